What follows belongs to an exercise in optimizing a design on an open flow for small area and a short achievable clock period; a production flow would make more cautious choices.
At most, simulation tests tie the RTL to the original design; equivalence was not proved.
Order is by start time. A run may have started before the one above it ended, and the first run may already hold edits.
The series may have gaps, and a smaller design here may also do less where the tests do not look.
Only the layout flow was run in runs 3 to 7, 11, 20 and 22; the RTL was not checked for function there.
Power is estimated from default activity; no workload was simulated.

$ cat config.mk
export PLATFORM = sky130hd
export DESIGN_NAME = lru
export DESIGN_NICKNAME = lru
export VERILOG_FILES = /design/flow/design.v
export SDC_FILE = /design/flow/constraint.sdc
export NUM_CORES = 4
export LEC_CHECK = 0
export CAP_MARGIN = 20
export CORE_MARGIN = 2
export CORE_UTILIZATION = 30
export SETUP_SLACK_MARGIN = 0.5
export SLEW_MARGIN = 20
$ cat constraint.sdc
create_clock -name core_clock -period 7.5 [get_ports {clk}]
set_input_delay 1.5000 -clock core_clock [delete_from_list [all_inputs] [get_ports {clk}]]
set_output_delay 1.5000 -clock core_clock [all_outputs]
set_load 0.01 [all_outputs]
$ cat design.v
module lru #(
  parameter NUM_WAYS = 32
)(
  input   logic                         clk,
  input   logic                         reset,
  input   logic                         ls_valid_i,
  input   logic [1:0]                   ls_op_i,
  input   logic [$clog2(NUM_WAYS)-1:0]  ls_way_i,
  output  logic                         lru_valid_o,
  output  logic [NUM_WAYS-1:0]          lru_way_o
);
  localparam WAYS_LOG2 = $clog2(NUM_WAYS);
  typedef enum logic [1:0] {
    LOAD       = 2'b01,
    STORE      = 2'b10,
    INVALIDATE = 2'b11
  } op_t;
  logic                ld_valid;
  logic [NUM_WAYS-1:0] ld_way;
  logic                st_valid;
  logic                inv_valid;
  logic [NUM_WAYS-1:0] inv_way;
  assign ld_valid = ls_valid_i & (ls_op_i == LOAD);
  for (genvar i = 0; i < NUM_WAYS; i++) begin : ld_one_hot_signal
    assign ld_way[i] = ld_valid & (ls_way_i == i[WAYS_LOG2-1:0]);
  end
  assign st_valid = ls_valid_i & (ls_op_i == STORE);
  assign inv_valid = ls_valid_i & (ls_op_i == INVALIDATE);
  for (genvar i = 0; i < NUM_WAYS; i++) begin : inv_one_hot_signal
    assign inv_way[i] = inv_valid & (ls_way_i == i[WAYS_LOG2-1:0]);
  end
  logic [NUM_WAYS-1:0] available_ways_q;
  logic [NUM_WAYS-1:0] nxt_available_ways;
  logic [NUM_WAYS-1:0] valid_ways;
  logic [NUM_WAYS-1:0] selected_way;
  logic [NUM_WAYS-1:0] [NUM_WAYS-1:0] lru_matrix;
  logic [NUM_WAYS-1:0] active_ways;
  logic [NUM_WAYS-1:0] oldest_way;
  always_ff @(posedge clk or posedge reset) begin
    if (reset)
      available_ways_q <= {NUM_WAYS{1'b1}};
    else
      available_ways_q <= nxt_available_ways;
  end
  assign nxt_available_ways = inv_way | (available_ways_q & ~selected_way);
  assign valid_ways = ~available_ways_q;
  assign oldest_way[0] = ~|(lru_matrix[0] & valid_ways);
  assign selected_way[0] = st_valid & (available_ways_q[0] | (~|available_ways_q & oldest_way[0]));
  for (genvar i = 1; i < NUM_WAYS; i++) begin
    assign oldest_way[i] = ~|(lru_matrix[i] & valid_ways);
    assign selected_way[i] = st_valid & ~|selected_way[i-1:0] & (available_ways_q[i] | (~|available_ways_q & oldest_way[i]));
  end
  assign active_ways = selected_way | ld_way;
  for (genvar i = 0; i < NUM_WAYS; i++) begin
    for (genvar j = 0; j < NUM_WAYS; j++) begin
      if (i == j) begin
        assign lru_matrix[i][j] = 1'b0;
      end else if (i < j) begin
        assign lru_matrix[i][j] = ~lru_matrix[j][i];
      end else begin
        logic value_q;
        logic nxt_value;
        assign nxt_value = (active_ways[i] | lru_matrix[i][j]) & ~active_ways[j];
        always_ff @(posedge clk)
          if (|active_ways)
            value_q <= nxt_value;
        assign lru_matrix[i][j] = value_q;
      end
    end
  end
  assign lru_valid_o = st_valid;
  assign lru_way_o = selected_way;
endmodule
$ cat run.sh
#!/bin/bash
# synth_recipe.tcl (not shown) runs the flow's synth.tcl, then flattens the netlist and writes it again
# the make line also repeats each setting of config.mk as NAME=value (left out here)
make -C /OpenROAD-flow-scripts/flow DESIGN_CONFIG=/design/flow/config.mk WORK_HOME=/design/flow/orfs CLKGATE_MAP_FILE= SYNTH_SCRIPT=/design/flow/synth_recipe.tcl finish
==> metrics list, run 1 <==
- Status: finished clean
* Worst clock skew on the final layout: roughly 27 ps
- The share of the Yosys chip area taken by registers is 0.566.
- Slew at the pin closest to its max-slew limit: around 1300 ps
- Clock net sink count: 528
- Entering global routing, the biggest net connects between 100 and 150 pins.
* Buffers inserted by post-CTS timing repair: 0
- P&R area growth vs syn: 16.1%
* Initial DRC Count: around 5300
* Initial core utilization: 0.303
* Distinct cell type count of the synthesized netlist: 73
- CTS Buf Count: 60
* Wire length after detailed routing: between 150000 and 200000 um
* Filler cell count: between 9000 and 10000
- In the final layout, the share of cells above drive strength 1 is 0.113.
- IR analysis of the VDD net gives a maximum drop of 0.198 mV.
* Avg Synthesized Cell Area: between 10 and 15 sq um
* Synthesized net count: ~2700
* Number of enable flip-flop cells after synthesis: roughly 500
- Clock network latency to the later pin of the worst-skew pair: between 600 and 700 ps
* Number of instances in the synthesized netlist: 2727
- Setup violations remaining at the end of the flow were counted as 0.
- The worst register-to-register path begins at available_ways_q[20].
- The initialized floorplan defines approximately 110 standard-cell rows.
* Beginning of the worst hold path: genblk4[27].genblk1[17].genblk1.genblk1.value_q
* Boundary Pins: between 40 and 50
- Logic depth of the worst register-to-register path: 15
- Number of storage elements in the synthesis netlist: 528
- For this run, the leading register cell type out of synthesis is edfxtp_1.
- Across all hold checks on the routed design, the worst slack comes to approximately 580 ps.
- The via count of the first global-routing pass came to between 20000 and 25000.
- Period minus WS final: 7030 ps
- In this run the worst path has a maximum fanout of 20.
- Hold violation total from the final report: 0
- Cell area after synthesis: about 28000 sq um
- For this run, the number of Yosys warnings is 1.
* Total Die Area: 95100 sq um
- In this run the deepest clock path goes through 3 buffers.
- Detailed placement finished with a half-perimeter wire length of between 100000 and 150000 um.
- H-tree depth reported by CTS: 2
- Drt pass-1 iters: 9
- In this run the vertical extent of the chip is a little over 300 um.
- Worst slew margin relative to its limit: 0.149
- Count of nets left with antenna violations after detail routing: 0
- The detailed router placed between 20000 and 30000 vias in this run.
- Final Wtd Congestion: 1.09
- DRC: 0
- Leakage power figure: between 10 and 15 nW
- The tool flagged a number of max-cap violations equal to 0.
* Post-CTS clock slew at the launch and capture registers of the worst setup and hold paths: approximately 60 ps
- Across every metal layer, demand over resource in global routing totals 0.338.
* Number of antenna violations at the first check in global routing: 14
- Data required time at the worst endpoint: 6000 ps
- Setup repair after global routing left no endpoint under its margin.
* Number of input and output port buffers inserted: 42
- Wire length of the first global-routing pass: 218000 um
* X dimension of the die: around 310 um
- Number of cells on the worst hold path: 2
* Endpoint arrival time on the critical path: between 5000 and 6000 ps
- The final count of pins violating max slew is 0.
- CP Class: reg -> out
* CP Launch Type: flip-flop
* Overall power after layout: 11.8 mW
* CTS tree: yes
- Hold-critical path endpoint: genblk4[27].genblk1[17].genblk1.genblk1.value_q
- Crit end category: output pin
- In the layout the commonest cells are 751 x nor2_1, 496 x edfxtp_1, 191 x o22ai_1, 145 x nor2b_1, 140 x o21a_1.
- The library cell used most frequently in the layout, excluding fill and tap cells, is nor2_1.
- Based on the critical path, the design can be clocked at up to around 140 MHz.
* Worst reg2reg path endpoint: genblk4[23].genblk1[5].genblk1.genblk1.value_q
- The tightest min-delay check is of the reg -> reg type.
- In this run the standard cell core region covers just over 90000 sq um.
* Cell chosen for the clock root: clkbuf_16
* Proportion of register bits with asynchronous set or reset after synthesis: 0.0606
* Average routed wire per standard cell: 41.3 um
- For this run the aggregate overflow at the end of global routing stands at 0.
- In the routed layout, each cell is associated on average with a via count of between 6 and 7.
- Dividing total power by cell area gives a power density of between 300 and 400 nW/um^2.
- Share of the clock period used by the worst path after layout: 0.937
* Number of nets in the layout: between 2000 and 3000
* Register-to-register path setup slack: 1060 ps
area by class of cell:
class | count | area (sq um) | share of cell area
Antenna cell | 6 | 15.0 | 0.000465
Clock buffer | 70 | 1560 | 0.0484
Clock inverter | 41 | 438 | 0.0136
Inverter | 97 | 365 | 0.0113
Multi-Input combinational cell | 1895 | 11300 | 0.350
Sequential cell | 528 | 15700 | 0.488
Tap cell | 1186 | 1480 | 0.0460
Timing Repair Buffer | 159 | 1360 | 0.0422
through the flow:
step / setup TNS, ps / worst slack, ps / instance area, sq um / utilization / std cells
final: 0 / 474 / 32300 / 0.352 / 3982
after global routing: 0 / 502 / 32300 / 0.352 / 3976
after CTS: 0 / 524 / 32200 / 0.351 / 3976
after detailed placement: 0 / 329 / 30200 / 0.330 / 3865
after global placement: 0 / 443 / 30200 / 0.330 / 3865
after floorplan: -609640 / -1230 / 27900 / - / 2727
where the power goes:
part | total (mW) | internal, mW | switching [mW]
Clock | 3.09 | 1.76 | 1.33
Combinational | 3.03 | 0.973 | 2.05
Sequential | 5.64 | 4.46 | 1.17
Total | 11.8 | 7.20 | 4.55
worst max-delay path by stage:
stage,start,end,cells after the start,slack (ps)
5_1_grt,available_ways_q[29],lru_way_o[31],10,500
4_1_cts,ls_op_i[1],lru_way_o[27],10,520
2_1_floorplan,available_ways_q[9],genblk4[10].genblk1[0].genblk1.genblk1.value_q,14,-1230
3_3_place_gp,ls_op_i[1],lru_way_o[24],11,440
6_report,available_ways_q[29],lru_way_o[31],10,470
3_5_place_dp,ls_op_i[1],lru_way_o[24],11,330
repair_timing:
action,in CTS,in global routing
endpoints found under the setup margin,1,10
gates resized for setup,1,6
pin swaps,0,1
hold buffers,0,0
sequential cells by signal (all words and copies together), names as in the netlist:
register / count
available_ways_q: 32
genblk4.genblk1.genblk1.genblk1.value_q: 496
critical path, cell delays in order, from the launching register on:
cell and delay (ps):
dfstp_2 930, nor3_1 230, nand4_1 210, nor4_2 60
buf_4 250, a31oi_1 770, nand3_1 520, or4_1 790
nor4bb_1 340, and2_1 200, clkdlybuf4s50_1 560
routing by layer:
layer | routed length (um) | track usage | vias to the layer above
li1 | - | - | 10193
met1 | 60700 | 0.437 | 13214
met2 | 65100 | 0.469 | 2614
met3 | 23600 | 0.118 | 692
met4 | 14900 | 0.238 | 12
met5 | 231 | 0.00724 | -
Yosys cell counts, drive strengths merged (10+ instances only):
cell type | instances | area [sq um]
a221o | 13 | 130
edfxtp | 496 | 14900
a22o | 29 | 254
buf | 44 | 218
o21a | 140 | 1050
nor4 | 56 | 363
o2bb2ai | 30 | 263
dfstp | 32 | 841
a22oi | 16 | 120
nand2 | 46 | 173
clkbuf | 163 | 612
inv | 94 | 353
a21boi | 20 | 150
o31a | 10 | 87.6
a2111o | 38 | 428
or4 | 10 | 78.8
a21oi | 59 | 295
o22ai | 196 | 1230
o21ai | 23 | 115
nand3 | 21 | 105
a2111oi | 45 | 394
a221oi | 18 | 158
and2 | 14 | 87.6
or2 | 10 | 62.6
nor2b | 145 | 907
nand2b | 10 | 62.6
a211oi | 21 | 158
nor2 | 753 | 2830
nor3 | 28 | 140
o221ai | 10 | 87.6
nand4 | 22 | 138
cell families after synthesis:
kind of cell | Yosys count | synth area share
and+or+nand+nor | 1158 | 0.191
buffers and inverters | 304 | 0.0430
DFF | 528 | 0.566
xor gates and xnor gates | 1 | 0.000315
AOI/OAI and AO/OA | 736 | 0.199
==> inputs of run 2 (changes only) <==
==> design.v (replaced) <==
module lru #(
  parameter NUM_WAYS = 32
)(
  input   logic                         clk,
  input   logic                         reset,
  input   logic                         ls_valid_i,
  input   logic [1:0]                   ls_op_i,
  input   logic [$clog2(NUM_WAYS)-1:0]  ls_way_i,
  output  logic                         lru_valid_o,
  output  logic [NUM_WAYS-1:0]          lru_way_o
);
  localparam W = $clog2(NUM_WAYS);
  logic ld, st, inv;
  assign ld  = ls_valid_i & (ls_op_i == 2'b01);
  assign st  = ls_valid_i & (ls_op_i == 2'b10);
  assign inv = ls_valid_i & (ls_op_i == 2'b11);
  logic [NUM_WAYS-1:0] valid_q;    
  logic [W-1:0]        slot_q [NUM_WAYS];
  logic                full;
  logic [NUM_WAYS-1:0] first_free;
  logic [NUM_WAYS-1:0] oldest;
  logic [NUM_WAYS-1:0] choice;
  logic [W-1:0]        ff_idx;
  assign full = &valid_q;
  for (genvar i = 0; i < NUM_WAYS; i++) begin : g_sel
    if (i == 0) begin : g0
      assign first_free[i] = ~valid_q[i];
    end else begin : gn
      assign first_free[i] = ~valid_q[i] & (&valid_q[i-1:0]);
    end
    assign oldest[i] = (slot_q[NUM_WAYS-1] == i);
  end
  always_comb begin
    ff_idx = '0;
    for (int i = 0; i < NUM_WAYS; i++)
      ff_idx = ff_idx | (i[W-1:0] & {W{first_free[i]}});
  end
  assign choice = full ? oldest : first_free;
  assign lru_valid_o = st;
  assign lru_way_o   = st ? choice : '0;
  logic [W-1:0] use_idx;
  assign use_idx = ld ? ls_way_i : (full ? slot_q[NUM_WAYS-1] : ff_idx);
  logic act;
  assign act = ld | st;
  logic [NUM_WAYS-1:0] hit;
  logic [NUM_WAYS-1:0] move;    
  for (genvar k = 0; k < NUM_WAYS; k++) begin : g_hit
    assign hit[k] = (slot_q[k] == use_idx);
    if (k == 0) begin : g0
      assign move[k] = act;
    end else begin : gn
      assign move[k] = act & ~(|hit[k-1:0]);
    end
  end
  for (genvar k = 0; k < NUM_WAYS; k++) begin : g_slot
    always_ff @(posedge clk)
      if (move[k])
        slot_q[k] <= (k == 0) ? use_idx : slot_q[(k == 0) ? 0 : k-1];
  end
  always_ff @(posedge clk or posedge reset) begin
    if (reset)
      valid_q <= '0;
    else
      for (int i = 0; i < NUM_WAYS; i++)
        valid_q[i] <= (inv & (ls_way_i == i)) ? 1'b0 : (valid_q[i] | (st & choice[i]));
  end
endmodule
==> run 2 against run 1 <==
Compared with the run above: global-route usage decreased by 19 points; first-iteration DRC count down 87%; still clean; critical path depth rose by 1; critical endpoint is now slot_q[30][0]; largest power group unchanged; wire length down 84%; fmax grew 12%; synthesized cell count decreased by 68%; clock skew fell by 12 ps.
==> metrics list, run 2 <==
- Setup violations remaining at the end of the flow were counted as 0.
* Via count of the first global-routing pass: between 6000 and 7000
* Worst slew margin relative to its limit: 0.308
- Of all cell types, the one taking the most synthesized area is edfxtp_1.
- Cell family with most CP delay: simple AND/OR/NAND/NOR gates
* Post-layout utilization of the core: 0.345
- CP Class: in -> reg
- The worst setup path is captured at a flip-flop.
* Share of final-layout standard cells stronger than drive strength 1: 0.0886
* Wire length after detailed routing: roughly 26000 um
* H-tree depth reported by CTS: 4
* DRC: 0
* Slew at the pin closest to its max-slew limit: between 1000 and 1500 ps
- The first detailed-routing pass took 5 iterations.
- Ys Warns: 2
- Area post-placement: approximately 11000 sq um
- Unrepaired setup endpoints after global routing: no
- After filler insertion, the fill cell instance count of the layout stands at around 3300.
- The worst-case IR drop observed on VDD is approximately 0.16 mV.
* Hold Crit Class: reg -> reg
- After synthesis, the share of flip-flops with an asynchronous set or reset is 0.167.
* Max clock buf depth: 2
* Max_cap viols: 0
- Timing analysis after detailed placement gives a worst setup slack of 783 ps.
* Commonest cells after routing, fill and taps aside: 160 x edfxtp_1, 99 x nor2_1, 92 x xnor2_1, 57 x a21oi_1, 49 x nand2_1
- Clock network latency to the later pin of the worst-skew pair: ~450 ps
- Cell with the most instances after synthesis: edfxtp_1
* Proportion of netlist area held by the largest area contributor: 0.477
- Number of cells on the worst hold path: 0
* Prevailing post-synth register cell: edfxtp_1
- Across all setup checks in the final design, the least slack found is ~1200 ps.
- Number of enable flip-flop cells after synthesis: 160
- For this run the aggregate overflow at the end of global routing stands at 0.
- The first global-routing pass estimated 40200 um of wire.
* Initial DRC Count: 710
- Critical path's slowest cell: nor4_1
* Number of instances in the synthesized netlist: ~880
- Leakage power figure: about 3.7 nW
* Standard cell core area: between 30000 and 40000 sq um
- Ranked by instance count, the synthesized netlist is headed by 160 x edfxtp_1, 99 x nor2_1, 92 x xnor2_1, 57 x a21oi_1, 49 x nand2_1.
* Data required time at the worst endpoint: between 7000 and 8000 ps
* Initial core utilization: 0.302
- The largest registers in the layout are slot_q (160), valid_q (32).
- For this run, the register share of the synthesized area comes to 0.557.
* X dimension of the die: about 190 um
- Along the worst path, the maximum fanout reaches 19.
- Entering global routing, the biggest net connects 33 pins.
* Peak per-stage delay on the critical path: slightly below 900 ps
* Overall die height: around 190 um
* Most common cell after layout, fill and taps aside: edfxtp_1
- Post-CTS clock slew at the launch and capture registers of the worst setup and hold paths: ~90 ps
* Distinct cell type count of the synthesized netlist: 80
- Hold violation total from the final report: 0
* Largest cells by area after synthesis: edfxtp_1 48%, xnor2_1 8.0%, dfrtp_1 8.0%
- The worst register-to-register path begins at valid_q[0].
- Number of nets in the layout: 923
- Status: finished clean
* Detailed-route vias per instance: around 5.2
- Once the clock tree was built, the resizer swapped 0 gates to a different size.
- For this design the top-level I/O count stands at 43.
- Once detail routing completed, the nets flagged for antenna violations numbered 0.
* Top register by number of flip-flops: slot_q
* Endpoint arrival time on the critical path: between 6000 and 7000 ps
- In this run the power density over the cells is 339 nW/um^2.
- The number of buffers and inverters on the critical path is 2.
* Clock net sink count: between 150 and 200
- The routed design could run at a clock period as short as around 6300 ps.
* Register-to-register path setup slack: 1480 ps
* Final TNS setup: 0 ps
- Across the routed clock network, the largest skew measured is around 15 ps.
- P&R area growth vs syn: 14.2%
* Cell Rows: 67
- Average routed wire per standard cell: around 19 um
- Cts-stage hold buffer count: 0
- Final instance area: between 10000 and 15000 sq um
- Number of pins exceeding their max-slew limit in the final report: 0
* Synthesized net count: between 800 and 900
- Buffers inserted by post-CTS timing repair: 0
- Of the available clock period, the critical path in the final layout requires 0.835.
- Walking the worst path, the cells encountered are clkdlybuf4s50_1, and3b_1, nor3_1, or2_1, inv_6, xnor2_1, a41oi_2, nand4_4, nor3_4, nand3_2, nor4_1.
- Counting cells, the worst reg-to-reg path comes to 13.
* Vias after detailed routing: approximately 7100
* Final Wtd Congestion: around 0.87
- Number of flip-flops under the largest register name: 160
* Worst reg2reg path endpoint: slot_q[30][0]
- The count of buffers added on input and output ports is 42.
- In this run the cell area of the synthesized design comes to between 10000 and 15000 sq um.
- CTS Buf Count: 17
- The number of antenna violations at the first check in global routing was 0.
* Number of storage elements in the synthesis netlist: approximately 190
- Avg Synthesized Cell Area: around 11 sq um
- 0 antenna diodes ended up in the layout.
- Cell chosen for the clock root: clkbuf_16
- CTS tree: yes
- Beginning of the worst hold path: slot_q[25][2]
- Overall power after layout: between 3 and 4 mW
- Global-route usage over all layers: 0.148
- CP Launch Type: input pin
- Timing would allow up to between 150 and 200 MHz.
* DPL Wire Length: approximately 18000 um
- The die covers roughly 35000 sq um.
- Hold-critical path endpoint: slot_q[26][2]
run 2: logic make-up (layout without fill, tap and decap cells):
family                 Yosys count  count (layout)  synth area share
multiplexers                     4               4           0.00423
XOR/XNOR                       124             124             0.108
flip-flops                     192             192             0.557
AND/OR/NAND/NOR                326             326             0.183
AO/OA/AOI/OAI                  165             165             0.109
buffers and inverters           70             115            0.0389
run 2: per-layer routing:
metal  vias to the layer above  global-route usage  wire, um
met4                         0              0.0424       408
met3                        28              0.0345      1770
met5                         -                   0         0
met1                      3536               0.203     11900
li1                       3325                   -         -
met2                       257               0.233     11700
run 2: layout make-up:
class / count / area, sq um / share of cell area
Sequential cell: 192 / 5610 / 0.488
Multi-Input combinational cell: 619 / 4070 / 0.354
Tap cell: 448 / 561 / 0.0488
Timing Repair Buffer: 53 / 503 / 0.0438
Clock buffer: 17 / 425 / 0.0370
Clock inverter: 15 / 206 / 0.0180
Inverter: 30 / 124 / 0.0108
run 2: worst reg2reg max path, stage by stage (launching register included):
cell     delay [ps]
dfrtp_1         480
nand4_1         560
nor4_4          380
buf_4           260
nand3_1         130
mux2i_1         340
or2_1           690
inv_6           250
xnor2_1         210
a41oi_2         440
nand4_4         240
nor3_4          510
nand3_2         290
nor4_1          880
run 2: per-stage QoR:
step	hold WS, ps	std cells
6_report	469	1374
5_1_grt	477	1374
4_1_cts	471	1374
3_5_place_dp	455	1342
3_3_place_gp	445	1342
2_1_floorplan	436	881
run 2: worst max-delay path by stage:
stage               startpoint            end  slack (ps)  depth (start not counted)
finish              ls_op_i[1]  slot_q[30][0]        1230                         11
global route        ls_op_i[1]  slot_q[30][0]         750                         11
CTS                 ls_op_i[1]  slot_q[30][2]        1240                         11
detailed placement  ls_op_i[1]  slot_q[30][1]         780                         11
global placement    ls_op_i[1]  slot_q[29][3]        1070                         11
floorplan           ls_op_i[1]  slot_q[31][0]        2550                         12
run 2: where the power goes:
group | leakage, nW | switching (mW) | internal (mW) | total, mW
Clock | 0.307 | 0.502 | 0.470 | 0.972
Combinational | 1.54 | 0.742 | 0.453 | 1.19
Sequential | 1.89 | 0.211 | 1.51 | 1.72
==> inputs of run 3 (changes only) <==
==> design.v (replaced) <==
module lru #(
  parameter NUM_WAYS = 32
)(
  input   logic                         clk,
  input   logic                         reset,
  input   logic                         ls_valid_i,
  input   logic [1:0]                   ls_op_i,
  input   logic [$clog2(NUM_WAYS)-1:0]  ls_way_i,
  output  logic                         lru_valid_o,
  output  logic [NUM_WAYS-1:0]          lru_way_o
);
  localparam W = $clog2(NUM_WAYS);
  logic ld, st, inv, act;
  assign ld  = ls_valid_i & ~ls_op_i[1] &  ls_op_i[0];
  assign st  = ls_valid_i &  ls_op_i[1] & ~ls_op_i[0];
  assign inv = ls_valid_i &  ls_op_i[1] &  ls_op_i[0];
  assign act = ls_valid_i & (ls_op_i[1] ^ ls_op_i[0]);
  logic [NUM_WAYS-1:0] valid_q;    
  logic [W-1:0]        slot_q [NUM_WAYS];
  logic [NUM_WAYS:0]   all_below;
  logic [NUM_WAYS-1:0] first_free;
  logic                full;
  logic [W-1:0]        ff_idx;
  logic [W-1:0]        lru_idx;
  logic [NUM_WAYS-1:0] choice;
  always_comb begin
    for (int i = 0; i <= NUM_WAYS; i++) begin
      all_below[i] = 1'b1;
      for (int j = 0; j < i; j++)
        all_below[i] = all_below[i] & valid_q[j];
    end
  end
  assign full    = all_below[NUM_WAYS];
  assign lru_idx = slot_q[NUM_WAYS-1];
  for (genvar i = 0; i < NUM_WAYS; i++) begin : g_sel
    assign first_free[i] = ~valid_q[i] & all_below[i];
    assign choice[i]     = first_free[i] | (full & (lru_idx == i));
  end
  always_comb begin
    ff_idx = '0;
    for (int i = 0; i < NUM_WAYS; i++)
      ff_idx = ff_idx | (i[W-1:0] & {W{first_free[i]}});
  end
  assign lru_valid_o = st;
  assign lru_way_o   = choice & {NUM_WAYS{st}};
  logic [W-1:0] use_idx;
  assign use_idx = ls_op_i[0] ? ls_way_i : (full ? lru_idx : ff_idx);
  logic [NUM_WAYS-1:0] hit;
  logic [NUM_WAYS:0]   nohit_below;    
  for (genvar k = 0; k < NUM_WAYS; k++) begin : g_hit
    assign hit[k] = (slot_q[k] == use_idx);
  end
  always_comb begin
    for (int k = 0; k <= NUM_WAYS; k++) begin
      nohit_below[k] = 1'b1;
      for (int j = 0; j < k; j++)
        nohit_below[k] = nohit_below[k] & ~hit[j];
    end
  end
  always_ff @(posedge clk) begin
    if (act)
      slot_q[0] <= use_idx;
    for (int k = 1; k < NUM_WAYS; k++)
      if (act & nohit_below[k])
        slot_q[k] <= slot_q[k-1];
  end
  always_ff @(posedge clk or posedge reset) begin
    if (reset)
      valid_q <= '0;
    else
      for (int i = 0; i < NUM_WAYS; i++)
        valid_q[i] <= (inv & (ls_way_i == i)) ? 1'b0 : (valid_q[i] | (st & first_free[i]));
  end
endmodule
--- a/config.mk
+++ b/config.mk
@@ -8,5 +8,5 @@
 export CAP_MARGIN = 20
 export CORE_MARGIN = 2
 export CORE_UTILIZATION = 30
-export SETUP_SLACK_MARGIN = 0.5
+export SETUP_SLACK_MARGIN = 4.0
 export SLEW_MARGIN = 20
==> run 3 against run 2 <==
Compared with the run above: still clean on timing, DRC and antenna; final cell count rose by 18%; first-iteration DRC count rose by 61%; worst hold slack improved by 3.1 ps; synthesized cell count rose by 5.8%; wire length rose by 39%; non-clock buffer count rose by 189; power rose by 11%; clock-buffer cell count rose by 2; clock skew rose by 0.86 ps; global-route usage rose by 3.9 points; highest routed layer unchanged.
==> metrics list, run 3 <==
* Max clock buf depth: 2
- The largest registers in the layout are slot_q (160), valid_q (32).
* Number of flip-flops under the largest register name: 160
* Net switching share of the total power: 0.380
* Standard cell core area: 34500 sq um
* Share of the clock period used by the worst path after layout: 0.604
* Number of instances in the synthesized netlist: 932
- Boundary Pins: 43
- Number of antenna violations at the first check in global routing: 2
* Hold violation total from the final report: 0
* Final Wtd Congestion: roughly 0.9
- slot_q holds more flip-flops than any other register.
- Clock net sink count: approximately 190
- The top cell types in the final layout, fill and taps aside, are 160 x edfxtp_1, 146 x buf_4, 83 x xnor2_1, 57 x a21oi_1, 47 x nand2_1.
- The count of buffers added on input and output ports is 42.
* Post-synthesis cell type with the largest combined area: edfxtp_1
- Counting every net in the synthesized netlist gives 942.
- Hold Crit Class: reg -> reg
- The detailed router finished its first iteration with about 1100 violations.
- Compared with the post-synthesis result, the final layout area differs by 43.6%.
- At the worst endpoint, the required time is approximately 6000 ps.
- Final TNS setup: 0 ps
- In the synthesized netlist the dominant register cell turns out to be edfxtp_1.
- Number of pins exceeding their max-slew limit in the final report: 0
- For this run, design rule violations remaining after detail routing come to 0.
- Entering global routing, the biggest net connects 33 pins.
- Via count of the first global-routing pass: approximately 8500
* H-tree depth reported by CTS: 4
- X dimension of the die: ~190 um
- Global-route usage over all layers: 0.187
- Number of storage elements in the synthesis netlist: 192
- Cts-stage hold buffer count: 0
- Vias after detailed routing: approximately 9000
- Period minus WS final: between 4000 and 5000 ps
- After filler insertion, the fill cell instance count of the layout stands at about 3100.
* Flop pwr share: 0.390
- CTS placed an instance of clkbuf_16 at the clock tree root.
- Along the worst path, the maximum fanout reaches 4.
- The later pin in the worst-skew pair is clocked with a latency of between 400 and 500 ps.
* Proportion of register bits with asynchronous set or reset after synthesis: 0.167
- Total Die Area: between 30000 and 40000 sq um
- Cell area after synthesis: ~10000 sq um
- Count of endpoints failing setup in the final report: 0
- Of the post-synthesis cell area, the dominant cell type holds 0.459.
- Yosys attributes the largest share of cell area to edfxtp_1 46%, dfrtp_1 7.6%, xnor2_1 7.4%.
- Antenna Diode Count: 0
* Ys Warns: 2
- Unrepaired setup endpoints after global routing: yes
* Logic depth of the worst register-to-register path: 14
- Avg Synthesized Cell Area: around 11 sq um
- Derived from the worst setup path, the maximum achievable clock frequency is 221 MHz.
* Worst slew margin relative to its limit: 0.298
- Most common cell after layout, fill and taps aside: edfxtp_1
- Post-CTS clock slew at the launch and capture registers of the worst setup and hold paths: roughly 70 ps
- Wire length after detailed routing: between 30000 and 40000 um
* Overflow left after global routing: 0
- STA classifies the critical path endpoint as an output pin.
- CP Launch Type: input pin
* Critical path's slowest cell: o32ai_2
- Number of cells on the worst hold path: 0
- Post-layout utilization of the core: 0.436
- Synth top cells by count: 160 x edfxtp_1, 89 x xnor2_1, 66 x nand2_1, 65 x nor2_1, 58 x a21oi_1
- Peak per-stage delay on the critical path: 280 ps
- Counting the buffers created by CTS gives 17.
- Of the total power, combinational logic draws 0.397.
* Cell with the most instances after synthesis: edfxtp_1
- The count of nets left with antenna violations once routing finished came out at 0.
- Max_cap viols: 0
- Proportion of synthesized chip area in sequential cells: 0.535
* Worst voltage drop across the vdd grid: 0.175 mV
- After detailed routing, the average wire length per cell comes to roughly 22 um.
- Summed over all cells, the static leakage comes to ~5.3 nW.
- Synthesis instantiated 85 different standard cells from the library.
* Power per unit of standard cell area: about 290 nW/um^2
- The net count of the finished layout is around 1200.
* Critical Path, Cell by Cell: buf_8, buf_12, inv_16, nand3_4, buf_6, nor3_4, nand2_4, nor2_4, nand2_4, o32ai_2, buf_2
- For this configuration, the core starts out at a cell density of 0.304.
- Net Switching: roughly 1.6 mW
- CTS tree: yes
- Detailed placement finished with a half-perimeter wire length of around 22000 um.
- Final hold analysis gives a worst-case slack of about 470 ps.
* CP Class: in -> out
- Overall die height: 191 um
- The pre-antenna-repair detailed-routing pass consisted of 6 iterations.
- Detailed-route vias per instance: about 5.6
- The internal power of the cells totals 2.67 mW.
* Relative contribution of the clock network to total power: 0.213
- Share of final-layout standard cells stronger than drive strength 1: 0.414
- The synthesized design contains 160 enable-type register cells.
* Slew at the pin closest to its max-slew limit: 1050 ps
- Most used cell, CP: nand2_4
- Across the routed clock network, the largest skew measured is ~16 ps.
- The initialized floorplan defines 68 standard-cell rows.
* Endpoint arrival time on the critical path: just over 3000 ps
- Status: finished clean
- The first global-routing pass estimated roughly 52000 um of wire.
-- run 3: cell types whose count changed after synthesis, moves of 6 or more --
cell / change
nand3_1: +6
nor2_1: -34
nor4_1: +6
mux2i_1: +8
o21ai_0: +16
o22ai_1: +22
xor2_1: +7
nand2_1: +17
-- run 3: worst paths after layout --
| check | startpoint | slack, ps | to |
|---|---|---|---|
| hold / removal | slot_q[29][0] | 470 | slot_q[30][0] |
| hold reg to reg | slot_q[29][0] | 470 | slot_q[30][0] |
| setup / recovery | ls_op_i[0] | 2970 | lru_way_o[20] |
| min in group asynchronous | reset | 1470 | valid_q[27] |
| setup reg to reg | valid_q[17] | 3070 | slot_q[31][0] |
| max in group asynchronous | reset | 5680 | valid_q[16] |
-- run 3: critical path, delay by kind of cell --
family,cells,cell delay (ps)
buf+inv,5,620
simple gates,5,620
compound gates,1,280
-- run 3: kinds of logic (layout without fill, tap and decap cells) --
| group | after synthesis | count (layout) | synth area share |
|---|---|---|---|
| and+or+nand+nor | 318 | 320 | 0.177 |
| AOI/OAI and AO/OA | 215 | 216 | 0.137 |
| muxes | 11 | 11 | 0.0106 |
| xor gates and xnor gates | 128 | 128 | 0.107 |
| DFF | 192 | 192 | 0.535 |
| buffers and inverters | 68 | 300 | 0.0326 |
-- run 3: layout make-up --
class                           instances  area [sq um]  area share
Multi-Input combinational cell        675          5930       0.394
Tap cell                              455           569      0.0379
Timing Repair Buffer                  242          2190       0.146
Inverter                               25           140     0.00932
Clock inverter                         13           146     0.00973
Timing Repair inverter                  1          8.76    0.000582
Sequential cell                       192          5620       0.374
Clock buffer                           19           433      0.0288
-- run 3: per-layer routing --
layer	global-route usage	wire length (um)
met1	0.250	14700
met2	0.296	16500
met3	0.0403	3140
met4	0.0710	1340
met5	0	0
-- run 3: per-stage QoR --
step                      setup slack, ps  std cells  cell area (sq um)  total power [mW]
final                                2970       1622              15000              4.31
after global placement               1540       1396              12000              2.87
after CTS                            2920       1544              14000              4.08
after detailed placement             1500       1396              12000              2.88
after global routing                 2900       1622              15000              4.48
after floorplan                      3070        932              11200              2.57
-- run 3: power groups by stage --
| stage | Combinational [mW] | Clock [mW] | Sequential (mW) |
|---|---|---|---|
| 4_1_cts | 1.48 | 0.930 | 1.67 |
| 6_report | 1.71 | 0.918 | 1.68 |
| 3_3_place_gp | 1.19 | 0 | 1.68 |
| 2_1_floorplan | 0.982 | 0 | 1.58 |
| 3_5_place_dp | 1.20 | 0 | 1.68 |
| 5_1_grt | 1.81 | 0.972 | 1.70 |
-- run 3: timing repair --
item,CTS,global route
gates cloned,5,1
endpoints found under the setup margin,190,188
buffers inserted,111,77
pin swaps,44,43
resized for setup,274,97
endpoints found under the hold margin,0,0
==> inputs of run 4 (changes only) <==
--- a/config.mk
+++ b/config.mk
@@ -8,5 +8,5 @@
 export CAP_MARGIN = 20
 export CORE_MARGIN = 2
 export CORE_UTILIZATION = 30
-export SETUP_SLACK_MARGIN = 4.0
+export SETUP_SLACK_MARGIN = 0.5
 export SLEW_MARGIN = 20
==> run 4 against run 3 <==
Compared with the run above: die area is the same; first-iteration DRC count shrank 16%; cell area shrank 20%; critical path depth is the same; clock-buffer cell count shrank 2; synthesized cell count is the same; worst hold slack gained 3.8 ps.
==> metrics list, run 4 <==
- The run finished with no timing, DRC or antenna violations.
- Drt pass-1 iters: 8
- The share of the Yosys chip area taken by registers is 0.535.
* Max Fclk: roughly 150 MHz
* Max clock buf depth: 2
* Count of nets left with antenna violations after detail routing: 0
- The worst hold path belongs to the class reg -> reg.
* Largest cells by area after synthesis: edfxtp_1 46%, dfrtp_1 7.6%, xnor2_1 7.4%
* P&R area growth vs syn: 14.6%
* Crit end category: output pin
- After detailed routing, the total wire length is 30300 um.
- DRC: 0
- Endpoint arrival time on the critical path: ~5200 ps
- Leaving out fill and tap cells, the most frequent cell in the layout is edfxtp_1.
- Standard cell core area: around 34000 sq um
- Ranked by instance count, the synthesized netlist is headed by 160 x edfxtp_1, 89 x xnor2_1, 66 x nand2_1, 65 x nor2_1, 58 x a21oi_1.
* Pin count of the biggest net entering global routing: 34
- TritonCTS created 17 clock buffers.
- Share of the clock period used by the worst path after layout: 0.898
- Prevailing post-synth register cell: edfxtp_1
- After clock tree synthesis, the repair step resized 0 gates.
- Maximum fanout count along the critical path: 12
- Leaving out fill and tap cells, the most frequent cells in the layout are 160 x edfxtp_1, 89 x xnor2_1, 66 x nand2_1, 65 x nor2_1, 58 x a21oi_1.
* Avg Synthesized Cell Area: between 10 and 15 sq um
- Period minus WS final: 6740 ps
- Post-synthesis cell type with the largest combined area: edfxtp_1
- Post-synthesis share of cell area spent on and, or, nand and nor gates: 0.177
- Top register by number of flip-flops: slot_q
* Synthesized net count: roughly 940
* Cell area after synthesis: about 10000 sq um
- The netlist uses 85 different library cells.
- Vias after detailed routing: 7912
* Max_cap viols: 0
- For this block, the initial DRC count from the detailed router was about 950.
- Worst slew margin relative to its limit: 0.284
- CP Class: in -> out
- The share of synthesized area in the top cell type comes to 0.459.
* Main combinational cell family by area after synthesis: simple AND/OR/NAND/NOR gates
- Number of storage elements in the synthesis netlist: between 150 and 200
- After detailed routing, the number of vias per cell comes to 5.53.
- Unrepaired setup endpoints after global routing: no
- At the end of routability-driven placement, the weighted congestion stood at 0.929.
- The floorplan step defined a die boundary enclosing roughly 36000 sq um.
- Of all flip-flops after synthesis, the portion carrying an async set or reset was 0.167.
- The root buffer cell chosen for the clock tree is clkbuf_16.
* Initial core utilization: 0.304
* Power per unit of standard cell area: between 300 and 400 nW/um^2
* Largest regs: slot_q (160), valid_q (32)
- Number of enable flip-flop cells after synthesis: 160
* Adder-cell share of the synthesized area: 0
- The floorplan step set the die height to 191 um.
- The final count of pins violating max slew was 0.
* Overflow left after global routing: 0
- Yosys instantiated no cell more often than edfxtp_1.
- Boundary Pins: 43
- The tree built by TritonCTS fans out to 192 sinks.
* Number of antenna violations at the first check in global routing: 0
- H-tree depth reported by CTS: 4
- Via count of the first global-routing pass: ~7700
- Clock-pin slew was measured on the worst setup and hold paths at 80 ps.
* Filler cell count: around 3400
* Number of instances in the synthesized netlist: approximately 930
* CP Launch Type: input pin
- Clock network latency to the later pin of the worst-skew pair: 450 ps
* Data required time at the worst endpoint: 6000 ps
- Number of nets in the layout: between 900 and 1000
* Post-layout utilization of the core: 0.348
- Dividing the detail-routed wire length by the instance count gives around 21 um.
* Hold violation total from the final report: 0
* Leakage power figure: between 3 and 4 nW
- Across the routed clock network, the largest skew measured is about 16 ps.
- TritonCTS built the clock tree.
- The floorplan has slightly below 70 rows.
- The die is ~190 um wide.
* Xor and xnor area share after synthesis: 0.107
* Final TNS setup: 0 ps
- Slew at the pin closest to its max-slew limit: 1070 ps
* Worst voltage drop across the vdd grid: ~0.14 mV
- Number of flip-flops under the largest register name: 160
- Ys Warns: 2
- Number of input and output port buffers inserted: 42
- The post-synthesis compound-gate area fraction is 0.137.
- The repair_antennas step left the layout with diodes totalling 0.
* Overall power after layout: roughly 3.8 mW
- Cts-stage hold buffer count: 0
- Wire length of the first global-routing pass: approximately 47000 um
* Global-route usage over all layers: 0.169
- Buffers inserted by post-CTS timing repair: 0
- After synthesis, the share of cell area in mux cells is 0.0106.
- The HPWL after detailed placement is 21600 um.
- Share of final-layout standard cells stronger than drive strength 1: 0.0890
- Count of endpoints failing setup in the final report: 0
-- run 4: power breakdown --
part | leakage, nW | internal [mW] | switching (mW)
registers | 1.87 | 1.45 | 0.202
logic | 1.68 | 0.403 | 0.705
clock network | 0.312 | 0.499 | 0.501
total | 3.86 | 2.35 | 1.41
-- run 4: cell type report --
cell class | instances | area [sq um] | share of cell area
multi-input cells | 672 | 4540 | 0.378
flip-flops and latches | 192 | 5610 | 0.467
repair buffers | 56 | 546 | 0.0455
clock inverters | 15 | 215 | 0.0179
well taps | 455 | 569 | 0.0474
inverters | 25 | 100 | 0.00834
clock buffers | 17 | 425 | 0.0354
-- run 4: logic make-up after synthesis --
logic type,Yosys count
DFF,192
and+or+nand+nor,318
muxes,11
xor gates and xnor gates,128
buffers and inverters,68
AOI/OAI and AO/OA,215
-- run 4: through the flow --
step / std cells / instance area [sq um] / hold WS (ps) / worst slack (ps)
2_1_floorplan: 932 / 10500 / 445 / 2640
3_3_place_gp: 1399 / 11300 / 451 / 939
3_5_place_dp: 1400 / 11400 / 455 / 774
4_1_cts: 1432 / 12000 / 473 / 739
5_1_grt: 1432 / 12000 / 481 / 511
6_report: 1432 / 12000 / 476 / 763
-- run 4: worst paths after layout --
| check | startpoint | end | slack [ps] | depth (start not counted) |
|---|---|---|---|---|
| worst max-delay path | ls_op_i[0] | lru_way_o[22] | 760 | 11 |
| worst min-delay path | slot_q[27][1] | slot_q[28][1] | 480 | 0 |
| worst max register to register | valid_q[10] | slot_q[31][3] | 1830 | 11 |
| worst min register to register | slot_q[27][1] | slot_q[28][1] | 480 | 0 |
| max in group asynchronous | reset | valid_q[13] | 5740 | 3 |
| min in group asynchronous | reset | valid_q[28] | 1450 | 3 |
-- run 4: per-layer routing --
layer	global-route usage	up-vias	share of wire
li1	-	3600	-
met1	0.236	3908	0.45
met2	0.269	364	0.46
met3	0.0294	40	0.074
met4	0.0468	0	0.015
met5	0	-	0
-- run 4: worst max-delay path, cell delays in order --
cell and delay [ps]:
clkdlybuf4s50_1 700, clkinvlp_4 390, nand3_1 360, clkinv_1 320, nand2_1 150, nor3_1 470
nand2_1 190, nor3_1 340, nand2_1 110, o22ai_1 140, clkdlybuf4s50_1 560
==> inputs of run 5 (changes only) <==
==> design.v (replaced) <==
module lru_choice #(
  parameter N = 32,
  parameter W = 5
)(
  input  logic [N-1:0] valid,
  input  logic [W-1:0] lru_idx,
  output logic [N-1:0] choice,
  output logic         full,
  output logic [W-1:0] st_idx
);
  logic [N:0]   all_below;    
  logic [N-1:0] first_free;
  logic [W-1:0] ff_idx;
  always_comb begin
    for (int i = 0; i <= N; i++) begin
      all_below[i] = 1'b1;
      for (int j = 0; j < i; j++)
        all_below[i] = all_below[i] & valid[j];
    end
  end
  assign full = all_below[N];
  for (genvar i = 0; i < N; i++) begin : g_sel
    assign first_free[i] = ~valid[i] & all_below[i];
    assign choice[i]     = first_free[i] | (full & (lru_idx == i));
  end
  always_comb begin
    ff_idx = '0;
    for (int i = 0; i < N; i++)
      ff_idx = ff_idx | (i[W-1:0] & {W{first_free[i]}});
  end
  assign st_idx = full ? lru_idx : ff_idx;
endmodule
module lru_move #(
  parameter N = 32,
  parameter W = 5
)(
  input  logic [N*W-1:0] slots,
  input  logic [W-1:0]   use_idx,
  input  logic           act,
  output logic [N-1:0]   move
);
  logic [N-1:0] hit;
  for (genvar k = 0; k < N; k++) begin : g_hit
    assign hit[k] = (slots[k*W +: W] == use_idx);
  end
  always_comb begin
    for (int k = 0; k < N; k++) begin
      move[k] = act;
      for (int j = 0; j < k; j++)
        move[k] = move[k] & ~hit[j];
    end
  end
endmodule
module lru_out #(
  parameter N = 32
)(
  input  logic         ls_valid_i,
  input  logic [1:0]   ls_op_i,
  input  logic [N-1:0] choice,
  output logic         lru_valid_o,
  output logic [N-1:0] lru_way_o
);
  logic st;
  assign st = ls_valid_i & ls_op_i[1] & ~ls_op_i[0];
  assign lru_valid_o = st;
  assign lru_way_o   = choice & {N{st}};
endmodule
module lru #(
  parameter NUM_WAYS = 32
)(
  input   logic                         clk,
  input   logic                         reset,
  input   logic                         ls_valid_i,
  input   logic [1:0]                   ls_op_i,
  input   logic [$clog2(NUM_WAYS)-1:0]  ls_way_i,
  output  logic                         lru_valid_o,
  output  logic [NUM_WAYS-1:0]          lru_way_o
);
  localparam W = $clog2(NUM_WAYS);
  logic st, inv, act;
  assign st  = ls_valid_i &  ls_op_i[1] & ~ls_op_i[0];
  assign inv = ls_valid_i &  ls_op_i[1] &  ls_op_i[0];
  assign act = ls_valid_i & (ls_op_i[1] ^ ls_op_i[0]);
  logic [NUM_WAYS-1:0]   valid_q;    
  logic [NUM_WAYS*W-1:0] slot_q;     
  logic [NUM_WAYS-1:0] choice;
  logic                full;
  logic [W-1:0]        st_idx;
  lru_choice #(.N(NUM_WAYS), .W(W)) u_choice (
    .valid(valid_q), .lru_idx(slot_q[(NUM_WAYS-1)*W +: W]),
    .choice(choice), .full(full), .st_idx(st_idx)
  );
  lru_out #(.N(NUM_WAYS)) u_out (
    .ls_valid_i(ls_valid_i), .ls_op_i(ls_op_i), .choice(choice),
    .lru_valid_o(lru_valid_o), .lru_way_o(lru_way_o)
  );
  logic [W-1:0]        use_idx;
  logic [NUM_WAYS-1:0] move;
  assign use_idx = ls_op_i[0] ? ls_way_i : st_idx;
  lru_move #(.N(NUM_WAYS), .W(W)) u_move (
    .slots(slot_q), .use_idx(use_idx), .act(act), .move(move)
  );
  always_ff @(posedge clk) begin
    if (move[0])
      slot_q[0 +: W] <= use_idx;
    for (int k = 1; k < NUM_WAYS; k++)
      if (move[k])
        slot_q[k*W +: W] <= slot_q[(k-1)*W +: W];
  end
  always_ff @(posedge clk or posedge reset) begin
    if (reset)
      valid_q <= '0;
    else
      for (int i = 0; i < NUM_WAYS; i++)
        valid_q[i] <= (inv & (ls_way_i == i)) ? 1'b0 : (valid_q[i] | (st & choice[i]));
  end
endmodule
--- a/config.mk
+++ b/config.mk
@@ -8,5 +8,7 @@
 export CAP_MARGIN = 20
 export CORE_MARGIN = 2
 export CORE_UTILIZATION = 30
-export SETUP_SLACK_MARGIN = 0.5
+export SETUP_SLACK_MARGIN = 3.9
 export SLEW_MARGIN = 20
+export SYNTH_HIERARCHICAL = 1
+export SYNTH_MINIMUM_KEEP_SIZE = 0
==> run 5 against run 4 <==
Compared with the run above: still clean; sequential power about the same; first-iteration DRC count decreased by 4.2%; combinational power increased by 23%; worst hold slack got worse by 8.6 ps; via count decreased by 2.0%; worst setup slack improved by 2100 ps; fmax increased by 47%; utilization increased by 7.0 points.
==> metrics list, run 5 <==
* Status: finished clean
- At the pin with the least slew margin, the transition time is between 1000 and 1500 ps.
- Number of pins exceeding their max-slew limit in the final report: 0
* Share of synthesized area spent on multiplexers: 0.00551
- Average routed wire per standard cell: about 21 um
- Data required time at the worst endpoint: about 6000 ps
- Max clock buf depth: 2
* Hold violation total from the final report: 0
- During synthesis, Yosys emitted a total of 9 warnings.
- Number of input and output port buffers inserted: 42
- For this block, the initial DRC count from the detailed router was 913.
- Number of cells on the worst hold path: 0
* Top register by number of flip-flops: slot_q
- Max Fclk: 218 MHz
- For this design the ratio of total power to cell area is 281 nW/um^2.
- After synthesis the netlist holds a flip-flop and latch count of 192.
- The register with the most flip-flops in the layout has 160 of them.
- The final route contains roughly 7800 vias.
- The post-synthesis compound-gate area fraction came to 0.0815.
- Number of nets in the layout: a little under 1000
- Largest regs: slot_q (160), valid_q (32)
- Cell area after synthesis: between 10000 and 15000 sq um
* Met3 Usage GRT: 0.0227
- For this run, the leading register cell type out of synthesis is edfxtp_1.
* Unrepaired setup endpoints after global routing: yes
- 43 I/O pins were placed.
- Number of enable flip-flop cells after synthesis: 160
* Beginning of the worst hold path: slot_q[79]
- Most common cell after layout, fill and taps aside: edfxtp_1
- Cell Rows: 67
- Counting the buffers created by CTS gives 17.
- The worst setup path is captured at an output pin.
- Walking the worst path, the cells encountered are nand3_2, or4_4, or4_4, buf_6, buf_4, o32ai_4, and4b_1, clkdlybuf4s15_2.
* Avg Synthesized Cell Area: 13.0 sq um
- For this run, asynchronously set or reset flops after synthesis account for 0.167.
- DPL Wire Length: between 15000 and 20000 um
- Post-synthesis share of cell area spent on and, or, nand and nor gates: 0.185
- Worst slew margin relative to its limit: 0.298
- Among all cell types in the netlist, the one instantiated most often is edfxtp_1.
- Clock network latency to the later pin of the worst-skew pair: between 400 and 500 ps
- Endpoint arrival time on the critical path: between 3000 and 4000 ps
- Count of endpoints failing setup in the final report: 0
* Drt pass-1 iters: 5
- Overflow left after global routing: 0
* Max_cap viols: 0
- Once detail routing completed, the nets flagged for antenna violations numbered 0.
- At the end of routability-driven placement, the weighted congestion stood at approximately 0.94.
- CP Class: reg -> out
- Proportion of netlist area held by the largest area contributor: 0.470
* H-tree depth reported by CTS: 4
- For met2 alone, demand over resource in global routing was 0.248.
- Number of antenna violations at the first check in global routing: 0
* Initial core utilization: 0.305
* Distinct cell type count of the synthesized netlist: between 60 and 70
* Commonest cells after routing, fill and taps aside: 160 x edfxtp_1, 128 x buf_4, 81 x xnor2_1, 74 x xor2_1, 61 x and4b_1
- Clock-pin slew was measured on the worst setup and hold paths at approximately 80 ps.
- Peak per-stage delay on the critical path: approximately 550 ps
- Along the worst path, the maximum fanout reaches 7.
- Adder-cell share of the synthesized area: 0
- The worst-case IR drop observed on VDD is 0.191 mV.
* Final cell count without fillers: 1427
* Number of instances in the synthesized netlist: slightly below 800
* Antenna Diode Count: 0
- For met1 alone, demand over resource in global routing was 0.218.
* Largest cells by area after synthesis: edfxtp_1 47%, dfrtp_1 7.8%, xnor2_1 6.9%
- Wire length of the first global-routing pass: around 44000 um
- Xor and xnor area share after synthesis: 0.134
- CP Launch Type: flip-flop
* CTS tree: yes
* Global-route usage over all layers: 0.157
* Critical path's slowest cell: or4_4
* Worst reg2reg path endpoint: slot_q[146]
- Dividing the final minimum period by the clock period gives 0.613.
- Wires add up to a little under 30000 um.
- The cell sitting at the root of the clock tree is a clkbuf_16.
- Worst reg2reg startpoint: valid_q[5]
- Hold Crit Class: reg -> reg
- Via count of the first global-routing pass: around 7300
- The die is 189 um tall.
- Standard cell core area: approximately 34000 sq um
- Most used cell, CP: or4_4
* Synth top cells by count: 160 x edfxtp_1, 81 x xnor2_1, 75 x xor2_1, 61 x and4b_1, 36 x nand3_1
- Total Die Area: around 36000 sq um
- Hold-critical path endpoint: slot_q[84]
- Summed over all cells, the static leakage comes to roughly 5.3 nW.
* Clock net sink count: 192
- Final TNS setup: 0 ps
* Register-to-register path setup slack: about 3000 ps
* P&R area growth vs syn: 37.4%
* Logic depth of the worst register-to-register path: 17
* Filler cell count: about 3000
- Period minus WS final: 4590 ps
- Entering global routing, the biggest net connects 38 pins.
- Detailed-route vias per instance: between 5 and 6
* Proportion of synthesized chip area in sequential cells: 0.548
* DRC: 0
- Post-synthesis cell type with the largest combined area: edfxtp_1
* Main combinational cell family by area after synthesis: simple AND/OR/NAND/NOR gates
- When the netlist entered floorplanning its net count stood at 794.
- X dimension of the die: 189 um
* Most crowded layer after global routing: met2
- Between clock sinks in the finished design, the worst skew comes to 22.2 ps.
- Placed Cells incl. Taps: 1228
- Share of final-layout standard cells stronger than drive strength 1: 0.416
[run 5: changes by cell type in the layout (fill, tap and decap cells not counted), moves of 37 or more]
cell,delta
o21ai_0,-37
buf_4,+115
and4b_1,+61
nand2_1,-49
a21oi_1,-51
nor2_1,-55
clkdlybuf4s50_1,-39
[run 5: worst max path at each step]
stage | startpoint | slack [ps] | endpoint
3_5_place_dp | valid_q[1] | 1620 | slot_q[146]
5_1_grt | valid_q[19] | 2860 | slot_q[158]
3_3_place_gp | valid_q[0] | 1590 | slot_q[155]
2_1_floorplan | valid_q[10] | 3100 | slot_q[125]
4_1_cts | valid_q[11] | 2880 | lru_way_o[1]
6_report | valid_q[5] | 2910 | lru_way_o[16]
[run 5: metal layers]
metal  up-vias  part of all wire
li1       3394                 -
met1      3848              0.43
met2       423              0.47
met3        88             0.064
met4         0             0.034
met5         -                 0
[run 5: cells by family after synthesis]
| family | Yosys count |
|---|---|
| simple gates | 263 |
| flops | 192 |
| xor+xnor | 156 |
| compound gates | 102 |
| buf+inv | 66 |
| mux | 5 |
[run 5: per-stage QoR]
| step | hold slack (ps) | power [mW] | setup slack (ps) | cell area, sq um | util |
|---|---|---|---|---|---|
| final | 468 | 3.94 | 2910 | 14000 | 0.419 |
| after global routing | 480 | 4.12 | 2860 | 14000 | 0.419 |
| after CTS | 475 | 3.83 | 2880 | 13300 | 0.396 |
| after detailed placement | 456 | 2.61 | 1620 | 11100 | 0.332 |
| after global placement | 451 | 2.61 | 1590 | 11100 | 0.332 |
| after floorplan | 447 | 2.46 | 3100 | 10600 | - |
[run 5: repair_timing]
item / CTS / global route
setup endpoints to repair: 188 / 189
gates cloned: 11 / 1
hold buffers: 0 / 0
endpoints found under the hold margin: 0 / 0
buffers inserted: 93 / 62
resized for setup: 250 / 65
pin swaps: 47 / 49
[run 5: layout make-up]
cell class              instances  area [sq um]  share of cell area
multi-input cells             531          5190               0.370
repair buffers                211          1960               0.140
inverters                      13          58.8             0.00419
clock buffers                  17           425              0.0303
clock inverters                15           210              0.0150
flip-flops and latches        192          5630               0.401
well taps                     448           561              0.0399
[run 5: report_power, final]
part	switching, mW	internal [mW]
Clock	0.467	0.486
Combinational	0.739	0.628
Sequential	0.177	1.45
Total	1.38	2.56
[run 5: worst max-delay path: cells and delay by family (launching register included)]
kind | cells | cell delay [ps]
flip-flops | 1 | 470
buffers and inverters | 3 | 530
AO/OA/AOI/OAI | 1 | 250
AND/OR/NAND/NOR | 4 | 1400
==> inputs of run 6 (changes only) <==
--- a/config.mk
+++ b/config.mk
@@ -8,7 +8,7 @@
 export CAP_MARGIN = 20
 export CORE_MARGIN = 2
 export CORE_UTILIZATION = 30
-export SETUP_SLACK_MARGIN = 3.9
+export SETUP_SLACK_MARGIN = 0.5
 export SLEW_MARGIN = 20
 export SYNTH_HIERARCHICAL = 1
 export SYNTH_MINIMUM_KEEP_SIZE = 0
==> run 6 against run 5 <==
Compared with the run above: worst hold slack better by 2.2 ps; still clean on timing, DRC and antenna; global-route usage decreased by 2.1 points; utilization is 7.6 points lower; worst setup slack got worse by 1600 ps; via count shrank 15%; area after synthesis unchanged; synthesized cell count unchanged; sequential power barely moved; highest routed layer unchanged.
==> metrics list, run 6 <==
* Status: finished clean
- Dividing the detail-routed wire length by the instance count gives 18.8 um.
* Worst reg2reg startpoint: valid_q[10]
- The tool flagged a number of max-cap violations equal to 0.
* Number of pins exceeding their max-slew limit in the final report: 0
* Detailed-route vias per instance: roughly 5.2
- Worst slew margin relative to its limit: 0.384
- The sequential cells in the finished layout cover a total of between 5000 and 6000 sq um.
- Avg Synthesized Cell Area: 13.0 sq um
- Boundary Pins: 43
- Worst voltage drop across the vdd grid: between 0.15 and 0.2 mV
- Most used cell, CP: or4_1
- The worst setup path is captured at a flip-flop.
- Once the clock tree was built, the setup fixing pass inserted 0 buffers.
- Adding up every negative setup slack in the final design gives 0 ps.
- The Yosys step of the flow raised 9 warnings.
- Standard cell core area: approximately 34000 sq um
* Relative contribution of the clock network to total power: 0.275
* H-tree depth reported by CTS: 4
- Of the synthesized area, sequential elements account for 0.548.
- By area the synthesized netlist is led by edfxtp_1 47%, dfrtp_1 7.8%, xnor2_1 6.9%.
- In the final layout, the share of cells above drive strength 1 is 0.124.
* Number of flip-flops under the largest register name: 160
- Drt pass-1 iters: 5
- Leakage power figure: between 3 and 4 nW
- The area growth from synthesis to layout is 12.3%.
- Of the total synthesized cell area, the portion taken by AND, OR, NAND and NOR gates is 0.185.
* CP Launch Type: flip-flop
* Combinational group share of total power: 0.262
- The floorplan step defined a die boundary enclosing between 30000 and 40000 sq um.
- The commonest cells after synthesis are 160 x edfxtp_1, 81 x xnor2_1, 75 x xor2_1, 61 x and4b_1, 36 x nand3_1.
- During placement, the flow inserted port buffers numbering 42.
* CP Class: reg -> reg
- Synthesis inferred 192 register bits.
- X dimension of the die: between 150 and 200 um
* Post-CTS clock slew at the launch and capture registers of the worst setup and hold paths: ~80 ps
* Prevailing post-synth register cell: edfxtp_1
- Critical Path, Cell by Cell: nand4_2, or4_4, or4_1, nor2_1, a21oi_1, mux2_2, buf_4, xnor2_1, nand3_1, nor3_1, or4_1, a31oi_1, nand4bb_1, nor4_1
* Vias after detailed routing: 6569
* Wire length of the first global-routing pass: between 30000 and 40000 um
- Setup repair after global routing left no endpoint under its margin.
* Post-route setup slack: 1340 ps
- Maximum fanout count along the critical path: 22
* Wire length after detailed routing: about 24000 um
- The initial utilization of the core area, before any placement, comes to 0.305.
- Power per unit of standard cell area: 301 nW/um^2
- The path class of the tightest hold or removal check is reg -> reg.
- Commonest cells after routing, fill and taps aside: 160 x edfxtp_1, 81 x xnor2_1, 75 x xor2_1, 61 x and4b_1, 39 x clkdlybuf4s50_1
* Proportion of register bits with asynchronous set or reset after synthesis: 0.167
- CTS Buf Count: 17
- In this run the deepest clock path goes through 2 buffers.
* Final Wtd Congestion: between 0.9 and 1
* Count of nets left with antenna violations after detail routing: 0
* Overall die height: 189 um
- The final hold violation count was 0.
- Top register by number of flip-flops: slot_q
* Post-synthesis cell type with the largest combined area: edfxtp_1
* Main combinational cell family by area after synthesis: simple AND/OR/NAND/NOR gates
- Number of gates given a new drive strength after cts: 0
- Data required time at the worst endpoint: 7570 ps
* Register-to-register path setup slack: between 1000 and 1500 ps
- In the global route stage, overall resource usage came out at 0.137.
- Cell area after synthesis: about 10000 sq um
- Share of the clock period used by the worst path after layout: 0.822
- Xor and xnor area share after synthesis: 0.134
* Internal Pwr Total: roughly 2.3 mW
* Net switching share of the total power: 0.331
- Via count of the first global-routing pass: about 6600
- The slowest stage of the critical path belongs to the cell nor4_1.
- Count of endpoints failing setup in the final report: 0
- Initial DRC Count: 690
- Distinct cell type count of the synthesized netlist: 69
- Cell Rows: 67
* Adder-cell share of the synthesized area: 0
* Peak per-stage delay on the critical path: roughly 920 ps
- The repair_antennas step left the layout with diodes totalling 0.
* Pre-CTS setup slack: ~1400 ps
- Number of enable flip-flop cells after synthesis: 160
- Max Fclk: 162 MHz
- The critical path ends at slot_q[149].
- The analysis attributes to net switching a power of between 1 and 1.5 mW.
- CTS tree: yes
- Area of the multi-input gates: 4150 sq um
* Period minus WS final: around 6000 ps
* Logic depth of the worst register-to-register path: 14
- Overflow left after global routing: 0
- Number of instances in the synthesized netlist: between 700 and 800
- At the end of the flow, the number of nets in the layout was a little over 800.
* Pin count of the biggest net entering global routing: 75
* Most common cell after layout, fill and taps aside: edfxtp_1
- Of the total power, registers draw 0.463.
- Yosys instantiated no cell more often than edfxtp_1.
- Proportion of netlist area held by the largest area contributor: 0.470
- The post-synthesis compound-gate area fraction was 0.0815.
* Share of synthesized area spent on multiplexers: 0.00551
- Once detailed placement completed, the half-perimeter wirelength came to about 16000 um.
- Number of antenna violations at the first check in global routing: 0
* Cell chosen for the clock root: clkbuf_16
- Clock net sink count: between 150 and 200
- The most critical setup path has its startpoint at valid_q[10].
- Filler cell count: about 3300
- At the pin with the least slew margin, the transition time is a little over 900 ps.
- STA puts the critical path data arrival time at ~6200 ps.
* Synthesized net count: around 790
* Cts-stage hold buffer count: 0
- For this run, design rule violations remaining after detail routing come to 0.
* Clock network latency to the later pin of the worst-skew pair: ~440 ps
* Worst reg2reg path endpoint: slot_q[149]
- Worst clock skew on the final layout: ~14 ps
* Largest regs: slot_q (160), valid_q (32)
-- run 6: how the worst min path moves through the flow --
stage,slack (ps),start,cells past startpoint,to
floorplan,450,slot_q[97],0,slot_q[102]
global placement,450,slot_q[52],0,slot_q[57]
detailed placement,460,slot_q[150],0,slot_q[155]
CTS,470,slot_q[96],0,slot_q[101]
global route,480,slot_q[153],0,slot_q[158]
finish,470,slot_q[96],0,slot_q[101]
-- run 6: area by class of cell --
| type | count | area share |
|---|---|---|
| clock inverter | 15 | 0.0170 |
| multi-input combinational | 526 | 0.362 |
| clock buffer | 17 | 0.0371 |
| inverter | 13 | 0.00425 |
| tap | 448 | 0.0489 |
| timing repair buffer | 53 | 0.0425 |
| sequential | 192 | 0.489 |
-- run 6: through the flow --
stage                     total power [mW]  hold WS, ps  instance area (sq um)   util  std cells
after floorplan                       2.33          447                  10200      -        784
after global placement                2.51          450                  10800  0.323       1232
after detailed placement              2.52          456                  10800  0.323       1232
after CTS                             3.48          469                  11500  0.342       1264
after global routing                  3.63          479                  11500  0.342       1264
final                                 3.46          470                  11500  0.342       1264
-- run 6: routing by layer --
metal  vias to the layer above  part of all wire  global-route usage
met5                         -                 0                   0
met4                         0             0.021              0.0469
met3                        30             0.050              0.0304
met2                       178              0.45               0.208
met1                      3314              0.47               0.192
li1                       3047                 -                   -
-- run 6: power by group through the flow --
| stage | Sequential, mW | Clock, mW | Combinational, mW |
|---|---|---|---|
| after floorplan | 1.56 | 0 | 0.776 |
| after global placement | 1.61 | 0 | 0.897 |
| final | 1.60 | 0.951 | 0.906 |
| after detailed placement | 1.62 | 0 | 0.907 |
| after global routing | 1.62 | 1.01 | 0.998 |
| after CTS | 1.60 | 0.971 | 0.911 |
-- run 6: critical path, delay by kind of cell, from the launching register on --
family	cells	cell delay [ps]
buf+inv	1	320
xor+xnor	1	140
simple gates	9	3890
mux	1	550
compound gates	2	390
flops	1	470
-- run 6: cells by family (layout without fill, tap and decap cells) --
| logic type | Yosys count | after routing |
|---|---|---|
| buffers and inverters | 66 | 98 |
| AOI/OAI and AO/OA | 102 | 102 |
| muxes | 5 | 5 |
| and+or+nand+nor | 263 | 263 |
| DFF | 192 | 192 |
| xor gates and xnor gates | 156 | 156 |
==> inputs of run 7 (changes only) <==
--- a/config.mk
+++ b/config.mk
@@ -7,8 +7,8 @@
 export LEC_CHECK = 0
 export CAP_MARGIN = 20
 export CORE_MARGIN = 2
-export CORE_UTILIZATION = 30
-export SETUP_SLACK_MARGIN = 0.5
+export CORE_UTILIZATION = 55
+export SETUP_SLACK_MARGIN = 3.9
 export SLEW_MARGIN = 20
 export SYNTH_HIERARCHICAL = 1
 export SYNTH_MINIMUM_KEEP_SIZE = 0
==> run 7 against run 6 <==
Compared with the run above: die area is 45% lower; clock-buffer cell count stayed put; synthesized cell count stayed put; highest routed layer unchanged.
==> metrics list, run 7 <==
- OpenSTA, run right after detailed placement, puts the worst setup slack at around 1600 ps.
- Max Fclk: ~220 MHz
- Total Die Area: 19700 sq um
* Number of input and output port buffers inserted: 42
- Leakage power figure: between 5 and 6 nW
- Overflow left after global routing: 0
- Cts-stage hold buffer count: 0
- For this configuration, the core starts out at a cell density of 0.565.
- Initial DRC Count: just over 700
* Overall die height: between 100 and 150 um
- Number of storage elements in the synthesis netlist: about 190
* Worst reg2reg path endpoint: slot_q[125]
- Met2 wire len: 13800 um
- Post-CTS clock slew at the launch and capture registers of the worst setup and hold paths: about 80 ps
* Average routed wire per standard cell: 24.3 um
- In the final layout, the registers with the most flip-flops are slot_q (160), valid_q (32).
- Top register by number of flip-flops: slot_q
- Among all flip-flop cells after synthesis, the most frequent one is edfxtp_1.
- Across every metal layer, demand over resource in global routing totals 0.280.
* Share of synthesized area spent on multiplexers: 0.00551
* Worst slew margin relative to its limit: 0.282
* Standard cell core area: between 15000 and 20000 sq um
- Cell with the most instances after synthesis: edfxtp_1
- In this run the count of I/O pins placed on the die edge is between 40 and 50.
- The worst setup path is captured at a flip-flop.
* Cell family with most CP delay: simple AND/OR/NAND/NOR gates
- Main combinational cell family by area after synthesis: simple AND/OR/NAND/NOR gates
- Endpoint arrival time on the critical path: approximately 4700 ps
- Critical Path, Cell by Cell: buf_4, buf_4, nand3_1, or3_1, a311oi_1, a211oi_1, a31oi_1, mux2_4, buf_12, xor2_1, nor3_2, or4_4, nor4_4, buf_6, nand2_8, buf_12, nor3b_4
* Number of instances in the synthesized netlist: 784
* Detailed-route vias per instance: roughly 6.5
* Number of nets in the layout: 945
* Routed metal-1 wire length: approximately 12000 um
- CTS Buf Count: 17
- The most critical setup path has its startpoint at valid_q[11].
- Ys Warns: 9
- Logic depth of the worst register-to-register path: 17
- STA classifies the critical path startpoint as a flip-flop.
- The first global-routing pass estimated 42300 um of wire.
- The tightest min-delay check is of the reg -> reg type.
- Most common cell after layout, fill and taps aside: edfxtp_1
- X dimension of the die: approximately 140 um
- The tree is rooted in a clkbuf_16.
- Commonest cells after routing, fill and taps aside: 160 x edfxtp_1, 88 x buf_4, 78 x xnor2_1, 68 x xor2_1, 61 x and4b_1
- Post-synthesis share of cell area spent on and, or, nand and nor gates: 0.185
* Wire length after detailed routing: between 20000 and 30000 um
- Of the total synthesized cell area, the portion taken by XOR and XNOR cells is 0.134.
- Measured on the finished design, the core utilization comes to 0.754.
- In this run the remaining antenna-violating nets after routing total 0.
- The number of antenna violations at the first check in global routing came to 0.
- Post-synthesis cell type with the largest combined area: edfxtp_1
- Compared with the post-synthesis result, the final layout area differs by 33.3%.
* Clock network latency to the later pin of the worst-skew pair: 430 ps
* Synth top cells by count: 160 x edfxtp_1, 81 x xnor2_1, 75 x xor2_1, 61 x and4b_1, 36 x nand3_1
- The highest metal layer carrying signal wires in the routed design is met4.
- Maximum fanout count along the critical path: 15
- The register with the most flip-flops in the layout has 160 of them.
* Period minus WS final: 4610 ps
- Proportion of netlist area held by the largest area contributor: 0.470
- The synthesized design contains 160 enable-type register cells.
- Count of endpoints failing setup in the final report: 0
- DPL Wire Length: roughly 16000 um
- Distinct cell type count of the synthesized netlist: just under 70
* Worst clock skew on the final layout: 14.3 ps
* Adder-cell share of the synthesized area: 0
- Largest cells by area after synthesis: edfxtp_1 47%, dfrtp_1 7.8%, xnor2_1 6.9%
* Via count of the first global-routing pass: about 7400
* Max_cap viols: 0
- Status: finished clean
* Share of the clock period used by the worst path after layout: 0.615
* Crit path capture: slot_q[125]
* Filler cell count: 1096
- Worst voltage drop across the vdd grid: between 0.2 and 0.25 mV
- The worst register-to-register path has a setup slack of 2890 ps.
* Number of pins exceeding their max-slew limit in the final report: 0
* CP Class: reg -> reg
- Data required time at the worst endpoint: around 7600 ps
- Final TNS setup: 0 ps
- H-tree depth reported by CTS: 4
- Critical path's slowest cell: or4_4
- The clock drives roughly 190 sinks.
- 0 antenna diodes ended up in the layout.
- Cell Rows: 49
- The critical path crosses 17 cells after its start point.
- Synthesized net count: around 790
- For this run, the slowest stage of the critical path takes 560 ps.
* Proportion of synthesized chip area in sequential cells: 0.548
- Slew at the pin closest to its max-slew limit: about 1100 ps
- Metal3 WL: a little under 2000 um
- Count of buffer and inverter cells on the critical path: 5
- For this design the ratio of total power to cell area is slightly below 300 nW/um^2.
- TritonCTS built the clock tree.
* Hold violation total from the final report: 0
* Vias after detailed routing: roughly 7600
- Once routing completed, OpenROAD measured the worst setup slack at a little under 3000 ps.
- Setup repair after global routing could not meet its margin everywhere.
- Worst reg2reg startpoint: valid_q[11]
- Cell area after synthesis: a little over 10000 sq um
- Of the cells placed in the final design, the portion with a size suffix greater than 1 is 0.402.
* Proportion of register bits with asynchronous set or reset after synthesis: 0.167
- Avg Synthesized Cell Area: 13.0 sq um
* Drt pass-1 iters: 6
- For this run, design rule violations remaining after detail routing come to 0.
* Max clock buf depth: 2
- The congestion estimate from routability-driven global placement came to between 0.9 and 1.
- Pin count of the biggest net entering global routing: 75
- Compound-gate portion of the synthesized area: 0.0815
==> run 7: cell counts after synthesis <==
Identical to the previous run, type by type.
==> run 7: power breakdown <==
| part | internal (mW) | switching (mW) | total, mW |
|---|---|---|---|
| Clock | 0.469 | 0.428 | 0.897 |
| Combinational | 0.688 | 0.791 | 1.48 |
| Sequential | 1.45 | 0.183 | 1.63 |
==> run 7: cell type report <==
cell class	instances	area, sq um	area share
Inverter	13	70.1	0.00514
Tap cell	229	287	0.0210
Clock buffer	17	425	0.0312
Clock inverter	13	153	0.0112
Timing Repair Buffer	180	1770	0.130
Sequential cell	192	5630	0.413
Multi-Input combinational cell	531	5300	0.389
==> run 7: metal layers <==
| layer | global-route usage | vias up |
|---|---|---|
| met3 | 0.0499 | 78 |
| met5 | 0 | - |
| met4 | 0.0840 | 0 |
| li1 | - | 3311 |
| met1 | 0.395 | 3816 |
| met2 | 0.448 | 413 |
==> run 7: cells by family after synthesis <==
| group | Yosys count |
|---|---|
| buf+inv | 66 |
| xor+xnor | 156 |
| simple gates | 263 |
| mux | 5 |
| compound gates | 102 |
| flops | 192 |
==> run 7: through the flow <==
| stage | hold WS (ps) | area (sq um) | std cells | power (mW) |
|---|---|---|---|---|
| 3_3_place_gp | 450 | 10900 | 1008 | 2.60 |
| 6_report | 472 | 13600 | 1175 | 4.00 |
| 5_1_grt | 478 | 13600 | 1175 | 4.16 |
| 4_1_cts | 473 | 12800 | 1121 | 3.79 |
| 2_1_floorplan | 447 | 10600 | 784 | 2.46 |
| 3_5_place_dp | 456 | 10900 | 1008 | 2.63 |
==> run 7: worst min path at each step <==
stage | from | to | slack (ps) | depth (start not counted)
finish | slot_q[134] | slot_q[139] | 470 | 0
global placement | slot_q[84] | slot_q[89] | 450 | 0
global route | slot_q[134] | slot_q[139] | 480 | 0
detailed placement | slot_q[97] | slot_q[102] | 460 | 0
CTS | slot_q[134] | slot_q[139] | 470 | 0
floorplan | slot_q[97] | slot_q[102] | 450 | 0
==> run 7: what timing repair did <==
item                       CTS  global route
cloned                       7             1
gates resized for setup    258            78
pin swaps                   47            47
buffers inserted            76            53
setup endpoints to repair  188           188
==> inputs of run 8 (changes only) <==
==> design.v (replaced) <==
module lru_out #(
  parameter N = 32,
  parameter W = 5
)(
  input  logic         ls_valid_i,
  input  logic [1:0]   ls_op_i,
  input  logic [W-1:0] sel_idx,
  output logic         lru_valid_o,
  output logic [N-1:0] lru_way_o
);
  logic st;
  assign st = ls_valid_i & ls_op_i[1] & ~ls_op_i[0];
  assign lru_valid_o = st;
  for (genvar i = 0; i < N; i++) begin : g_out
    assign lru_way_o[i] = st & (sel_idx == i);
  end
endmodule
module lru_free #(
  parameter N = 32,
  parameter W = 5
)(
  input  logic [N-1:0] valid,
  output logic         full,
  output logic [W-1:0] ff_idx
);
  logic [N:0]   all_below;    
  logic [N-1:0] first_free;
  always_comb begin
    for (int i = 0; i <= N; i++) begin
      all_below[i] = 1'b1;
      for (int j = 0; j < i; j++)
        all_below[i] = all_below[i] & valid[j];
    end
  end
  assign full = all_below[N];
  for (genvar i = 0; i < N; i++) begin : g_ff
    assign first_free[i] = ~valid[i] & all_below[i];
  end
  always_comb begin
    ff_idx = '0;
    for (int i = 0; i < N; i++)
      ff_idx = ff_idx | (i[W-1:0] & {W{first_free[i]}});
  end
endmodule
module lru_move #(
  parameter N = 32,
  parameter W = 5
)(
  input  logic [N*W-1:0] slots,
  input  logic [W-1:0]   use_idx,
  input  logic           act,
  output logic [N-1:0]   move
);
  logic [N-1:0] hit;
  for (genvar k = 0; k < N; k++) begin : g_hit
    assign hit[k] = (slots[k*W +: W] == use_idx);
  end
  always_comb begin
    for (int k = 0; k < N; k++) begin
      move[k] = act;
      for (int j = 0; j < k; j++)
        move[k] = move[k] & ~hit[j];
    end
  end
endmodule
module lru #(
  parameter NUM_WAYS = 32
)(
  input   logic                         clk,
  input   logic                         reset,
  input   logic                         ls_valid_i,
  input   logic [1:0]                   ls_op_i,
  input   logic [$clog2(NUM_WAYS)-1:0]  ls_way_i,
  output  logic                         lru_valid_o,
  output  logic [NUM_WAYS-1:0]          lru_way_o
);
  localparam W = $clog2(NUM_WAYS);
  logic st, inv, act;
  assign st  = ls_valid_i &  ls_op_i[1] & ~ls_op_i[0];
  assign inv = ls_valid_i &  ls_op_i[1] &  ls_op_i[0];
  assign act = ls_valid_i & (ls_op_i[1] ^ ls_op_i[0]);
  logic [NUM_WAYS-1:0]   valid_q;    
  logic [NUM_WAYS*W-1:0] slot_q;     
  logic [W-1:0]          ff_q;
  logic                  full_q;
  logic [W-1:0] sel_idx;
  assign sel_idx = full_q ? slot_q[(NUM_WAYS-1)*W +: W] : ff_q;
  lru_out #(.N(NUM_WAYS), .W(W)) u_out (
    .ls_valid_i(ls_valid_i), .ls_op_i(ls_op_i), .sel_idx(sel_idx),
    .lru_valid_o(lru_valid_o), .lru_way_o(lru_way_o)
  );
  logic [W-1:0]        use_idx;
  logic [NUM_WAYS-1:0] move;
  assign use_idx = ls_op_i[0] ? ls_way_i : sel_idx;
  lru_move #(.N(NUM_WAYS), .W(W)) u_move (
    .slots(slot_q), .use_idx(use_idx), .act(act), .move(move)
  );
  always_ff @(posedge clk) begin
    if (move[0])
      slot_q[0 +: W] <= use_idx;
    for (int k = 1; k < NUM_WAYS; k++)
      if (move[k])
        slot_q[k*W +: W] <= slot_q[(k-1)*W +: W];
  end
  logic [NUM_WAYS-1:0] valid_d;
  logic                full_d;
  logic [W-1:0]        ff_d;
  for (genvar i = 0; i < NUM_WAYS; i++) begin : g_valid
    assign valid_d[i] = (inv & (ls_way_i == i)) ? 1'b0 : (valid_q[i] | lru_way_o[i]);
  end
  lru_free #(.N(NUM_WAYS), .W(W)) u_free (
    .valid(valid_d), .full(full_d), .ff_idx(ff_d)
  );
  always_ff @(posedge clk or posedge reset) begin
    if (reset) begin
      valid_q <= '0;
      ff_q    <= '0;
      full_q  <= 1'b0;
    end else begin
      valid_q <= valid_d;
      ff_q    <= ff_d;
      full_q  <= full_d;
    end
  end
endmodule
==> flow/run.sh (new file) <==
#!/bin/bash
# Standard layout (standard.sh), with slow many-input cells (or4, nor4, or3,
# nor3, a2111, ...) kept out of synthesis and repair in addition to the
# platform's own don't-use list. dont_use.txt holds the platform's list
# followed by the added cells. standard.sh's make output goes to standard.log.
set -euo pipefail
here=$(cd "$(dirname "$0")" && pwd)
cells=$(tr '\n' ' ' < "$here/dont_use.txt")
bash standard.sh "DONT_USE_CELLS=$cells" finish > standard.log 2>&1
==> flow/dont_use.txt (new file) <==
sky130_fd_sc_hd__probe_p_8
sky130_fd_sc_hd__probec_p_8
sky130_fd_sc_hd__lpflow_bleeder_1
sky130_fd_sc_hd__lpflow_clkbufkapwr_1
sky130_fd_sc_hd__lpflow_clkbufkapwr_16
sky130_fd_sc_hd__lpflow_clkbufkapwr_2
sky130_fd_sc_hd__lpflow_clkbufkapwr_4
sky130_fd_sc_hd__lpflow_clkbufkapwr_8
sky130_fd_sc_hd__lpflow_clkinvkapwr_1
sky130_fd_sc_hd__lpflow_clkinvkapwr_16
sky130_fd_sc_hd__lpflow_clkinvkapwr_2
sky130_fd_sc_hd__lpflow_clkinvkapwr_4
sky130_fd_sc_hd__lpflow_clkinvkapwr_8
sky130_fd_sc_hd__lpflow_decapkapwr_12
sky130_fd_sc_hd__lpflow_decapkapwr_3
sky130_fd_sc_hd__lpflow_decapkapwr_4
sky130_fd_sc_hd__lpflow_decapkapwr_6
sky130_fd_sc_hd__lpflow_decapkapwr_8
sky130_fd_sc_hd__lpflow_inputiso0n_1
sky130_fd_sc_hd__lpflow_inputiso0p_1
sky130_fd_sc_hd__lpflow_inputiso1n_1
sky130_fd_sc_hd__lpflow_inputiso1p_1
sky130_fd_sc_hd__lpflow_inputisolatch_1
sky130_fd_sc_hd__lpflow_isobufsrc_1
sky130_fd_sc_hd__lpflow_isobufsrc_16
sky130_fd_sc_hd__lpflow_isobufsrc_2
sky130_fd_sc_hd__lpflow_isobufsrc_4
sky130_fd_sc_hd__lpflow_isobufsrc_8
sky130_fd_sc_hd__lpflow_isobufsrckapwr_16
sky130_fd_sc_hd__lpflow_lsbuf_lh_hl_isowell_tap_1
sky130_fd_sc_hd__lpflow_lsbuf_lh_hl_isowell_tap_2
sky130_fd_sc_hd__lpflow_lsbuf_lh_hl_isowell_tap_4
sky130_fd_sc_hd__lpflow_lsbuf_lh_isowell_4
sky130_fd_sc_hd__lpflow_lsbuf_lh_isowell_tap_1
sky130_fd_sc_hd__lpflow_lsbuf_lh_isowell_tap_2
sky130_fd_sc_hd__lpflow_lsbuf_lh_isowell_tap_4
sky130_fd_sc_hd__a2111o_1
sky130_fd_sc_hd__a2111o_2
sky130_fd_sc_hd__a2111o_4
sky130_fd_sc_hd__a2111oi_0
sky130_fd_sc_hd__a2111oi_1
sky130_fd_sc_hd__a2111oi_2
sky130_fd_sc_hd__a2111oi_4
sky130_fd_sc_hd__nor4_1
sky130_fd_sc_hd__nor4_2
sky130_fd_sc_hd__nor4_4
sky130_fd_sc_hd__nor4b_1
sky130_fd_sc_hd__nor4b_2
sky130_fd_sc_hd__nor4b_4
sky130_fd_sc_hd__nor4bb_1
sky130_fd_sc_hd__nor4bb_2
sky130_fd_sc_hd__nor4bb_4
sky130_fd_sc_hd__o2111a_1
sky130_fd_sc_hd__o2111a_2
sky130_fd_sc_hd__o2111a_4
sky130_fd_sc_hd__o2111ai_1
sky130_fd_sc_hd__o2111ai_2
sky130_fd_sc_hd__o2111ai_4
sky130_fd_sc_hd__or4_1
sky130_fd_sc_hd__or4_2
sky130_fd_sc_hd__or4_4
sky130_fd_sc_hd__or4b_1
sky130_fd_sc_hd__or4b_2
sky130_fd_sc_hd__or4b_4
sky130_fd_sc_hd__or4bb_1
sky130_fd_sc_hd__or4bb_2
sky130_fd_sc_hd__or4bb_4
sky130_fd_sc_hd__a311o_1
sky130_fd_sc_hd__a311o_2
sky130_fd_sc_hd__a311o_4
sky130_fd_sc_hd__a311oi_1
sky130_fd_sc_hd__a311oi_2
sky130_fd_sc_hd__a311oi_4
sky130_fd_sc_hd__a32o_1
sky130_fd_sc_hd__a32o_2
sky130_fd_sc_hd__a32o_4
sky130_fd_sc_hd__a32oi_1
sky130_fd_sc_hd__a32oi_2
sky130_fd_sc_hd__a32oi_4
sky130_fd_sc_hd__a41o_1
sky130_fd_sc_hd__a41o_2
sky130_fd_sc_hd__a41o_4
sky130_fd_sc_hd__a41oi_1
sky130_fd_sc_hd__a41oi_2
sky130_fd_sc_hd__a41oi_4
sky130_fd_sc_hd__nor3_1
sky130_fd_sc_hd__nor3_2
sky130_fd_sc_hd__nor3_4
sky130_fd_sc_hd__nor3b_1
sky130_fd_sc_hd__nor3b_2
sky130_fd_sc_hd__nor3b_4
sky130_fd_sc_hd__o311a_1
sky130_fd_sc_hd__o311a_2
sky130_fd_sc_hd__o311a_4
sky130_fd_sc_hd__o311ai_0
sky130_fd_sc_hd__o311ai_1
sky130_fd_sc_hd__o311ai_2
sky130_fd_sc_hd__o311ai_4
sky130_fd_sc_hd__o32a_1
sky130_fd_sc_hd__o32a_2
sky130_fd_sc_hd__o32a_4
sky130_fd_sc_hd__o32ai_1
sky130_fd_sc_hd__o32ai_2
sky130_fd_sc_hd__o32ai_4
sky130_fd_sc_hd__o41a_1
sky130_fd_sc_hd__o41a_2
sky130_fd_sc_hd__o41a_4
sky130_fd_sc_hd__o41ai_1
sky130_fd_sc_hd__o41ai_2
sky130_fd_sc_hd__o41ai_4
sky130_fd_sc_hd__or3_1
sky130_fd_sc_hd__or3_2
sky130_fd_sc_hd__or3_4
sky130_fd_sc_hd__or3b_1
sky130_fd_sc_hd__or3b_2
sky130_fd_sc_hd__or3b_4
==> standard.sh (new file) <==
#!/bin/bash
# synth_recipe.tcl (not shown) runs the flow's synth.tcl, then flattens the netlist and writes it again
# the make line also repeats each setting of config.mk as NAME=value (left out here)
make -C /OpenROAD-flow-scripts/flow DESIGN_CONFIG=/design/flow/config.mk WORK_HOME=/design/flow/orfs CLKGATE_MAP_FILE= SYNTH_SCRIPT=/design/flow/synth_recipe.tcl "${@:-finish}"
--- a/config.mk
+++ b/config.mk
@@ -7,7 +7,7 @@
 export LEC_CHECK = 0
 export CAP_MARGIN = 20
 export CORE_MARGIN = 2
-export CORE_UTILIZATION = 55
+export CORE_UTILIZATION = 30
 export SETUP_SLACK_MARGIN = 3.9
 export SLEW_MARGIN = 20
 export SYNTH_HIERARCHICAL = 1
removed: run.sh
==> run 8 against run 7 <==
Compared with the run above: still clean on timing, DRC and antenna; first-iteration DRC count fell by 28%; worst hold slack got worse by 2.5 ps; non-clock buffer count fell by 51; area after synthesis fell by 8.1%; synthesized cell count fell by 12%; utilization fell by 35 points; largest cell class unchanged.
==> metrics list, run 8 <==
- Crit end category: output pin
- Cts-stage hold buffer count: 0
- Final TNS setup: 0 ps
* Hold Crit Class: reg -> reg
* Worst slew margin relative to its limit: 0.487
* Status: finished clean
- Post-synthesis share of cell area spent on and, or, nand and nor gates: 0.131
* Final Wtd Congestion: between 0.8 and 0.9
- STA classifies the critical path startpoint as an input pin.
- Net switching share of the total power: 0.311
* Worst clock skew on the final layout: between 10 and 15 ps
* Wire length after detailed routing: about 24000 um
* Xor and xnor area share after synthesis: 0.145
* CP Class: in -> out
- Cell area after synthesis: around 9400 sq um
- Global routing finished with a remaining overflow of 0.
* Proportion of register bits with asynchronous set or reset after synthesis: 0.192
- By count the netlist is led by 160 x edfxtp_1, 109 x xnor2_1, 65 x nor2_1, 47 x xor2_1, 38 x dfrtp_1.
- Boundary Pins: 43
- The share of total power dissipated in sequential elements is 0.437.
* Area post-placement: between 10000 and 15000 sq um
* Relative contribution of the clock network to total power: 0.278
* Clock net sink count: roughly 200
- The via count of the first global-routing pass is ~6300.
- Combinational group share of total power: 0.286
- Max Fclk: between 200 and 300 MHz
* Share of synthesized area spent on multiplexers: 0.0108
- Initial DRC Count: ~520
- In this run the remaining antenna-violating nets after routing total 0.
* Power per unit of standard cell area: about 280 nW/um^2
* Distinct cell type count of the synthesized netlist: 57
- The region available for standard cell placement spans roughly 30000 sq um.
* Clock network latency to the later pin of the worst-skew pair: about 440 ps
- Summed over all cells, the static leakage comes to between 4 and 5 nW.
- For this run, the leading register cell type out of synthesis is edfxtp_1.
* Ys Warns: 9
- Slew at the pin closest to its max-slew limit: ~770 ps
* Proportion of synthesized chip area in sequential cells: 0.613
- Of all cell types, the one taking the most synthesized area is edfxtp_1.
* Main combinational cell family by area after synthesis: XOR/XNOR gates
* CTS Buf Count: 17
- The clock passes through at most 2 buffers.
* P&R area growth vs syn: 31.1%
- Number of enable flip-flop cells after synthesis: 160
- STA puts the critical path data required time at roughly 6000 ps.
* Cell chosen for the clock root: clkbuf_16
- The first global-routing pass estimated approximately 36000 um of wire.
- Internal power comes to 2.40 mW.
- DRC: 0
* Cell with the most instances after synthesis: edfxtp_1
- Largest regs: slot_q (160), valid_q (32), ff_q (5)
- Post-CTS clock slew at the launch and capture registers of the worst setup and hold paths: ~70 ps
* Detailed-route vias per instance: between 5 and 6
- Final worst hold slack: about 470 ps
- The final hold violation count was 0.
- Number of cells on the worst hold path: 0
- Compound-gate portion of the synthesized area: 0.0641
- For this design the total switching power over the nets is around 1.1 mW.
* Number of input and output port buffers inserted: 42
* Count of endpoints failing setup in the final report: 0
- Worst voltage drop across the vdd grid: about 0.15 mV
* Final instance area: roughly 12000 sq um
- The first detailed-routing pass ran for 6 iterations.
* Number of storage elements in the synthesis netlist: just under 200
* Average routed wire per standard cell: just under 20 um
* Vias after detailed routing: 6174
- Share of the clock period used by the worst path after layout: 0.501
* Overall die height: 181 um
- CTS tree: yes
- Share of final-layout standard cells stronger than drive strength 1: 0.335
* Largest cells by area after synthesis: edfxtp_1 51%, xnor2_1 10%, dfrtp_1 10%
- Total Die Area: between 30000 and 40000 sq um
* Proportion of netlist area held by the largest area contributor: 0.511
- Cell Rows: 64
- The number of antenna violations at the first check in global routing came to 0.
- For this configuration, the core starts out at a cell density of 0.306.
* Max_cap viols: 0
- Adder-cell share of the synthesized area: 0
- Most common cell after layout, fill and taps aside: edfxtp_1
- Maximum fanout count along the critical path: 4
- The library cells used most frequently in the layout, excluding fill and tap cells, are 160 x edfxtp_1, 106 x xnor2_1, 59 x buf_4, 45 x xor2_1, 45 x buf_6.
* Number of flip-flops under the largest register name: 160
- The die is roughly 180 um wide.
* Endpoint arrival time on the critical path: approximately 2300 ps
- Unrepaired setup endpoints after global routing: yes
* H-tree depth reported by CTS: 4
* DPL Wire Length: 13700 um
- Fill cells in the final layout number ~2900.
- Period minus WS final: ~3800 ps
- Synthesis produced between 600 and 700 cells.
- Top register by number of flip-flops: slot_q
* Pin count of the biggest net entering global routing: 39
- The final count of pins violating max slew was 0.
* Post-layout utilization of the core: 0.400
- Avg Synthesized Cell Area: 13.6 sq um
* Antenna Diode Count: 0
* Synthesized net count: between 700 and 800
- Number of nets in the layout: 827
* Global-route usage over all layers: 0.145
- For the worst flop-to-flop path, the logic depth is 9.
## run 8: routing by layer
| layer | track usage | vias to the layer above | wire, um |
|---|---|---|---|
| li1 | - | 2802 | - |
| met1 | 0.192 | 3097 | 10500 |
| met2 | 0.236 | 225 | 11500 |
| met3 | 0.0292 | 50 | 1490 |
| met4 | 0.0520 | 0 | 552 |
| met5 | 0 | - | 0 |
## run 8: power by group through the flow
stage                     Clock (mW)  Sequential, mW  Combinational [mW]
final                          0.968            1.52               0.995
after global routing            1.02            1.54                1.07
after CTS                      0.981            1.52               0.886
after detailed placement           0            1.54               0.709
after global placement             0            1.54               0.702
after floorplan                    0            1.50               0.610
## run 8: cell families after synthesis
family          after synthesis
buf+inv                      43
mux                           9
flops                       198
compound gates               75
simple gates                211
xor+xnor                    156
## run 8: through the flow
step | total power, mW | setup slack (ps) | std cells
detailed placement | 2.25 | 1970 | 1104
CTS | 3.39 | 3740 | 1201
global route | 3.63 | 3710 | 1226
global placement | 2.24 | 2060 | 1104
floorplan | 2.11 | 3670 | 692
finish | 3.48 | 3740 | 1226
## run 8: final cells by class
class,count,area (sq um),area share
multi-input cells,458,4000,0.325
clock inverters,15,194,0.0158
flip-flops and latches,198,5760,0.467
clock buffers,17,425,0.0345
well taps,396,495,0.0402
inverters,13,75.1,0.00610
repair buffers,129,1370,0.111
## run 8: path summary, 6_finish.rpt
path / to / slack [ps] / startpoint
min reg2reg: slot_q[108] / 470 / slot_q[103]
max reg2reg: slot_q[157] / 4140 / full_q
max: lru_way_o[28] / 3740 / ls_op_i[1]
min in group asynchronous: valid_q[3] / 1490 / reset
min: slot_q[108] / 470 / slot_q[103]
max in group asynchronous: ff_q[3] / 5650 / reset
## run 8: repair_timing
item,CTS,global route
resized for setup,328,24
pin swaps,31,20
setup endpoints to repair,194,117
gates cloned,10,2
setup buffers,55,23
endpoints found under the hold margin,0,0
## run 8: critical path, cell delays in order
cell and delay (ps):
buf_12 90, buf_12 100, and4_4 240, and3_4 220, buf_6 110
==> inputs of run 9 (changes only) <==
==> flow/run.sh (replaced) <==
#!/bin/bash
# Standard layout (standard.sh), with slow many-input cells (or4, nor4, or3,
# nor3, a2111, ...) kept out of synthesis and repair in addition to the
# platform's own don't-use list. dont_use.txt holds the platform's list
# followed by the added cells; extra_vars.txt holds further ORFS make
# variables. standard.sh's make output goes to standard.log.
set -euo pipefail
here=$(cd "$(dirname "$0")" && pwd)
cells=$(tr '\n' ' ' < "$here/dont_use.txt")
read -r -a extra < "$here/extra_vars.txt" || true
bash standard.sh "DONT_USE_CELLS=$cells" "${extra[@]}" finish > standard.log 2>&1
==> flow/extra_vars.txt (new file) <==

--- a/config.mk
+++ b/config.mk
@@ -7,7 +7,8 @@
 export LEC_CHECK = 0
 export CAP_MARGIN = 20
 export CORE_MARGIN = 2
-export CORE_UTILIZATION = 30
+export CORE_UTILIZATION = 50
+export PLACE_DENSITY = 0.75
 export SETUP_SLACK_MARGIN = 3.9
 export SLEW_MARGIN = 20
 export SYNTH_HIERARCHICAL = 1
==> run 9 against run 8 <==
Compared with the run above: fmax down 4.5%; sequential share of layout area down 1.1 points; largest power group unchanged; largest cell class unchanged; flip-flop and latch count unchanged; clock-buffer cell count up 2; clock power down 9.2%; first-iteration DRC count up 62%.
==> metrics list, run 9 <==
- Pre-CTS setup slack: ~1700 ps
* Cell Rows: 50
- The number of antenna diodes in the final layout is 0.
- Drt pass-1 iters: 6
* Status: finished clean
- Overall power consumption after layout is estimated at 3.54 mW.
- Data required time at the worst endpoint: roughly 6000 ps
- Entering global routing, the biggest net connects 39 pins.
- CP Launch Type: input pin
- Clock tree synthesis inserted a total of 17 buffers.
* Count of nets left with antenna violations after detail routing: 0
* Cts-stage hold buffer count: 0
- Hold Crit Class: reg -> reg
- By instance count, the leading cell after synthesis is edfxtp_1.
- Across the VDD grid, the largest voltage drop is approximately 0.22 mV.
- Max-cap violations in this run came to 0.
- Setup violations remaining at the end of the flow were counted as 0.
- For hold timing, the worst endpoint is slot_q[25].
- After detailed routing, the average wire length per cell comes to 25.4 um.
* Synth top cells by count: 160 x edfxtp_1, 109 x xnor2_1, 65 x nor2_1, 47 x xor2_1, 38 x dfrtp_1
* Register-to-register path setup slack: between 4000 and 5000 ps
- Yosys attributes the largest share of cell area to edfxtp_1 51%, xnor2_1 10%, dfrtp_1 10%.
- The finished cells cover 12600 sq um.
- The finished layout holds 1121 standard cells, fillers aside.
- The clock net in this run drives a total of around 200 sinks.
- The detailed router finished its first iteration with about 850 violations.
- Maximum fanout count along the critical path: 6
- Via count of the first global-routing pass: between 6000 and 7000
* Area post-placement: 9950 sq um
* Beginning of the worst hold path: slot_q[20]
- For this run, the register share of the synthesized area comes to 0.613.
* Distinct cell type count of the synthesized netlist: 57
* Vias after detailed routing: approximately 7000
* Proportion of register bits with asynchronous set or reset after synthesis: 0.192
* Unrepaired setup endpoints after global routing: yes
- Max clock buf depth: 2
- After routing, the total negative slack on setup checks comes to 0 ps.
- At the later pin of the worst-skew pair, clock insertion delay measures around 460 ps.
* Boundary Pins: 43
* Number of nets in the layout: a little under 900
- Worst reg2reg path endpoint: slot_q[156]
- In the global route stage, overall resource usage came out at 0.264.
- Post-CTS clock slew at the launch and capture registers of the worst setup and hold paths: around 70 ps
* Worst reg2reg startpoint: full_q
- Crit end category: output pin
- After floorplanning, the core was sized to cover roughly 19000 sq um.
* Wire length after detailed routing: 28500 um
- Placed Cells incl. Taps: 940
- Number of pins exceeding their max-slew limit in the final report: 0
- Number of enable flip-flop cells after synthesis: between 150 and 200
* H-tree depth reported by CTS: 4
- Of the cells placed in the final design, the portion with a size suffix greater than 1 is 0.383.
* DRC: 0
* Overall die height: between 100 and 150 um
* Post-synthesis cell type with the largest combined area: edfxtp_1
- Cell area after synthesis: 9390 sq um
* Number of cells on the worst hold path: 0
- Across all hold checks on the routed design, the worst slack comes to 470 ps.
* Cell chosen for the clock root: clkbuf_16
- The register with the most flip-flops in the layout has between 150 and 200 of them.
- The largest registers in the layout are slot_q (160), valid_q (32), ff_q (5).
- The critical path is of the in -> out type.
* Number of storage elements in the synthesis netlist: between 150 and 200
- In this run the tool buffered the top-level ports with 42 buffer cells.
- The smallest clock period supported by the final layout is computed as 3940 ps.
* Detailed-route vias per instance: ~6.3
- Leakage power figure: between 4 and 5 nW
- Based on the critical path, the design can be clocked at up to roughly 250 MHz.
* Prevailing post-synth register cell: edfxtp_1
- Number of instances in the synthesized netlist: 692
* DPL Wire Length: ~13000 um
- Endpoint arrival time on the critical path: ~2400 ps
- The first global-routing pass estimated ~40000 um of wire.
* Ys Warns: 9
- Final Wtd Congestion: a little over 0.9
- For this configuration, the core starts out at a cell density of 0.506.
- In this run the mean area of a mapped cell was about 14 sq um.
* Post-layout utilization of the core: 0.679
* Logic depth of the worst register-to-register path: 10
- X dimension of the die: 141 um
- Post-route setup slack: ~3600 ps
* Most common cell after layout, fill and taps aside: edfxtp_1
- In this run the power density over the cells is between 200 and 300 nW/um^2.
- The final hold violation count was 0.
- Worst slew margin relative to its limit: 0.391
- slot_q holds more flip-flops than any other register.
- TritonCTS built the clock tree.
* Worst clock skew on the final layout: between 15 and 20 ps
- Proportion of netlist area held by the largest area contributor: 0.511
- Filler cell count: between 1000 and 1500
* Overflow left after global routing: 0
* P&R area growth vs syn: 34.3%
- Share of the clock period used by the worst path after layout: 0.525
- For the pin with the worst max-slew slack, the measured transition is approximately 900 ps.
- Synthesized net count: about 700
- Total Die Area: between 15000 and 20000 sq um
- The number of antenna violations at the first check in global routing came to 0.
- Commonest cells after routing, fill and taps aside: 160 x edfxtp_1, 107 x xnor2_1, 95 x buf_4, 61 x buf_6, 45 x xor2_1
## run 9: cell count changes in the layout (fill, tap and decap cells not counted), moves of 4 or more
cell,change
buf_12,+7
buf_2,-6
buf_4,+36
buf_6,+16
clkdlybuf4s15_2,+4
clkinv_4,-5
inv_1,-4
nor2_1,-4
## run 9: worst max path at each step
stage	cells past startpoint	slack, ps	end	startpoint
after floorplan	11	3670	slot_q[155]	ls_op_i[0]
after global placement	10	1920	slot_q[100]	ls_op_i[0]
after detailed placement	10	1740	slot_q[100]	ls_op_i[0]
after CTS	6	3650	lru_way_o[31]	ls_op_i[0]
after global routing	12	3570	slot_q[156]	ls_op_i[0]
final	5	3560	lru_way_o[19]	ls_op_i[0]
## run 9: cell type report
class	instances	area, sq um	area share
Clock inverter	13	105	0.00833
Clock buffer	19	433	0.0343
Multi-Input combinational cell	458	4070	0.323
Inverter	13	63.8	0.00506
Tap cell	234	293	0.0232
Timing Repair Buffer	186	1890	0.150
Sequential cell	198	5760	0.456
## run 9: what timing repair did
action,4_1_cts,5_1_grt
resized for setup,292,72
pin swaps,31,33
buffers inserted,82,58
cloned,9,0
setup endpoints to repair,194,166
## run 9: critical path: stages
cell and delay (ps):
buf_16 120, nand4b_1 220, buf_4 210, nor2_2 200
buf_2 190
## run 9: logic make-up after synthesis
logic type / Yosys count / share of synthesized area
compound gates: 75 / 0.0641
xor+xnor: 156 / 0.145
flops: 198 / 0.613
simple gates: 211 / 0.131
buf+inv: 43 / 0.0357
mux: 9 / 0.0108
## run 9: routing by layer
| metal | vias to the layer above | wire length (um) | GRT usage |
|---|---|---|---|
| met5 | - | 0 | 0 |
| met3 | 143 | 2420 | 0.0601 |
| met4 | 0 | 1300 | 0.124 |
| met2 | 479 | 13800 | 0.423 |
| met1 | 3489 | 11000 | 0.343 |
| li1 | 2907 | - | - |
## run 9: power by group
part           internal (mW)  total [mW]  switching, mW
clock network          0.455       0.879          0.424
registers               1.42        1.53          0.109
logic                  0.507        1.13          0.624
==> inputs of run 10 (changes only) <==
--- a/config.mk
+++ b/config.mk
@@ -8,7 +8,6 @@
 export CAP_MARGIN = 20
 export CORE_MARGIN = 2
 export CORE_UTILIZATION = 50
-export PLACE_DENSITY = 0.75
 export SETUP_SLACK_MARGIN = 3.9
 export SLEW_MARGIN = 20
 export SYNTH_HIERARCHICAL = 1
==> run 10 against run 9 <==
Compared with the run above: still clean on timing, DRC and antenna; via count fell by 7.6%; area after synthesis did not move; flip-flop and latch count did not move; first-iteration DRC count fell by 43%; clock power rose by 4.4%; clock skew barely moved; critical path type unchanged; largest power group unchanged.
==> metrics list, run 10 <==
* Endpoint arrival time on the critical path: 2290 ps
- Final TNS setup: 0 ps
- Largest regs: slot_q (160), valid_q (32), ff_q (5)
- The detailed router finished its first iteration with 485 violations.
- Crit path capture: lru_way_o[8]
* Clock network latency to the later pin of the worst-skew pair: about 440 ps
* Wire length of the first global-routing pass: ~37000 um
- Share of the clock period used by the worst path after layout: 0.505
- For this run, asynchronously set or reset flops after synthesis account for 0.192.
- After layout, the minimum clock period comes to about 3800 ps.
- H-tree depth reported by CTS: 4
- Yosys mapped a number of flops with a built-in enable equal to 160.
- Number of input and output port buffers inserted: 42
* Overall die height: ~140 um
- The number of nets in the synthesized netlist is approximately 700.
- The final layout contains routed wiring with a total length of 24900 um.
- CTS tree: yes
* Hold violation total from the final report: 0
- Across the run, the number of max-cap violations was 0.
* Post-synthesis cell type with the largest combined area: edfxtp_1
* Slew at the pin closest to its max-slew limit: slightly below 700 ps
* X dimension of the die: roughly 140 um
- Drt pass-1 iters: 5
- Crit end category: output pin
- Dividing total power by cell area gives a power density of 277 nW/um^2.
- The share of synthesized area in the top cell type comes to 0.511.
- Cell area after synthesis: between 9000 and 10000 sq um
- Detailed-route vias per instance: around 5.9
* Synth top cells by count: 160 x edfxtp_1, 109 x xnor2_1, 65 x nor2_1, 47 x xor2_1, 38 x dfrtp_1
- Initial core utilization: 0.506
- Derived from the worst setup path, the maximum achievable clock frequency is roughly 260 MHz.
- Worst voltage drop across the vdd grid: around 0.22 mV
- The run finished with no timing, DRC or antenna violations.
- Average routed wire per standard cell: 22.5 um
* Final Wtd Congestion: between 0.8 and 0.9
* Antenna Diode Count: 0
- Count of endpoints failing setup in the final report: 0
- In this run the standard cell core region covers between 15000 and 20000 sq um.
- The floorplan has 50 rows.
- Clock tree synthesis selected as its root buffer the cell clkbuf_16.
- Of all nets on the critical path, the largest fanout is 5.
- CP Launch Type: input pin
- The count of nets left with antenna violations once routing finished came out at 0.
* Clock net sink count: between 150 and 200
- For this design the top-level I/O count stands at 43.
- slot_q holds more flip-flops than any other register.
* Post-CTS clock slew at the launch and capture registers of the worst setup and hold paths: 70 ps
* CP Class: in -> out
- CTS Buf Count: 17
- Data on the critical path is required at its endpoint by around 6000 ps.
- Global routing finished with a remaining overflow of 0.
- Distinct cell type count of the synthesized netlist: 57
- The final count of pins violating max slew was 0.
- The via count of the first global-routing pass is 6500.
- Prevailing post-synth register cell: edfxtp_1
* Vias after detailed routing: around 6500
- After detailed routing, the number of remaining DRC violations is 0.
- DPL Wire Length: 13800 um
* P&R area growth vs syn: 33.1%
- In the final design database the tool counted around 870 nets.
* Number of storage elements in the synthesis netlist: around 200
* Ys Warns: 9
* Pin count of the biggest net entering global routing: 39
* Unrepaired setup endpoints after global routing: yes
* Number of flip-flops under the largest register name: 160
* Logic depth of the worst register-to-register path: 13
- Yosys attributes the largest share of cell area to edfxtp_1 51%, xnor2_1 10%, dfrtp_1 10%.
- Setup slack on the worst reg-to-reg path comes out at between 4000 and 5000 ps.
- Worst reg2reg path endpoint: ff_q[0]
* Overall power after layout: 3.46 mW
- Worst slew margin relative to its limit: 0.539
- Avg Synthesized Cell Area: between 10 and 15 sq um
* Number of instances in the synthesized netlist: just under 700
- The filler cells instantiated in the layout total 1266.
- Hold Crit Class: reg -> reg
* Proportion of synthesized chip area in sequential cells: 0.613
- For this design, the CTS-stage hold fixing added 0 buffers.
* Global-route usage over all layers: 0.247
* Number of antenna violations at the first check in global routing: 0
- Commonest cells after routing, fill and taps aside: 160 x edfxtp_1, 104 x xnor2_1, 89 x buf_4, 59 x buf_6, 46 x xor2_1
- The critical path starts at ls_op_i[1].
- Leakage power figure: ~4.6 nW
- The most common cell in the synthesized netlist is edfxtp_1.
* Total Die Area: about 20000 sq um
* Share of final-layout standard cells stronger than drive strength 1: 0.377
- Max clock buf depth: 2
* Most common cell after layout, fill and taps aside: edfxtp_1
- The worst hold path passes through 0 cells.
- Worst clock skew on the final layout: approximately 16 ps
- The startpoint identified for the worst register-to-register timing path is full_q.
run 10: changes by cell type in the layout (fill, tap and decap cells not counted), sizes merged:
cell           previous run  this run
buf                     177       164
inv                      14        20
clkbuf                   23        18
clkinv                    6         2
clkdlybuf4s15             4         1
mux2                     15        18
bufbuf                    0         2
clkinvlp                  5         4
nor2                     68        69
o21ba                     2         1
run 10: final cells by class:
class | count | area (sq um) | share of cell area
repair buffers | 168 | 1690 | 0.135
flip-flops and latches | 198 | 5760 | 0.460
clock buffers | 18 | 429 | 0.0343
inverters | 13 | 72.6 | 0.00580
well taps | 234 | 293 | 0.0234
clock inverters | 14 | 158 | 0.0126
multi-input cells | 461 | 4100 | 0.328
run 10: timing repair:
action / in CTS / in global routing
setup buffers: 81 / 37
gates cloned: 12 / 2
gates resized for setup: 321 / 52
endpoints found under the hold margin: 0 / 0
pin swaps: 44 / 40
setup endpoints to repair: 194 / 129
run 10: worst min-delay path by stage:
stage	from	endpoint	slack (ps)
2_1_floorplan	slot_q[95]	slot_q[100]	450
3_3_place_gp	slot_q[57]	slot_q[62]	450
3_5_place_dp	slot_q[82]	slot_q[87]	450
4_1_cts	slot_q[82]	slot_q[87]	460
5_1_grt	slot_q[82]	slot_q[87]	470
6_report	slot_q[82]	slot_q[87]	460
run 10: power breakdown:
group	total (mW)	switching, mW	leakage [nW]	internal (mW)
Sequential	1.52	0.105	1.99	1.42
Combinational	1.02	0.561	2.36	0.459
Clock	0.918	0.442	0.284	0.476
Total	3.46	1.11	4.63	2.35
run 10: through the flow:
step	cells	utilization	setup WS [ps]	hold slack [ps]	instance area, sq um
floorplan	692	-	3670	447	9550
global placement	942	0.536	1970	450	9970
detailed placement	942	0.536	1830	454	9970
CTS	1067	0.643	3740	464	12000
global route	1106	0.673	3680	472	12500
finish	1106	0.673	3710	464	12500
run 10: logic make-up after synthesis:
| kind of cell | Yosys count | synth area share |
|---|---|---|
| compound gates | 75 | 0.0641 |
| xor+xnor | 156 | 0.145 |
| buf+inv | 43 | 0.0357 |
| flops | 198 | 0.613 |
| mux | 9 | 0.0108 |
| simple gates | 211 | 0.131 |
run 10: worst max-delay path: stages:
cell and delay [ps]:
buf_12 90, and4b_1 260, buf_6 130, and3_4 200, buf_6 100
run 10: metal layers:
metal | up-vias | track usage | wire, um
met5 | - | 0 | 0
met4 | 0 | 0.0942 | 607
met3 | 54 | 0.0510 | 1470
met2 | 259 | 0.391 | 11900
met1 | 3285 | 0.338 | 10900
li1 | 2890 | - | -
==> inputs of run 11 (changes only) <==
--- a/design.v
+++ b/design.v
@@ -1,19 +1,43 @@
-module lru_out #(
-  parameter N = 32,
+module lru_predec #(
   parameter W = 5
 )(
-  input  logic         ls_valid_i,
-  input  logic [1:0]   ls_op_i,
   input  logic [W-1:0] sel_idx,
-  output logic         lru_valid_o,
+  output logic [3:0]   lo,       
+  output logic [7:0]   hi        
+);
+  for (genvar i = 0; i < 4; i++) begin : g_lo
+    assign lo[i] = (sel_idx[1:0] == i);
+  end
+  for (genvar i = 0; i < 8; i++) begin : g_hi
+    assign hi[i] = (sel_idx[4:2] == i);
+  end
+endmodule
+module lru_selgate #(
+  parameter N = 32
+)(
+  input  logic [3:0]   lo,
+  input  logic [7:0]   hi,
+  output logic [N-1:0] sel_n
+);
+  for (genvar i = 0; i < N; i++) begin : g_sel
+    assign sel_n[i] = ~(lo[i%4] & hi[i/4]);
+  end
+endmodule
+module lru_stn (
+  input  logic       ls_valid_i,
+  input  logic [1:0] ls_op_i,
+  output logic       st_n
+);
+  assign st_n = ~(ls_valid_i & ls_op_i[1] & ~ls_op_i[0]);
+endmodule
+module lru_outgate #(
+  parameter N = 32
+)(
+  input  logic         st_n,
+  input  logic [N-1:0] sel_n,
   output logic [N-1:0] lru_way_o
 );
-  logic st;
-  assign st = ls_valid_i & ls_op_i[1] & ~ls_op_i[0];
-  assign lru_valid_o = st;
-  for (genvar i = 0; i < N; i++) begin : g_out
-    assign lru_way_o[i] = st & (sel_idx == i);
-  end
+  assign lru_way_o = ~(sel_n | {N{st_n}});
 endmodule
 module lru_free #(
   parameter N = 32,
@@ -85,10 +109,15 @@
   logic                  full_q;
   logic [W-1:0] sel_idx;
   assign sel_idx = full_q ? slot_q[(NUM_WAYS-1)*W +: W] : ff_q;
-  lru_out #(.N(NUM_WAYS), .W(W)) u_out (
-    .ls_valid_i(ls_valid_i), .ls_op_i(ls_op_i), .sel_idx(sel_idx),
-    .lru_valid_o(lru_valid_o), .lru_way_o(lru_way_o)
-  );
+  logic [3:0]          sel_lo;
+  logic [7:0]          sel_hi;
+  logic [NUM_WAYS-1:0] sel_n;
+  logic                st_n;
+  lru_predec #(.W(W)) u_predec (.sel_idx(sel_idx), .lo(sel_lo), .hi(sel_hi));
+  lru_selgate #(.N(NUM_WAYS)) u_selgate (.lo(sel_lo), .hi(sel_hi), .sel_n(sel_n));
+  lru_stn u_stn (.ls_valid_i(ls_valid_i), .ls_op_i(ls_op_i), .st_n(st_n));
+  lru_outgate #(.N(NUM_WAYS)) u_outgate (.st_n(st_n), .sel_n(sel_n), .lru_way_o(lru_way_o));
+  assign lru_valid_o = st;
   logic [W-1:0]        use_idx;
   logic [NUM_WAYS-1:0] move;
   assign use_idx = ls_op_i[0] ? ls_way_i : sel_idx;
--- a/config.mk
+++ b/config.mk
@@ -7,7 +7,7 @@
 export LEC_CHECK = 0
 export CAP_MARGIN = 20
 export CORE_MARGIN = 2
-export CORE_UTILIZATION = 50
+export CORE_UTILIZATION = 30
 export SETUP_SLACK_MARGIN = 3.9
 export SLEW_MARGIN = 20
 export SYNTH_HIERARCHICAL = 1
==> run 11 against run 10 <==
Compared with the run above: clock-buffer cell count decreased by 1; sequential share of layout area up 0.39 points; non-clock buffer count is 29 lower; cell area fell by 0.81%; critical path depth up 2; first-iteration DRC count up 0.62%; global-route usage fell by 10 points; flip-flop and latch count unchanged; critical path type unchanged.
==> metrics list, run 11 <==
- Status: finished clean
* Max Fclk: roughly 250 MHz
- Clock net sink count: 198
- CP Class: in -> out
- Worst reg2reg startpoint: full_q
- The via count of the first global-routing pass was around 6500.
* Proportion of synthesized chip area in sequential cells: 0.607
* Sequential standard cell area: 5760 sq um
* Unrepaired setup endpoints after global routing: yes
- The critical path contains buffers and inverters numbering 5 combined.
* Number of cells on the worst hold path: 0
* Number of instances in the synthesized netlist: 760
- The HPWL after detailed placement is approximately 13000 um.
- Worst voltage drop across the vdd grid: around 0.14 mV
- Number of enable flip-flop cells after synthesis: between 150 and 200
- Share of the clock period used by the worst path after layout: 0.527
* Boundary Pins: 43
* CTS tree: yes
* Post-synthesis share of cell area spent on and, or, nand and nor gates: 0.140
- In this run the number of H-tree levels came out at 4.
- Dividing the synthesized area by the synthesized cell count gives 12.5 sq um.
* Cell with the most instances after synthesis: edfxtp_1
- In the routed design, unresolved DRC markers number 0.
* Worst slew margin relative to its limit: 0.664
- After synthesis, the share of cell area in mux cells is 0.0107.
- The floorplan step defined a die boundary enclosing between 30000 and 40000 sq um.
- Number of antenna violations at the first check in global routing: 0
- Main combinational cell family by area after synthesis: XOR/XNOR gates
- For this configuration, the core starts out at a cell density of 0.303.
* Most used cell, CP: buf_6
* Number of input and output port buffers inserted: 42
* Worst reg2reg path endpoint: ff_q[1]
* Count of nets left with antenna violations after detail routing: 0
- Slew at the pin closest to its max-slew limit: 501 ps
* Post-layout utilization of the core: 0.396
- The worst setup path is launched from an input pin.
- For the worst setup path, the data required time is about 6000 ps.
* Relative contribution of the clock network to total power: 0.279
- Vias after detailed routing: 6319
* Share of final-layout standard cells stronger than drive strength 1: 0.323
- In this run, synthesis produced a sequential element count of 198.
- The post-synthesis compound-gate area fraction came to 0.0569.
* Maximum fanout count along the critical path: 5
* Internal Pwr Total: about 2.4 mW
* Clock network latency to the later pin of the worst-skew pair: ~440 ps
* Net switching share of the total power: 0.314
- Beginning of the worst hold path: slot_q[66]
* Most common cell after layout, fill and taps aside: edfxtp_1
- Critical Path, Cell by Cell: buf_12, nand3b_1, buf_6, buf_6, buf_16, nor2_4, buf_6
- Hold violation total from the final report: 0
- Antenna Diode Count: 0
- The tree is rooted in a clkbuf_16.
* Critical path's slowest cell: buf_6
* Post-route setup slack: 3550 ps
- Post-synthesis cell type with the largest combined area: edfxtp_1
- The detailed router finished its first iteration with between 400 and 500 violations.
- The register with the most flip-flops in the layout has 160 of them.
- Top register by number of flip-flops: slot_q
* Hold-critical path endpoint: slot_q[71]
- Setup violations remaining at the end of the flow were counted as 0.
- Global-route usage over all layers: 0.142
* Distinct cell type count of the synthesized netlist: 59
* Synth top cells by count: 160 x edfxtp_1, 116 x nor2_1, 109 x xnor2_1, 57 x nand2_1, 47 x xor2_1
* Filler cell count: about 2800
- Dividing total power by cell area gives a power density of between 200 and 300 nW/um^2.
- The area growth from synthesis to layout is 30.9%.
- After global routing the overflow that remains totals 0.
- Standard cell core area: ~31000 sq um
* Pin count of the biggest net entering global routing: 39
- Wire length after detailed routing: 23200 um
* Logic depth of the worst register-to-register path: 12
- Endpoint arrival time on the critical path: 2450 ps
- Across all register-to-register paths, the minimum setup slack is roughly 4300 ps.
- Number of pins exceeding their max-slew limit in the final report: 0
- When the netlist entered floorplanning its net count stood at 770.
- Max-cap violations in this run came to 0.
* Area of the multi-input gates: between 4000 and 5000 sq um
* Proportion of netlist area held by the largest area contributor: 0.507
* Max clock buf depth: 2
- Final Wtd Congestion: between 0.8 and 0.9
- On the worst path, the slowest cell contributes a delay of approximately 180 ps.
- Final cell count without fillers: ~1300
- The tightest min-delay check is of the reg -> reg type.
- For this run, the leading register cell type out of synthesis is edfxtp_1.
* Flop pwr share: 0.430
* Proportion of register bits with asynchronous set or reset after synthesis: 0.192
* Average routed wire per standard cell: 17.8 um
- Largest cells by area after synthesis: edfxtp_1 51%, xnor2_1 10%, dfrtp_1 10%
- Number of nets in the layout: just under 900
- Overall die height: between 150 and 200 um
- Of the total synthesized cell area, the portion taken by full adders, half adders and majority gates is 0.
* Net Switching: between 1 and 1.5 mW
- CTS Buf Count: 17
* Combinational group share of total power: 0.290
* Wire length of the first global-routing pass: around 36000 um
* Overall power after layout: approximately 3.5 mW
- After routing, the total negative slack on setup checks comes to 0 ps.
- Final worst hold slack: approximately 470 ps
* Drt pass-1 iters: 6
* Crit end category: output pin
* Xor and xnor area share after synthesis: 0.144
- Counting tap cells, the placed design contains a total of 1172 instances.
- Cts-stage hold buffer count: 0
* Leakage power figure: roughly 4.4 nW
- Cell family with most CP delay: buffers and inverters
- Once placement finished, the instance area stood at between 10000 and 15000 sq um.
- During synthesis, Yosys emitted a total of 9 warnings.
- Commonest cells after routing, fill and taps aside: 160 x edfxtp_1, 107 x xnor2_1, 71 x buf_4, 66 x nor2_1, 55 x nand2_1
- After synthesis the cells add up to ~9500 sq um.
* Period minus WS final: approximately 4000 ps
* Detailed-route vias per instance: approximately 4.9
- Row generation in the floorplan step produced 65 rows.
* Largest regs: slot_q (160), valid_q (32), ff_q (5)
* X dimension of the die: about 180 um
- After clock tree synthesis, the clock-pin slew on the worst setup and hold paths is about 70 ps.
- Prior to clock tree synthesis, the placed netlist has a worst setup slack of approximately 1700 ps.
* Final instance area: roughly 12000 sq um
- Worst clock skew on the final layout: around 13 ps
## run 11: how the worst max path moves through the flow
stage	startpoint	slack, ps	to	cells past startpoint
after global placement	ls_op_i[0]	1740	lru_way_o[0]	5
after detailed placement	ls_op_i[0]	1720	lru_way_o[0]	5
after floorplan	ls_op_i[0]	3600	slot_q[155]	13
after CTS	ls_op_i[0]	3580	lru_way_o[26]	7
after global routing	ls_op_i[0]	3520	lru_way_o[28]	7
final	ls_op_i[0]	3550	lru_way_o[28]	7
## run 11: Yosys stat by module (local to each module, per instance), excerpt
module	times used	area [sq um]	cells
lru	1	6390	303
lru_stn	1	7.51	1
## run 11: cell families after synthesis
| kind of cell | count (synthesis) |
|---|---|
| buffers and inverters | 52 |
| AND/OR/NAND/NOR | 270 |
| AO/OA/AOI/OAI | 76 |
| flip-flops | 198 |
| XOR/XNOR | 156 |
| multiplexers | 8 |
## run 11: routing by layer
| layer | up-vias | routed length, um | track usage |
|---|---|---|---|
| met1 | 3188 | 10600 | 0.192 |
| met2 | 177 | 11100 | 0.227 |
| met5 | - | 0 | 0 |
| met3 | 21 | 1110 | 0.0289 |
| met4 | 0 | 320 | 0.0517 |
| li1 | 2933 | - | - |
## run 11: worst register-to-register path, delay by kind of cell (launching register included)
family,cells,cell delay [ps]
mux,1,430
compound gates,5,1110
simple gates,5,980
buf+inv,1,120
flops,1,450
## run 11: final cells by class
class / instances / share of cell area
Tap cell: 402 / 0.0406
Inverter: 14 / 0.00636
Clock inverter: 15 / 0.0163
Multi-Input combinational cell: 514 / 0.323
Timing Repair Buffer: 139 / 0.115
Clock buffer: 17 / 0.0343
Sequential cell: 198 / 0.464
## run 11: timing repair
item / in CTS / in global routing
gates resized for setup: 257 / 70
endpoints found under the setup margin: 216 / 153
cloned: 8 / 0
pin swaps: 40 / 26
setup buffers: 57 / 30
## run 11: power groups by stage
stage          combinational, mW  sequential (mW)  clock, mW
6_report                    1.02             1.51      0.981
2_1_floorplan              0.629             1.50          0
3_5_place_dp               0.739             1.53          0
3_3_place_gp               0.729             1.53          0
5_1_grt                     1.10             1.53       1.04
4_1_cts                    0.906             1.51       1.00
==> inputs of run 12 (changes only) <==
--- a/design.v
+++ b/design.v
@@ -112,11 +112,16 @@
   logic [3:0]          sel_lo;
   logic [7:0]          sel_hi;
   logic [NUM_WAYS-1:0] sel_n;
-  logic                st_n;
+  logic [3:0]          st_n;       
   lru_predec #(.W(W)) u_predec (.sel_idx(sel_idx), .lo(sel_lo), .hi(sel_hi));
   lru_selgate #(.N(NUM_WAYS)) u_selgate (.lo(sel_lo), .hi(sel_hi), .sel_n(sel_n));
-  lru_stn u_stn (.ls_valid_i(ls_valid_i), .ls_op_i(ls_op_i), .st_n(st_n));
-  lru_outgate #(.N(NUM_WAYS)) u_outgate (.st_n(st_n), .sel_n(sel_n), .lru_way_o(lru_way_o));
+  for (genvar c = 0; c < 4; c++) begin : g_st
+    lru_stn u_stn (.ls_valid_i(ls_valid_i), .ls_op_i(ls_op_i), .st_n(st_n[c]));
+    lru_outgate #(.N(NUM_WAYS/4)) u_outgate (
+      .st_n(st_n[c]), .sel_n(sel_n[c*NUM_WAYS/4 +: NUM_WAYS/4]),
+      .lru_way_o(lru_way_o[c*NUM_WAYS/4 +: NUM_WAYS/4])
+    );
+  end
   assign lru_valid_o = st;
   logic [W-1:0]        use_idx;
   logic [NUM_WAYS-1:0] move;
==> run 12 against run 11 <==
Compared with the run above: worst hold slack worse by 1.4 ps; power down 4.4%; final cell count down 0.54%; still clean on timing, DRC and antenna; global-route usage up 0.60 points; combinational power down 4%; cell area down 2.3%; sequential share of layout area up 1.1 points; area after synthesis up 0.36%; clock skew down 2.5 ps.
==> metrics list, run 12 <==
- The flow ran to the end and the layout has no timing, DRC or antenna violations.
- In this run the deepest clock path goes through 2 buffers.
- Drt pass-1 iters: 5
- Worst reg2reg path endpoint: slot_q[158]
* Standard cell core area: 31400 sq um
- Endpoint arrival time on the critical path: 2290 ps
- Number of storage elements in the synthesis netlist: ~200
- Post-CTS clock slew at the launch and capture registers of the worst setup and hold paths: around 70 ps
- Proportion of register bits with asynchronous set or reset after synthesis: 0.192
- Post-synthesis cell type with the largest combined area: edfxtp_1
* Worst clock skew on the final layout: between 10 and 15 ps
- The register with the most flip-flops in the layout has 160 of them.
- The share of synthesized area in the top cell type comes to 0.505.
- Number of enable flip-flop cells after synthesis: 160
* Beginning of the worst hold path: slot_q[57]
- Cell with the most instances after synthesis: edfxtp_1
* Distinct cell type count of the synthesized netlist: slightly below 60
- For this run, the total global-route usage over all layers was measured as 0.148.
- The largest registers in the layout are slot_q (160), valid_q (32), ff_q (5).
- Hold violation total from the final report: 0
- The clock reaches the later pin of the worst-skew pair after around 440 ps.
- In the layout the commonest cells are 160 x edfxtp_1, 109 x xnor2_1, 67 x buf_4, 66 x nor2_1, 57 x nand2_1.
* X dimension of the die: roughly 180 um
- Count of nets left with antenna violations after detail routing: 0
* Data required time at the worst endpoint: 6000 ps
- Vias after detailed routing: between 6000 and 7000
* Number of input and output port buffers inserted: between 40 and 50
- Clock tree synthesis selected as its root buffer the cell clkbuf_16.
- Leakage power figure: roughly 4.3 nW
* Avg Synthesized Cell Area: approximately 12 sq um
* Overflow left after global routing: 0
- Wire length after detailed routing: 23900 um
- Pin count of the biggest net entering global routing: 39
* Final cell count without fillers: around 1300
* Slew at the pin closest to its max-slew limit: about 560 ps
* Post-route setup slack: 3710 ps
* Number of pins exceeding their max-slew limit in the final report: 0
- H-tree depth reported by CTS: 4
- CP Launch Type: input pin
- 0 antenna diodes ended up in the layout.
* Ys Warns: 9
* Clock net sink count: 198
* Overall die height: between 150 and 200 um
- Cell area after synthesis: around 9500 sq um
- The worst path needs ~3800 ps of the cycle, external delays included.
* Worst reg2reg startpoint: full_q
* Final TNS setup: 0 ps
* Pre-CTS setup slack: 1850 ps
- Pin placement for this block handled 43 I/O pins.
- Via count of the first global-routing pass: between 6000 and 7000
- Counting instances, the worst hold path has a depth of 0.
- Number of antenna violations at the first check in global routing: 0
- Prevailing post-synth register cell: edfxtp_1
* Number of nets in the layout: ~900
- Synthesis produced a netlist whose cell count is roughly 760.
- DPL Wire Length: between 10000 and 15000 um
- Placed Cells incl. Taps: roughly 1200
* Crit end category: output pin
* Hold-critical path endpoint: slot_q[62]
- In the synthesized netlist, the cells that appear most often are 160 x edfxtp_1, 116 x nor2_1, 109 x xnor2_1, 57 x nand2_1, 47 x xor2_1.
- Logic depth of the worst register-to-register path: 10
* Count of endpoints failing setup in the final report: 0
- Initial DRC Count: about 560
- Setup slack on the worst reg-to-reg path comes out at roughly 4300 ps.
* Total Die Area: between 30000 and 40000 sq um
* Synthesized net count: between 700 and 800
- Unrepaired setup endpoints after global routing: yes
* Worst voltage drop across the vdd grid: 0.178 mV
- The congestion estimate from routability-driven global placement came to ~0.83.
* P&R area growth vs syn: 27.4%
- By area the synthesized netlist is led by edfxtp_1 51%, xnor2_1 10%, dfrtp_1 10%.
- Cts-stage hold buffer count: 0
- CTS tree: yes
- Dividing total power by cell area gives a power density of 277 nW/um^2.
* Proportion of synthesized chip area in sequential cells: 0.605
- Counting flops per register, the top entry is slot_q.
* Average routed wire per standard cell: 18.5 um
- Max_cap viols: 0
- Maximum fanout count along the critical path: 8
- Share of final-layout standard cells stronger than drive strength 1: 0.300
- Cell Rows: between 60 and 70
- Filler cell count: 2971
- Buffers inserted during clock tree synthesis total 17.
* Worst slew margin relative to its limit: 0.624
- After detailed routing, the number of vias per cell comes to ~4.9.
- For this configuration, the core starts out at a cell density of 0.303.
- DRC: 0
- Leaving out fill and tap cells, the most frequent cell in the layout is edfxtp_1.
* Max Fclk: between 200 and 300 MHz
- Share of the clock period used by the worst path after layout: 0.505
- CP Class: in -> out
- Wire length of the first global-routing pass: approximately 37000 um
* Hold Crit Class: reg -> reg
run 12: cell types whose count changed in the layout (fill, tap and decap cells not counted), moves of 3 or more:
cell,previous run,this run
buf_4,71,67
inv_6,9,3
nand3b_1,4,7
buf_16,5,1
buf_8,3,0
clkbuf_1,0,4
run 12: worst max-delay path by stage:
stage / slack [ps] / from / end / cells after the start
2_1_floorplan: 3600 / ls_op_i[0] / slot_q[155] / 13
3_3_place_gp: 1920 / ls_op_i[0] / slot_q[102] / 10
3_5_place_dp: 1850 / ls_op_i[0] / slot_q[103] / 10
4_1_cts: 3780 / ls_op_i[0] / lru_way_o[22] / 5
5_1_grt: 3710 / ls_op_i[0] / lru_way_o[16] / 5
6_report: 3710 / ls_op_i[0] / lru_way_o[20] / 5
run 12: timing repair:
| action | CTS | global route |
|---|---|---|
| pin swaps | 48 | 17 |
| gates resized for setup | 324 | 24 |
| setup endpoints to repair | 194 | 147 |
| cloned | 5 | 0 |
| setup buffers | 73 | 10 |
run 12: power breakdown:
group | total [mW] | switching (mW) | internal (mW) | leakage [nW]
Sequential | 1.52 | 0.103 | 1.42 | 1.97
Clock | 0.863 | 0.404 | 0.459 | 0.255
Combinational | 0.975 | 0.556 | 0.419 | 2.04
run 12: kinds of logic (layout without fill, tap and decap cells):
family	count (synthesis)	after routing	share of synthesized area
flops	198	198	0.605
buf+inv	53	174	0.0422
mux	8	11	0.0107
compound gates	76	78	0.0567
simple gates	273	273	0.141
xor+xnor	156	156	0.144
run 12: routing by layer:
layer  up-vias  routed length (um)  GRT usage
li1       2924                   -          -
met2       227               11100      0.231
met5         -                   0          0
met4         0                 443     0.0432
met3        39                1640     0.0319
met1      3184               10700      0.208
run 12: final cells by class:
type	instances	area (sq um)	share of cell area
Clock buffer	21	440	0.0364
Clock inverter	9	97.6	0.00806
Inverter	14	60.1	0.00496
Multi-Input combinational cell	518	3970	0.327
Sequential cell	198	5760	0.475
Tap cell	402	503	0.0415
Timing Repair Buffer	130	1290	0.106
run 12: critical path, stage by stage:
cell      delay [ps]
buf_16           120
nand3b_1         230
buf_6            200
nor2_4           120
buf_6            110
run 12: through the flow:
step | instance area, sq um | hold slack, ps | total power, mW | utilization
after global routing | 12100 | 474 | 3.52 | 0.386
final | 12100 | 468 | 3.36 | 0.386
after global placement | 10200 | 447 | 2.26 | 0.326
after CTS | 12000 | 468 | 3.32 | 0.381
after floorplan | 9640 | 447 | 2.12 | -
after detailed placement | 10200 | 456 | 2.26 | 0.326
run 12: modules after synthesis (local to each module, per instance), a selection:
module	cells inside	flip-flops and latches
lru_stn	1	0
lru	303	198
==> inputs of run 13 (changes only) <==
--- a/config.mk
+++ b/config.mk
@@ -8,6 +8,7 @@
 export CAP_MARGIN = 20
 export CORE_MARGIN = 2
 export CORE_UTILIZATION = 30
+export CTS_BUF_LIST = sky130_fd_sc_hd__clkbuf_8
 export SETUP_SLACK_MARGIN = 3.9
 export SLEW_MARGIN = 20
 export SYNTH_HIERARCHICAL = 1
==> run 13 against run 12 <==
Compared with the run above: combinational power grew 2%; worst hold slack gained 5.2 ps; still clean on timing, DRC and antenna; largest cell class unchanged; cell area shrank 0.20%; first-iteration DRC count shrank 10%; sequential power is essentially flat; synthesized cell count is the same; register-to-register slack lost 190 ps; clock-buffer cell count shrank 4; critical path depth is the same; clock skew grew 5.7 ps.
==> metrics list, run 13 <==
- The flow ran to the end and the layout has no timing, DRC or antenna violations.
* Period minus WS final: 3780 ps
- H-tree depth reported by CTS: 4
- Unrepaired setup endpoints after global routing: yes
- After clock tree synthesis, the clock-pin slew on the worst setup and hold paths is roughly 100 ps.
* Data required time at the worst endpoint: around 6000 ps
* Number of enable flip-flop cells after synthesis: 160
* Cell area after synthesis: about 9500 sq um
- Ranked by instance count, the synthesized netlist is headed by 160 x edfxtp_1, 116 x nor2_1, 109 x xnor2_1, 57 x nand2_1, 47 x xor2_1.
* Met2 wire len: around 11000 um
* Hold violation total from the final report: 0
- Prevailing post-synth register cell: edfxtp_1
- Power spread over the standard cell area amounts to 260 nW/um^2.
- The number of antenna violations at the first check in global routing was 0.
- Max_cap viols: 0
- Synthesis handed over a netlist of around 760 instances.
- Across all layers, the routed design uses between 6000 and 7000 vias.
- Of the cells placed in the final design, the portion with a size suffix greater than 1 is 0.317.
- Crit path capture: lru_way_o[20]
- Clock tree synthesis selected as its root buffer the cell clkbuf_8.
* Final TNS setup: 0 ps
- Across every metal layer, demand over resource in global routing totals 0.147.
- Initial DRC Count: ~500
- Endpoint arrival time on the critical path: between 2000 and 2500 ps
- Of the post-synthesis cell area, the dominant cell type holds 0.505.
- Detailed placement ended at an HPWL of 13700 um.
- After detailed placement, the total cell area comes to roughly 10000 sq um.
- Timing would allow up to approximately 260 MHz.
* Largest regs: slot_q (160), valid_q (32), ff_q (5)
* Clock net sink count: approximately 200
- Of the synthesized area, sequential elements account for 0.605.
- In this run, synthesis produced a sequential element count of about 200.
* Number of pins exceeding their max-slew limit in the final report: 0
* Antenna Diode Count: 0
* Number of input and output port buffers inserted: 42
- Headroom to the max-slew limit came out at 0.621.
- Yosys attributes the largest share of cell area to edfxtp_1 51%, xnor2_1 10%, dfrtp_1 10%.
- After the last flow step, the layout net total stands at 903.
- Routed metal-1 wire length: roughly 11000 um
* Count of endpoints failing setup in the final report: 0
* CP Launch Type: input pin
- Average routed wire per standard cell: about 18 um
* Worst setup path start: ls_op_i[0]
- Hold Crit Class: reg -> reg
* CTS tree: yes
- Worst clock skew on the final layout: around 16 ps
- The first global-routing pass estimated roughly 37000 um of wire.
- After global routing the overflow that remains totals 0.
* Commonest cells after routing, fill and taps aside: 160 x edfxtp_1, 106 x xnor2_1, 74 x buf_4, 66 x nor2_1, 57 x nand2_1
- In this run the critical register-to-register path is launched from full_q.
* CP Class: in -> out
* Clock network latency to the later pin of the worst-skew pair: between 400 and 500 ps
* Boundary Pins: 43
- After detailed routing, no signal wire sits above met4.
* Top register by number of flip-flops: slot_q
* Share of the clock period used by the worst path after layout: 0.505
- The largest total area in the synthesized netlist belongs to edfxtp_1.
- Drt pass-1 iters: 5
- CTS Buf Count: 17
- The die is about 180 um wide.
- Entering global routing, the biggest net connects 39 pins.
* Maximum fanout count along the critical path: 8
* Wire length after detailed routing: 24000 um
- Standard cell core area: between 30000 and 40000 sq um
* Synthesized net count: about 770
- The detail route stage leaves a number of antenna-violating nets equal to 0.
- Register-to-register path setup slack: around 4000 ps
- After detailed routing, the number of remaining DRC violations is 0.
* Logic depth of the worst register-to-register path: 10
- Proportion of register bits with asynchronous set or reset after synthesis: 0.192
* Cell with the most instances after synthesis: edfxtp_1
- Final instance area: 12100 sq um
- At the end of routability-driven placement, the weighted congestion stood at about 0.83.
* Slew at the pin closest to its max-slew limit: between 500 and 600 ps
* Avg Synthesized Cell Area: 12.4 sq um
* Crit end category: output pin
- The register with the most flip-flops in the layout has 160 of them.
- The worst register-to-register path ends at slot_q[156].
* Total Die Area: around 33000 sq um
- Row generation in the floorplan step produced 65 rows.
- Leaving out fill and tap cells, the most frequent cell in the layout is edfxtp_1.
- The initial utilization of the core area, before any placement, comes to 0.303.
- Synthesis instantiated 59 different standard cells from the library.
* P&R area growth vs syn: 27.2%
- Ys Warns: 9
- After detailed routing, the number of vias per cell comes to about 4.9.
- The worst-case IR drop observed on VDD is about 0.13 mV.
- Wire segments on met3 add up to about 1700 um in the final route.
* Max clock buf depth: 2
- In this run, post-CTS hold repair placed 0 buffers.
- The analysis attributes to cell leakage a power of roughly 4.3 nW.
- Overall die height: ~180 um
- In this run the most critical hold path is launched from slot_q[57].
- Via count of the first global-routing pass: 6400
-- run 13: cell counts after synthesis --
No cell type changed its count.
-- run 13: worst min path at each step --
stage / end / slack (ps) / cells past startpoint
final: slot_q[62] / 470 / 0
after floorplan: slot_q[100] / 450 / 0
after global routing: slot_q[56] / 480 / 0
after detailed placement: slot_q[56] / 460 / 0
after CTS: slot_q[56] / 470 / 0
after global placement: slot_q[62] / 450 / 0
-- run 13: per-layer routing --
layer	GRT usage	up-vias
li1	-	2950
met2	0.227	227
met3	0.0337	35
met1	0.206	3140
met5	0	-
met4	0.0429	0
-- run 13: cells by family after synthesis --
group,after synthesis,share of synthesized area
xor gates and xnor gates,156,0.144
DFF,198,0.605
buffers and inverters,53,0.0422
muxes,8,0.0107
AOI/OAI and AO/OA,76,0.0567
and+or+nand+nor,273,0.141
-- run 13: worst max-delay path, cell delays in order --
cell,delay (ps)
buf_16,120
nand3b_1,230
buf_6,200
nor2_4,120
buf_6,110
-- run 13: what timing repair did --
item | in CTS | in global routing
endpoints found under the setup margin | 193 | 145
pin swaps | 43 | 18
setup buffers | 65 | 30
gates resized for setup | 310 | 54
cloned | 6 | 1
-- run 13: per-stage QoR --
stage	setup WS, ps	util	instances	hold slack (ps)	total power [mW]
3_3_place_gp	1920	0.326	1174	447	2.26
3_5_place_dp	1850	0.326	1174	456	2.26
2_1_floorplan	3600	-	764	447	2.12
6_report	3720	0.385	1306	473	3.14
5_1_grt	3700	0.385	1306	480	3.31
4_1_cts	3780	0.371	1275	472	3.08
-- run 13: per-module statistics from Yosys, one instance, submodules excluded, a selection --
module,cells,copies in the design,flops+latches,area (sq um)
lru_stn,1,4,0,7.51
lru,303,1,198,6390
-- run 13: power breakdown --
part / switching, mW / internal (mW) / total [mW]
combinational: 0.560 / 0.431 / 0.991
clock: 0.376 / 0.259 / 0.635
sequential: 0.105 / 1.41 / 1.52
-- run 13: final cells by class --
type	count	area [sq um]
well taps	402	503
fillers	2983	19300
inverters	14	65.1
multi-input cells	519	4030
clock inverters	13	113
flip-flops and latches	198	5760
repair buffers	143	1390
clock buffers	17	234
==> inputs of run 14 (changes only) <==
--- a/config.mk
+++ b/config.mk
@@ -9,7 +9,7 @@
 export CORE_MARGIN = 2
 export CORE_UTILIZATION = 30
 export CTS_BUF_LIST = sky130_fd_sc_hd__clkbuf_8
-export SETUP_SLACK_MARGIN = 3.9
+export SETUP_SLACK_MARGIN = 3.45
 export SLEW_MARGIN = 20
 export SYNTH_HIERARCHICAL = 1
 export SYNTH_MINIMUM_KEEP_SIZE = 0
==> run 14 against run 13 <==
Compared with the run above: critical path depth did not move; flip-flop and latch count did not move; synthesized cell count did not move; cell area fell by 10%; sequential power barely moved; largest power group unchanged; clock power rose by 16%.
==> metrics list, run 14 <==
- For this configuration, the core starts out at a cell density of 0.303.
* Boundary Pins: 43
* Synth top cells by count: 160 x edfxtp_1, 116 x nor2_1, 109 x xnor2_1, 57 x nand2_1, 47 x xor2_1
- Largest cells by area after synthesis: edfxtp_1 51%, xnor2_1 10%, dfrtp_1 10%
* Leakage power figure: between 3 and 4 nW
- Once layout is complete, the utilization of the core stands at 0.346.
- Max clock buf depth: 2
- Worst slew margin relative to its limit: 0.622
- Worst clock skew on the final layout: 15.2 ps
* Wire length of the first global-routing pass: around 32000 um
- Setup violations remaining at the end of the flow were counted as 0.
- After clock tree synthesis, the clock-pin slew on the worst setup and hold paths is 100 ps.
- The critical path runs through a total of 5 cells.
- Share of the clock period used by the worst path after layout: 0.537
* P&R area growth vs syn: 14.1%
- Summing all non-filler instances in the final layout gives an area of approximately 11000 sq um.
* Average routed wire per standard cell: about 17 um
- Post-route setup slack: between 3000 and 4000 ps
- Max_cap viols: 0
- Distinct cell type count of the synthesized netlist: about 60
- The die is 182 um tall.
- After the flow finishes, the layout carries non-filler instances totaling about 1200.
- Final Wtd Congestion: between 0.8 and 0.9
* Overflow left after global routing: 0
* Drt pass-1 iters: 7
- The H-tree was split into 4 levels.
* DRC: 0
* Most common cell after layout, fill and taps aside: edfxtp_1
- Standard cell core area: roughly 31000 sq um
- Cell Rows: 65
- After detailed placement, the design holds a cell count of about 1200.
- Entering global routing, the biggest net connects 39 pins.
* Largest regs: slot_q (160), valid_q (32), ff_q (5)
- Filler cell count: about 3100
- In this run the cell area of the synthesized design comes to approximately 9500 sq um.
* Hold-critical path endpoint: slot_q[25]
- Wires add up to 20900 um.
- Peak per-stage delay on the critical path: around 290 ps
* Register-to-register path setup slack: approximately 4200 ps
* Antenna Diode Count: 0
- In this run, synthesis produced a sequential element count of between 150 and 200.
- Clock net sink count: 198
- Period minus WS final: between 4000 and 5000 ps
- Initial DRC Count: a little under 500
- Ys Warns: 9
* Met3 Usage GRT: 0.0209
- Count of nets left with antenna violations after detail routing: 0
* Max Fclk: between 200 and 250 MHz
- Setup repair after global routing could not meet its margin everywhere.
- At the later pin of the worst-skew pair, clock insertion delay measures 470 ps.
- Cts-stage hold buffer count: 0
* Status: finished clean
* Prevailing post-synth register cell: edfxtp_1
- Critical path's slowest cell: dlygate4sd2_1
* Critical Path, Cell by Cell: clkbuf_4, nand3b_1, buf_4, nor2_1, dlygate4sd2_1
- Global-route usage over all layers: 0.126
* Total Die Area: between 30000 and 40000 sq um
- Proportion of synthesized chip area in sequential cells: 0.605
- Cell chosen for the clock root: clkbuf_8
* Pre-CTS setup slack: between 2000 and 2500 ps
- The critical path contains buffers and inverters numbering 3 combined.
- Met1 routing resource usage after global routing: 0.176
- CP Class: in -> out
- The top cell types in the final layout, fill and taps aside, are 160 x edfxtp_1, 109 x xnor2_1, 92 x nor2_1, 57 x nand2_1, 47 x xor2_1.
* CTS Buf Count: 17
* Proportion of register bits with asynchronous set or reset after synthesis: 0.192
* CTS tree: yes
- Summing all placed instances gives a cell area of 10100 sq um.
- Detailed-route vias per instance: approximately 4.8
- Number of antenna violations at the first check in global routing: 0
- Counting every net in the synthesized netlist gives roughly 770.
* Data required time at the worst endpoint: 6000 ps
* Met2 capacity usage during global routing: 0.197
- Measured along the x axis, the die boundary spans 182 um.
* Final TNS setup: 0 ps
* Most crowded layer after global routing: met2
- Number of pins exceeding their max-slew limit in the final report: 0
- For the pin with the worst max-slew slack, the measured transition is between 500 and 600 ps.
* Cell family with most CP delay: buffers and inverters
* Hold violation total from the final report: 0
* Endpoint arrival time on the critical path: approximately 2500 ps
- More flip-flops sit in one register than any other, and that register is slot_q.
- Number of cells on the worst hold path: 0
- Averaged over all synthesized cells, the footprint is about 12 sq um.
- Crit end category: output pin
- Worst reg2reg path endpoint: slot_q[158]
- The register with the most flip-flops in the layout has 160 of them.
- Hold Crit Class: reg -> reg
- Measured in cells, the most critical reg-to-reg path has a length of 9.
- Among all cell types in the netlist, the one instantiated most often is edfxtp_1.
* DPL Wire Length: roughly 13000 um
- Beginning of the worst hold path: slot_q[20]
* Proportion of netlist area held by the largest area contributor: 0.505
- The net count of the finished layout is 817.
- Power per unit of standard cell area: around 280 nW/um^2
- The worst setup path is launched from an input pin.
- Maximum fanout count along the critical path: 13
- Share of final-layout standard cells stronger than drive strength 1: 0.152
* Via count of the first global-routing pass: between 5000 and 6000
* Number of enable flip-flop cells after synthesis: 160
- Worst reg2reg startpoint: full_q
* Post-synthesis cell type with the largest combined area: edfxtp_1
- Number of instances in the synthesized netlist: around 760
- Worst voltage drop across the vdd grid: between 0.1 and 0.15 mV
* Vias after detailed routing: 5911
- In this run the tool buffered the top-level ports with between 40 and 50 buffer cells.
-- run 14: what timing repair did --
item,CTS,global route
setup buffers,7,4
pin swaps,4,2
cloned,1,2
endpoints found under the setup margin,178,140
resized for setup,88,34
-- run 14: power by group --
group | internal [mW] | switching, mW | total, mW
clock network | 0.339 | 0.395 | 0.735
registers | 1.41 | 0.0991 | 1.51
logic | 0.299 | 0.470 | 0.770
-- run 14: per-module statistics from Yosys (local to each module, per instance), excerpt --
| module | cells inside | copies in the design | cell area (sq um) | flops+latches |
|---|---|---|---|---|
| lru_stn | 1 | 4 | 7.51 | 0 |
| lru | 303 | 1 | 6390 | 198 |
-- run 14: cell type report --
type	instances	area, sq um	share of cell area
Tap cell	402	503	0.0463
Timing Repair Buffer	60	549	0.0506
Clock inverter	15	193	0.0178
Inverter	14	56.3	0.00519
Clock buffer	17	234	0.0216
Sequential cell	198	5760	0.530
Multi-Input combinational cell	516	3560	0.328
-- run 14: cell families after synthesis --
family | Yosys count | share of synthesized area
and+or+nand+nor | 273 | 0.141
DFF | 198 | 0.605
xor gates and xnor gates | 156 | 0.144
AOI/OAI and AO/OA | 76 | 0.0567
buffers and inverters | 53 | 0.0422
muxes | 8 | 0.0107
-- run 14: routing by layer --
layer,vias to the layer above,routed length (um)
li1,2775,-
met1,2956,9840
met2,155,9880
met3,25,823
met4,0,356
met5,-,0
-- run 14: how the worst max path moves through the flow --
stage	start	to
global placement	ls_op_i[0]	slot_q[100]
finish	ls_op_i[0]	lru_way_o[14]
CTS	ls_way_i[0]	slot_q[140]
floorplan	ls_op_i[0]	slot_q[125]
global route	ls_op_i[0]	lru_way_o[10]
detailed placement	ls_op_i[0]	slot_q[100]
-- run 14: per-stage QoR --
stage / hold slack, ps / power, mW
global route: 479 / 3.18
floorplan: 447 / 2.08
CTS: 479 / 3.01
global placement: 451 / 2.22
detailed placement: 455 / 2.23
finish: 469 / 3.02
==> inputs of run 15 (changes only) <==
--- a/config.mk
+++ b/config.mk
@@ -9,7 +9,7 @@
 export CORE_MARGIN = 2
 export CORE_UTILIZATION = 30
 export CTS_BUF_LIST = sky130_fd_sc_hd__clkbuf_8
-export SETUP_SLACK_MARGIN = 3.45
+export SETUP_SLACK_MARGIN = 3.3
 export SLEW_MARGIN = 20
 export SYNTH_HIERARCHICAL = 1
 export SYNTH_MINIMUM_KEEP_SIZE = 0
==> run 15 against run 14 <==
Compared with the run above: still clean; wire length shrank 3.6%; largest cell class unchanged; flip-flop and latch count is the same; global-route usage shrank 0.42 points; clock-buffer cell count is the same; worst setup slack lost 80 ps; first-iteration DRC count grew 3.6%.
==> metrics list, run 15 <==
* Status: finished clean
* Cts-stage hold buffer count: 0
- CTS Buf Count: 17
- The top cell types in the final layout, fill and taps aside, are 160 x edfxtp_1, 109 x xnor2_1, 103 x nor2_1, 57 x nand2_1, 47 x xor2_1.
- Count of endpoints failing setup in the final report: 0
- The H-tree was split into 4 levels.
- Peak per-stage delay on the critical path: roughly 550 ps
- At the pin with the least slew margin, the transition time is approximately 580 ps.
* Max Fclk: ~240 MHz
* Max_cap viols: 0
- Prior to clock tree synthesis, the placed netlist has a worst setup slack of 2030 ps.
- Grouping stages by cell kind, the critical path spends the most delay in buffers and inverters.
* Top register by number of flip-flops: slot_q
- Clock network latency to the later pin of the worst-skew pair: approximately 470 ps
- At the worst endpoint, the arrival time is between 2000 and 3000 ps.
- Cell area after synthesis: around 9500 sq um
- Of the cells placed in the final design, the portion with a size suffix greater than 1 is 0.140.
- For this run, the leading register cell type out of synthesis is edfxtp_1.
* Post-CTS clock slew at the launch and capture registers of the worst setup and hold paths: roughly 100 ps
* Final cell count without fillers: ~1200
- Number of cells on the worst hold path: 0
- The worst path meets setup with between 3000 and 4000 ps of slack.
- Detailed placement finished with a half-perimeter wire length of between 10000 and 15000 um.
- The library cell used most frequently in the layout, excluding fill and tap cells, is edfxtp_1.
* Number of antenna violations at the first check in global routing: 0
* Antenna Diode Count: 0
- For this run, the detailed router's first-pass iteration total came to 5.
- The first global-routing pass estimated 31600 um of wire.
- Number of input and output port buffers inserted: 42
- Final TNS setup: 0 ps
* Logic depth of the worst register-to-register path: 10
- Wire length after detailed routing: 20100 um
- Register-to-register path setup slack: between 4000 and 5000 ps
* Hold-critical path endpoint: slot_q[100]
- The detail route stage leaves a number of antenna-violating nets equal to 0.
* Vias after detailed routing: 5868
* Area of the multi-input gates: approximately 3500 sq um
* DRC: 0
- Post-synthesis cell type with the largest combined area: edfxtp_1
* Period minus WS final: between 4000 and 5000 ps
- The layout has between 3000 and 4000 filler cells.
* Worst reg2reg startpoint: full_q
- The via count of the first global-routing pass came to 5759.
* Max clock buf depth: 2
* Logic depth of the worst path, buffers included: 4
- Worst voltage drop across the vdd grid: about 0.10 mV
* Synthesized net count: ~770
- The critical path is of the in -> out type.
- Initial core utilization: 0.303
* Leakage power figure: slightly below 4 nW
- After detailed routing, the average wire length per cell comes to 16.4 um.
* Avg Synthesized Cell Area: 12.4 sq um
- Critical path's slowest cell: clkdlybuf4s50_1
- Overflow left after global routing: 0
- At the worst endpoint, the required time is around 6000 ps.
* Largest cells by area after synthesis: edfxtp_1 51%, xnor2_1 10%, dfrtp_1 10%
- The final count of pins violating max slew is 0.
- Power per unit of standard cell area: approximately 270 nW/um^2
- For the final database, setup skew stands at between 20 and 25 ps.
- X dimension of the die: 182 um
- Relative to the synthesized area, the layout overhead comes to 13.3%.
- Overall die height: approximately 180 um
- Unrepaired setup endpoints after global routing: no
* Worst reg2reg path endpoint: slot_q[158]
- The synthesized design contains between 150 and 200 register bits.
- Cell chosen for the clock root: clkbuf_8
- In this run the count of I/O pins placed on the die edge is 43.
- Detailed-route vias per instance: between 4 and 5
* Number of nets in the layout: between 800 and 900
* Global-route usage over all layers: 0.121
- Pin count of the biggest net entering global routing: 39
* Total Die Area: ~33000 sq um
- Of the post-synthesis cell area, the dominant cell type holds 0.505.
- Sequential standard cell area: 5760 sq um
* Beginning of the worst hold path: slot_q[95]
- TritonCTS built the clock tree.
- Initial DRC Count: about 510
* Synth top cells by count: 160 x edfxtp_1, 116 x nor2_1, 109 x xnor2_1, 57 x nand2_1, 47 x xor2_1
* Number of enable flip-flop cells after synthesis: 160
- In the finished design, the share of the clock period the worst path needs comes to 0.548.
* Proportion of register bits with asynchronous set or reset after synthesis: 0.192
- The clock net in this run drives a total of 198 sinks.
* Crit end category: output pin
- Placed Cells incl. Taps: 1176
* Standard cell core area: 31400 sq um
- At the end of the flow the core is filled with cells to 0.343.
* Largest regs: slot_q (160), valid_q (32), ff_q (5)
- Counting every instance in the synthesized netlist gives between 700 and 800.
* Distinct cell type count of the synthesized netlist: 59
- Count of buffer and inverter cells on the critical path: 3
- Maximum fanout count along the critical path: 13
* Ys Warns: 9
- The final hold violation count was 0.
* Number of flip-flops under the largest register name: 160
* CP Launch Type: input pin
* Cell Rows: 65
- For this run, the register share of the synthesized area comes to 0.605.
- Worst slew margin relative to its limit: 0.614
- Final Wtd Congestion: approximately 0.82
- By instance count, the leading cell after synthesis is edfxtp_1.
* Critical Path, Cell by Cell: buf_2, inv_2, and3_1, clkdlybuf4s50_1
- The tightest min-delay check is of the reg -> reg type.
==> run 15: cell counts after synthesis <==
Identical to the previous run, type by type.
==> run 15: worst max path at each step <==
stage,end,from
final,lru_valid_o,ls_op_i[0]
after global routing,slot_q[155],ls_way_i[0]
after CTS,slot_q[155],ls_way_i[0]
after detailed placement,slot_q[104],ls_op_i[0]
after global placement,slot_q[102],ls_op_i[0]
after floorplan,slot_q[35],ls_op_i[0]
==> run 15: stage by stage <==
stage | total power, mW | hold slack, ps | area [sq um]
4_1_cts | 2.92 | 474 | 10700
5_1_grt | 3.09 | 476 | 10800
6_report | 2.92 | 472 | 10800
3_3_place_gp | 2.23 | 449 | 10100
3_5_place_dp | 2.24 | 454 | 10100
2_1_floorplan | 2.08 | 447 | 9510
==> run 15: layer usage <==
layer  part of all wire  wire length [um]  global-route usage  vias to the layer above
li1                   -                 -                   -                     2789
met1               0.48              9640               0.169                     2941
met2               0.47              9510               0.194                      127
met3              0.039               787              0.0251                       11
met4              0.010               209              0.0303                        0
met5                  0                 0                   0                        -
==> run 15: layout make-up <==
type | count | area share
Tap cell | 402 | 0.0467
Clock inverter | 15 | 0.0110
Clock buffer | 17 | 0.0217
Sequential cell | 198 | 0.534
Multi-Input combinational cell | 514 | 0.326
Timing Repair Buffer | 70 | 0.0554
Inverter | 14 | 0.00488
==> run 15: power by group <==
group | total, mW | internal (mW) | switching [mW]
logic | 0.790 | 0.315 | 0.475
clock network | 0.622 | 0.236 | 0.386
registers | 1.51 | 1.41 | 0.0966
==> run 15: cell families after synthesis <==
kind of cell	count (synthesis)	synth area share
flops	198	0.605
mux	8	0.0107
simple gates	273	0.141
xor+xnor	156	0.144
buf+inv	53	0.0422
compound gates	76	0.0567
==> run 15: timing repair <==
action	in CTS	in global routing
buffers inserted	9	12
gates cloned	0	1
resized for setup	82	10
pin swaps	5	2
setup endpoints to repair	168	129
==> run 15: per-module statistics from Yosys, one instance, submodules excluded, a selection <==
module / flops+latches / cells inside
lru: 198 / 303
lru_stn: 0 / 1
==> inputs of run 16 (changes only) <==
--- a/config.mk
+++ b/config.mk
@@ -9,7 +9,7 @@
 export CORE_MARGIN = 2
 export CORE_UTILIZATION = 30
 export CTS_BUF_LIST = sky130_fd_sc_hd__clkbuf_8
-export SETUP_SLACK_MARGIN = 3.3
+export SETUP_SLACK_MARGIN = 3.6
 export SLEW_MARGIN = 20
 export SYNTH_HIERARCHICAL = 1
 export SYNTH_MINIMUM_KEEP_SIZE = 0
==> run 16 against run 15 <==
Compared with the run above: clock power up 7.4%; via count up 1.1%; critical endpoint is now lru_way_o[18]; flip-flop and latch count unchanged; register-to-register slack better by 40 ps; wire length up 7.3%; critical path type unchanged; clock-buffer cell count unchanged; utilization up 0.61 points; non-clock buffer count up 2; sequential share of layout area down 0.93 points; worst hold slack better by 3.1 ps; largest cell class unchanged; highest routed layer unchanged.
==> metrics list, run 16 <==
* Number of input and output port buffers inserted: between 40 and 50
- The number of nets handed over by synthesis was between 700 and 800.
- Data arrives at the worst endpoint at around 2400 ps.
- Number of storage elements in the synthesis netlist: around 200
- The core region is about 31000 sq um.
- Initial DRC Count: ~500
- Logic depth of the worst register-to-register path: 10
- Overflow left after global routing: 0
- The path class of the tightest hold or removal check is reg -> reg.
* Detailed-route vias per instance: about 4.8
- During synthesis, Yosys emitted a total of 9 warnings.
* Antenna Diode Count: 0
* Period minus WS final: approximately 3900 ps
- Sequential standard cell area: 5760 sq um
- Cell Rows: 65
- In the final routed layout, each cell accounts on average for ~17 um.
- Adder-cell share of the synthesized area: 0
- DRC: 0
* Worst reg2reg path endpoint: slot_q[155]
- Wire length of the first global-routing pass: 33800 um
* CTS tree: yes
* CP Launch Type: input pin
* Main combinational cell family by area after synthesis: XOR/XNOR gates
- In the final layout, the multi-input gates occupy around 3700 sq um.
- Maximum fanout count along the critical path: 15
- The most common cell in the synthesized netlist is edfxtp_1.
- Count of endpoints failing setup in the final report: 0
* Number of enable flip-flop cells after synthesis: 160
- Wire length after detailed routing: between 20000 and 25000 um
- Clock latency on the worst-skew pair, taken at its later pin, is ~460 ps.
- Leaving out fill and tap cells, the most frequent cell in the layout is edfxtp_1.
* Share of the clock period used by the worst path after layout: 0.516
* Number of nets in the layout: slightly above 800
- For this configuration, the core starts out at a cell density of 0.303.
- Entering global routing, the biggest net connects 39 pins.
* Global-route usage over all layers: 0.133
- The floorplan step defined a die boundary enclosing approximately 33000 sq um.
- The worst hold path terminates at slot_q[100].
- The worst register-to-register path has a setup slack of ~4200 ps.
* Power per unit of standard cell area: about 280 nW/um^2
* P&R area growth vs syn: 15.3%
* Top register by number of flip-flops: slot_q
- The final count of pins violating max slew was 0.
- The flow ran to the end and the layout has no timing, DRC or antenna violations.
- In the final layout, the registers with the most flip-flops are slot_q (160), valid_q (32), ff_q (5).
* Drt pass-1 iters: 5
* Compound-gate portion of the synthesized area: 0.0567
- In the synthesized netlist, the number of instances is around 760.
- Cell area after synthesis: approximately 9500 sq um
- Beginning of the worst hold path: slot_q[95]
* Hold violation total from the final report: 0
- The clock tree synthesis step divided the H-tree into 4 levels.
* Proportion of netlist area held by the largest area contributor: 0.505
- Setup slack on the critical path of the routed design comes to 3630 ps.
- CP Class: in -> out
* Max_cap viols: 0
- Summed over all nets, the half-perimeter wirelength after detailed placement is around 13000 um.
- Counting instances, the worst hold path has a depth of 0.
- Xor and xnor area share after synthesis: 0.144
* Filler cell count: between 3000 and 4000
- Final TNS setup: 0 ps
- The via count of the first global-routing pass was around 6000.
* Post-synthesis share of cell area spent on and, or, nand and nor gates: 0.141
- Boundary Pins: 43
- Pre-CTS setup slack: 2010 ps
- Count of nets left with antenna violations after detail routing: 0
* Unrepaired setup endpoints after global routing: yes
- At the pin with the least slew margin, the transition time is about 540 ps.
- Distinct cell type count of the synthesized netlist: 59
- Max Fclk: 258 MHz
- The number of antenna violations at the first check in global routing is 0.
- Data on the critical path is required at its endpoint by around 6000 ps.
- Detailed routing inserted a total of between 5000 and 6000 vias.
* Commonest cells after routing, fill and taps aside: 160 x edfxtp_1, 109 x xnor2_1, 73 x nor2_1, 57 x nand2_1, 47 x xor2_1
- Post-synthesis cell type with the largest combined area: edfxtp_1
- Share of synthesized area spent on multiplexers: 0.0107
* Leakage power figure: 3.80 nW
* Post-CTS clock slew at the launch and capture registers of the worst setup and hold paths: ~100 ps
* Clock net sink count: 198
* CTS Buf Count: 17
- The clock passes through at most 2 buffers.
* Prevailing post-synth register cell: edfxtp_1
- Averaged over all synthesized cells, the footprint is approximately 12 sq um.
* Cell chosen for the clock root: clkbuf_8
* Number of flip-flops under the largest register name: between 150 and 200
- Worst clock skew on the final layout: between 15 and 20 ps
* Cts-stage hold buffer count: 0
* Worst slew margin relative to its limit: 0.636
- Final worst hold slack: 475 ps
* Largest cells by area after synthesis: edfxtp_1 51%, xnor2_1 10%, dfrtp_1 10%
- Overall die height: ~180 um
* Final Wtd Congestion: between 0.8 and 0.9
* X dimension of the die: ~180 um
- Worst voltage drop across the vdd grid: between 0.1 and 0.15 mV
* Proportion of register bits with asynchronous set or reset after synthesis: 0.192
* Crit end category: output pin
- Worst reg2reg startpoint: full_q
- Share of final-layout standard cells stronger than drive strength 1: 0.225
- Counting instances in the post-synthesis netlist gives the leading cell types as 160 x edfxtp_1, 116 x nor2_1, 109 x xnor2_1, 57 x nand2_1, 47 x xor2_1.
- The share of the Yosys chip area taken by registers is 0.605.
-- run 16: report_power, final --
| part | leakage [nW] | switching, mW | internal (mW) |
|---|---|---|---|
| clock | 0.186 | 0.396 | 0.272 |
| combinational | 1.64 | 0.508 | 0.346 |
| sequential | 1.97 | 0.0980 | 1.41 |
-- run 16: cell type report --
type                            count  area share
Sequential cell                   198       0.525
Tap cell                          402      0.0459
Multi-Input combinational cell    518       0.336
Clock buffer                       17      0.0213
Clock inverter                     15      0.0130
Timing Repair Buffer               72      0.0534
Inverter                           14     0.00525
-- run 16: cells by family (layout without fill, tap and decap cells) --
| logic type | count (synthesis) | after routing |
|---|---|---|
| DFF | 198 | 198 |
| muxes | 8 | 11 |
| AOI/OAI and AO/OA | 76 | 78 |
| xor gates and xnor gates | 156 | 156 |
| buffers and inverters | 53 | 118 |
| and+or+nand+nor | 273 | 273 |
-- run 16: worst max-delay path, stage by stage --
cell             delay, ps
buf_6                  140
nand3b_1               160
buf_4                  190
nor2_2                 140
clkdlybuf4s15_2        240
-- run 16: how the worst max path moves through the flow --
stage                     from             to  slack (ps)
finish              ls_op_i[0]  lru_way_o[18]        3630
global route        ls_op_i[0]  lru_way_o[18]        3580
CTS                 ls_op_i[0]   lru_way_o[7]        3560
detailed placement  ls_op_i[0]    slot_q[118]        2010
global placement    ls_op_i[0]     slot_q[92]        2110
floorplan           ls_op_i[0]    slot_q[110]        3560
-- run 16: per-stage QoR --
step / util / area (sq um) / total power [mW] / instances
2_1_floorplan: - / 9590 / 2.10 / 764
3_3_place_gp: 0.324 / 10200 / 2.24 / 1174
3_5_place_dp: 0.324 / 10200 / 2.25 / 1174
4_1_cts: 0.352 / 11000 / 3.04 / 1235
5_1_grt: 0.349 / 11000 / 3.19 / 1236
6_report: 0.349 / 11000 / 3.03 / 1236
-- run 16: Yosys stat by module, one instance, submodules excluded, excerpt --
module / cell area (sq um) / cells inside / times used
lru: 6390 / 303 / 1
lru_stn: 7.51 / 1 / 4
-- run 16: metal layers --
metal	vias up	wire, um	part of all wire	GRT usage
li1	2805	-	-	-
met1	2972	10100	0.47	0.179
met2	132	10300	0.48	0.216
met3	25	800	0.037	0.0233
met4	0	466	0.022	0.0461
met5	-	0	0	0
-- run 16: repair_timing --
item,4_1_cts,5_1_grt
pin swaps,4,3
buffers inserted,24,1
hold endpoints to repair,0,0
endpoints found under the setup margin,184,103
cloned,5,0
gates resized for setup,146,55
==> inputs of run 17 (changes only) <==
--- a/config.mk
+++ b/config.mk
@@ -9,7 +9,7 @@
 export CORE_MARGIN = 2
 export CORE_UTILIZATION = 30
 export CTS_BUF_LIST = sky130_fd_sc_hd__clkbuf_8
-export SETUP_SLACK_MARGIN = 3.6
+export SETUP_SLACK_MARGIN = 3.7
 export SLEW_MARGIN = 20
 export SYNTH_HIERARCHICAL = 1
 export SYNTH_MINIMUM_KEEP_SIZE = 0
==> run 17 against run 16 <==
Compared with the run above: still clean on timing, DRC and antenna; combinational power about the same; worst hold slack worse by 3.1 ps; utilization up 0.43 points; fmax up 2.0%; register-to-register slack better by 110 ps; sequential power about the same; non-clock buffer count up 5; clock skew down 5.1 ps; critical endpoint is now lru_way_o[0].
==> metrics list, run 17 <==
- The run finished with no timing, DRC or antenna violations.
- Initial core utilization: 0.303
- In this run, the number of DRC markers left after iteration 0 of detailed routing was between 400 and 500.
* Largest cells by area after synthesis: edfxtp_1 51%, xnor2_1 10%, dfrtp_1 10%
- CTS placed an instance of clkbuf_8 at the clock tree root.
- For this design the ratio of total power to cell area is ~270 nW/um^2.
* Clock network latency to the later pin of the worst-skew pair: 460 ps
- Drt pass-1 iters: 5
* Proportion of register bits with asynchronous set or reset after synthesis: 0.192
- The layout has 3067 filler cells.
* Worst voltage drop across the vdd grid: between 0.1 and 0.15 mV
- The synthesized netlist contains 59 unique library cells.
* CTS tree: yes
- The register with the most flip-flops in the final layout is slot_q.
- Average routed wire per standard cell: approximately 18 um
- CP Launch Type: input pin
* X dimension of the die: 182 um
- The first global-routing pass estimated 34700 um of wire.
- The floorplan has between 60 and 70 rows.
- In this run, synthesis produced a sequential element count of roughly 200.
- Setup violations remaining at the end of the flow were counted as 0.
- Count of nets left with antenna violations after detail routing: 0
- Ys Warns: 9
- The synthesized netlist occupies a cell area of approximately 9500 sq um.
- Number of input and output port buffers inserted: 42
- The die covers ~33000 sq um.
* Worst slew margin relative to its limit: 0.659
- Post-synthesis cell type with the largest combined area: edfxtp_1
- The tree built by TritonCTS fans out to 198 sinks.
- Proportion of netlist area held by the largest area contributor: 0.505
- Hold Crit Class: reg -> reg
* Number of pins exceeding their max-slew limit in the final report: 0
* Critical path's slowest cell: nand3b_1
- The top cell types in the final layout, fill and taps aside, are 160 x edfxtp_1, 109 x xnor2_1, 71 x nor2_1, 57 x nand2_1, 47 x xor2_1.
- Averaged over all synthesized cells, the footprint is approximately 12 sq um.
* Worst clock skew on the final layout: 12.6 ps
* P&R area growth vs syn: 16.7%
- Period minus WS final: 3800 ps
* DPL Wire Length: roughly 14000 um
- Max Fclk: 263 MHz
- Area post-placement: approximately 10000 sq um
* Number of enable flip-flop cells after synthesis: 160
* CP Class: in -> out
- Max clock buf depth: 2
* Overall die height: 182 um
* Critical Path, Cell by Cell: buf_12, nand3b_1, buf_6, buf_6, nor2_4, buf_6
* Number of antenna violations at the first check in global routing: 0
- For this run, design rule violations remaining after detail routing come to 0.
- Endpoint arrival time on the critical path: around 2300 ps
- Most common cell after layout, fill and taps aside: edfxtp_1
- Pin count of the biggest net entering global routing: 39
- For this run the aggregate overflow at the end of global routing stands at 0.
* Cts-stage hold buffer count: 0
* Worst setup path start: ls_op_i[0]
- In the final layout, the share of cells above drive strength 1 is 0.230.
* Synthesized net count: just under 800
* Wire length after detailed routing: about 22000 um
- Antenna Diode Count: 0
- In the finished design, the share of the clock period the worst path needs comes to 0.506.
* Final TNS setup: 0 ps
- Data required time at the worst endpoint: 6000 ps
- In the synthesized netlist, the number of instances is approximately 760.
- Vias after detailed routing: approximately 6000
* Beginning of the worst hold path: slot_q[56]
* Worst reg2reg startpoint: full_q
* Most used cell, CP: buf_6
- Unrepaired setup endpoints after global routing: yes
- The register with the most flip-flops in the layout has 160 of them.
- Final Wtd Congestion: ~0.8
- Using the TritonRoute via totals, the vias-per-cell ratio works out to between 4 and 5.
- STA classifies the critical path endpoint as an output pin.
* Boundary Pins: 43
* CTS Buf Count: 17
- Largest regs: slot_q (160), valid_q (32), ff_q (5)
* Slew at the pin closest to its max-slew limit: roughly 510 ps
* Max_cap viols: 0
- H-tree depth reported by CTS: 4
- The final hold violation count is 0.
* Leakage power figure: 3.88 nW
* Proportion of synthesized chip area in sequential cells: 0.605
- Prevailing post-synth register cell: edfxtp_1
- Final instance area: 11100 sq um
- Maximum fanout count along the critical path: 7
- Cell with the most instances after synthesis: edfxtp_1
- Number of nets in the layout: 836
- Global-route usage over all layers: 0.136
- Standard cell core area: about 31000 sq um
- Synth top cells by count: 160 x edfxtp_1, 116 x nor2_1, 109 x xnor2_1, 57 x nand2_1, 47 x xor2_1
* Post-CTS clock slew at the launch and capture registers of the worst setup and hold paths: 90 ps
- The via count of the first global-routing pass came to 6111.
- On the worst path, the slowest cell contributes a delay of 180 ps.
-- run 17: critical path, delay by kind of cell --
family / cells / cell delay (ps)
simple gates: 2 / 280
buf+inv: 4 / 510
-- run 17: where the power goes --
part | internal (mW) | switching (mW)
Clock | 0.252 | 0.358
Combinational | 0.350 | 0.504
Sequential | 1.41 | 0.0999
-- run 17: layer usage --
layer | part of all wire | GRT usage | wire length (um) | vias up
met3 | 0.047 | 0.0283 | 1040 | 16
met5 | 0 | 0 | 0 | -
met1 | 0.46 | 0.182 | 10200 | 3049
li1 | - | - | - | 2816
met2 | 0.48 | 0.225 | 10800 | 151
met4 | 0.012 | 0.0377 | 270 | 0
-- run 17: Yosys stat by module (local to each module, per instance), a selection --
module	flip-flops and latches	times used	cells
lru	198	1	303
lru_stn	0	4	1
-- run 17: what timing repair did --
action / in CTS / in global routing
gates resized for setup: 219 / 40
gates cloned: 5 / 1
pin swaps: 5 / 7
endpoints found under the setup margin: 192 / 139
buffers inserted: 24 / 6
-- run 17: cell type report --
cell class	count	area, sq um	share of cell area
sequential	198	5760	0.519
multi-input combinational	518	3770	0.340
timing repair buffer	77	672	0.0606
tap	402	503	0.0453
clock buffer	17	234	0.0211
clock inverter	14	98.8	0.00891
inverter	14	57.6	0.00519
-- run 17: cell families after synthesis --
group | Yosys count | share of synthesized area
flip-flops | 198 | 0.605
buffers and inverters | 53 | 0.0422
AND/OR/NAND/NOR | 273 | 0.141
XOR/XNOR | 156 | 0.144
multiplexers | 8 | 0.0107
AO/OA/AOI/OAI | 76 | 0.0567
-- run 17: final timing paths --
path	to	slack [ps]	depth (start not counted)
min	slot_q[61]	470	0
min in group asynchronous	valid_q[20]	1450	3
max	lru_way_o[0]	3700	6
min reg2reg	slot_q[61]	470	0
max reg2reg	slot_q[145]	4340	11
max in group asynchronous	full_q	5680	3
-- run 17: through the flow --
stage	power (mW)	utilization	setup WS, ps	cells	hold WS (ps)
4_1_cts	2.96	0.348	3560	1233	469
2_1_floorplan	2.11	-	3600	764	447
6_report	2.98	0.353	3700	1240	472
3_5_place_dp	2.25	0.325	1980	1173	456
5_1_grt	3.13	0.353	3630	1240	480
3_3_place_gp	2.25	0.325	2070	1173	450
==> inputs of run 18 (changes only) <==
--- a/config.mk
+++ b/config.mk
@@ -9,7 +9,7 @@
 export CORE_MARGIN = 2
 export CORE_UTILIZATION = 30
 export CTS_BUF_LIST = sky130_fd_sc_hd__clkbuf_8
-export SETUP_SLACK_MARGIN = 3.7
+export SETUP_SLACK_MARGIN = 3.8
 export SLEW_MARGIN = 20
 export SYNTH_HIERARCHICAL = 1
 export SYNTH_MINIMUM_KEEP_SIZE = 0
==> run 18 against run 17 <==
Compared with the run above: clock power up 5.9%; register-to-register slack worse by 80 ps; worst setup slack better by 68 ps; largest cell class unchanged; largest power group unchanged; cell area up 4.9%; fmax up 1.8%; die area unchanged; sequential share of layout area down 2.4 points; clock-buffer cell count unchanged; wire length up 2.6%; still clean on timing, DRC and antenna; sequential power about the same; worst hold slack better by 1.7 ps.
==> metrics list, run 18 <==
- The run finished with no timing, DRC or antenna violations.
- Final Wtd Congestion: a little under 0.9
- In the final layout, the share of cells above drive strength 1 is 0.278.
- Final cell count without fillers: around 1300
* Data required time at the worst endpoint: 6000 ps
- Worst voltage drop across the vdd grid: roughly 0.10 mV
- In this run the static leakage power is between 4 and 5 nW.
* Logic depth of the worst path, buffers included: 5
- Crit end category: output pin
- The pre-antenna-repair detailed-routing pass consisted of 8 iterations.
- Clock network latency to the later pin of the worst-skew pair: 480 ps
- Cell chosen for the clock root: clkbuf_8
- In the layout the commonest cells are 160 x edfxtp_1, 109 x xnor2_1, 64 x nor2_1, 57 x nand2_1, 46 x buf_4.
- Of the total synthesized cell area, the portion taken by XOR and XNOR cells is 0.144.
- Across the run, the number of max-cap violations was 0.
- Cell with the most instances after synthesis: edfxtp_1
* Vias after detailed routing: between 6000 and 7000
- For this block, the initial DRC count from the detailed router was 481.
- P&R area growth vs syn: 22.4%
* Pin count of the biggest net entering global routing: 39
- Post-synthesis share of cell area spent on and, or, nand and nor gates: 0.141
- Among cell families on the critical path, the largest total delay comes from buffers and inverters.
- The clock passes through at most 2 buffers.
- Most used cell, CP: buf_6
- In the global route stage, overall resource usage came out at 0.139.
* Power per unit of standard cell area: about 260 nW/um^2
- The first global-routing pass estimated between 30000 and 40000 um of wire.
* Prevailing post-synth register cell: edfxtp_1
* Post-synthesis cell type with the largest combined area: edfxtp_1
- Via count of the first global-routing pass: just over 6000
* CP Launch Type: input pin
- Count of endpoints failing setup in the final report: 0
* Largest cells by area after synthesis: edfxtp_1 51%, xnor2_1 10%, dfrtp_1 10%
- Avg Synthesized Cell Area: 12.4 sq um
- Final TNS setup: 0 ps
- Worst clock skew on the final layout: 18.4 ps
* Clock net sink count: about 200
- Crit path capture: lru_way_o[24]
- Detailed-route vias per instance: between 4 and 5
- At the pin with the least slew margin, the transition time is roughly 580 ps.
* Number of nets in the layout: 858
* Worst setup path start: ls_op_i[0]
* Initial core utilization: 0.303
* Adder-cell share of the synthesized area: 0
- The post-synthesis compound-gate area fraction came to 0.0567.
- On the worst path, the slowest cell contributes a delay of ~180 ps.
* Endpoint arrival time on the critical path: 2230 ps
- Synthesized net count: around 770
* CTS Buf Count: 17
- The synthesized netlist occupies a cell area of between 9000 and 10000 sq um.
- In this run the critical register-to-register path is launched from full_q.
- The final count of pins violating max slew came to 0.
- The largest registers in the layout are slot_q (160), valid_q (32), ff_q (5).
- Standard cell core area: 31400 sq um
- Count of buffer and inverter cells on the critical path: 3
- The register with the most flip-flops in the layout has 160 of them.
- The worst pin sits at a relative slew slack of 0.610.
- Timing analysis after detailed placement gives a worst setup slack of 1880 ps.
- The commonest cells after synthesis are 160 x edfxtp_1, 116 x nor2_1, 109 x xnor2_1, 57 x nand2_1, 47 x xor2_1.
- Distinct cell type count of the synthesized netlist: between 50 and 60
- Period minus WS final: ~3700 ps
- Logic depth of the worst register-to-register path: 10
- Cell Rows: between 60 and 70
* Final instance area: between 10000 and 15000 sq um
* Post-CTS clock slew at the launch and capture registers of the worst setup and hold paths: 90 ps
* Overflow left after global routing: 0
- Maximum fanout count along the critical path: 8
- CP Class: in -> out
- Worst reg2reg path endpoint: slot_q[159]
* Main combinational cell family by area after synthesis: XOR/XNOR gates
- The number of antenna violations at the first check in global routing is 0.
- In the synthesized netlist the async set-or-reset flop fraction comes to 0.192.
* Wire length after detailed routing: 22900 um
- Max Fclk: approximately 270 MHz
* Hold violation total from the final report: 0
- Proportion of netlist area held by the largest area contributor: 0.505
- The H-tree generated during clock tree synthesis spans 4 levels.
* Number of input and output port buffers inserted: 42
- Walking the worst path, the cells encountered are buf_16, nand3b_1, buf_6, nor2_4, buf_6.
- After detailed routing, the average wire length per cell comes to about 18 um.
- After detailed placement, the total cell area comes to around 10000 sq um.
- TritonCTS built the clock tree.
- Unrepaired setup endpoints after global routing: yes
- Ys Warns: 9
- For flop-to-flop paths, the worst setup slack is approximately 4300 ps.
- Number of storage elements in the synthesis netlist: roughly 200
- The min-delay analysis places its worst path in the category reg -> reg.
* Total Die Area: between 30000 and 40000 sq um
- DPL Wire Length: 13400 um
* Number of enable flip-flop cells after synthesis: 160
- Critical path's slowest cell: buf_6
- For this run, design rule violations remaining after detail routing come to 0.
* Count of nets left with antenna violations after detail routing: 0
- X dimension of the die: 182 um
* Proportion of synthesized chip area in sequential cells: 0.605
* Number of instances in the synthesized netlist: 764
- The number of placed instances, taps included, is about 1200.
* Most common cell after layout, fill and taps aside: edfxtp_1
- Overall power after layout: between 3 and 4 mW
- Boundary Pins: 43
- The floorplan step set the die height to roughly 180 um.
* Share of synthesized area spent on multiplexers: 0.0107
- Top register by number of flip-flops: slot_q
- Post-route setup slack: 3770 ps
* Share of the clock period used by the worst path after layout: 0.497
-- run 18: worst min path at each step --
stage	start	to	slack, ps	cells past startpoint
final	slot_q[58]	slot_q[63]	470	0
after global routing	slot_q[58]	slot_q[63]	480	0
after CTS	slot_q[60]	slot_q[65]	470	0
after detailed placement	slot_q[58]	slot_q[63]	450	0
after global placement	slot_q[60]	slot_q[65]	450	0
after floorplan	slot_q[95]	slot_q[100]	450	0
-- run 18: per-stage QoR --
step | utilization | hold WS (ps)
6_report | 0.371 | 473
5_1_grt | 0.371 | 485
4_1_cts | 0.363 | 474
3_5_place_dp | 0.326 | 454
3_3_place_gp | 0.326 | 449
2_1_floorplan | - | 447
-- run 18: cell type report --
type                            instances  area, sq um
Antenna cell                            1         2.50
Clock inverter                         15          131
Inverter                               14         65.1
Fill cell                            3000        19800
Clock buffer                           17          234
Timing Repair Buffer                   98          992
Multi-Input combinational cell        519         3960
Sequential cell                       198         5760
Tap cell                              402          503
-- run 18: layer usage --
layer,vias up,global-route usage,part of all wire
li1,2856,-,-
met4,0,0.0371,0.017
met1,3032,0.194,0.46
met2,199,0.216,0.46
met5,-,0,0
met3,34,0.0341,0.060
-- run 18: worst register-to-register path, delay by kind of cell, from the launching register on --
family,cells,cell delay [ps]
multiplexers,2,710
AO/OA/AOI/OAI,1,220
buffers and inverters,2,310
XOR/XNOR,1,120
flip-flops,1,470
AND/OR/NAND/NOR,4,1150
-- run 18: repair_timing --
action / CTS / global route
hold buffers: 0 / 0
pin swaps: 43 / 8
gates resized for setup: 299 / 30
buffers inserted: 35 / 15
setup endpoints to repair: 191 / 123
cloned: 5 / 2
-- run 18: Yosys stat by module (local to each module, per instance), a selection --
module   cells  times used  flops+latches  cell area, sq um
lru_stn      1           4              0              7.51
lru        303           1            198              6390
-- run 18: cells by family after synthesis --
kind of cell	Yosys count
and+or+nand+nor	273
DFF	198
xor gates and xnor gates	156
AOI/OAI and AO/OA	76
buffers and inverters	53
muxes	8
-- run 18: report_power, final --
part           total [mW]  internal, mW  leakage, nW  switching (mW)
clock               0.646         0.264        0.181           0.382
sequential           1.51          1.41         1.97          0.0976
combinational       0.893         0.371         1.87           0.522
==> inputs of run 19 (changes only) <==
--- a/config.mk
+++ b/config.mk
@@ -7,9 +7,9 @@
 export LEC_CHECK = 0
 export CAP_MARGIN = 20
 export CORE_MARGIN = 2
-export CORE_UTILIZATION = 30
+export CORE_UTILIZATION = 45
 export CTS_BUF_LIST = sky130_fd_sc_hd__clkbuf_8
-export SETUP_SLACK_MARGIN = 3.8
+export SETUP_SLACK_MARGIN = 3.7
 export SLEW_MARGIN = 20
 export SYNTH_HIERARCHICAL = 1
 export SYNTH_MINIMUM_KEEP_SIZE = 0
==> run 19 against run 18 <==
Compared with the run above: still clean; synthesized cell count unchanged; non-clock buffer count down 17; wire length decreased by 1.8%; critical endpoint is now lru_way_o[20].
==> metrics list, run 19 <==
- From left edge to right edge, the die measures about 150 um.
* Proportion of netlist area held by the largest area contributor: 0.505
- The die covers roughly 22000 sq um.
- Summing every instance area after synthesis gives between 9000 and 10000 sq um.
* Main combinational cell family by area after synthesis: XOR/XNOR gates
- Buffers placed on the I/O ports in this run total between 40 and 50.
- Leakage power figure: 3.92 nW
* Wire length of the first global-routing pass: approximately 35000 um
- Avg Synthesized Cell Area: about 12 sq um
- Traced cell by cell, the critical path runs through buf_16, nand3b_1, buf_6, buf_6, nor2_4, buf_6.
- More flip-flops sit in one register than any other, and that register is slot_q.
- Hold violation total from the final report: 0
* Vias after detailed routing: 6095
- Share of synthesized area spent on multiplexers: 0.0107
- The worst hold path belongs to the class reg -> reg.
* Beginning of the worst hold path: slot_q[62]
- Synthesis produced a netlist whose cell count is ~760.
- Share of the clock period used by the worst path after layout: 0.502
- DPL Wire Length: 13700 um
* CTS tree: yes
* Max Fclk: between 200 and 300 MHz
- Synth top cells by count: 160 x edfxtp_1, 116 x nor2_1, 109 x xnor2_1, 57 x nand2_1, 47 x xor2_1
- Among cell families on the critical path, the largest total delay comes from buffers and inverters.
* CP Launch Type: input pin
- Number of enable flip-flop cells after synthesis: 160
* Pin count of the biggest net entering global routing: 39
* Crit end category: output pin
- After detailed routing, the average wire length per cell comes to around 20 um.
- The most common cell in the synthesized netlist is edfxtp_1.
* Boundary Pins: 43
* Count of endpoints failing setup in the final report: 0
- Of the total power, the share spent switching nets is 0.329.
- Most used cell, CP: buf_6
- Number of antenna violations at the first check in global routing: 0
- From bottom edge to top edge, the die measures 149 um.
- TritonCTS created 17 clock buffers.
- Post-synthesis cell type with the largest combined area: edfxtp_1
* Adder-cell share of the synthesized area: 0
- The total area inside the core boundary comes to roughly 21000 sq um.
* Maximum fanout count along the critical path: 8
- Leaving out fill and tap cells, the most frequent cell in the layout is edfxtp_1.
- Cell Rows: between 50 and 60
- In the post-route analysis, the smallest setup slack over all paths is around 3700 ps.
- Initial DRC Count: ~460
* Largest regs: slot_q (160), valid_q (32), ff_q (5)
* Worst setup path start: ls_op_i[0]
* Unrepaired setup endpoints after global routing: no
- Ys Warns: 9
* CP Class: in -> out
* Overflow left after global routing: 0
* Largest cells by area after synthesis: edfxtp_1 51%, xnor2_1 10%, dfrtp_1 10%
* Critical path's slowest cell: nand3b_1
- Synthesized net count: 774
- Peak per-stage delay on the critical path: between 150 and 200 ps
* Clock net sink count: around 200
- Of the total synthesized cell area, the portion taken by XOR and XNOR cells is 0.144.
- For this run, the total global-route usage over all layers was measured as 0.207.
* H-tree depth reported by CTS: 4
- Final Wtd Congestion: between 0.8 and 0.9
- Data on the critical path arrives at its endpoint at ~2300 ps.
* Via count of the first global-routing pass: between 6000 and 7000
- Cell chosen for the clock root: clkbuf_8
- Across the run, the number of max-cap violations was 0.
- Summed over all failing endpoints, the final setup total negative slack is 0 ps.
- For the pin with the worst max-slew slack, the measured transition is between 700 and 800 ps.
- Proportion of synthesized chip area in sequential cells: 0.605
- Flop pwr share: 0.493
- Worst clock skew on the final layout: 13.2 ps
- The final layout contains ~840 nets.
- Combinational group share of total power: 0.270
* Detailed-route vias per instance: around 5.5
- The first TritonRoute pass finished after 6 iterations.
- The number of buffers and inverters on the critical path is 4.
- Of the total synthesized cell area, the portion taken by AND, OR, NAND and NOR gates is 0.141.
* Number of flip-flops under the largest register name: 160
- Number of pins exceeding their max-slew limit in the final report: 0
- Compound-gate portion of the synthesized area: 0.0567
- Data required time at the worst endpoint: around 6000 ps
* Wire length after detailed routing: around 23000 um
* Clock network latency to the later pin of the worst-skew pair: 470 ps
- For this design the total switching power over the nets is ~1.0 mW.
* Worst slew margin relative to its limit: 0.513
- At the placement stage, the worst setup path has a slack of between 1500 and 2000 ps.
- Post-CTS clock slew at the launch and capture registers of the worst setup and hold paths: roughly 110 ps
- Counting flops with an async set or reset pin after synthesis yields a share of 0.192.
* Worst reg2reg startpoint: full_q
- Antenna Diode Count: 0
- Relative contribution of the clock network to total power: 0.237
- Internal Pwr Total: roughly 2.1 mW
- Prevailing post-synth register cell: edfxtp_1
- Dividing total power by cell area gives a power density of around 280 nW/um^2.
- Status: finished clean
- In this run, distinct cell masters in the synthesized netlist total 59.
* Worst voltage drop across the vdd grid: roughly 0.12 mV
* DRC: 0
- Power comes to 3.07 mW.
- Count of nets left with antenna violations after detail routing: 0
- From synthesis to final layout, the design area changed by 15.5%.
- Max clock buf depth: 2
- Initial core utilization: 0.455
- Number of storage elements in the synthesis netlist: just under 200
* Share of final-layout standard cells stronger than drive strength 1: 0.247
* Commonest cells after routing, fill and taps aside: 160 x edfxtp_1, 109 x xnor2_1, 70 x nor2_1, 57 x nand2_1, 47 x xor2_1
- Subtracting the final worst setup slack from the clock period gives around 3800 ps.
run 19: cell counts after synthesis:
No cell type changed its count.
run 19: path summary, 6_finish.rpt:
check | to | slack [ps] | cells past startpoint
max | lru_way_o[20] | 3730 | 6
min | slot_q[67] | 480 | 0
max reg2reg | slot_q[159] | 4300 | 11
min reg2reg | slot_q[67] | 480 | 0
max in group asynchronous | full_q | 5650 | 3
min in group asynchronous | valid_q[13] | 1440 | 3
run 19: per-module statistics from Yosys, one instance, submodules excluded, a selection:
| module | flip-flops and latches | copies in the design |
|---|---|---|
| lru | 198 | 1 |
| lru_stn | 0 | 4 |
run 19: stage by stage:
| stage | hold slack, ps | cells | utilization | area, sq um |
|---|---|---|---|---|
| after floorplan | 447 | 764 | - | 9620 |
| after global placement | 450 | 1047 | 0.481 | 10000 |
| after detailed placement | 456 | 1047 | 0.481 | 10000 |
| after CTS | 481 | 1108 | 0.519 | 10800 |
| after global routing | 488 | 1116 | 0.526 | 11000 |
| final | 480 | 1116 | 0.526 | 11000 |
run 19: cell families (layout without fill, tap and decap cells):
family                    Yosys count  count (layout)
AOI/OAI and AO/OA                  76              77
xor gates and xnor gates          156             156
buffers and inverters              53             127
DFF                               198             198
muxes                               8              10
and+or+nand+nor                   273             273
run 19: area by class of cell:
type / count / area [sq um]
Fill cell: 1783 / 9910
Sequential cell: 198 / 5760
Multi-Input combinational cell: 516 / 3710
Timing Repair Buffer: 81 / 691
Tap cell: 275 / 344
Clock buffer: 17 / 234
Clock inverter: 15 / 189
Inverter: 14 / 57.6
run 19: power by group through the flow:
stage	Clock, mW	Sequential, mW	Combinational [mW]
detailed placement	0	1.53	0.731
floorplan	0	1.50	0.611
finish	0.727	1.52	0.832
global route	0.790	1.53	0.902
CTS	0.744	1.52	0.816
global placement	0	1.53	0.721
run 19: worst reg2reg max path: stages, from the launching register on:
cell      delay [ps]
dfrtp_2          470
mux2_4           360
mux2_4           300
buf_6            170
buf_4            180
xnor2_1          130
and3_4           170
a222oi_1         310
buf_4            180
o31a_2           170
nand2_1           90
and4bb_4         400
run 19: per-layer routing:
metal	routed length, um	track usage
met1	10400	0.292
met2	10600	0.326
met3	1210	0.0437
met4	297	0.0595
met5	0	0
run 19: repair_timing:
item | in CTS | in global routing
cloned | 2 | 2
setup buffers | 27 | 6
resized for setup | 210 | 42
hold buffers | 0 | 0
setup endpoints to repair | 191 | 110
pin swaps | 4 | 6
endpoints found under the hold margin | 0 | 0
==> inputs of run 20 (changes only) <==
--- a/design.v
+++ b/design.v
@@ -66,19 +66,25 @@
       ff_idx = ff_idx | (i[W-1:0] & {W{first_free[i]}});
   end
 endmodule
-module lru_move #(
+module lru_hit #(
   parameter N = 32,
   parameter W = 5
 )(
   input  logic [N*W-1:0] slots,
   input  logic [W-1:0]   use_idx,
-  input  logic           act,
-  output logic [N-1:0]   move
+  output logic [N-1:0]   hit
 );
-  logic [N-1:0] hit;
   for (genvar k = 0; k < N; k++) begin : g_hit
     assign hit[k] = (slots[k*W +: W] == use_idx);
   end
+endmodule
+module lru_prefix #(
+  parameter N = 32
+)(
+  input  logic [N-1:0] hit,
+  input  logic         act,
+  output logic [N-1:0] move
+);
   always_comb begin
     for (int k = 0; k < N; k++) begin
       move[k] = act;
@@ -126,9 +132,9 @@
   logic [W-1:0]        use_idx;
   logic [NUM_WAYS-1:0] move;
   assign use_idx = ls_op_i[0] ? ls_way_i : sel_idx;
-  lru_move #(.N(NUM_WAYS), .W(W)) u_move (
-    .slots(slot_q), .use_idx(use_idx), .act(act), .move(move)
-  );
+  logic [NUM_WAYS-1:0] hit;
+  lru_hit #(.N(NUM_WAYS), .W(W)) u_hit (.slots(slot_q), .use_idx(use_idx), .hit(hit));
+  lru_prefix #(.N(NUM_WAYS)) u_prefix (.hit(hit), .act(act), .move(move));
   always_ff @(posedge clk) begin
     if (move[0])
       slot_q[0 +: W] <= use_idx;
==> run 20 against run 19 <==
Compared with the run above: still clean on timing, DRC and antenna; final cell count rose by 2.8%; clock skew shrank 1.1 ps; sequential power about the same; via count rose by 0.38%; wire length down 4.2%; fmax decreased by 2.3%; non-clock buffer count up 3; largest cell class unchanged.
==> metrics list, run 20 <==
* Status: finished clean
- IR analysis of the VDD net gives a maximum drop of between 0.1 and 0.15 mV.
* Overflow left after global routing: 0
- Cell area after synthesis: 9570 sq um
- Endpoint arrival time on the critical path: 2360 ps
- CP Launch Type: input pin
* Share of final-layout standard cells stronger than drive strength 1: 0.227
* Leakage power figure: 3.78 nW
* Commonest cells after routing, fill and taps aside: 160 x edfxtp_1, 153 x xnor2_1, 87 x nor2_1, 76 x nand2_1, 37 x dfrtp_1
- DPL Wire Length: 13800 um
- Compared with the post-synthesis result, the final layout area differs by 15.6%.
* Final cell count without fillers: about 1100
* Drt pass-1 iters: 6
* CTS Buf Count: 17
- Avg Synthesized Cell Area: ~12 sq um
- Clock network latency to the later pin of the worst-skew pair: between 400 and 500 ps
- The via count of the first global-routing pass is 6056.
- For this design the ratio of total power to cell area is 275 nW/um^2.
- The final count of pins violating max slew came to 0.
* Total Die Area: approximately 22000 sq um
- Measured on the finished design, the core utilization comes to 0.528.
* CTS tree: yes
- Unrepaired setup endpoints after global routing: yes
- between 40 and 50 I/O pins were placed.
- Overall die height: approximately 150 um
* DRC: 0
* Count of nets left with antenna violations after detail routing: 0
- Final Wtd Congestion: around 0.85
- The final layout contains approximately 870 nets.
- Leaving out fill and tap cells, the most frequent cell in the layout is edfxtp_1.
- Clock net sink count: between 150 and 200
* Count of endpoints failing setup in the final report: 0
* Initial DRC Count: approximately 500
* Wire length after detailed routing: approximately 22000 um
- Counting I/O delays and the setup requirement, the final critical path takes a little under 4000 ps.
- Worst clock skew on the final layout: between 10 and 15 ps
- Number of antenna violations at the first check in global routing: 0
* Synthesized net count: ~800
* Max_cap viols: 0
* Detailed-route vias per instance: 5.33
* Final TNS setup: 0 ps
- slot_q holds more flip-flops than any other register.
- The cell sitting at the root of the clock tree is a clkbuf_8.
- Based on the critical path, the design can be clocked at up to 259 MHz.
- Data on the critical path is required at its endpoint by 6000 ps.
- Ys Warns: 9
- The register with the most flip-flops in the layout has 160 of them.
- H-tree depth reported by CTS: 4
* Final worst hold slack: around 480 ps
- Cell Rows: 53
- Wire length of the first global-routing pass: approximately 34000 um
- From left edge to right edge, the die measures 150 um.
- In this run the tightest slew margin relative to its limit is 0.624.
- Largest regs: slot_q (160), valid_q (32), ff_q (5)
- Crit end category: output pin
* Slew at the pin closest to its max-slew limit: between 500 and 600 ps
- The critical path in this run is classified as in -> out.
- Post-CTS clock slew at the launch and capture registers of the worst setup and hold paths: approximately 100 ps
- Filler cell count: 1818
- Number of input and output port buffers inserted: 42
* Maximum fanout count along the critical path: 11
* Initial core utilization: 0.457
- Antenna Diode Count: 0
- Average routed wire per standard cell: roughly 19 um
- Hold violation total from the final report: 0
- Global-route usage over all layers: 0.198
- Vias after detailed routing: approximately 6100
* Placed Cells incl. Taps: 1072
* Share of the clock period used by the worst path after layout: 0.514
* Number of instances in the synthesized netlist: 791
- Standard cell core area: 21000 sq um
- Entering global routing, the biggest net connects 39 pins.
- Max clock buf depth: 2
* Hold Crit Class: reg -> reg
==> run 20: final timing paths <==
check,start,to,slack (ps),cells past startpoint
worst min register to register,slot_q[32],slot_q[37],480,0
worst max register to register,full_q,ff_q[1],4190,12
max in group asynchronous,reset,full_q,5680,3
worst max-delay path,ls_op_i[0],lru_way_o[1],3640,6
worst min-delay path,slot_q[32],slot_q[37],480,0
min in group asynchronous,reset,valid_q[8],1450,3
==> run 20: report_power, final <==
| part | total [mW] | internal (mW) | switching [mW] |
|---|---|---|---|
| logic | 0.830 | 0.348 | 0.482 |
| clock network | 0.691 | 0.304 | 0.387 |
| registers | 1.52 | 1.42 | 0.102 |
| total | 3.04 | 2.07 | 0.970 |
==> run 20: area by class of cell <==
type,instances,area [sq um],area share
clock inverters,15,168,0.0152
flip-flops and latches,198,5760,0.520
repair buffers,84,711,0.0642
inverters,14,55.1,0.00498
well taps,275,344,0.0311
clock buffers,17,234,0.0211
multi-input cells,544,3800,0.343
==> run 20: repair_timing <==
action | 4_1_cts | 5_1_grt
hold buffers | 0 | 0
gates cloned | 5 | 0
gates resized for setup | 196 | 59
buffers inserted | 22 | 16
endpoints found under the setup margin | 186 | 134
pin swaps | 5 | 10
==> run 20: per-stage QoR <==
step                worst slack (ps)  cell area (sq um)  total power [mW]
finish                          3640              11100              3.04
global route                    3590              11100              3.19
CTS                             3560              10800              3.03
detailed placement              1750              10100              2.26
global placement                1840              10100              2.24
floorplan                       3560               9670              2.12
==> run 20: critical path, cell delays in order <==
cell      delay (ps)
buf_12           120
nand3b_1         170
buf_6            160
buf_4            140
nor2_4           110
clkbuf_2         140
==> run 20: routing by layer <==
metal,part of all wire,vias to the layer above,GRT usage
met2,0.48,182,0.314
li1,-,2878,-
met3,0.051,30,0.0393
met4,0.016,0,0.0623
met5,0,-,0
met1,0.46,3028,0.277
==> inputs of run 21 (changes only) <==
--- a/design.v
+++ b/design.v
@@ -66,25 +66,19 @@
       ff_idx = ff_idx | (i[W-1:0] & {W{first_free[i]}});
   end
 endmodule
-module lru_hit #(
+module lru_move #(
   parameter N = 32,
   parameter W = 5
 )(
   input  logic [N*W-1:0] slots,
   input  logic [W-1:0]   use_idx,
-  output logic [N-1:0]   hit
+  input  logic           act,
+  output logic [N-1:0]   move
 );
+  logic [N-1:0] hit;
   for (genvar k = 0; k < N; k++) begin : g_hit
     assign hit[k] = (slots[k*W +: W] == use_idx);
   end
-endmodule
-module lru_prefix #(
-  parameter N = 32
-)(
-  input  logic [N-1:0] hit,
-  input  logic         act,
-  output logic [N-1:0] move
-);
   always_comb begin
     for (int k = 0; k < N; k++) begin
       move[k] = act;
@@ -132,9 +126,9 @@
   logic [W-1:0]        use_idx;
   logic [NUM_WAYS-1:0] move;
   assign use_idx = ls_op_i[0] ? ls_way_i : sel_idx;
-  logic [NUM_WAYS-1:0] hit;
-  lru_hit #(.N(NUM_WAYS), .W(W)) u_hit (.slots(slot_q), .use_idx(use_idx), .hit(hit));
-  lru_prefix #(.N(NUM_WAYS)) u_prefix (.hit(hit), .act(act), .move(move));
+  lru_move #(.N(NUM_WAYS), .W(W)) u_move (
+    .slots(slot_q), .use_idx(use_idx), .act(act), .move(move)
+  );
   always_ff @(posedge clk) begin
     if (move[0])
       slot_q[0 +: W] <= use_idx;
==> flow/run.sh (replaced) <==
#!/bin/bash
# Standard layout (standard.sh), with slow many-input cells (or4, nor4, or3,
# nor3, a2111, ...) kept out of synthesis and repair in addition to the
# platform's own don't-use list. dont_use.txt holds the platform's list
# followed by the added cells; extra_vars.txt holds further ORFS make
# variables. Synthesis runs my_synth.tcl: the standard flow's synthesis script with ABC
# run by abc_nobuf.script. standard.sh's make output goes to standard.log.
set -euo pipefail
here=$(cd "$(dirname "$0")" && pwd)
cells=$(tr '\n' ' ' < "$here/dont_use.txt")
read -r -a extra < "$here/extra_vars.txt" || true
bash standard.sh "DONT_USE_CELLS=$cells" "SYNTH_SCRIPT=$here/my_synth.tcl" "${extra[@]}" finish > standard.log 2>&1
==> flow/abc_nobuf.script (new file) <==
&get -n
&st
&dch
&nf
&st
&syn2
&if -g -K 6
&synch2
&nf
&st
&syn2
&if -g -K 6
&synch2
&nf
&st
&syn2
&if -g -K 6
&synch2
&nf
&st
&syn2
&if -g -K 6
&synch2
&nf
&st
&syn2
&if -g -K 6
&synch2
&nf
&put
topo
stime -c
==> flow/my_synth.tcl (new file) <==
# The standard flow's synthesis script, with ABC run by a script of our own: the speed
# script without ABC's own buffering and gate sizing (OpenROAD sizes and
# buffers later).
set ::my_abc_script [file join [file dirname [info script]] abc_nobuf.script]
trace add variable ::abc_args write {apply {{n1 n2 op} {
  set i [lsearch -exact $::abc_args -script]
  if {$i >= 0 && [lindex $::abc_args [expr {$i+1}]] ne $::my_abc_script} {
    lset ::abc_args [expr {$i+1}] $::my_abc_script
  }
}}}
proc synth {args} { yosys synth -nofsm -noshare {*}$args }
source $::env(SCRIPTS_DIR)/synth.tcl
# left out here: clear keep_hierarchy, flatten, clean up, hide names made inside functions, write 1_2_yosys.v
==> run 21 against run 20 <==
Compared with the run above: still clean; sequential share of layout area decreased by 0.62 points; fmax increased by 1.4%; wire length increased by 3.4%; non-clock buffer count increased by 19; final cell count decreased by 1.4%; utilization increased by 4.2 points; combinational power increased by 7.2%; register-to-register slack improved by 20 ps; global-route usage increased by 1.3 points; worst hold slack got worse by 8.7 ps; largest power group unchanged.
==> metrics list, run 21 <==
- After layout, the worst setup slack is approximately 3700 ps.
* DPL Wire Length: approximately 13000 um
* Cell area after synthesis: about 9000 sq um
* Proportion of netlist area held by the largest area contributor: 0.529
- The floorplan step defined a die boundary enclosing approximately 21000 sq um.
- The later pin in the worst-skew pair is clocked with a latency of about 470 ps.
* Hold Crit Class: reg -> reg
- Vias after detailed routing: a little over 6000
* Max Fclk: ~260 MHz
- Number of instances in the synthesized netlist: roughly 730
- Leakage power figure: ~4.0 nW
* Flop pwr share: 0.486
- For this run, the slowest stage of the critical path takes about 230 ps.
- Entering global routing, the biggest net connects 39 pins.
- The floorplan step defined a core boundary enclosing just under 20000 sq um.
- Synth top cells by count: 160 x edfxtp_1, 119 x nor2_1, 109 x xnor2_1, 57 x nand2_1, 47 x xor2_1
- Slew at the pin closest to its max-slew limit: between 600 and 700 ps
- Endpoint arrival time on the critical path: between 2000 and 2500 ps
* Max clock buf depth: 2
* Proportion of register bits with asynchronous set or reset after synthesis: 0.192
- Post-layout utilization of the core: 0.570
- The pre-antenna-repair detailed-routing pass consisted of 4 iterations.
* Overflow left after global routing: 0
- The multi-input combinational cells in the finished layout cover a total of approximately 3800 sq um.
- In the final layout, the share of cells above drive strength 1 is 0.251.
* H-tree depth reported by CTS: 4
* Average routed wire per standard cell: ~20 um
- Area post-placement: ~10000 sq um
* Net switching share of the total power: 0.315
- Clock net sink count: 198
- Proportion of synthesized chip area in sequential cells: 0.634
* Ys Warns: 9
- For this design the ratio of total power to cell area is between 200 and 300 nW/um^2.
* Logic depth of the worst register-to-register path: 9
- The critical path is of the in -> out type.
- Cell Rows: 51
- After detailed routing, the number of vias per cell comes to between 5 and 6.
- In this run the horizontal extent of the chip is between 100 and 150 um.
- The most common cell in the synthesized netlist is edfxtp_1.
- The count of nets left with antenna violations once routing finished came out at 0.
- Synthesized net count: ~740
* Number of storage elements in the synthesis netlist: 198
- Counting instances, the worst hold path has a depth of 0.
- Sequential standard cell area: 5760 sq um
- The count of buffers added on input and output ports is 42.
- Largest regs: slot_q (160), valid_q (32), ff_q (5)
- The final layout contains about 860 nets.
- For this run, design rule violations remaining after detail routing come to 0.
* Crit end category: output pin
- The final hold violation count was 0.
- Number of enable flip-flop cells after synthesis: between 150 and 200
- Cell chosen for the clock root: clkbuf_8
- P&R area growth vs syn: 23.3%
- Counting the fill cells in the layout gives between 1500 and 2000.
* Initial DRC Count: around 350
- The flow ran to the end and the layout has no timing, DRC or antenna violations.
- Number of antenna violations at the first check in global routing: 0
- Beginning of the worst hold path: slot_q[12]
- The path with the worst hold slack has its endpoint at slot_q[17].
* Number of pins exceeding their max-slew limit in the final report: 0
* Count of buffer and inverter cells on the critical path: 3
* Cts-stage hold buffer count: 0
* Worst voltage drop across the vdd grid: roughly 0.15 mV
* Post-CTS clock slew at the launch and capture registers of the worst setup and hold paths: 100 ps
* CTS tree: yes
- CP Launch Type: input pin
- STA puts the critical path data required time at ~6000 ps.
- Number of flip-flops under the largest register name: 160
- The analysis attributes to net switching a power of roughly 980 uW.
* Final TNS setup: 0 ps
* Pre-CTS setup slack: approximately 1900 ps
- Register-to-register path setup slack: roughly 4200 ps
* Prevailing post-synth register cell: edfxtp_1
* Maximum fanout count along the critical path: 7
* Worst reg2reg path endpoint: slot_q[156]
* Critical path's slowest cell: clkdlybuf4s15_2
- For this configuration, the core starts out at a cell density of 0.462.
* Combinational group share of total power: 0.286
* Cell family with most CP delay: buffers and inverters
- Worst reg2reg startpoint: full_q
- Worst slew margin relative to its limit: 0.591
- The biggest area contributor in the post-synthesis netlist is edfxtp_1.
* Antenna Diode Count: 0
* Worst clock skew on the final layout: ~15 ps
- Count of endpoints failing setup in the final report: 0
* Period minus WS final: 3800 ps
* Unrepaired setup endpoints after global routing: yes
- Via count of the first global-routing pass: between 6000 and 7000
- Critical Path, Cell by Cell: buf_16, nand3b_1, buf_6, nor2_4, clkdlybuf4s15_2
- Internal power comes to ~2.1 mW.
* Commonest cells after routing, fill and taps aside: 160 x edfxtp_1, 109 x xnor2_1, 72 x nor2_1, 57 x nand2_1, 50 x buf_4
- Boundary Pins: 43
- Distinct cell type count of the synthesized netlist: 41
- Max_cap viols: 0
- The die is 146 um tall.
- The finished cells cover roughly 11000 sq um.
- Buffers inserted during clock tree synthesis total 17.
- Largest cells by area after synthesis: edfxtp_1 53%, xnor2_1 11%, dfrtp_1 10%
- Ranked by flip-flop count, first place goes to slot_q.
* Share of the clock period used by the worst path after layout: 0.507
- Wire length of the first global-routing pass: roughly 34000 um
- Averaged over all synthesized cells, the footprint is approximately 13 sq um.
* Most common cell after layout, fill and taps aside: edfxtp_1
* Final Wtd Congestion: about 0.79
- Relative contribution of the clock network to total power: 0.228
- Final worst hold slack: 469 ps
* Global-route usage over all layers: 0.211
* Wire length after detailed routing: between 20000 and 25000 um
[run 21: cell count changes in the layout (fill, tap and decap cells not counted), moves of 6 or more]
cell and delta:
xor2_1 +46, xnor2_1 -44, nand2_1 -19, nand3_1 -19
buf_4 +17, nor2_1 -15, nand4_1 +13, clkinv_1 +12
and3_1 +11, inv_1 -10, nor2_2 +9, and2_1 -7
buf_2 +6
[run 21: area by class of cell]
type / instances / area share
multi-input combinational: 519 / 0.338
clock inverter: 13 / 0.0140
timing repair buffer: 103 / 0.0757
clock buffer: 19 / 0.0233
inverter: 14 / 0.00581
tap: 265 / 0.0296
sequential: 198 / 0.514
[run 21: per-layer routing]
metal  GRT usage  share of wire  up-vias  wire [um]
met5           0              0        -          0
met2       0.370           0.51      197      11400
met3      0.0366          0.048       34       1080
met4      0.0806          0.022        0        484
met1       0.262           0.42     3135       9390
li1            -              -     2870          -
[run 21: what timing repair did]
action,in CTS,in global routing
setup buffers,38,21
pin swaps,7,10
cloned,6,1
gates resized for setup,224,43
setup endpoints to repair,186,139
[run 21: cells by family (layout without fill, tap and decap cells)]
| kind of cell | count (synthesis) | in the layout | synth area share |
|---|---|---|---|
| buf+inv | 15 | 149 | 0.00661 |
| simple gates | 273 | 273 | 0.142 |
| compound gates | 76 | 78 | 0.0568 |
| xor+xnor | 156 | 156 | 0.150 |
| mux | 8 | 12 | 0.00992 |
| flops | 198 | 198 | 0.634 |
[run 21: metrics by stage]
step	std cells	power, mW
after global routing	1131	3.26
final	1131	3.11
after CTS	1109	3.09
after detailed placement	1033	2.24
after global placement	1033	2.22
after floorplan	726	2.04
[run 21: per-module statistics from Yosys, one instance, submodules excluded, excerpt]
| module | times used | flops+latches | area, sq um | cells |
|---|---|---|---|---|
| lru_stn | 4 | 0 | 7.51 | 1 |
| lru | 1 | 198 | 6330 | 294 |
[run 21: power groups by stage]
stage	combinational (mW)	sequential, mW	clock [mW]
after floorplan	0.544	1.50	0
after global placement	0.686	1.53	0
after detailed placement	0.702	1.53	0
after CTS	0.855	1.51	0.724
after global routing	0.967	1.53	0.767
final	0.890	1.51	0.710
[run 21: how the worst max path moves through the flow]
stage                     slack (ps)        from            end  cells after the start
after floorplan                 3520  ls_op_i[0]    slot_q[100]                      8
after global placement          2000  ls_op_i[0]    slot_q[100]                      9
after detailed placement        1860  ls_op_i[0]    slot_q[104]                      9
after CTS                       3620  ls_op_i[0]  lru_way_o[20]                      5
after global routing            3640      full_q  lru_way_o[20]                      6
final                           3700  ls_op_i[0]  lru_way_o[13]                      5
==> inputs of run 22 (changes only) <==
--- a/design.v
+++ b/design.v
@@ -2,25 +2,14 @@
   parameter W = 5
 )(
   input  logic [W-1:0] sel_idx,
-  output logic [3:0]   lo,       
-  output logic [7:0]   hi        
+  output logic [3:0]   lo_n,     
+  output logic [7:0]   hi_n      
 );
   for (genvar i = 0; i < 4; i++) begin : g_lo
-    assign lo[i] = (sel_idx[1:0] == i);
+    assign lo_n[i] = (sel_idx[1:0] != i);
   end
   for (genvar i = 0; i < 8; i++) begin : g_hi
-    assign hi[i] = (sel_idx[4:2] == i);
-  end
-endmodule
-module lru_selgate #(
-  parameter N = 32
-)(
-  input  logic [3:0]   lo,
-  input  logic [7:0]   hi,
-  output logic [N-1:0] sel_n
-);
-  for (genvar i = 0; i < N; i++) begin : g_sel
-    assign sel_n[i] = ~(lo[i%4] & hi[i/4]);
+    assign hi_n[i] = (sel_idx[4:2] != i);
   end
 endmodule
 module lru_stn (
@@ -31,13 +20,17 @@
   assign st_n = ~(ls_valid_i & ls_op_i[1] & ~ls_op_i[0]);
 endmodule
 module lru_outgate #(
-  parameter N = 32
+  parameter N  = 8,
+  parameter HI = 0      
 )(
   input  logic         st_n,
-  input  logic [N-1:0] sel_n,
+  input  logic [3:0]   lo_n,
+  input  logic [7:0]   hi_n,
   output logic [N-1:0] lru_way_o
 );
-  assign lru_way_o = ~(sel_n | {N{st_n}});
+  for (genvar i = 0; i < N; i++) begin : g_out
+    assign lru_way_o[i] = ~(st_n | lo_n[i%4] | hi_n[HI + i/4]);
+  end
 endmodule
 module lru_free #(
   parameter N = 32,
@@ -109,16 +102,14 @@
   logic                  full_q;
   logic [W-1:0] sel_idx;
   assign sel_idx = full_q ? slot_q[(NUM_WAYS-1)*W +: W] : ff_q;
-  logic [3:0]          sel_lo;
-  logic [7:0]          sel_hi;
-  logic [NUM_WAYS-1:0] sel_n;
+  logic [3:0]          lo_n;
+  logic [7:0]          hi_n;
   logic [3:0]          st_n;       
-  lru_predec #(.W(W)) u_predec (.sel_idx(sel_idx), .lo(sel_lo), .hi(sel_hi));
-  lru_selgate #(.N(NUM_WAYS)) u_selgate (.lo(sel_lo), .hi(sel_hi), .sel_n(sel_n));
+  lru_predec #(.W(W)) u_predec (.sel_idx(sel_idx), .lo_n(lo_n), .hi_n(hi_n));
   for (genvar c = 0; c < 4; c++) begin : g_st
     lru_stn u_stn (.ls_valid_i(ls_valid_i), .ls_op_i(ls_op_i), .st_n(st_n[c]));
-    lru_outgate #(.N(NUM_WAYS/4)) u_outgate (
-      .st_n(st_n[c]), .sel_n(sel_n[c*NUM_WAYS/4 +: NUM_WAYS/4]),
+    lru_outgate #(.N(NUM_WAYS/4), .HI(c*NUM_WAYS/16)) u_outgate (
+      .st_n(st_n[c]), .lo_n(lo_n), .hi_n(hi_n),
       .lru_way_o(lru_way_o[c*NUM_WAYS/4 +: NUM_WAYS/4])
     );
   end
==> flow/run.sh (replaced) <==
#!/bin/bash
# Standard layout (standard.sh), with slow many-input cells (or4, nor4, or3,
# a2111, ...) kept out of synthesis and repair in addition to the
# platform's own don't-use list. dont_use.txt holds the platform's list
# followed by the added cells; extra_vars.txt holds further ORFS make
# variables. standard.sh's make output goes to standard.log.
set -euo pipefail
here=$(cd "$(dirname "$0")" && pwd)
cells=$(tr '\n' ' ' < "$here/dont_use.txt")
read -r -a extra < "$here/extra_vars.txt" || true
bash standard.sh "DONT_USE_CELLS=$cells" "${extra[@]}" finish > standard.log 2>&1
--- a/flow/dont_use.txt
+++ b/flow/dont_use.txt
@@ -83,12 +83,6 @@
 sky130_fd_sc_hd__a41oi_1
 sky130_fd_sc_hd__a41oi_2
 sky130_fd_sc_hd__a41oi_4
-sky130_fd_sc_hd__nor3_1
-sky130_fd_sc_hd__nor3_2
-sky130_fd_sc_hd__nor3_4
-sky130_fd_sc_hd__nor3b_1
-sky130_fd_sc_hd__nor3b_2
-sky130_fd_sc_hd__nor3b_4
 sky130_fd_sc_hd__o311a_1
 sky130_fd_sc_hd__o311a_2
 sky130_fd_sc_hd__o311a_4
removed: flow/abc_nobuf.script
removed: flow/my_synth.tcl
==> run 22 against run 21 <==
Compared with the run above: still clean; synthesized cell count fell by 1.1%; fmax fell by 2.7%; global-route usage fell by 0.88 points; non-clock buffer count rose by 17; area after synthesis rose by 5.5%; register-to-register slack improved by 40 ps; clock-buffer cell count fell by 2; wire length rose by 0.76%; sequential power barely moved; flip-flop and latch count did not move; worst setup slack got worse by 100 ps; power fell by 0.23%; critical endpoint is now lru_way_o[26].
==> metrics list, run 22 <==
* Status: finished clean
- Worst clock skew on the final layout: ~18 ps
* Maximum fanout count along the critical path: 6
- Wire length after detailed routing: roughly 22000 um
* Final instance area: between 10000 and 15000 sq um
- Initial core utilization: 0.457
* Synth top cells by count: 160 x edfxtp_1, 84 x xnor2_1, 72 x xor2_1, 54 x nor2_1, 38 x dfrtp_1
- For this run, design rule violations remaining after detail routing come to 0.
- The via count of the first global-routing pass is 6011.
- Critical Path, Cell by Cell: buf_12, nand3b_1, buf_6, buf_4, nor3_4, buf_2
- The final count of pins violating max slew came to 0.
- Standard cell core area: approximately 21000 sq um
* Total Die Area: ~22000 sq um
* Number of nets in the layout: about 840
- CP Launch Type: input pin
- Summing all multi-input logic gate instances after layout gives approximately 4000 sq um.
* Post-layout utilization of the core: 0.552
* Hold Crit Class: reg -> reg
- Entering global routing, the biggest net connects 39 pins.
* Share of final-layout standard cells stronger than drive strength 1: 0.309
- STA puts the critical path data required time at about 6000 ps.
- After detailed routing, the number of vias per cell comes to ~5.4.
- After synthesis, the share of flip-flops with an asynchronous set or reset is 0.192.
- X dimension of the die: between 100 and 150 um
* Largest cells by area after synthesis: edfxtp_1 50%, dfrtp_1 9.9%, xnor2_1 7.7%
- Cell chosen for the clock root: clkbuf_8
- For this design the static power due to leakage is between 4 and 5 nW.
- Period minus WS final: approximately 4000 ps
- Sequential standard cell area: between 5000 and 6000 sq um
- Number of enable flip-flop cells after synthesis: 160
* Wire length of the first global-routing pass: between 30000 and 40000 um
* Hold violation total from the final report: 0
- Number of antenna violations at the first check in global routing: 0
- Derived from the worst setup path, the maximum achievable clock frequency is roughly 260 MHz.
- After synthesis, the netlist uses 65 different library cells.
- CTS Buf Count: 17
- Area post-placement: around 10000 sq um
- Proportion of synthesized chip area in sequential cells: 0.601
- Crit end category: output pin
- The die is 150 um tall.
* Most common cell after layout, fill and taps aside: edfxtp_1
* Final worst hold slack: 476 ps
* Final Wtd Congestion: 0.869
* Vias after detailed routing: between 6000 and 7000
- Synthesis handed over a netlist of roughly 700 instances.
- Overall power after layout: around 3.1 mW
- During synthesis, Yosys emitted a total of 9 warnings.
- Share of the clock period used by the worst path after layout: 0.521
- No sink is reached through more buffers than the 2 on the longest clock path.
- Summed over all instances, the cell type with the most area after synthesis is edfxtp_1.
* Boundary Pins: 43
- For this run, the slowest stage of the critical path takes approximately 170 ps.
- CTS tree: yes
- H-tree depth reported by CTS: 4
- P&R area growth vs syn: 20.7%
* Cell Rows: between 50 and 60
- Number of flip-flops under the largest register name: 160
- Commonest cells after routing, fill and taps aside: 160 x edfxtp_1, 84 x xnor2_1, 65 x xor2_1, 61 x buf_4, 49 x nor2_1
* Endpoint arrival time on the critical path: about 2400 ps
* Overflow left after global routing: 0
- The layout has about 1800 filler cells.
- Clock network latency to the later pin of the worst-skew pair: 470 ps
- Average routed wire per standard cell: about 20 um
* Cell with the most instances after synthesis: edfxtp_1
* Final TNS setup: 0 ps
- Power per unit of standard cell area: between 200 and 300 nW/um^2
- DPL Wire Length: 13800 um
* Critical path's slowest cell: buf_2
* Max_cap viols: 0
* Clock net sink count: 198
* Proportion of netlist area held by the largest area contributor: 0.502
- The worst pin sits at a relative slew slack of 0.596.
- Drt pass-1 iters: 5
* Initial DRC Count: 412
- After synthesis the netlist holds a flip-flop and latch count of ~200.
- After synthesis the cells add up to between 9000 and 10000 sq um.
* Worst voltage drop across the vdd grid: around 0.13 mV
- Across every metal layer, demand over resource in global routing totals 0.202.
- The largest registers in the layout are slot_q (160), valid_q (32), ff_q (5).
- Buffers placed on the I/O ports in this run total 42.
- Unrepaired setup endpoints after global routing: yes
- For the pin with the worst max-slew slack, the measured transition is 603 ps.
- Count of endpoints failing setup in the final report: 0
* Prevailing post-synth register cell: edfxtp_1
- The detail route stage leaves a number of antenna-violating nets equal to 0.
- After clock tree synthesis, the clock-pin slew on the worst setup and hold paths is 100 ps.
- CP Class: in -> out
- When the netlist entered floorplanning its net count stood at 728.
* Top register by number of flip-flops: slot_q
- Antenna Diode Count: 0
- Avg Synthesized Cell Area: ~13 sq um
run 22: power breakdown:
part / internal [mW] / total [mW] / switching (mW)
registers: 1.41 / 1.52 / 0.103
logic: 0.382 / 0.942 / 0.560
clock network: 0.265 / 0.647 / 0.382
total: 2.06 / 3.11 / 1.05
run 22: per-stage QoR:
| step | std cells | worst slack [ps] |
|---|---|---|
| floorplan | 718 | 3390 |
| global placement | 1005 | 1960 |
| detailed placement | 1005 | 1820 |
| CTS | 1076 | 3580 |
| global route | 1113 | 3570 |
| finish | 1113 | 3590 |
run 22: path summary, 6_finish.rpt:
path                             from  slack, ps            end  cells after the start
hold / removal             slot_q[76]        480     slot_q[81]                      0
setup / recovery           ls_op_i[0]       3590  lru_way_o[26]                      6
hold reg to reg            slot_q[76]        480     slot_q[81]                      0
setup reg to reg               full_q       4250    slot_q[147]                     10
max in group asynchronous       reset       5670         full_q                      3
min in group asynchronous       reset       1450    valid_q[20]                      3
run 22: critical path, delay by kind of cell:
family                 cells  cell delay (ps)
buffers and inverters      4              590
and+or+nand+nor            2              300
run 22: cell type report:
| cell class | instances | area share |
|---|---|---|
| clock buffers | 17 | 0.0202 |
| clock inverters | 14 | 0.0110 |
| inverters | 13 | 0.00530 |
| multi-input cells | 476 | 0.347 |
| flip-flops and latches | 198 | 0.498 |
| well taps | 275 | 0.0298 |
| repair buffers | 120 | 0.0891 |
run 22: per-module statistics from Yosys, one instance, submodules excluded, a selection:
module / area [sq um] / copies in the design / cells / flops+latches
lru: 6390 / 1 / 303 / 198
lru_stn: 7.51 / 4 / 1 / 0
run 22: kinds of logic (layout without fill, tap and decap cells):
kind of cell	count (synthesis)	count (layout)	synth area share
xor gates and xnor gates	156	156	0.143
DFF	198	198	0.601
muxes	8	10	0.0106
buffers and inverters	48	164	0.0432
and+or+nand+nor	237	238	0.152
AOI/OAI and AO/OA	71	72	0.0507
run 22: repair_timing:
action                                  CTS  global route
pin swaps                                24            18
hold buffers                              0             0
setup buffers                            36            35
gates resized for setup                 229            36
cloned                                    4             2
endpoints found under the setup margin  182           132
run 22: layer usage:
metal,global-route usage,share of wire
met3,0.0424,0.048
met1,0.280,0.45
met5,0,0
met4,0.0618,0.015
met2,0.322,0.49

## re-timing with driven ports
No port has a modelled driver above. Below, the same layouts with a new extraction and two added sets of constraints. Step 1 sets driving cells, clkbuf_16 on the clock port and buf_2 on the other inputs (assumed; they add their load-dependent delay and slew). Step 2, shift: input delay + t, output delay - t, t = (earliest + latest rising clock arrival at the registers) / 2. This alone moves slack from input paths to output paths. a / b / c = no drivers / after step 1 / after step 2; a / b = the first two.
| run | t, ns | setup WS [ns] | worst hold slack (ns) | latest minus earliest clock arrival (ns) | cell pins on the clock port's net |
|---|---|---|---|---|---|
| run 1 | 0.720 | 0.474 / 0.404 / 0.627 | 0.582 / 0.582 / 0.582 | 0.027 / 0.027 | 1 |
| run 2 | 0.490 | 1.235 / 1.253 / 0.762 | 0.469 / 0.469 / 0.469 | 0.015 / 0.015 | 1 |
| run 3 | 0.487 | 2.967 / 2.905 / 2.527 | 0.472 / 0.472 / 0.472 | 0.016 / 0.016 | 1 |
| run 4 | 0.495 | 0.763 / 0.738 / 0.684 | 0.476 / 0.476 / 0.476 | 0.016 / 0.016 | 1 |
| run 5 | 0.486 | 2.906 / 2.859 / 2.607 | 0.468 / 0.468 / 0.468 | 0.022 / 0.022 | 1 |
| run 6 | 0.483 | 1.336 / 1.336 / 1.336 | 0.470 / 0.470 / 0.470 | 0.013 / 0.013 | 1 |
| run 7 | 0.474 | 2.888 / 2.863 / 2.589 | 0.472 / 0.472 / 0.472 | 0.014 / 0.014 | 1 |
| run 8 | 0.483 | 3.739 / 3.569 / 3.193 | 0.470 / 0.470 / 0.470 | 0.015 / 0.016 | 1 |
| run 9 | 0.498 | 3.563 / 3.444 / 3.084 | 0.470 / 0.470 / 0.470 | 0.016 / 0.017 | 1 |
| run 10 | 0.484 | 3.713 / 3.536 / 3.256 | 0.464 / 0.464 / 0.464 | 0.016 / 0.017 | 1 |
| run 11 | 0.482 | 3.550 / 3.502 / 3.210 | 0.470 / 0.470 / 0.470 | 0.015 / 0.015 | 1 |
| run 12 | 0.481 | 3.713 / 3.652 / 3.319 | 0.468 / 0.468 / 0.468 | 0.011 / 0.011 | 1 |
| run 13 | 0.505 | 3.715 / 3.654 / 3.227 | 0.473 / 0.473 / 0.473 | 0.016 / 0.016 | 1 |
| run 14 | 0.508 | 3.471 / 3.449 / 3.075 | 0.469 / 0.469 / 0.469 | 0.015 / 0.015 | 1 |
| run 15 | 0.502 | 3.391 / 3.369 / 2.935 | 0.472 / 0.472 / 0.472 | 0.023 / 0.022 | 1 |
| run 16 | 0.498 | 3.630 / 3.594 / 3.175 | 0.475 / 0.475 / 0.475 | 0.019 / 0.019 | 1 |
| run 17 | 0.504 | 3.704 / 3.618 / 3.321 | 0.472 / 0.472 / 0.472 | 0.013 / 0.013 | 1 |
| run 18 | 0.517 | 3.772 / 3.676 / 3.279 | 0.473 / 0.473 / 0.473 | 0.019 / 0.018 | 1 |
| run 19 | 0.510 | 3.732 / 3.632 / 3.256 | 0.480 / 0.480 / 0.480 | 0.014 / 0.013 | 1 |
| run 20 | 0.507 | 3.645 / 3.591 / 3.310 | 0.478 / 0.478 / 0.478 | 0.012 / 0.012 | 1 |
| run 21 | 0.496 | 3.699 / 3.597 / 3.217 | 0.469 / 0.469 / 0.469 | 0.016 / 0.015 | 1 |
| run 22 | 0.508 | 3.595 / 3.492 / 3.163 | 0.476 / 0.476 / 0.476 | 0.017 / 0.018 | 1 |
After both steps every run listed still meets setup and hold. For run 8, which loses most, drivers alone change the setup slack by -0.170 ns; drivers and shift together by -0.546 ns.
